This is an optimization exercise on Yosys and OpenROAD, whose aim is small area, not a production implementation. RTL that was checked went through simulation tests only; none was proved equivalent to the original. Order is by start time. A run may have started before the one above it ended, and the first run may already hold edits. The series may have gaps, and a smaller design here may also do less where the tests do not look. The RTL of runs 8 and 10 was laid out without a check of its function. No activity file was given, so power comes from the tool's default toggle rates.

<file path="design/flow/design.v">
module register_file (sys_clk, sys_rst_n, addr, wdata, strb, wr_en, rd_en, rdata, div_val, div_en, timer_en, error_res, TDR, TCMP, int_en, int_st, int_clr, halt_req, halt_ack, cnt, load_back, cnt_clr, TDR_wr, tdr_wr_en);
	input wire sys_clk, sys_rst_n;
	input wire wr_en, rd_en;		 
	input wire [3:0] strb;
	input wire [11:0] addr;			
	input wire [31:0] wdata;
	output wire[31:0] rdata;		
	output wire error_res;			 
	input wire int_st;				 
	output wire int_en;				 
	output reg int_clr;				 
	output wire [63:0] TDR, TCMP;	 
	input wire [63:0] cnt;			 
	input wire load_back;
	output reg cnt_clr;				 
	output reg tdr_wr_en;			 
	output reg [63:0] TDR_wr;			
	output wire [3:0] div_val;
	output wire div_en, timer_en;
	output wire  halt_req;
	input wire halt_ack;			 
	parameter ADDR_TCR 		= 12'h00;	 
	parameter ADDR_TDR0 	= 12'h04;	 
	parameter ADDR_TDR1 	= 12'h08;
	parameter ADDR_TCMP0	= 12'h0C;	 
	parameter ADDR_TCMP1	= 12'h10;
	parameter ADDR_TIER		= 12'h14;	 
	parameter ADDR_TISR		= 12'h18;	 
	parameter ADDR_THCSR	= 12'h1C;	 
	reg [31:0] TCR, TDR0, TDR1, TCMP0, TCMP1, TIER, TISR, THCSR;
	wire [31:0] mask 	= { {8{strb[3]}}, {8{strb[2]}}, {8{strb[1]}}, {8{strb[0]}}};
	wire [31:0] TDR0_n 	= (TDR0 & ~mask) | (wdata & mask);
	wire [31:0] TDR1_n 	= (TDR1 & ~mask) | (wdata & mask);
	wire addr_is_TCR = (addr == ADDR_TCR);
	wire b0 = strb[0];
	wire b1 = strb[1];
	wire change_div_en 	= wr_en && addr_is_TCR && b0 && (wdata[1] != TCR[1]);
	wire change_div_val	= wr_en && addr_is_TCR && b1 && (wdata[11:8] != TCR[11:8]);
	wire err_illegal_div_val = wr_en && addr_is_TCR && b1 && (wdata[11:8] > 4'd8);
	wire err_change_when_run = TCR[0] && (change_div_en || change_div_val);
	always @(posedge sys_clk or negedge sys_rst_n) begin
		if (!sys_rst_n) begin	 
			TCR 	<= 32'h0000_0100;
			TCMP0 	<= 32'hFFFF_FFFF;
			TCMP1 	<= 32'hFFFF_FFFF;
			TIER 	<= 32'd0;
			TISR[31:1]	<= 31'd0;
			THCSR[31:2]	<= 30'd0;
			THCSR[0]	<= 1'b0;
			cnt_clr		<= 1'b0;
			int_clr		<= 1'b0;
		end else begin
			int_clr	<= 1'b0;
			cnt_clr	<= 1'b0;
			if (wr_en) begin	 
				case (addr)
					ADDR_TCR:
					begin
						TCR[31:12]	<= 20'd0;
						TCR[7:2]	<= 6'd0;
						if (!error_res) begin
							if (b0)	 
								TCR[0]		<= wdata[0];
							if (b0)	 
								TCR[1]		<= wdata[1];
							if (b1)	 
								TCR[11:8]	<= wdata[11:8];
						end
						if (b0 && (TCR[0] == 1'b1) && (wdata[0] == 1'b0)) begin
							cnt_clr	<= 1'b1;
						end
					end
					ADDR_TCMP0:
					begin
						if (strb[0] == 1'b1) begin
							TCMP0[7:0]		<= wdata[7:0];
						end
						if (strb[1] == 1'b1) begin
							TCMP0[15:8]		<= wdata[15:8];
						end
						if (strb[2] == 1'b1) begin
							TCMP0[23:16]	<= wdata[23:16];
						end
						if (strb[3] == 1'b1) begin
							TCMP0[31:24]	<= wdata[31:24];
						end
					end
					ADDR_TCMP1:	
					begin
						if (strb[0] == 1'b1) begin
							TCMP1[7:0]		<= wdata[7:0];
						end
						if (strb[1] == 1'b1) begin
							TCMP1[15:8]		<= wdata[15:8];
						end
						if (strb[2] == 1'b1) begin
							TCMP1[23:16]	<= wdata[23:16];
						end
						if (strb[3] == 1'b1) begin
							TCMP1[31:24]	<= wdata[31:24];
						end
					end
					ADDR_TIER:
					begin
						TIER[31:1]		<= 31'd0;
						if (strb[0] == 1'b1) begin
							TIER[0]			<= wdata[0];	 
						end
					end
					ADDR_TISR:
					begin
						TISR[31:1]		<= 31'd0;
						if (int_st == 1'b1) begin		
							if (wdata[0] == 1'b1 && strb[0] == 1'b1) begin	 
								int_clr	<= 1'b1;
							end 
						end
					end
					ADDR_THCSR:
					begin
						THCSR[31:2]		<= 30'd0;
						if (strb[0] == 1'b1) begin
							THCSR[0]	<= wdata[0];	 
						end
					end
					default: begin
					end 
				endcase
			end 
		end	
	end
	always @(posedge sys_clk or negedge sys_rst_n) begin
		if (!sys_rst_n) begin
			TDR0	<= 32'd0;
			TDR1	<= 32'd0;
			tdr_wr_en	<= 1'b0;
			TDR_wr		<= 64'd0;
		end else begin
			tdr_wr_en	<= 1'b0;	 
			if (wr_en == 1'b1 && addr == ADDR_TDR0) begin	 
				TDR0		<= TDR0_n;	
				tdr_wr_en	<= 1'b1;
				TDR_wr		<= {TDR1, TDR0_n};
			end else if (wr_en == 1'b1 && addr == ADDR_TDR1) begin	 
				TDR1		<= TDR1_n;
				tdr_wr_en	<= 1'b1;
				TDR_wr		<= {TDR1_n, TDR0};
			end else if (load_back == 1'b1) begin	 
				TDR0		<= cnt[31:0];
				TDR1		<= cnt[63:32];
			end
		end
	end
	always @(posedge sys_clk or negedge sys_rst_n) begin
		if (!sys_rst_n)
			TISR[0]		<= 1'b0;
		else
			TISR[0]		<= int_st;
	end	
	always @(posedge sys_clk or negedge sys_rst_n) begin
		if (!sys_rst_n) 
			THCSR[1]	<= 1'b0;
		else
			THCSR[1]	<= halt_ack;
	end
	assign rdata	= 	rd_en? 
						(addr == ADDR_TCR) 	? TCR 	:
						(addr == ADDR_TDR0)	? TDR0	:
						(addr == ADDR_TDR1)	? TDR1	:
						(addr == ADDR_TCMP0)? TCMP0 :
						(addr == ADDR_TCMP1)? TCMP1 :
						(addr == ADDR_TIER)	? TIER	:
						(addr == ADDR_TISR)	? TISR	:
						(addr == ADDR_THCSR)? THCSR	: 32'd0
						:32'd0;
	assign error_res=	err_illegal_div_val || err_change_when_run;
	assign timer_en = 	TCR[0];
	assign div_en 	= 	TCR[1];
	assign div_val	= 	TCR[11:8];
	assign TDR		= 	{TDR0, TDR1};
	assign TCMP		= 	{TCMP0, TCMP1};
	assign int_en 	= 	TIER[0];
	assign halt_req	= 	THCSR[0];
endmodule
module interrupt_control (sys_clk, sys_rst_n, TDR, TCMP, int_en, int_st, int_clr, timer_int);
	input wire sys_clk, sys_rst_n;
	input wire int_en, int_clr;
	input wire [63:0] TDR, TCMP;
	output reg int_st;
	output wire timer_int;
	wire cmp_hit = (TDR == TCMP);
	always @(posedge sys_clk or negedge sys_rst_n) begin
		if (!sys_rst_n) begin
			int_st <= 1'b0;
		end else if (int_clr) begin	 
			int_st <= 1'b0;
		end else if (cmp_hit) begin	 
			int_st <= 1'b1;
		end else 
			int_st <= int_st;
	end
	assign timer_int = int_en ? int_st : 1'b0;
endmodule
module counter_control (sys_clk, sys_rst_n, timer_en, halt_req, div_en, div_val, cnt_en);
	input wire sys_clk, sys_rst_n;
	input wire timer_en, halt_req, div_en;
	input wire [3:0] div_val;
	output reg cnt_en;
	reg [7:0] cnt_div;
	reg timer_en_q;		 
	reg warm_up;		 
	reg div_en_q;		 
	reg [3:0] div_val_q; 
	always @(posedge sys_clk or negedge sys_rst_n) begin
		if (!sys_rst_n) begin
			timer_en_q	<= 1'b0;
		end else begin
			timer_en_q	<= timer_en;
		end
	end
	wire en_rise = timer_en && ~timer_en_q;
	always @(posedge sys_clk or negedge sys_rst_n) begin
		if (!sys_rst_n) begin
			div_en_q 	<= 1'b0;
			div_val_q	<= 4'd0;
		end else begin
			div_en_q	<= div_en;
			div_val_q	<= div_val;
		end
	end	
	wire div_en_rise	= div_en && ~div_en_q;
	wire div_val_chg	= (div_val != div_val_q);
	always @(posedge sys_clk or negedge sys_rst_n) begin
		if (!sys_rst_n) begin
			warm_up	<= 1'b0;
		end	else begin
			warm_up	<= en_rise;
		end
	end
	always @(posedge sys_clk or negedge sys_rst_n) begin
		if (!sys_rst_n) begin
			cnt_en	<= 1'b0;
			cnt_div	<= 8'd0;
		end else if (!timer_en) begin
			cnt_en	<= 1'b0;
			cnt_div	<= 8'd0;
		end else if (halt_req) begin
			cnt_en	<= 1'b0;
			cnt_div	<= cnt_div;
		end else begin
			if (div_val == 4'd0) begin
				if (en_rise) begin
					cnt_en	<= 1'b0;
					cnt_div	<= 8'd0;
				end else begin 
					cnt_en	<= 1'b1;
					cnt_div	<= cnt_div;
				end
			end else begin
				if (!div_en) begin
					if (en_rise) begin
						cnt_en	<= 1'b0;
						cnt_div	<= 8'd0;
					end else begin
						cnt_en	<= 1'b1;
						cnt_div	<= cnt_div;
					end
				end else if (en_rise || div_en_rise || (div_val_chg && timer_en && div_en)) begin
					cnt_en	<= 1'b0;
					cnt_div	<= 8'd0;
				end else if (cnt_div == (8'd1 << div_val) - 1) begin
					if (warm_up) begin
						cnt_en	<= 1'b0;
					end else begin
						cnt_en	<= 1'b1;
					end
					cnt_div	<= 8'd0;
				end else begin
					cnt_div	<= cnt_div + 8'd1;
					cnt_en	<= 1'b0;
				end
			end
		end
	end
endmodule
module counter (sys_clk, sys_rst_n, cnt_en, cnt, load_back, cnt_clr, tdr_wr_en, TDR_wr);
	input wire sys_clk, sys_rst_n;
	input wire cnt_en;
	input wire cnt_clr;
	input wire tdr_wr_en;
	input wire [63:0] TDR_wr;
	output reg [63:0] cnt;
	output reg load_back;
	always @(posedge sys_clk or negedge sys_rst_n) begin
		if (!sys_rst_n) begin
			cnt 		<= 64'd0;
			load_back	<= 1'b0;
		end else if (cnt_clr == 1'b1 || cnt == 64'hFFFF_FFFF_FFFF_FFFF) begin
			cnt 		<= 64'd0;
			load_back	<= 1'b1;
		end else if (tdr_wr_en == 1'b1) begin	 
			cnt			<= TDR_wr;
			load_back	<= 1'b0;
		end else if (cnt_en == 1'b1) begin		 
			cnt 		<= cnt + 1;
			load_back	<= 1'b1;
		end else begin
			load_back	<= 1'b0;
		end
	end
endmodule
module halt_gen (sys_clk, sys_rst_n, dbg_en, halt_req, halt_ack);
	input wire sys_clk, sys_rst_n;
	input wire dbg_en, halt_req;
	output reg halt_ack;
	always @(posedge sys_clk or negedge sys_rst_n) begin
		if (!sys_rst_n) begin
			halt_ack 	<= 1'b0;
		end else
			halt_ack	<= dbg_en & halt_req;		
	end
endmodule
module apb_slave (sys_clk, sys_rst_n, dbg_mode, tim_psel, tim_pwrite, tim_penable, tim_paddr, tim_pwdata, tim_pstrb, strb, tim_pslverr, tim_prdata, tim_pready, error_res, addr, wdata, rdata, wr_en, rd_en);
	input wire sys_clk, sys_rst_n;
	input wire dbg_mode, tim_psel, tim_pwrite, tim_penable;
	input wire [11:0] tim_paddr;
	input wire [31:0] tim_pwdata;
	input wire [3:0] tim_pstrb;
	output reg tim_pready, tim_pslverr;
	output wire [31:0] tim_prdata;
	output wire [11:0] addr;
	output wire [31:0] wdata;
	output reg wr_en, rd_en;
	output wire [3:0] strb;
	input wire [31:0] rdata;
	input wire error_res;
	reg [1:0] present_state, next_state;
	parameter IDLE		= 2'b00;
	parameter SETUP		= 2'b01;
	parameter ACCESS	= 2'b10;
	reg [11:0] 	addr_t;
	reg [31:0] 	wdata_t;
	reg [3:0]	strb_t;
	reg			pwrite_t;
	always @(posedge sys_clk or negedge sys_rst_n) begin
		if (!sys_rst_n) begin
			addr_t		<= 12'd0;
			wdata_t		<= 32'd0;
			pwrite_t	<= 1'b0;
			strb_t		<= 4'hF;
		end else if (tim_psel && !tim_penable) begin	 
			addr_t		<= tim_paddr;
			wdata_t		<= tim_pwdata;
			pwrite_t	<= tim_pwrite;
			strb_t		<= tim_pstrb;
		end
	end
	always @(posedge sys_clk or negedge sys_rst_n) begin
		if (!sys_rst_n)
			present_state	<= IDLE;
		else
			present_state	<= next_state;
	end
	always @(*) begin
		tim_pslverr = 1'b0;
		tim_pready 	= 1'b0;
		wr_en		= 1'b0;
		rd_en		= 1'b0;
		next_state	= present_state;
		case (present_state)
			IDLE: begin
				if (tim_psel && !tim_penable) 
					next_state	= SETUP;
				else
					next_state	= IDLE;
			end
			SETUP: begin
				if (!tim_psel) 
					next_state 	= IDLE;
				else if (tim_penable)
					next_state	= ACCESS;
				else
					next_state	= SETUP;
			end
			ACCESS: begin	
				if (pwrite_t) 
					wr_en	= 1'b1;
				else
					rd_en	= 1'b1;
				tim_pready	= 1'b1;
				tim_pslverr = error_res;
				next_state	= IDLE;
			end
			default: tim_pslverr = 1'b1;
		endcase
	end
	assign tim_prdata 	= rd_en ? rdata : 32'd0;
	assign addr 		= addr_t;
	assign wdata		= wdata_t;
	assign strb			= pwrite_t ? strb_t : 4'b0000;
endmodule
module timer_top (sys_clk, sys_rst_n, tim_psel, tim_pwrite, tim_penable, tim_paddr, tim_pwdata, tim_prdata, tim_pstrb, tim_pready, tim_pslverr, tim_int, dbg_mode); 
	input wire sys_clk, sys_rst_n;
	input wire tim_psel, tim_pwrite, tim_penable, dbg_mode;
	input wire [11:0] tim_paddr;
	input wire [31:0] tim_pwdata;
	input wire [3:0] tim_pstrb;
	output wire [31:0] tim_prdata;
	output wire tim_pready, tim_pslverr, tim_int;
	wire error_res, wr_en, rd_en;
	wire [11:0] addr;
	wire [31:0] wdata, rdata;
	wire [3:0] strb;
	wire timer_en, div_en;
	wire [3:0] div_val;
	wire [63:0] cnt;
	wire cnt_clr, tdr_wr_en;
	wire [63:0] TDR_wr;
	wire load_back;
	wire cnt_en;
	wire [63:0] TDR, TCMP;
	wire int_en, int_st, int_clr;
	wire halt_req, halt_ack;
	apb_slave apb_1 (
		.sys_clk	(sys_clk),
		.sys_rst_n	(sys_rst_n),
		.dbg_mode	(dbg_mode),
		.tim_psel	(tim_psel),
		.tim_pwrite	(tim_pwrite),
		.tim_penable(tim_penable),
		.tim_paddr	(tim_paddr),
		.tim_pwdata	(tim_pwdata),
		.tim_pstrb	(tim_pstrb),
		.tim_pslverr(tim_pslverr),
		.tim_prdata	(tim_prdata),
		.tim_pready	(tim_pready),
		.error_res	(error_res),
		.addr		(addr),
		.wdata		(wdata),
		.rdata		(rdata),
		.wr_en		(wr_en),
		.rd_en		(rd_en),
		.strb		(strb)
	);
	register_file register_1 (
		.sys_clk	(sys_clk),
		.sys_rst_n	(sys_rst_n),
		.addr		(addr),
		.wdata		(wdata),
		.rdata		(rdata),
		.wr_en		(wr_en),
		.rd_en		(rd_en),
		.div_en		(div_en),
		.div_val	(div_val),
		.timer_en	(timer_en),
		.cnt		(cnt),
		.cnt_clr	(cnt_clr),
		.tdr_wr_en	(tdr_wr_en),
		.TDR_wr		(TDR_wr),
		.error_res	(error_res),
		.TDR		(TDR),
		.TCMP		(TCMP),
		.int_en		(int_en),
		.int_st		(int_st),
		.int_clr	(int_clr),
		.halt_req	(halt_req),
		.halt_ack	(halt_ack),
		.strb		(strb),
		.load_back	(load_back)
	);
	counter_control cnt_ctrl_1 (
		.sys_clk	(sys_clk),
		.sys_rst_n	(sys_rst_n),
		.timer_en	(timer_en),
		.halt_req	(halt_ack),
		.div_en		(div_en),
		.div_val	(div_val),
		.cnt_en		(cnt_en)
	);
	counter counter_1 (
		.sys_clk	(sys_clk),
		.sys_rst_n	(sys_rst_n),
		.cnt_en		(cnt_en),
		.cnt		(cnt),
		.cnt_clr	(cnt_clr),
		.tdr_wr_en	(tdr_wr_en),
		.TDR_wr		(TDR_wr),
		.load_back	(load_back)
	);
	interrupt_control int_ctrl_1 (
		.sys_clk	(sys_clk),
		.sys_rst_n	(sys_rst_n),
		.TDR		(TDR),
		.TCMP		(TCMP),
		.int_en		(int_en),
		.int_st		(int_st),
		.int_clr	(int_clr),
		.timer_int	(tim_int)
	);
	halt_gen halt_1 (
		.sys_clk	(sys_clk),
		.sys_rst_n	(sys_rst_n),
		.dbg_en		(dbg_mode),
		.halt_req	(halt_req),
		.halt_ack	(halt_ack)
	);
endmodule
</file>
<file path="design/flow/run.sh">
#!/bin/bash
# synth_recipe.tcl (not shown) runs the flow's synth.tcl, then flattens the netlist and writes it again
# the make line also repeats each setting of config.mk as NAME=value (left out here)
make -C /OpenROAD-flow-scripts/flow DESIGN_CONFIG=/design/flow/config.mk WORK_HOME=/design/flow/orfs CLKGATE_MAP_FILE= SYNTH_SCRIPT=/design/flow/synth_recipe.tcl finish
</file>
<file path="design/flow/config.mk">
export PLATFORM = sky130hd
export DESIGN_NAME = timer_top
export DESIGN_NICKNAME = timer_top
export VERILOG_FILES = /design/flow/design.v
export SDC_FILE = /design/flow/constraint.sdc
export NUM_CORES = 4
export LEC_CHECK = 0
export CAP_MARGIN = 20
export CORE_MARGIN = 2
export CORE_UTILIZATION = 40
export SLEW_MARGIN = 20
</file>
<file path="design/flow/constraint.sdc">
create_clock -name core_clock -period 7.0 [get_ports {sys_clk}]
set_input_delay 1.4000 -clock core_clock [delete_from_list [all_inputs] [get_ports {sys_clk}]]
set_output_delay 1.4000 -clock core_clock [all_outputs]
set_load 0.01 [all_outputs]
</file>
==> results_dict.tcl, run 1 <==
set metrics [dict create \
    reg2reg_to "register_1.TDR0[1]" \
    grt_pass1_wl_um 93800 \
    area_growth_pct 14.8 \
    max_stage_delay_ps 590 \
    crit_slowest_cell "clkdlybuf4s50_1" \
    yosys-top-cells-area "dfrtp_1 (37%), dfstp_2 (10%), mux2_2 (7.3%)" \
    min_period_ps 5170 \
    dp.final_hpwl_um 43700 \
    place.gp.congestion 0.936 \
    cts_hold_buf 0 \
    yosysSeqAreaShare 0.474 \
    cp.required_ps 5600 \
    wl_um 62000 \
    cts_buffers 39 \
    r2r_slack_ps 2710 \
    layout.nets 1911 \
    place_ws_ps 2480 \
    critical_path.cell_chain "nor4_2 > and2_1 > buf_4 > nand2_1 > nor2_2 > buf_4 > nand2_1 > o21ai_0 > clkdlybuf4s50_1" \
    io_buffers 88 \
    grt_setup_unrepaired "no" \
    status "finished clean" \
    worst_setup_path_end_kind "primary output" \
    irDropWorstVdd_mv 0.169 \
    async_reset_ff_frac 1.00 \
    worst_pin_slew_ps 1000 \
    setup-tns-final_ps 0 \
    diodes 0 \
    synthCells 1808 \
    min_from "register_1.int_clr" \
    via_per_inst 6.11 \
    slew-limit-headroom 0.331 \
    skew_ps 20.8 \
    rows 77 \
    r2r_start "apb_1.present_state[0]" \
    grt.total_usage 0.263 \
    fin_cells 2471 \
    setup_violations 0 \
    synthDominantCellAreaShare 0.374 \
    die_x_um 217 \
    cts_tree "yes" \
    fmax_mhz 193 \
    core-area_um2 44400 \
    grt_pass1_vias 14800 \
    layout_setup_ws_ps 1830 \
    postCtsResizedCells 0 \
    grt_max_degree 154 \
    die_y_um 217 \
    htreeDepth 2 \
    io_pins 89 \
    start_util 0.407 \
    synth_top_area_cell "dfrtp_1" \
    drtAntennaViolNets 0 \
    clockRootBuffer "clkbuf_16" \
    ys.warnings.count 6 \
    drt_iter0_markers 1490 \
    whs_path_depth 1 \
    worstPathArrival_ps 3770 \
    timing.final.crit_share 0.738 \
    drive_gt1_frac 0.179 \
    leakage_uw 0.00919 \
    synth_area_um2 18100 \
    synth_nets 1869 \
    die_area_um2 46900 \
    worstSetupStartpoint "apb_1.addr_t[4]" \
    gr-total-overflow 0 \
    clkTransAtPathRegs_ps 60 \
    synth_edf_count 0 \
    placedCellCount 2401 \
    path_class "reg -> out" \
    synth_cell_types 75 \
    cts_setup_buffers 0 \
    maxCapViolCount 0 \
    vias 15100 \
    critical_path.startpoint_type "register" \
    firstDrtPassIters 6 \
    whs_endpoint "int_ctrl_1.int_st" \
    cts_buffer_depth 3 \
    drc_errors 0 \
    hold_viol_final 0 \
    ff2ff_path_depth 11 \
    hold_path_class "reg -> reg" \
    insertion_delay_ps 560 \
    wire_per_inst_um 25.1 \
    cts_sinks 339 \
    cellPowerDensity_nw_per_um2 212 \
    critPathMaxFanout 25 \
    finalMaxSlewViolations 0 \
    ys_seq_elements 339 \
    ys_dominant_reg_cell "dfrtp_1" \
    grt_antenna_before_repair 0 \
    synth_area_per_cell_um2 10.0 \
]
[power by group]
| group | internal, uW | total, uW | switching, uW |
|---|---|---|---|
| combinational | 90.2 | 199 | 109 |
| clock | 1240 | 2090 | 849 |
| sequential | 2010 | 2120 | 114 |
| total | 3340 | 4410 | 1070 |
[cell usage after synthesis (24+ instances only)]
library cell	number
a2bb2oi_1	29
xor2_1	79
clkbuf_1	69
xnor2_1	42
nand3_1	63
nor2_1	154
o21ai_0	86
buf_2	28
dfstp_2	69
dfrtp_1	270
a21oi_1	130
mux2i_1	52
mux2_2	118
nand2_1	171
nand4_1	31
a211oi_1	36
o22ai_1	33
nor4_1	24
a22oi_1	44
nor3_1	25
[cells in the final DEF (no fill, tap or decap), drive strengths merged, types with 17 or more instances in the layout]
cell and n:
xor2 79, clkdlybuf4s50 87, a22o 17, nand4 35, and3 17, mux2i 52, mux2 118, buf 25
nand3 66, nand2 173, nor4 32, a211oi 38, nor3 34, and2 30, a2bb2oi 29, a21oi 130
inv 20, nor2 155, dfstp 69, clkbuf 54, a22oi 44, o22ai 33, dfrtp 270, o21ai 88
nor2b 19, xnor2 42
[metal layers]
metal | wire (um) | global-route usage | vias up
li1 | - | - | 6670
met4 | 2490 | 0.109 | 0
met2 | 27400 | 0.395 | 743
met3 | 5510 | 0.0515 | 131
met5 | 0 | 0 | -
met1 | 26600 | 0.371 | 7551
[worst max-delay path: cells and delay by family (launching register included)]
kind / cells / cell delay [ps]
and+or+nand+nor: 5 / 1380
buffers and inverters: 3 / 1280
AOI/OAI and AO/OA: 1 / 110
DFF: 1 / 420
[flip-flops by register name, indices dropped and copies added (netlist names), 2 cells and up]
signal	flops
cnt_ctrl_1.cnt_div	8
register_1.TCR	6
apb_1.wdata_t	32
apb_1.addr_t	12
register_1.THCSR	2
apb_1.present_state	2
cnt_ctrl_1.div_val_q	4
register_1.TDR_wr	64
register_1.TCMP0	32
register_1.TCMP1	32
register_1.TDR1	32
counter_1.cnt	64
apb_1.strb_t	4
register_1.TDR0	32
[worst max-delay path by stage]
stage	endpoint	depth (start not counted)
final	tim_prdata[17]	9
after global routing	tim_prdata[2]	7
after CTS	tim_prdata[29]	7
after detailed placement	tim_prdata[29]	7
after global placement	tim_prdata[2]	9
after floorplan	tim_prdata[14]	7
[per-stage QoR]
stage	hold WS [ps]	instance area (um^2)	total power, uW	util
floorplan	349	18100	2200	-
global placement	382	19500	2340	0.438
detailed placement	394	19500	2350	0.438
CTS	402	20800	4440	0.467
global route	421	20800	4550	0.467
finish	397	20800	4410	0.467
[cell families after synthesis]
kind of cell,after synthesis,share of synthesized area
buffers and inverters,130,0.0305
DFF,339,0.474
and+or+nand+nor,600,0.170
muxes,171,0.103
adders and majority gates,7,0.00484
xor gates and xnor gates,121,0.0586
AOI/OAI and AO/OA,440,0.159
[area by class of cell]
| class | instances | area (um^2) |
|---|---|---|
| inverters | 19 | 71.3 |
| clock inverters | 16 | 165 |
| fillers | 4142 | 23700 |
| flip-flops and latches | 339 | 8570 |
| repair buffers | 112 | 1080 |
| clock buffers | 54 | 1130 |
| multi-input cells | 1339 | 9000 |
| well taps | 592 | 741 |
==> run 2, diff against run 1 <==
==> design/flow/design.v (replaced) <==
module timer_top (sys_clk, sys_rst_n, tim_psel, tim_pwrite, tim_penable, tim_paddr, tim_pwdata, tim_prdata, tim_pstrb, tim_pready, tim_pslverr, tim_int, dbg_mode);
	input wire sys_clk, sys_rst_n;
	input wire tim_psel, tim_pwrite, tim_penable, dbg_mode;
	input wire [11:0] tim_paddr;
	input wire [31:0] tim_pwdata;
	input wire [3:0] tim_pstrb;
	output wire [31:0] tim_prdata;
	output wire tim_pready, tim_pslverr, tim_int;
	reg acc;
	always @(posedge sys_clk or negedge sys_rst_n)
		if (!sys_rst_n) acc <= 1'b0;
		else            acc <= tim_psel & tim_penable & ~acc;
	wire wr = acc &  tim_pwrite;
	wire rd = acc & ~tim_pwrite;
	wire [31:0] wdata = tim_pwdata;
	wire [3:0]  strb  = tim_pstrb;
	wire a_ok   = (tim_paddr[11:5] == 7'd0) && (tim_paddr[1:0] == 2'd0);
	wire [2:0] ai = tim_paddr[4:2];
	wire is_tcr   = a_ok && (ai == 3'd0);
	wire is_tdr0  = a_ok && (ai == 3'd1);
	wire is_tdr1  = a_ok && (ai == 3'd2);
	wire is_tcmp0 = a_ok && (ai == 3'd3);
	wire is_tcmp1 = a_ok && (ai == 3'd4);
	wire is_tier  = a_ok && (ai == 3'd5);
	wire is_tisr  = a_ok && (ai == 3'd6);
	wire is_thcsr = a_ok && (ai == 3'd7);
	reg timer_en, div_en;
	reg [3:0] div_val;
	reg int_en, halt_req, int_st;
	reg [31:0] tcmp0, tcmp1;
	reg [31:0] tdr0, tdr1;
	reg [63:0] cnt;
	reg load_back, tdr_wr_en, cnt_clr, int_clr;
	reg int_st_q, halt_ack, halt_ack_q, timer_en_q, cnt_en, rst_q;
	reg [7:0] cnt_div;
	wire tcr_wr = wr & is_tcr;
	wire err_div_val = strb[1] & (wdata[11:8] > 4'd8);
	wire err_run = timer_en & ((strb[0] & (wdata[1] != div_en)) | (strb[1] & (wdata[11:8] != div_val)));
	wire error_res = tcr_wr & (err_div_val | err_run);
	always @(posedge sys_clk or negedge sys_rst_n) begin
		if (!sys_rst_n) begin
			timer_en <= 1'b0;
			div_en   <= 1'b0;
			div_val  <= 4'd1;
			int_en   <= 1'b0;
			halt_req <= 1'b0;
		end else begin
			if (tcr_wr & ~error_res & strb[0]) begin
				timer_en <= wdata[0];
				div_en   <= wdata[1];
			end
			if (tcr_wr & ~error_res & strb[1])
				div_val <= wdata[11:8];
			if (wr & is_tier & strb[0])
				int_en <= wdata[0];
			if (wr & is_thcsr & strb[0])
				halt_req <= wdata[0];
		end
	end
	genvar b;
	generate for (b = 0; b < 4; b = b + 1) begin : g_cmp
		always @(posedge sys_clk) begin
			if (!sys_rst_n) begin
				tcmp0[8*b+7:8*b] <= 8'hFF;
				tcmp1[8*b+7:8*b] <= 8'hFF;
			end else begin
				if (wr & is_tcmp0 & strb[b]) tcmp0[8*b+7:8*b] <= wdata[8*b+7:8*b];
				if (wr & is_tcmp1 & strb[b]) tcmp1[8*b+7:8*b] <= wdata[8*b+7:8*b];
			end
		end
	end endgenerate
	wire tdr_wr = wr & (is_tdr0 | is_tdr1);
	wire tdr_lb = load_back & ~tdr_wr;
	generate for (b = 0; b < 4; b = b + 1) begin : g_tdr
		always @(posedge sys_clk) begin
			if (wr & is_tdr0 & strb[b])  tdr0[8*b+7:8*b] <= wdata[8*b+7:8*b];
			else if (tdr_lb)             tdr0[8*b+7:8*b] <= cnt[8*b+7:8*b];
			if (wr & is_tdr1 & strb[b])  tdr1[8*b+7:8*b] <= wdata[8*b+7:8*b];
			else if (tdr_lb)             tdr1[8*b+7:8*b] <= cnt[32+8*b+7:32+8*b];
		end
	end endgenerate
	always @(posedge sys_clk) begin
		tdr_wr_en  <= tdr_wr;
		cnt_clr    <= tcr_wr & strb[0] & timer_en & ~wdata[0];
		int_clr    <= wr & is_tisr & int_st & wdata[0] & strb[0];
		int_st_q   <= int_st;
		halt_ack   <= dbg_mode & halt_req;
		halt_ack_q <= halt_ack;
		timer_en_q <= timer_en;
		rst_q      <= ~sys_rst_n;
	end
	wire all_ones = &cnt;
	wire cnt_zero = cnt_clr | all_ones | ~sys_rst_n;
	always @(posedge sys_clk) begin
		if (cnt_zero) begin
			cnt       <= 64'd0;
			load_back <= 1'b1;
		end else if (tdr_wr_en) begin
			cnt       <= {tdr1, tdr0};
			load_back <= 1'b0;
		end else begin
			cnt       <= cnt + {63'd0, cnt_en};
			load_back <= cnt_en;
		end
	end
	wire en_rise = timer_en & ~timer_en_q;
	wire no_div  = ~div_en | (div_val == 4'd0);
	wire [7:0] div_mask = ~(8'hFF << div_val);
	wire div_term = ((cnt_div | ~div_mask) == 8'hFF);
	always @(posedge sys_clk) begin
		if (!timer_en) begin
			cnt_en  <= 1'b0;
			cnt_div <= 8'd0;
		end else if (halt_ack) begin
			cnt_en  <= 1'b0;
		end else if (no_div | en_rise | div_term) begin
			cnt_en  <= ~en_rise;
			cnt_div <= 8'd0;
		end else begin
			cnt_en  <= 1'b0;
			cnt_div <= cnt_div + 8'd1;
		end
	end
	wire cmp_hit = ({tdr1, tdr0} == {tcmp1, tcmp0}) & ~rst_q;
	always @(posedge sys_clk or negedge sys_rst_n)
		if (!sys_rst_n)   int_st <= 1'b0;
		else if (int_clr) int_st <= 1'b0;
		else if (cmp_hit) int_st <= 1'b1;
	assign tim_int = int_en & int_st;
	reg [31:0] rdata;
	always @(*) begin
		rdata = 32'd0;
		if (a_ok)
			case (ai)
				3'd0: rdata = {20'd0, div_val, 6'd0, div_en, timer_en};
				3'd1: rdata = tdr0;
				3'd2: rdata = tdr1;
				3'd3: rdata = tcmp0;
				3'd4: rdata = tcmp1;
				3'd5: rdata = {31'd0, int_en};
				3'd6: rdata = {31'd0, int_st_q};
				3'd7: rdata = {30'd0, halt_ack_q, halt_req};
			endcase
	end
	assign tim_prdata  = rd ? rdata : 32'd0;
	assign tim_pready  = acc;
	assign tim_pslverr = error_res;
endmodule
==> results_dict.tcl, run 2 <==
set metrics [dict create \
    status "finished clean" \
    ys.warnings.count 1 \
    io_buffers 88 \
    maxCapViolCount 0 \
    hold_viol_final 0 \
    cts_setup_buffers 0 \
    vias 9984 \
    start_util 0.406 \
    path_common_cell "clkdlybuf4s50_1" \
    yosysSeqAreaShare 0.439 \
    synth_area_per_cell_um2 9.15 \
    setup_violations 0 \
    synth_cell_types 67 \
    grt.total_usage 0.246 \
    skew_ps 15.3 \
    grt_pass1_wl_um 58100 \
    largest_reg_flops 64 \
    path_buf_inv 3 \
    min_period_ps 5610 \
    fmax_mhz 178 \
    cts_buffer_depth 3 \
    cts_hold_buf 0 \
    hold_path_class "reg -> reg" \
    grt_setup_unrepaired "no" \
    grt_max_degree 86 \
    area_growth_pct 17.3 \
    postCtsResizedCells 0 \
    min_from "acc" \
    async_reset_ff_frac 0.0455 \
    place.gp.congestion 0.889 \
    clockRootBuffer "clkbuf_16" \
    synthMostInstantiatedCell "nand3_1" \
    wl_um 37900 \
    timing.final.crit_share 0.802 \
    ys_dominant_reg_cell "dfxtp_1" \
    yosys.area_share.simple 0.232 \
    max_stage_delay_ps 740 \
    placedCellCount 1685 \
    io_pins 89 \
    worst_pin_slew_ps 1010 \
    htreeDepth 1 \
    yosys.area_share.xor_xnor 0.0913 \
    slew-limit-headroom 0.327 \
    drive_gt1_frac 0.120 \
    wire_per_inst_um 22.0 \
    met2_usage 0.386 \
    largest_register "cnt" \
    core-area_um2 28600 \
    layout.nets 1385 \
    dp.final_hpwl_um 26800 \
    muxShareOfSynthArea 0.0830 \
    final_core_util 0.476 \
    synth_area_um2 11600 \
    ys_seq_elements 220 \
    cts_buffers 25 \
    critical_path.cell_chain "clkdlybuf4s50_1 > nor2_1 > and2_1 > buf_12 > a22oi_1 > a21oi_1 > clkdlybuf4s50_1" \
    synth_compound_area_frac 0.116 \
    yosys-top-cells-area "dfxtp_1 (25%), edfxtp_1 (17%), xnor2_1 (7.2%)" \
    die_y_um 174 \
    synthDominantCellAreaShare 0.252 \
    grt_pass1_vias 9518 \
    final_cell_mix "nand3_1 (161), nand2_1 (146), dfxtp_1 (146), nor2_1 (105), xnor2_1 (96)" \
    grt_util_met1 0.336 \
    irDropWorstVdd_mv 0.159 \
    grt_antenna_before_repair 0 \
    drtAntennaViolNets 0 \
    top_usage_layer "met2" \
    clkTransAtPathRegs_ps 60 \
    path_class "in -> out" \
    final_common_cell "nand3_1" \
    critPathMaxFanout 18 \
    firstDrtPassIters 7 \
    worst_setup_path_end_kind "primary output" \
    leakage_uw 0.00505 \
    critical_path.startpoint_type "input port" \
    r2r_start "acc" \
    critPathTopFamily "buffers and inverters" \
    cellPowerDensity_nw_per_um2 201 \
    setup-tns-final_ps 0 \
    met3_usage 0.0429 \
    gr-total-overflow 0 \
    cp.required_ps 5600 \
    fin_cells 1727 \
    die_area_um2 30400 \
    synth_top_family_by_area "simple AND/OR/NAND/NOR gates" \
    worstPathArrival_ps 4210 \
    synth_edf_count 64 \
    drc_errors 0 \
    finalMaxSlewViolations 0 \
    insertion_delay_ps 520 \
    synth_top_area_cell "dfxtp_1" \
    synth_fa_ha_area_frac 0.00323 \
    synth_nets 1326 \
    diodes 0 \
    drt_iter0_markers 1037 \
    via_per_inst 5.78 \
    synth_commonest_cells "nand3_1 (161), dfxtp_1 (146), nand2_1 (146)" \
    cts_tree "yes" \
    die_x_um 174 \
    cts_sinks 220 \
    rows 62 \
    crit_slowest_cell "clkdlybuf4s50_1" \
    worstSetupStartpoint "tim_paddr[4]" \
    synthCells 1269 \
]
## run 2: logic make-up after synthesis
group	after synthesis
AND/OR/NAND/NOR	538
adder cells (fa/ha/maj)	3
buffers and inverters	106
multiplexers	87
XOR/XNOR	121
AO/OA/AOI/OAI	194
flip-flops	220
## run 2: layout make-up
cell class,count,area (um^2)
fillers,2686,15000
multi-input cells,943,6110
flip-flops and latches,220,5100
repair buffers,106,1050
clock buffers,31,688
well taps,384,480
inverters,32,120
clock inverters,11,80.1
## run 2: worst reg2reg max path: cells and delay by family (launching register included)
family        cells  cell delay (ps)
flops             1              360
simple gates      5             2470
buf+inv           1              340
## run 2: power breakdown
| group | switching, uW | internal (uW) | leakage [uW] | total [uW] |
|---|---|---|---|---|
| logic | 90.0 | 55.1 | 0.00270 | 145 |
| clock network | 530 | 726 | 0.000376 | 1260 |
| registers | 16.8 | 1320 | 0.00197 | 1340 |
| total | 637 | 2100 | 0.00505 | 2740 |
## run 2: layer usage
layer | vias up | share of wire | wire length, um
met5 | - | 0 | 0
li1 | 4705 | - | -
met4 | 0 | 0.042 | 1590
met2 | 403 | 0.45 | 17000
met1 | 4798 | 0.44 | 16600
met3 | 78 | 0.072 | 2730
## run 2: final timing paths
kind                                   to  slack [ps]  cells past startpoint
max                        tim_prdata[20]        1390                      7
max in group asynchronous      div_val[1]        5290                      2
min reg2reg                           acc         440                      1
min in group asynchronous        halt_req        1120                      2
max reg2reg                      tdr0[13]        3470                      6
min                                   acc         440                      1
## run 2: metrics by stage
step	area (um^2)	total power (uW)	hold slack [ps]	setup WS, ps
final	13600	2740	443	1390
after global routing	13600	2820	464	1170
after CTS	13600	2750	445	1430
after detailed placement	12900	1510	434	1440
after global placement	12900	1510	431	1440
after floorplan	11600	1430	345	2620
==> run 3, diff against run 2 <==
--- a/design/flow/config.mk
+++ b/design/flow/config.mk
@@ -5,6 +5,7 @@
 export SDC_FILE = /design/flow/constraint.sdc
 export NUM_CORES = 4
 export LEC_CHECK = 0
+export ABC_AREA = 1
 export CAP_MARGIN = 20
 export CORE_MARGIN = 2
 export CORE_UTILIZATION = 40
==> results_dict.tcl, run 3 <==
set metrics [dict create \
    insertion_delay_ps 530 \
    worstSetupStartpoint "tim_paddr[6]" \
    drive_gt1_frac 0.0388 \
    place.gp.congestion 1.01 \
    grt.total_usage 0.286 \
    dp.final_hpwl_um 36800 \
    wire_per_inst_um 19.8 \
    grt_pass1_vias 12000 \
    start_util 0.405 \
    timing.final.crit_share 0.818 \
    firstDrtPassIters 6 \
    irDropWorstVdd_mv 0.141 \
    placedInstanceArea_um2 14000 \
    ys.warnings.count 1 \
    io_buffers 88 \
    path_class "in -> out" \
    hold_path_class "reg -> reg" \
    r2r_start "acc" \
    area_growth_pct 16.8 \
    max_stage_delay_ps 590 \
    path_common_cell "clkdlybuf4s50_1" \
    cts_sinks 220 \
    critical_path.cell_chain "clkdlybuf4s50_1 > or2_1 > nor2_1 > nand2_1 > nor3b_2 > nand2_2 > a41oi_1 > clkdlybuf4s50_1" \
    grt_antenna_before_repair 0 \
    synth_cell_types 41 \
    grt_setup_unrepaired "no" \
    vias 13000 \
    r2r_slack_ps 3890 \
    fmax_mhz 175 \
    maxCapViolCount 0 \
    wl_um 47800 \
    largest_reg_flops 64 \
    gr-total-overflow 0 \
    final_common_cell "nand2_1" \
    skew_ps 10.6 \
    placedCellCount 2365 \
    yosysSeqAreaShare 0.401 \
    path_depth 8 \
    status "finished clean" \
    synthMostInstantiatedCell "nand2_1" \
    setup-tns-final_ps 0 \
    ys_seq_elements 220 \
    reg2reg_to "tdr1[14]" \
    synth_commonest_cells "nand2_1 (543), nor2_1 (274), inv_1 (263)" \
    ys_dominant_reg_cell "dfxtp_1" \
    crit_slowest_cell "clkdlybuf4s50_1" \
    fin_cells 2413 \
    layout.nets 2048 \
    grt_max_degree 85 \
    cts_tree "yes" \
    htreeDepth 1 \
    worst_pin_slew_ps 1090 \
    min_period_ps 5720 \
    synthCells 1918 \
    postCtsResizedCells 0 \
    slew-limit-headroom 0.268 \
    synth_area_per_cell_um2 6.63 \
    critPathMaxFanout 26 \
    core-area_um2 31400 \
    whs_ps 386 \
    rows 65 \
    async_reset_ff_frac 0.0455 \
    critical_path.startpoint_type "input port" \
    hold_viol_final 0 \
    finalMaxSlewViolations 0 \
    grt_pass1_wl_um 72400 \
    synth_area_um2 12700 \
    largest_register "cnt" \
    cts_setup_buffers 0 \
    final_cell_area_um2 14900 \
    yosys-top-cells-area "dfxtp_1 (23%), nand2_1 (16%), edfxtp_1 (15%)" \
    clkTransAtPathRegs_ps 60 \
    io_pins 89 \
    clockRootBuffer "clkbuf_16" \
    drc_errors 0 \
    drtAntennaViolNets 0 \
    worst_setup_path_end_kind "primary output" \
    synth_edf_count 64 \
    synth_nets 1975 \
    cellPowerDensity_nw_per_um2 197 \
    die_y_um 182 \
    ff2ff_path_depth 4 \
    final_cell_mix "nand2_1 (543), nor2_1 (273), inv_1 (262), o21ai_0 (148), dfxtp_1 (146)" \
    drt_iter0_markers 1461 \
    synthDominantCellAreaShare 0.230 \
    cts_buffer_depth 3 \
    diodes 0 \
    setup_violations 0 \
    cp.required_ps 5600 \
    synth_top_area_cell "dfxtp_1" \
    die_area_um2 33200 \
    via_per_inst 5.37 \
    endpoint "tim_prdata[3]" \
    die_x_um 182 \
    leakage_uw 0.00639 \
    critPathTopFamily "simple AND/OR/NAND/NOR gates" \
    cts_buffers 26 \
    path_buf_inv 2 \
    worstPathArrival_ps 4320 \
    cts_hold_buf 0 \
]
[run 3: cell types whose count changed after synthesis, moves of 79 or more]
| cell | delta |
|---|---|
| inv_1 | +232 |
| nand3_1 | -91 |
| nor2_1 | +169 |
| o21ai_0 | +135 |
| nand2_1 | +397 |
| xnor2_1 | -79 |
[run 3: layer usage]
metal	GRT usage	routed length [um]	vias to the layer above
li1	-	-	6359
met1	0.423	22400	6097
met2	0.439	20600	446
met3	0.0413	3650	48
met4	0.0703	1100	0
met5	0	0	-
[run 3: final cells by class]
type / instances / area (um^2)
clock buffer: 34 / 722
clock inverter: 14 / 171
fill: 3290 / 16500
inverter: 267 / 1000
multi-input combinational: 1377 / 6400
sequential: 220 / 5100
tap: 402 / 503
timing repair buffer: 99 / 958
[run 3: power by group]
part	internal, uW	switching [uW]	leakage (uW)	total [uW]
clock	871	555	0.000443	1430
sequential	1320	18.5	0.00197	1340
combinational	53.1	97.4	0.00398	151
[run 3: kinds of logic after synthesis]
logic type               after synthesis  share of synthesized area
AO/OA/AOI/OAI                        335                      0.148
XOR/XNOR                              49                     0.0338
adder cells (fa/ha/maj)                3                    0.00295
buffers and inverters                321                     0.0960
flip-flops                           220                      0.401
multiplexers                           2                    0.00157
AND/OR/NAND/NOR                      988                      0.317
[run 3: how the worst min path moves through the flow]
stage            start       end  slack, ps  depth (start not counted)
5_1_grt         int_st  int_st_q        400                          0
3_3_place_gp   int_clr    int_st        370                          1
6_report       int_clr    int_st        390                          1
2_1_floorplan  int_clr    int_st        360                          1
3_5_place_dp    int_st  int_st_q        380                          0
4_1_cts        int_clr    int_st        390                          1
[run 3: worst register-to-register path: cells and delay by family (launching register included)]
kind	cells	cell delay, ps
flip-flops	1	400
AND/OR/NAND/NOR	4	2350
[run 3: through the flow]
stage / setup WS [ps] / util / total power, uW
after detailed placement: 1290 / 0.445 / 1520
after global placement: 1380 / 0.445 / 1520
after global routing: 1070 / 0.473 / 3000
final: 1280 / 0.473 / 2920
after floorplan: 2820 / - / 1430
after CTS: 1280 / 0.473 / 2930
==> run 4, diff against run 3 <==
--- a/design/flow/config.mk
+++ b/design/flow/config.mk
@@ -5,8 +5,8 @@
 export SDC_FILE = /design/flow/constraint.sdc
 export NUM_CORES = 4
 export LEC_CHECK = 0
-export ABC_AREA = 1
 export CAP_MARGIN = 20
 export CORE_MARGIN = 2
 export CORE_UTILIZATION = 40
+export CTS_BUF_LIST = sky130_fd_sc_hd__clkbuf_4
 export SLEW_MARGIN = 20
==> results_dict.tcl, run 4 <==
set metrics [dict create \
    status "finished clean" \
    synth_area_um2 11600 \
    grt_pass1_vias 9891 \
    path_common_cell "clkdlybuf4s50_1" \
    reg2reg_to "tdr0[12]" \
    cts_tree "yes" \
    core-area_um2 28600 \
    firstDrtPassIters 5 \
    area_growth_pct 18.7 \
    die_area_um2 30400 \
    critical_path.startpoint_type "input port" \
    setup-tns-final_ps 0 \
    synthMostInstantiatedCell "nand3_1" \
    die_y_um 174 \
    whs_endpoint "acc" \
    final_common_cell "nand3_1" \
    timing.final.crit_share 0.800 \
    placedCellCount 1685 \
    min_period_ps 5600 \
    synth_top_area_cell "dfxtp_1" \
    layout.nets 1426 \
    yosys-top-cells-area "dfxtp_1 (25%), edfxtp_1 (17%), xnor2_1 (7.2%)" \
    comb_power_share 0.051 \
    cp.required_ps 5600 \
    clkTransAtPathRegs_ps 60 \
    setup_violations 0 \
    drive_gt1_frac 0.166 \
    grt.total_usage 0.252 \
    vias 10300 \
    cts_buffers 66 \
    synthCells 1269 \
    grt_setup_unrepaired "no" \
    p_int_uw 2170 \
    slew-limit-headroom 0.318 \
    io_pins 89 \
    synthDominantCellAreaShare 0.252 \
    postCtsResizedCells 0 \
    cellPowerDensity_nw_per_um2 208 \
    via_per_inst 5.69 \
    critPathMaxFanout 18 \
    skew_ps 32.6 \
    hold_viol_final 0 \
    async_reset_ff_frac 0.0455 \
    placedInstanceArea_um2 12900 \
    wl_um 38600 \
    ys.warnings.count 1 \
    hold_path_class "reg -> reg" \
    synth_cell_types 67 \
    max_stage_delay_ps 730 \
    irDropWorstVdd_mv 0.118 \
    multi_input_area_um2 6110 \
    synth_nets 1326 \
    pwr-share-clk 0.482 \
    crit_slowest_cell "clkdlybuf4s50_1" \
    fmax_mhz 179 \
    critical_path.cell_chain "clkdlybuf4s50_1 > nor2_1 > and2_1 > buf_12 > a22oi_1 > a21oi_1 > clkdlybuf4s50_1" \
    power_switching_share 0.242 \
    largest_reg_flops 64 \
    seqCellArea_um2 5100 \
    p_seq_frac 0.467 \
    fin_cells 1806 \
    die_x_um 174 \
    whs_path_depth 1 \
    maxCapViolCount 0 \
    grt_max_degree 86 \
    insertion_delay_ps 670 \
    htreeDepth 3 \
    cts_hold_buf 0 \
    final_cell_mix "nand3_1 (161), nand2_1 (146), dfxtp_1 (146), clkbuf_4 (106), nor2_1 (105)" \
    drtAntennaViolNets 0 \
    synth_commonest_cells "nand3_1 (161), dfxtp_1 (146), nand2_1 (146)" \
    place.gp.congestion 0.889 \
    synth_edf_count 64 \
    wire_per_inst_um 21.4 \
    min_from "acc" \
    r2r_start "acc" \
    ys_seq_elements 220 \
    yosysSeqAreaShare 0.439 \
    leakage_uw 0.00522 \
    drt_iter0_markers 1007 \
    worst_setup_path_end_kind "primary output" \
    fillers 2727 \
    clockRootBuffer "clkbuf_4" \
    start_util 0.406 \
    largest_register "cnt" \
    synth_area_per_cell_um2 9.15 \
    r2r_slack_ps 3490 \
    io_buffers 88 \
    ys_dominant_reg_cell "dfxtp_1" \
    finalMaxSlewViolations 0 \
    gr-total-overflow 0 \
    worst_pin_slew_ps 1020 \
    p_sw_uw 694 \
    grt_antenna_before_repair 1 \
    rows 62 \
    path_class "in -> out" \
    drc_errors 0 \
    final_cell_area_um2 13800 \
    grt_pass1_wl_um 59200 \
    worstPathArrival_ps 4200 \
    cts_setup_buffers 0 \
    ff2ff_path_depth 6 \
    cts_buffer_depth 3 \
    cts_sinks 220 \
    dp.final_hpwl_um 26800 \
]
==> run 4: cell count changes after synthesis, sizes merged, moves of 45 or more <==
cell,change
nand2,-400
inv,-235
nor2,-176
o21ai,-159
nand3,+95
xnor2,+79
mux2,+74
a22oi,+45
==> run 4: routing by layer <==
metal,vias up,wire [um],global-route usage
li1,4829,-,-
met1,4968,16900,0.336
met2,416,17800,0.396
met3,71,2500,0.0475
met4,0,1370,0.115
met5,-,0,0
==> run 4: cells by family after synthesis <==
logic type      count (synthesis)  synth area share
compound gates                194             0.116
xor+xnor                      121            0.0913
fa+ha+maj                       3           0.00323
buf+inv                       106            0.0359
flops                         220             0.439
mux                            87            0.0830
simple gates                  538             0.232
==> run 4: worst max-delay path: cells and delay by family <==
family / cells / cell delay (ps)
compound gates: 2 / 290
buf+inv: 3 / 1550
simple gates: 2 / 930
==> run 4: stage by stage <==
| stage | hold WS (ps) | utilization | total power [uW] | worst slack, ps |
|---|---|---|---|---|
| floorplan | 345 | - | 1430 | 2620 |
| global placement | 431 | 0.449 | 1510 | 1440 |
| detailed placement | 434 | 0.449 | 1510 | 1440 |
| CTS | 446 | 0.481 | 2890 | 1430 |
| global route | 464 | 0.481 | 2980 | 1170 |
| finish | 443 | 0.481 | 2870 | 1400 |
==> run 4: worst max path at each step <==
| stage | endpoint | from | cells after the start | slack (ps) |
|---|---|---|---|---|
| after floorplan | tim_prdata[21] | tim_paddr[4] | 8 | 2620 |
| after global placement | tim_prdata[14] | tim_paddr[4] | 7 | 1440 |
| after detailed placement | tim_prdata[7] | tim_paddr[4] | 7 | 1440 |
| final | tim_prdata[20] | tim_paddr[4] | 7 | 1400 |
| after global routing | tim_prdata[21] | tim_paddr[4] | 7 | 1170 |
| after CTS | tim_prdata[7] | tim_paddr[4] | 7 | 1430 |
==> run 4: area by class of cell <==
type / count / share of cell area
flip-flops and latches: 220 / 0.370
well taps: 384 / 0.0349
repair buffers: 106 / 0.0761
clock buffers: 106 / 0.0577
clock inverters: 13 / 0.00926
multi-input cells: 943 / 0.443
diodes: 2 / 0.000363
inverters: 32 / 0.00872
==> run 4: power groups by stage <==
stage | Sequential (uW) | Clock, uW | Combinational, uW
3_5_place_dp | 1370 | 0 | 143
4_1_cts | 1340 | 1400 | 144
3_3_place_gp | 1370 | 0 | 143
2_1_floorplan | 1360 | 0 | 66.1
5_1_grt | 1340 | 1480 | 155
6_report | 1340 | 1380 | 145
==> run 5, diff against run 4 <==
--- a/design/flow/config.mk
+++ b/design/flow/config.mk
@@ -8,5 +8,6 @@
 export CAP_MARGIN = 20
 export CORE_MARGIN = 2
 export CORE_UTILIZATION = 40
-export CTS_BUF_LIST = sky130_fd_sc_hd__clkbuf_4
+export CTS_BUF_LIST = sky130_fd_sc_hd__clkbuf_2
+export CTS_CLUSTER_SIZE = 20
 export SLEW_MARGIN = 20
==> results_dict.tcl, run 5 <==
set metrics [dict create \
    yosysSeqAreaShare 0.439 \
    path_common_cell "clkdlybuf4s50_1" \
    timing.final.crit_share 0.805 \
    grt_pass1_vias 9902 \
    drc_errors 0 \
    final_common_cell "nand3_1" \
    wl_um 38300 \
    synth_nets 1326 \
    synth_cell_types 67 \
    grt_pass1_wl_um 59000 \
    setup_violations 0 \
    ys.warnings.count 1 \
    max_stage_delay_ps 730 \
    cts_tree "yes" \
    io_buffers 88 \
    synth_edf_count 64 \
    start_util 0.406 \
    whs_path_depth 2 \
    vias 10200 \
    ff2ff_path_depth 6 \
    largest_reg_flops 64 \
    worstSetupStartpoint "tim_paddr[4]" \
    postCtsResizedCells 0 \
    synth_area_per_cell_um2 9.15 \
    synth_area_um2 11600 \
    cts_setup_buffers 0 \
    cts_buffer_depth 3 \
    crit_slowest_cell "clkdlybuf4s50_1" \
    clkTransAtPathRegs_ps 100 \
    skew_ps 34.5 \
    hold_viol_final 0 \
    gr-total-overflow 0 \
    cellPowerDensity_nw_per_um2 180 \
    r2r_slack_ps 3470 \
    grt_setup_unrepaired "no" \
    setup-tns-final_ps 0 \
    via_per_inst 5.69 \
    grt.total_usage 0.250 \
    synth_commonest_cells "nand3_1 (161), dfxtp_1 (146), nand2_1 (146)" \
    min_period_ps 5630 \
    slew-limit-headroom 0.346 \
    die_y_um 174 \
    critical_path.startpoint_type "input port" \
    grt_max_degree 86 \
    place.gp.congestion 0.889 \
    yosys-top-cells-area "dfxtp_1 (25%), edfxtp_1 (17%), xnor2_1 (7.2%)" \
    path_class "in -> out" \
    drive_gt1_frac 0.157 \
    async_reset_ff_frac 0.0455 \
    final_cell_mix "nand3_1 (161), nand2_1 (146), dfxtp_1 (146), nor2_1 (105), xnor2_1 (96)" \
    cp.required_ps 5600 \
    reg2reg_to "tdr0[11]" \
    placedCellCount 1685 \
    fin_cells 1797 \
    synthDominantCellAreaShare 0.252 \
    cts_hold_buf 0 \
    cts_sinks 220 \
    io_pins 89 \
    die_area_um2 30400 \
    critPathMaxFanout 18 \
    largest_register "cnt" \
    synth_top_area_cell "dfxtp_1" \
    irDropWorstVdd_mv 0.0712 \
    rows 62 \
    endpoint "tim_prdata[20]" \
    layout.nets 1419 \
    status "finished clean" \
    drtAntennaViolNets 0 \
    cts_buffers 59 \
    die_x_um 174 \
    worst_setup_path_end_kind "primary output" \
    ys_seq_elements 220 \
    fmax_mhz 177 \
    firstDrtPassIters 7 \
    finalMaxSlewViolations 0 \
    area_growth_pct 15.3 \
    clockRootBuffer "clkbuf_2" \
    htreeDepth 2 \
    synthMostInstantiatedCell "nand3_1" \
    leakage_uw 0.00509 \
    worstPathArrival_ps 4230 \
    core-area_um2 28600 \
    ys_dominant_reg_cell "dfxtp_1" \
    grt_antenna_before_repair 1 \
    wire_per_inst_um 21.3 \
    insertion_delay_ps 850 \
    drt_iter0_markers 975 \
    r2r_start "acc" \
    synthCells 1269 \
    worst_pin_slew_ps 982 \
    maxCapViolCount 0 \
    dp.final_hpwl_um 26800 \
    hold_path_class "reg -> reg" \
    critical_path.cell_chain "clkdlybuf4s50_1 > nor2_1 > and2_1 > buf_12 > a22oi_1 > a21oi_1 > clkdlybuf4s50_1" \
]
==> run 5: changes by cell type in the layout (fill, tap and decap cells not counted), sizes merged <==
cell    change
clkinv      +8
clkbuf     -11
bufinv      -3
inv         -2
diode       -1
==> run 5: cell families (layout without fill, tap and decap cells) <==
group | Yosys count | after routing | synth area share
AO/OA/AOI/OAI | 194 | 194 | 0.116
buffers and inverters | 106 | 249 | 0.0359
multiplexers | 87 | 87 | 0.0830
XOR/XNOR | 121 | 121 | 0.0913
adder cells (fa/ha/maj) | 3 | 3 | 0.00323
other | 0 | 1 | 0
flip-flops | 220 | 220 | 0.439
AND/OR/NAND/NOR | 538 | 538 | 0.232
==> run 5: worst max-delay path: cells and delay by family <==
kind	cells	cell delay (ps)
buffers and inverters	3	1560
and+or+nand+nor	2	960
AOI/OAI and AO/OA	2	290
==> run 5: how the worst min path moves through the flow <==
| stage | from | endpoint |
|---|---|---|
| 6_report | timer_en_q | cnt_en |
| 5_1_grt | acc | acc |
| 4_1_cts | acc | acc |
| 3_5_place_dp | acc | acc |
| 3_3_place_gp | acc | acc |
| 2_1_floorplan | timer_en | timer_en_q |
==> run 5: report_power, final <==
part / leakage, uW / switching (uW) / internal (uW) / total [uW]
clock: 0.000422 / 565 / 356 / 921
combinational: 0.00270 / 89.8 / 55.1 / 145
sequential: 0.00197 / 16.8 / 1320 / 1340
==> run 5: final cells by class <==
cell class              count  area [um^2]
fillers                  2757        15200
multi-input cells         943         6110
flip-flops and latches    220         5100
repair buffers            106         1050
well taps                 384          480
clock buffers              95          475
inverters                  32          120
clock inverters            16         61.3
diodes                      1         2.50
==> run 5: stage by stage <==
stage               setup slack (ps)  instance area (um^2)  total power [uW]  utilization  hold WS, ps
floorplan                       2620                 11600              1430            -          345
global placement                1440                 12900              1510        0.449          431
detailed placement              1440                 12900              1510        0.449          434
CTS                             1430                 13400              2430        0.468          452
global route                    1160                 13400              2510        0.468          470
finish                          1370                 13400              2400        0.468          448
==> run 5: per-layer routing <==
layer  GRT usage  vias to the layer above  part of all wire
met3      0.0553                       84             0.068
met2       0.388                      404              0.45
met1       0.331                     4925              0.44
li1            -                     4808                 -
met5           0                        -                 0
met4       0.122                        0             0.040
==> run 6, diff against run 5 <==
==> design/flow/flow/run.sh (new file) <==
#!/bin/bash
# Standard ORFS layout with two changes: ports get sky130_fd_sc_hd__buf_1
# buffers, and CTS uses small clock buffers without dummy loads.
set -euo pipefail
export BUFFER_PORTS_ARGS="-buffer_cell sky130_fd_sc_hd__buf_1"
export CTS_ARGS="-sink_clustering_enable -repair_clock_nets -dont_use_dummy_load -buf_list sky130_fd_sc_hd__clkbuf_2 -sink_clustering_size 20"
bash standard.sh > standard.log 2>&1
==> design/flow/standard.sh (new file) <==
#!/bin/bash
# synth_recipe.tcl (not shown) runs the flow's synth.tcl, then flattens the netlist and writes it again
# the make line also repeats each setting of config.mk as NAME=value (left out here)
make -C /OpenROAD-flow-scripts/flow DESIGN_CONFIG=/design/flow/config.mk WORK_HOME=/design/flow/orfs CLKGATE_MAP_FILE= SYNTH_SCRIPT=/design/flow/synth_recipe.tcl "${@:-finish}"
--- a/design/flow/config.mk
+++ b/design/flow/config.mk
@@ -8,6 +8,4 @@
 export CAP_MARGIN = 20
 export CORE_MARGIN = 2
 export CORE_UTILIZATION = 40
-export CTS_BUF_LIST = sky130_fd_sc_hd__clkbuf_2
-export CTS_CLUSTER_SIZE = 20
 export SLEW_MARGIN = 20
removed: design/flow/run.sh
==> results_dict.tcl, run 6 <==
set metrics [dict create \
    status "finished clean" \
    min_period_ps 5220 \
    clockRootBuffer "clkbuf_2" \
    final_cell_mix "nand3_1 (161), nand2_1 (146), dfxtp_1 (146), nor2_1 (105), xnor2_1 (96)" \
    yosysSeqAreaShare 0.439 \
    worstPathArrival_ps 3820 \
    grt_pass1_wl_um 57400 \
    grt_antenna_before_repair 1 \
    final_cell_area_um2 12600 \
    synth_cell_types 67 \
    grt.total_usage 0.244 \
    synth_area_um2 11600 \
    die_area_um2 30400 \
    cts_hold_buf 0 \
    async_reset_ff_frac 0.0455 \
    hold_viol_final 0 \
    vias 10200 \
    synth_edf_count 64 \
    via_per_inst 5.84 \
    drtAntennaViolNets 0 \
    largest_register "cnt" \
    synthCells 1269 \
    fmax_mhz 192 \
    synthDominantCellAreaShare 0.252 \
    cts_setup_buffers 0 \
    wl_um 37700 \
    skew_ps 140 \
    finalMaxSlewViolations 0 \
    path_class "in -> out" \
    yosys-top-cells-area "dfxtp_1 (25%), edfxtp_1 (17%), xnor2_1 (7.2%)" \
    muxShareOfSynthArea 0.0830 \
    p_int_uw 1580 \
    path_common_cell "buf_1" \
    io_pins 89 \
    synthMostInstantiatedCell "nand3_1" \
    core-area_um2 28600 \
    pwr-share-clk 0.330 \
    ys_seq_elements 220 \
    final_common_cell "nand3_1" \
    firstDrtPassIters 6 \
    start_util 0.406 \
    synth_top_family_by_area "simple AND/OR/NAND/NOR gates" \
    synth_commonest_cells "nand3_1 (161), dfxtp_1 (146), nand2_1 (146)" \
    max_stage_delay_ps 680 \
    ys.warnings.count 1 \
    p_seq_frac 0.614 \
    leakage_uw 0.00467 \
    gr-total-overflow 0 \
    die_x_um 174 \
    wire_per_inst_um 21.6 \
    grt_max_degree 86 \
    worst_pin_slew_ps 1020 \
    insertion_delay_ps 880 \
    hold_path_class "reg -> reg" \
    largest_reg_flops 64 \
    setup_violations 0 \
    postCtsResizedCells 0 \
    synth_nets 1326 \
    die_y_um 174 \
    grt_pass1_vias 9530 \
    synth_fa_ha_area_frac 0.00323 \
    drt_iter0_markers 970 \
    cts_tree "yes" \
    synth_area_per_cell_um2 9.15 \
    yosys.area_share.simple 0.232 \
    cp.required_ps 5600 \
    maxCapViolCount 0 \
    path_buf_inv 3 \
    io_buffers 88 \
    grt_setup_unrepaired "no" \
    htreeDepth 2 \
    critical_path.cell_chain "buf_1 > nor2b_1 > and2_2 > buf_12 > a22oi_1 > a21oi_1 > buf_1" \
    crit_slowest_cell "and2_2" \
    cellPowerDensity_nw_per_um2 174 \
    p_sw_uw 603 \
    synth_top_area_cell "dfxtp_1" \
    place.gp.congestion 0.872 \
    rows 62 \
    layout.nets 1415 \
    power_switching_share 0.276 \
    clkTransAtPathRegs_ps 90 \
    setup-tns-final_ps 0 \
    cts_buffer_depth 3 \
    yosys.area_share.xor_xnor 0.0913 \
    critical_path.startpoint_type "input port" \
    critPathMaxFanout 32 \
    area_growth_pct 8.08 \
    cts_buffers 60 \
    critPathTopFamily "buffers and inverters" \
    synth_compound_area_frac 0.116 \
    worst_setup_path_end_kind "primary output" \
    placedInstanceArea_um2 12200 \
    ys_dominant_reg_cell "dfxtp_1" \
    timing.final.crit_share 0.745 \
    irDropWorstVdd_mv 0.0849 \
    comb_power_share 0.056 \
    drc_errors 0 \
    cts_sinks 220 \
    dp.final_hpwl_um 26400 \
    drive_gt1_frac 0.133 \
    slew-limit-headroom 0.323 \
]
-- run 6: final timing paths --
path	from	to	slack [ps]	depth (start not counted)
min	acc	acc	450	1
max in group asynchronous	sys_rst_n	timer_en	5520	2
min reg2reg	acc	acc	450	1
max reg2reg	acc	tdr0[26]	3810	4
min in group asynchronous	sys_rst_n	div_val[2]	750	2
max	tim_paddr[2]	tim_prdata[30]	1780	7
-- run 6: through the flow --
step	setup slack [ps]	total power, uW	hold WS [ps]	instances	utilization
detailed placement	1830	1490	433	1680	0.428
CTS	1830	2200	444	1740	0.438
global placement	1890	1490	429	1680	0.428
global route	1550	2270	463	1741	0.438
finish	1780	2180	447	1741	0.438
floorplan	2620	1430	345	1269	-
-- run 6: cell families after synthesis --
family          Yosys count
mux                      87
xor+xnor                121
compound gates          194
flops                   220
fa+ha+maj                 3
buf+inv                 106
simple gates            538
-- run 6: area by class of cell --
class                   instances  area, um^2
fillers                      2888       16100
multi-input cells             943        6110
flip-flops and latches        220        5100
well taps                     384         480
repair buffers                101         442
clock buffers                  60         300
inverters                      32         120
diodes                          1        2.50
-- run 6: power by group through the flow --
stage	sequential [uW]	combinational (uW)	clock, uW
after floorplan	1360	66.1	0
after global placement	1370	119	0
after detailed placement	1370	120	0
after CTS	1340	121	738
after global routing	1340	132	798
final	1340	122	719
-- run 6: worst reg2reg max path, stage by stage, from the launching register on --
cell,delay (ps)
dfrtp_1,370
nor4b_1,330
nand4_1,610
o21ai_1,920
nand2_1,530
-- run 6: routing by layer --
metal | wire [um] | vias to the layer above | share of wire | global-route usage
li1 | - | 4755 | - | -
met3 | 2660 | 66 | 0.071 | 0.0446
met1 | 16700 | 4935 | 0.44 | 0.335
met5 | 0 | - | 0 | 0
met2 | 17200 | 417 | 0.46 | 0.384
met4 | 1120 | 0 | 0.030 | 0.0907
==> run 7, diff against run 6 <==
--- a/design/flow/design.v
+++ b/design/flow/design.v
@@ -89,6 +89,12 @@
 		timer_en_q <= timer_en;
 		rst_q      <= ~sys_rst_n;
 	end
+	wire [63:0] inc_c;
+	assign inc_c[0] = cnt_en;
+	genvar gi;
+	generate for (gi = 1; gi < 64; gi = gi + 1) begin : g_inc
+		assign inc_c[gi] = inc_c[gi-1] & cnt[gi-1];
+	end endgenerate
 	wire all_ones = &cnt;
 	wire cnt_zero = cnt_clr | all_ones | ~sys_rst_n;
 	always @(posedge sys_clk) begin
@@ -99,7 +105,7 @@
 			cnt       <= {tdr1, tdr0};
 			load_back <= 1'b0;
 		end else begin
-			cnt       <= cnt + {63'd0, cnt_en};
+			cnt <= cnt ^ inc_c;
 			load_back <= cnt_en;
 		end
 	end
@@ -121,7 +127,7 @@
 			cnt_div <= cnt_div + 8'd1;
 		end
 	end
-	wire cmp_hit = ({tdr1, tdr0} == {tcmp1, tcmp0}) & ~rst_q;
+	wire cmp_hit = ~(|({tdr1, tdr0} ^ {tcmp1, tcmp0})) & ~rst_q;
 	always @(posedge sys_clk or negedge sys_rst_n)
 		if (!sys_rst_n)   int_st <= 1'b0;
 		else if (int_clr) int_st <= 1'b0;
==> results_dict.tcl, run 7 <==
set metrics [dict create \
    core-area_um2 27700 \
    placedInstanceArea_um2 12800 \
    drive_gt1_frac 0.217 \
    synthMostInstantiatedCell "dfxtp_1" \
    largest_register "cnt" \
    irDropWorstVdd_mv 0.0916 \
    ff2ff_path_depth 67 \
    async_reset_ff_frac 0.0455 \
    gr-total-overflow 0 \
    hold_path_class "reg -> reg" \
    die_x_um 171 \
    layout_setup_ws_ps -3600 \
    cts_sinks 220 \
    wl_um 35900 \
    setup_violations 24 \
    largest_reg_flops 64 \
    path_common_cell "ha_4" \
    cts_buffer_depth 3 \
    final_cell_area_um2 13100 \
    hold_viol_final 0 \
    muxShareOfSynthArea 0.178 \
    via_per_inst 5.69 \
    synth_compound_area_frac 0.0872 \
    reg2reg_to "cnt[63]" \
    io_pins 89 \
    synth_commonest_cells "dfxtp_1 (146), mux2i_1 (115), nand2_1 (89)" \
    cts_tree "yes" \
    clockRootBuffer "clkbuf_2" \
    wire_per_inst_um 22.9 \
    critPathMaxFanout 2 \
    die_y_um 171 \
    synthDominantCellAreaShare 0.261 \
    worst_setup_path_end_kind "register" \
    worstPathArrival_ps 11310 \
    vias 8915 \
    synth_cell_types 62 \
    critical_path.startpoint_type "register" \
    clkTransAtPathRegs_ps 90 \
    seqCellArea_um2 5100 \
    fmax_mhz 94.3 \
    multi_input_area_um2 6540 \
    yosys.area_share.xor_xnor 0.0438 \
    htreeDepth 2 \
    min_from "halt_ack" \
    wl_met3_um 2060 \
    synth_edf_count 64 \
    cellPowerDensity_nw_per_um2 166 \
    max_stage_delay_ps 340 \
    cp.required_ps 7700 \
    insertion_delay_ps 920 \
    area_growth_pct 17.2 \
    violatedChecks "setup timing" \
    ys_dominant_reg_cell "dfxtp_1" \
    setup-tns-final_ps -43560 \
    synth_area_per_cell_um2 10.5 \
    min_period_ps 10600 \
    grt_antenna_before_repair 1 \
    whs_path_depth 0 \
    grt_setup_unrepaired "yes" \
    start_util 0.404 \
    layout.nets 1309 \
    final_common_cell "dfxtp_1" \
    cts_setup_buffers 0 \
    whs_endpoint "halt_ack_q" \
    ys_seq_elements 220 \
    worst_pin_slew_ps 1100 \
    die_area_um2 29400 \
    r2r_start "cnt[0]" \
    firstDrtPassIters 5 \
    path_class "reg -> reg" \
    p_total_uw 2180 \
    finalMaxSlewViolations 0 \
    top_layer "met4" \
    final_core_util 0.474 \
    dr_wl_met2_um 16400 \
    synth_fa_ha_area_frac 0.0715 \
    grt_pass1_vias 8898 \
    timing.final.crit_share 1.51 \
    synthCells 1062 \
    synth_nets 1180 \
    place.gp.congestion 0.876 \
    yosysSeqAreaShare 0.455 \
    grt.total_usage 0.248 \
    leakage_uw 0.00508 \
    io_buffers 88 \
    drc_errors 0 \
    final_cell_mix "dfxtp_1 (143), mux2i_1 (114), nand2_1 (89), buf_1 (87), nor2_1 (82)" \
    drt_iter0_markers 722 \
    slew-limit-headroom 0.268 \
    dp.final_hpwl_um 25000 \
    wl_met1_um 16800 \
    rows 61 \
    drtAntennaViolNets 0 \
    yosys.area_share.simple 0.131 \
    skew_ps 140 \
    synth_area_um2 11200 \
    maxCapViolCount 0 \
    status "failed layout checks" \
    grt_pass1_wl_um 54700 \
    cts_buffers 61 \
    grt_max_degree 77 \
    synth_top_family_by_area "multiplexers" \
    r2r_slack_ps -3600 \
    synth_top_area_cell "dfxtp_1" \
    ys.warnings.count 1 \
    yosys-top-cells-area "dfxtp_1 (26%), edfxtp_1 (17%), mux2i_1 (10%)" \
    cts_hold_buf 0 \
    crit_slowest_cell "dfxtp_2" \
    fillers 2608 \
]
==> run 7: cell count changes in the layout (fill, tap and decap cells not counted), moves of 33 or more <==
cell / delta
nand3_1: -119
mux2i_1: +101
ha_4: +63
nand2_1: -57
xnor2_1: -50
a211oi_1: -33
==> run 7: cell families after synthesis <==
| family | after synthesis |
|---|---|
| AO/OA/AOI/OAI | 143 |
| multiplexers | 190 |
| flip-flops | 220 |
| AND/OR/NAND/NOR | 301 |
| XOR/XNOR | 56 |
| buffers and inverters | 88 |
| adder cells (fa/ha/maj) | 64 |
==> run 7: metal layers <==
layer / vias to the layer above / track usage
met3: 60 / 0.0451
met1: 4442 / 0.351
met2: 296 / 0.389
met4: 0 / 0.0667
met5: - / 0
li1: 4117 / -
==> run 7: stage by stage <==
step / hold WS, ps / setup WS, ps / cells
global route: 430 / -3860 / 1568
CTS: 421 / -3590 / 1567
global placement: 419 / -3630 / 1506
floorplan: 345 / -3270 / 1062
detailed placement: 423 / -3660 / 1506
finish: 410 / -3600 / 1568
==> run 7: how the worst max path moves through the flow <==
stage                 from       to  slack (ps)  cells past startpoint
CTS                 cnt[0]  cnt[63]       -3590                     67
floorplan           cnt[0]  cnt[63]       -3270                     67
global placement    cnt_en  cnt[63]       -3630                     67
detailed placement  cnt_en  cnt[63]       -3660                     67
global route        cnt[0]  cnt[63]       -3860                     67
finish              cnt[0]  cnt[63]       -3600                     67
==> run 7: power by group <==
| group | switching, uW | internal, uW | total [uW] |
|---|---|---|---|
| clock | 499 | 226 | 725 |
| combinational | 87.9 | 33.4 | 121 |
| sequential | 16.8 | 1320 | 1340 |
==> run 7: area by class of cell <==
class / instances / share of cell area
Inverter: 31 / 0.00886
Timing Repair Buffer: 123 / 0.0455
Antenna cell: 1 / 0.000191
Tap cell: 378 / 0.0360
Clock buffer: 61 / 0.0232
Multi-Input combinational cell: 754 / 0.498
Sequential cell: 220 / 0.388
==> run 7: critical path, delay by kind of cell (launching register included) <==
family	cells	cell delay, ps
xor+xnor	1	110
flops	1	340
fa+ha+maj	63	9660
compound gates	1	150
simple gates	2	100
==> run 7: what timing repair did <==
action,4_1_cts,5_1_grt
endpoints found under the setup margin,24,25
pin swaps,12,12
gates resized for setup,1,1
==> run 8, diff against run 7 <==
--- a/design/flow/design.v
+++ b/design/flow/design.v
@@ -89,13 +89,21 @@
 		timer_en_q <= timer_en;
 		rst_q      <= ~sys_rst_n;
 	end
-	wire [63:0] inc_c;
-	assign inc_c[0] = cnt_en;
-	genvar gi;
-	generate for (gi = 1; gi < 64; gi = gi + 1) begin : g_inc
-		assign inc_c[gi] = inc_c[gi-1] & cnt[gi-1];
+	localparam NB = 64 / 8;
+	wire [NB-1:0] blk_ones;
+	wire [NB:0]   blk_c;
+	wire [63:0]   inc_c;
+	assign blk_c[0] = cnt_en;
+	genvar gi, gj;
+	generate for (gi = 0; gi < NB; gi = gi + 1) begin : g_blk
+		assign blk_ones[gi] = &cnt[8*gi +: 8];
+		assign blk_c[gi+1]  = blk_c[gi] & blk_ones[gi];
+		assign inc_c[8*gi] = blk_c[gi];
+		for (gj = 1; gj < 8; gj = gj + 1) begin : g_bit
+			assign inc_c[8*gi+gj] = inc_c[8*gi+gj-1] & cnt[8*gi+gj-1];
+		end
 	end endgenerate
-	wire all_ones = &cnt;
+	wire all_ones = &blk_ones;
 	wire cnt_zero = cnt_clr | all_ones | ~sys_rst_n;
 	always @(posedge sys_clk) begin
 		if (cnt_zero) begin
==> results_dict.tcl, run 8 <==
set metrics [dict create \
    synthMostInstantiatedCell "dfxtp_1" \
    synth_nets 1165 \
    wl_um 32100 \
    ys_dominant_reg_cell "dfxtp_1" \
    irDropWorstVdd_mv 0.0874 \
    vias 8590 \
    gr-total-overflow 0 \
    timing.final.crit_share 0.715 \
    die_y_um 172 \
    worst_setup_path_end_kind "primary output" \
    area_growth_pct 8.27 \
    core-area_um2 27700 \
    grt_setup_unrepaired "no" \
    largest_reg_flops 64 \
    ys.warnings.count 1 \
    slew-limit-headroom 0.348 \
    setup_violations 0 \
    p_sw_uw 578 \
    fin_cells 1537 \
    path_common_cell "buf_1" \
    cellPowerDensity_nw_per_um2 177 \
    grt_pass1_vias 8424 \
    final_core_util 0.440 \
    async_reset_ff_frac 0.0455 \
    power_switching_share 0.269 \
    whs_path_depth 1 \
    pwr-share-clk 0.324 \
    path_buf_inv 3 \
    whs_endpoint "acc" \
    synth_area_um2 11300 \
    synth_area_per_cell_um2 10.7 \
    cts_buffers 59 \
    cts_tree "yes" \
    skew_ps 176 \
    setup-tns-final_ps 0 \
    reg2reg_to "cnt[63]" \
    synth_top_area_cell "dfxtp_1" \
    drt_iter0_markers 628 \
    io_buffers 88 \
    p_int_uw 1570 \
    min_from "acc" \
    ys_seq_elements 220 \
    comb_power_share 0.054 \
    wire_per_inst_um 20.9 \
    grt_pass1_wl_um 49100 \
    final_cell_mix "dfxtp_1 (145), mux2i_1 (123), nor2_1 (92), nand2_1 (89), buf_1 (87)" \
    drive_gt1_frac 0.141 \
    grt.total_usage 0.220 \
    hold_viol_final 0 \
    synth_commonest_cells "dfxtp_1 (146), mux2i_1 (123), nor2_1 (92)" \
    synth_cell_types 65 \
    dp.final_hpwl_um 23000 \
    start_util 0.406 \
    worstPathArrival_ps 3600 \
    p_total_uw 2150 \
    path_class "in -> out" \
    maxCapViolCount 0 \
    place.gp.congestion 0.855 \
    insertion_delay_ps 910 \
    htreeDepth 2 \
    critical_path.startpoint_type "input port" \
    status "finished clean" \
    fillers 2709 \
    crit_slowest_cell "and2_1" \
    leakage_uw 0.00511 \
    grt_max_degree 75 \
    grt_antenna_before_repair 1 \
    cts_setup_buffers 0 \
    r2r_start "cnt[18]" \
    hold_path_class "reg -> reg" \
    firstDrtPassIters 7 \
    placedInstanceArea_um2 11900 \
    synthCells 1054 \
    min_period_ps 5000 \
    die_area_um2 29500 \
    rows 61 \
    fmax_mhz 200 \
    die_x_um 172 \
    r2r_slack_ps 3580 \
    cts_hold_buf 0 \
    synthDominantCellAreaShare 0.260 \
    final_cell_area_um2 12200 \
    finalMaxSlewViolations 0 \
    largest_register "cnt" \
    clockRootBuffer "clkbuf_2" \
    cts_sinks 220 \
    drc_errors 0 \
    critical_path.cell_chain "buf_1 > and2_1 > buf_4 > a22oi_1 > a21oi_1 > buf_1" \
    ff2ff_path_depth 15 \
    worst_pin_slew_ps 975 \
    placedCellCount 1477 \
    yosysSeqAreaShare 0.453 \
    critPathTopFamily "buffers and inverters" \
    critPathMaxFanout 19 \
    synth_edf_count 64 \
    layout.nets 1271 \
    p_seq_frac 0.622 \
    yosys-top-cells-area "dfxtp_1 (26%), edfxtp_1 (17%), mux2i_1 (11%)" \
    drtAntennaViolNets 0 \
    final_common_cell "dfxtp_1" \
    max_stage_delay_ps 690 \
    postCtsResizedCells 0 \
    via_per_inst 5.59 \
    clkTransAtPathRegs_ps 80 \
    io_pins 89 \
    cts_buffer_depth 3 \
    cp.required_ps 5600 \
]
-- run 8: cell count changes after synthesis, sizes merged, moves of 6 or more --
cell,previous run,this run
xor2,9,28
nand3,51,16
xnor2,47,37
nand2,91,97
nor2,82,92
mux2i,115,123
ha,64,57
-- run 8: per-layer routing --
layer / global-route usage / part of all wire
met4: 0.0741 / 0.021
met2: 0.349 / 0.47
met1: 0.301 / 0.46
met5: 0 / 0
met3: 0.0400 / 0.053
-- run 8: worst reg2reg max path, delay by kind of cell (launching register included) --
kind,cells,cell delay (ps)
simple gates,6,1520
xor+xnor,1,110
flops,1,380
fa+ha+maj,7,1090
compound gates,1,140
-- run 8: how the worst max path moves through the flow --
stage,start,to,slack [ps],cells after the start
5_1_grt,tim_paddr[3],tim_prdata[14],1850,7
6_report,tim_paddr[4],tim_prdata[17],2000,6
3_5_place_dp,tim_paddr[4],tim_prdata[15],1980,7
3_3_place_gp,tim_paddr[4],tim_prdata[15],2050,7
4_1_cts,tim_paddr[4],tim_prdata[15],1980,7
2_1_floorplan,tim_paddr[4],tim_prdata[20],2870,8
-- run 8: cells by family after synthesis --
group	after synthesis	synth area share
muxes	199	0.185
DFF	220	0.453
adders and majority gates	57	0.0634
buffers and inverters	80	0.0323
xor gates and xnor gates	65	0.0506
AOI/OAI and AO/OA	141	0.0872
and+or+nand+nor	292	0.128
-- run 8: final cells by class --
cell class	instances	area, um^2	share of cell area
Antenna cell	1	2.50	0.000205
Tap cell	378	473	0.0388
Multi-Input combinational cell	754	5800	0.476
Inverter	27	101	0.00832
Timing Repair Buffer	98	407	0.0334
Clock buffer	59	295	0.0242
Sequential cell	220	5100	0.419
-- run 8: power groups by stage --
stage	combinational (uW)	sequential (uW)	clock (uW)
after floorplan	66.1	1360	0
after global placement	117	1370	0
after detailed placement	118	1370	0
after CTS	118	1340	722
after global routing	127	1340	785
final	117	1340	696
-- run 8: through the flow --
step / setup slack [ps] / hold WS (ps)
floorplan: 2870 / 381
global placement: 2050 / 438
detailed placement: 1980 / 437
CTS: 1980 / 457
global route: 1850 / 477
finish: 2000 / 454
==> run 9, diff against run 8 <==
--- a/design/flow/design.v
+++ b/design/flow/design.v
@@ -89,18 +89,18 @@
 		timer_en_q <= timer_en;
 		rst_q      <= ~sys_rst_n;
 	end
-	localparam NB = 64 / 8;
+	localparam NB = 64 / 16;
 	wire [NB-1:0] blk_ones;
 	wire [NB:0]   blk_c;
 	wire [63:0]   inc_c;
 	assign blk_c[0] = cnt_en;
 	genvar gi, gj;
 	generate for (gi = 0; gi < NB; gi = gi + 1) begin : g_blk
-		assign blk_ones[gi] = &cnt[8*gi +: 8];
+		assign blk_ones[gi] = &cnt[16*gi +: 16];
 		assign blk_c[gi+1]  = blk_c[gi] & blk_ones[gi];
-		assign inc_c[8*gi] = blk_c[gi];
-		for (gj = 1; gj < 8; gj = gj + 1) begin : g_bit
-			assign inc_c[8*gi+gj] = inc_c[8*gi+gj-1] & cnt[8*gi+gj-1];
+		assign inc_c[16*gi] = blk_c[gi];
+		for (gj = 1; gj < 16; gj = gj + 1) begin : g_bit
+			assign inc_c[16*gi+gj] = inc_c[16*gi+gj-1] & cnt[16*gi+gj-1];
 		end
 	end endgenerate
 	wire all_ones = &blk_ones;
==> results_dict.tcl, run 9 <==
set metrics [dict create \
    synthMostInstantiatedCell "dfxtp_1" \
    path_class "in -> out" \
    met3_usage 0.0356 \
    final_cell_area_um2 12100 \
    wire_per_inst_um 21.3 \
    place.gp.congestion 0.852 \
    rows 61 \
    die_area_um2 29200 \
    slew-limit-headroom 0.368 \
    setup_violations 0 \
    core-area_um2 27600 \
    htreeDepth 2 \
    synth_cell_types 60 \
    skew_ps 109 \
    cp.required_ps 5600 \
    io_pins 89 \
    ys.warnings.count 1 \
    cts_buffers 57 \
    r2r_slack_ps 2650 \
    synthCells 1051 \
    dp.final_hpwl_um 23700 \
    p_total_uw 2140 \
    cts_sinks 220 \
    hold_viol_final 0 \
    largest_register "cnt" \
    status "finished clean" \
    grt_setup_unrepaired "no" \
    drt_iter0_markers 634 \
    synth_area_per_cell_um2 10.6 \
    cts_buffer_depth 3 \
    synthDominantCellAreaShare 0.262 \
    comb_power_share 0.055 \
    power_switching_share 0.268 \
    die_x_um 171 \
    wl_um 32700 \
    gr-total-overflow 0 \
    grt.total_usage 0.226 \
    final_common_cell "dfxtp_1" \
    synth_nets 1166 \
    p_int_uw 1570 \
    ys_seq_elements 220 \
    yosys-top-cells-area "dfxtp_1 (26%), edfxtp_1 (17%), mux2i_1 (10%)" \
    drtAntennaViolNets 0 \
    min_period_ps 5320 \
    area_growth_pct 8.52 \
    cellPowerDensity_nw_per_um2 177 \
    worst_setup_path_end_kind "primary output" \
    whs_ps 426 \
    postCtsResizedCells 0 \
    grt_pass1_vias 8419 \
    clkTransAtPathRegs_ps 100 \
    p_sw_uw 573 \
    irDropWorstVdd_mv 0.0829 \
    fin_cells 1533 \
    met2_usage 0.356 \
    hold_path_class "reg -> reg" \
    fillers 2757 \
    placedCellCount 1475 \
    cts_tree "yes" \
    async_reset_ff_frac 0.0455 \
    p_seq_frac 0.626 \
    synth_area_um2 11200 \
    clockRootBuffer "clkbuf_2" \
    timing.final.crit_share 0.759 \
    worstPathArrival_ps 3920 \
    grt_pass1_wl_um 50100 \
    setup-tns-final_ps 0 \
    ys_dominant_reg_cell "dfxtp_1" \
    worst_pin_slew_ps 948 \
    firstDrtPassIters 6 \
    fmax_mhz 188 \
    synth_commonest_cells "dfxtp_1 (146), mux2i_1 (113), nand2_1 (87)" \
    via_per_inst 5.61 \
    critical_path.startpoint_type "input port" \
    io_buffers 88 \
    placedInstanceArea_um2 11800 \
    cts_setup_buffers 0 \
    leakage_uw 0.00505 \
    pwr-share-clk 0.319 \
    grt_max_degree 50 \
    drc_errors 0 \
    synth_edf_count 64 \
    layout.nets 1271 \
    synth_top_area_cell "dfxtp_1" \
    grt_antenna_before_repair 1 \
    final_cell_mix "dfxtp_1 (145), mux2i_1 (113), nand2_1 (87), buf_1 (87), nor2_1 (80)" \
    yosysSeqAreaShare 0.457 \
    largest_reg_flops 64 \
    die_y_um 171 \
    maxCapViolCount 0 \
    start_util 0.404 \
    insertion_delay_ps 850 \
    finalMaxSlewViolations 0 \
    critPathMaxFanout 24 \
    grt_util_met1 0.314 \
    top_usage_layer "met2" \
    vias 8599 \
    cts_hold_buf 0 \
    drive_gt1_frac 0.136 \
]
-- run 9: changes by cell type in the layout (fill, tap and decap cells not counted), moves of 5 or more --
cell	change
nor2b_1	-7
mux2i_1	-10
nand3_1	+36
nand2_2	-5
and2_1	-6
mux2_1	-6
nor2_1	-12
xor2_1	-24
xnor2_1	+23
-- run 9: logic make-up after synthesis --
group                      synth area share
buffers and inverters                0.0291
xor gates and xnor gates             0.0503
muxes                                 0.178
adders and majority gates            0.0684
AOI/OAI and AO/OA                    0.0851
and+or+nand+nor                       0.132
DFF                                   0.457
-- run 9: final timing paths --
check	end	from	cells after the start
worst min register to register	int_st_q	int_st	0
max in group asynchronous	int_st	sys_rst_n	2
min in group asynchronous	div_val[1]	sys_rst_n	1
worst max register to register	cnt[63]	cnt[9]	23
worst max-delay path	tim_prdata[1]	tim_paddr[2]	7
worst min-delay path	int_st_q	int_st	0
-- run 9: area by class of cell --
cell class,count,area [um^2],share of cell area
antenna,1,2.50,0.000207
clock buffer,57,285,0.0236
sequential,220,5100,0.421
timing repair buffer,98,407,0.0336
inverter,25,93.8,0.00776
tap,378,473,0.0391
multi-input combinational,754,5740,0.474
-- run 9: metal layers --
metal	vias up	wire length [um]
li1	4063	-
met1	4160	15000
met2	311	15000
met3	65	1850
met4	0	852
met5	-	0
-- run 9: stage by stage --
stage               setup slack [ps]  utilization
floorplan                       2840            -
global placement                1690        0.428
detailed placement              1670        0.428
CTS                             1650        0.438
global route                    1390        0.438
finish                          1680        0.438
-- run 9: power groups by stage --
stage          logic, uW  clock network [uW]  registers (uW)
2_1_floorplan       64.9                   0            1360
3_5_place_dp         118                   0            1370
5_1_grt              129                 770            1340
6_report             118                 683            1340
4_1_cts              118                 707            1340
3_3_place_gp         117                   0            1370
-- run 9: worst max-delay path, cell delays in order --
cell and delay [ps]:
buf_1 570, nor2b_1 310, and2_1 670, buf_4 430, a22oi_1 120, a31oi_1 220, buf_1 180
==> run 10, diff against run 9 <==
--- a/design/flow/design.v
+++ b/design/flow/design.v
@@ -89,18 +89,18 @@
 		timer_en_q <= timer_en;
 		rst_q      <= ~sys_rst_n;
 	end
-	localparam NB = 64 / 16;
+	localparam NB = 64 / 32;
 	wire [NB-1:0] blk_ones;
 	wire [NB:0]   blk_c;
 	wire [63:0]   inc_c;
 	assign blk_c[0] = cnt_en;
 	genvar gi, gj;
 	generate for (gi = 0; gi < NB; gi = gi + 1) begin : g_blk
-		assign blk_ones[gi] = &cnt[16*gi +: 16];
+		assign blk_ones[gi] = &cnt[32*gi +: 32];
 		assign blk_c[gi+1]  = blk_c[gi] & blk_ones[gi];
-		assign inc_c[16*gi] = blk_c[gi];
-		for (gj = 1; gj < 16; gj = gj + 1) begin : g_bit
-			assign inc_c[16*gi+gj] = inc_c[16*gi+gj-1] & cnt[16*gi+gj-1];
+		assign inc_c[32*gi] = blk_c[gi];
+		for (gj = 1; gj < 32; gj = gj + 1) begin : g_bit
+			assign inc_c[32*gi+gj] = inc_c[32*gi+gj-1] & cnt[32*gi+gj-1];
 		end
 	end endgenerate
 	wire all_ones = &blk_ones;
==> results_dict.tcl, run 10 <==
set metrics [dict create \
    status "finished clean" \
    critPathMaxFanout 3 \
    synth_area_um2 11200 \
    final_cell_mix "dfxtp_1 (140), mux2i_1 (115), nand2_1 (89), buf_1 (87), nor2_1 (81)" \
    final_common_cell "dfxtp_1" \
    grt.total_usage 0.238 \
    irDropWorstVdd_mv 0.113 \
    largest_reg_flops 64 \
    path_class "reg -> reg" \
    ys_seq_elements 220 \
    ys.warnings.count 1 \
    cts_tree "yes" \
    clkTransAtPathRegs_ps 100 \
    worst_pin_slew_ps 1150 \
    comb_power_share 0.056 \
    pwr-share-clk 0.319 \
    synthCells 1057 \
    core-area_um2 27700 \
    vias 8817 \
    largest_register "cnt" \
    fmax_mhz 150 \
    max_stage_delay_ps 340 \
    cts_buffers 57 \
    firstDrtPassIters 5 \
    final_core_util 0.442 \
    synth_edf_count 64 \
    place_ws_ps 4.33 \
    leakage_uw 0.00510 \
    cellPowerDensity_nw_per_um2 175 \
    layout_setup_ws_ps 322 \
    fillers 2697 \
    via_per_inst 5.71 \
    area_growth_pct 9.33 \
    place.gp.congestion 0.915 \
    synth_commonest_cells "dfxtp_1 (146), mux2i_1 (115), nand2_1 (89)" \
    cts_buffer_depth 3 \
    synth_top_area_cell "dfxtp_1" \
    worst_setup_path_end_kind "register" \
    synthMostInstantiatedCell "dfxtp_1" \
    fin_cells 1544 \
    power_switching_share 0.269 \
    die_area_um2 29400 \
    rows 61 \
    cp.required_ps 7730 \
    path_common_cell "ha_1" \
    hold_viol_final 0 \
    synthDominantCellAreaShare 0.261 \
    grt_pass1_vias 8818 \
    die_y_um 171 \
    drive_gt1_frac 0.167 \
    min_period_ps 6680 \
    setup_violations 0 \
    gr-total-overflow 0 \
    start_util 0.405 \
    hold_path_class "reg -> reg" \
    maxCapViolCount 0 \
    p_seq_frac 0.625 \
    drc_errors 0 \
    async_reset_ff_frac 0.0455 \
    drtAntennaViolNets 0 \
    seqCellArea_um2 5110 \
    p_int_uw 1570 \
    multi_input_area_um2 5820 \
    synth_cell_types 60 \
    htreeDepth 2 \
    synth_area_per_cell_um2 10.6 \
    grt_antenna_before_repair 1 \
    io_buffers 88 \
    p_sw_uw 575 \
    slew-limit-headroom 0.236 \
    critical_path.startpoint_type "register" \
    dp.final_hpwl_um 24700 \
    timing.final.crit_share 0.954 \
    clockRootBuffer "clkbuf_2" \
    whs_ps 457 \
    wl_um 34300 \
    grt_max_degree 76 \
    crit_slowest_cell "dfxtp_1" \
    worstPathArrival_ps 7410 \
    cts_sinks 220 \
    placedCellCount 1482 \
    io_pins 89 \
    insertion_delay_ps 870 \
    wire_per_inst_um 22.2 \
    die_x_um 171 \
    finalMaxSlewViolations 0 \
    layout.nets 1281 \
    yosysSeqAreaShare 0.455 \
    ys_dominant_reg_cell "dfxtp_1" \
    drt_iter0_markers 740 \
    synth_nets 1174 \
    yosys-top-cells-area "dfxtp_1 (26%), edfxtp_1 (17%), mux2i_1 (10%)" \
    skew_ps 114 \
    grt_pass1_wl_um 52800 \
    cts_hold_buf 0 \
]
## run 10: cell count changes after synthesis, sizes merged, moves of 4 or more
cell	delta
nand4	-5
xnor2	-28
nor4	+4
clkbuf	-4
buf	+10
xor2	+21
## run 10: final cells by class
type                    instances  area share
flip-flops and latches        220       0.417
well taps                     378      0.0386
diodes                          4    0.000817
clock buffers                  57      0.0233
multi-input cells             754       0.475
inverters                      25     0.00766
repair buffers                106      0.0381
## run 10: critical path: cells and delay by family, from the launching register on
| family | cells | cell delay, ps |
|---|---|---|
| compound gates | 1 | 140 |
| simple gates | 5 | 500 |
| flops | 1 | 340 |
| xor+xnor | 1 | 140 |
| fa+ha+maj | 31 | 5430 |
## run 10: path summary, 6_finish.rpt
kind | from | end | slack, ps | depth (start not counted)
worst max-delay path | cnt[1] | cnt[63] | 320 | 38
worst min-delay path | halt_ack | halt_ack_q | 460 | 0
worst max register to register | cnt[1] | cnt[63] | 320 | 38
worst min register to register | halt_ack | halt_ack_q | 460 | 0
max in group asynchronous | sys_rst_n | div_val[2] | 5580 | 2
min in group asynchronous | sys_rst_n | halt_req | 760 | 2
## run 10: what timing repair did
| item | CTS | global route |
|---|---|---|
| setup buffers | 0 | 1 |
| pin swaps | 2 | 6 |
| resized for setup | 5 | 20 |
| setup endpoints to repair | 1 | 4 |
| endpoints found under the hold margin | 0 | 0 |
## run 10: power groups by stage
stage	Sequential, uW	Clock, uW	Combinational [uW]
2_1_floorplan	1360	0	64.3
3_3_place_gp	1370	0	120
3_5_place_dp	1370	0	121
4_1_cts	1340	706	121
5_1_grt	1340	766	131
6_report	1340	682	121
## run 10: metrics by stage
stage               TNS [ps]  power (uW)  instance area, um^2
floorplan                  0        1420                11200
global placement           0        1490                11900
detailed placement         0        1490                11900
CTS                        0        2160                12200
global route           -44.2        2240                12300
finish                     0        2140                12300
## run 10: cell families (layout without fill, tap and decap cells)
| logic type | after synthesis | after routing | share of synthesized area |
|---|---|---|---|
| compound gates | 144 | 144 | 0.0893 |
| xor+xnor | 57 | 57 | 0.0445 |
| buf+inv | 83 | 188 | 0.0317 |
| fa+ha+maj | 63 | 63 | 0.0703 |
| other cells | 0 | 4 | 0 |
| simple gates | 299 | 299 | 0.130 |
| flops | 220 | 220 | 0.455 |
| mux | 191 | 191 | 0.179 |
## run 10: layer usage
layer | global-route usage | vias up | share of wire
li1 | - | 4085 | -
met1 | 0.319 | 4331 | 0.44
met2 | 0.380 | 330 | 0.46
met3 | 0.0520 | 71 | 0.074
met4 | 0.0859 | 0 | 0.029
met5 | 0 | - | 0
==> run 11, diff against run 10 <==
--- a/design/flow/design.v
+++ b/design/flow/design.v
@@ -89,18 +89,18 @@
 		timer_en_q <= timer_en;
 		rst_q      <= ~sys_rst_n;
 	end
-	localparam NB = 64 / 32;
+	localparam NB = 64 / 16;
 	wire [NB-1:0] blk_ones;
 	wire [NB:0]   blk_c;
 	wire [63:0]   inc_c;
 	assign blk_c[0] = cnt_en;
 	genvar gi, gj;
 	generate for (gi = 0; gi < NB; gi = gi + 1) begin : g_blk
-		assign blk_ones[gi] = &cnt[32*gi +: 32];
+		assign blk_ones[gi] = &cnt[16*gi +: 16];
 		assign blk_c[gi+1]  = blk_c[gi] & blk_ones[gi];
-		assign inc_c[32*gi] = blk_c[gi];
-		for (gj = 1; gj < 32; gj = gj + 1) begin : g_bit
-			assign inc_c[32*gi+gj] = inc_c[32*gi+gj-1] & cnt[32*gi+gj-1];
+		assign inc_c[16*gi] = blk_c[gi];
+		for (gj = 1; gj < 16; gj = gj + 1) begin : g_bit
+			assign inc_c[16*gi+gj] = inc_c[16*gi+gj-1] & cnt[16*gi+gj-1];
 		end
 	end endgenerate
 	wire all_ones = &blk_ones;
==> design/flow/flow/run.sh (replaced) <==
#!/bin/bash
# Standard ORFS layout with two changes: ports get sky130_fd_sc_hd__buf_1
# buffers, and CTS uses small clock buffers without dummy loads.
set -euo pipefail
export BUFFER_PORTS_ARGS="-buffer_cell sky130_fd_sc_hd__buf_1"
export CTS_ARGS="-sink_clustering_enable -repair_clock_nets -dont_use_dummy_load -buf_list sky130_fd_sc_hd__clkbuf_4 -sink_clustering_size 40"
bash standard.sh > standard.log 2>&1
==> results_dict.tcl, run 11 <==
set metrics [dict create \
    synth_top_area_cell "dfxtp_1" \
    yosysSeqAreaShare 0.457 \
    grt_setup_unrepaired "no" \
    ys_seq_elements 220 \
    drc_errors 0 \
    rows 61 \
    skew_ps 102 \
    cp.required_ps 5600 \
    synth_area_per_cell_um2 10.6 \
    endpoint "tim_prdata[1]" \
    placedCellCount 1475 \
    dp.final_hpwl_um 23700 \
    fmax_mhz 187 \
    die_y_um 171 \
    final_core_util 0.444 \
    maxCapViolCount 0 \
    r2r_start "cnt[11]" \
    setup_violations 0 \
    drtAntennaViolNets 0 \
    via_per_inst 5.59 \
    cts_setup_buffers 0 \
    grt_pass1_vias 8449 \
    area_growth_pct 9.93 \
    die_x_um 171 \
    cts_buffer_depth 3 \
    path_class "in -> out" \
    start_util 0.404 \
    cts_hold_buf 0 \
    core-area_um2 27600 \
    r2r_slack_ps 2660 \
    synth_cell_types 60 \
    min_period_ps 5330 \
    ys_dominant_reg_cell "dfxtp_1" \
    postCtsResizedCells 0 \
    vias 8583 \
    cts_buffers 59 \
    htreeDepth 2 \
    io_buffers 88 \
    hold_viol_final 0 \
    synthDominantCellAreaShare 0.262 \
    finalMaxSlewViolations 0 \
    synthMostInstantiatedCell "dfxtp_1" \
    synthCells 1051 \
    hold_path_class "reg -> reg" \
    synth_area_um2 11200 \
    cellPowerDensity_nw_per_um2 188 \
    min_from "int_st" \
    critical_path.startpoint_type "input port" \
    slew-limit-headroom 0.357 \
    worstPathArrival_ps 3930 \
    wl_um 32600 \
    cts_sinks 220 \
    reg2reg_to "cnt[63]" \
    insertion_delay_ps 700 \
    largest_reg_flops 64 \
    worst_pin_slew_ps 964 \
    wire_per_inst_um 21.3 \
    synth_nets 1166 \
    grt.total_usage 0.225 \
    final_common_cell "dfxtp_1" \
    final_cell_mix "dfxtp_1 (145), mux2i_1 (113), nand2_1 (87), buf_1 (87), nor2_1 (80)" \
    ys.warnings.count 1 \
    gr-total-overflow 0 \
    status "finished clean" \
    setup-tns-final_ps 0 \
    grt_antenna_before_repair 1 \
    fin_cells 1535 \
    largest_register "cnt" \
    grt_max_degree 50 \
    synth_commonest_cells "dfxtp_1 (146), mux2i_1 (113), nand2_1 (87)" \
    layout.nets 1273 \
    ff2ff_path_depth 23 \
    drt_iter0_markers 704 \
    async_reset_ff_frac 0.0455 \
    worstSetupStartpoint "tim_paddr[2]" \
    grt_pass1_wl_um 50100 \
    io_pins 89 \
    worst_setup_path_end_kind "primary output" \
    timing.final.crit_share 0.762 \
    irDropWorstVdd_mv 0.0913 \
    clockRootBuffer "clkbuf_4" \
    die_area_um2 29200 \
    clkTransAtPathRegs_ps 70 \
    drive_gt1_frac 0.138 \
    synth_edf_count 64 \
    cts_tree "yes" \
    leakage_uw 0.00509 \
    critPathMaxFanout 24 \
    place.gp.congestion 0.852 \
    yosys-top-cells-area "dfxtp_1 (26%), edfxtp_1 (17%), mux2i_1 (10%)" \
    firstDrtPassIters 5 \
]
run 11: metrics by stage:
stage	total power, uW	hold WS [ps]	instance area (um^2)	setup slack [ps]
after detailed placement	1490	428	11800	1670
after global placement	1490	427	11800	1690
final	2310	411	12300	1670
after CTS	2340	386	12300	1650
after floorplan	1430	381	11200	2840
after global routing	2410	415	12300	1390
run 11: layout make-up:
| class | count | area, um^2 |
|---|---|---|
| diodes | 1 | 2.50 |
| inverters | 25 | 93.8 |
| repair buffers | 98 | 407 |
| multi-input cells | 754 | 5740 |
| flip-flops and latches | 220 | 5100 |
| fillers | 2750 | 15400 |
| clock buffers | 59 | 443 |
| well taps | 378 | 473 |
run 11: critical path, stage by stage:
cell and delay [ps]:
buf_1 580, nor2b_1 320, and2_1 670, buf_4 430, a22oi_1 120, a31oi_1 210
buf_1 180
run 11: where the power goes:
| part | internal [uW] | switching (uW) |
|---|---|---|
| combinational | 34.8 | 83.6 |
| sequential | 1320 | 17.6 |
| clock | 378 | 469 |
| total | 1740 | 570 |
run 11: per-layer routing:
metal  wire (um)  vias to the layer above  GRT usage
met2       14900                      300      0.355
met1       14900                     4161      0.313
li1            -                     4062          -
met3        1970                       60     0.0377
met4         852                        0     0.0718
met5           0                        -          0
run 11: kinds of logic (layout without fill, tap and decap cells):
family	Yosys count	in the layout	share of synthesized area
compound gates	140	140	0.0851
xor+xnor	64	64	0.0503
fa+ha+maj	61	61	0.0684
buf+inv	77	182	0.0291
flops	220	220	0.457
mux	188	188	0.178
other cells	0	1	0
simple gates	301	301	0.132
run 11: how the worst min path moves through the flow:
stage / to / cells past startpoint
final: int_st_q / 0
after global routing: int_st_q / 0
after CTS: int_st_q / 0
after detailed placement: int_st_q / 0
after global placement: int_st_q / 0
after floorplan: int_st_q / 0
==> run 12, diff against run 11 <==
==> design/flow/flow/run.sh (replaced) <==
#!/bin/bash
# Standard ORFS layout with two changes: ports get sky130_fd_sc_hd__buf_1
# buffers, and CTS uses small clock buffers without dummy loads.
set -euo pipefail
export BUFFER_PORTS_ARGS="-buffer_cell sky130_fd_sc_hd__buf_1"
export CTS_ARGS="-sink_clustering_enable -repair_clock_nets -dont_use_dummy_load -buf_list sky130_fd_sc_hd__clkbuf_8 -sink_clustering_size 16 -sink_clustering_max_diameter 100"
bash standard.sh > standard.log 2>&1
==> results_dict.tcl, run 12 <==
set metrics [dict create \
    area_growth_pct 8.03 \
    whs_path_depth 1 \
    gr-total-overflow 0 \
    grt_antenna_before_repair 0 \
    critPathMaxFanout 24 \
    path_common_cell "buf_1" \
    hold_path_class "reg -> reg" \
    hold_viol_final 0 \
    critical_path.cell_chain "buf_1 > nor2b_1 > and2_1 > buf_4 > a22oi_1 > a31oi_1 > buf_1" \
    yosys-top-cells-area "dfxtp_1 (26%), edfxtp_1 (17%), mux2i_1 (10%)" \
    path_buf_inv 3 \
    synthDominantCellAreaShare 0.262 \
    wire_per_inst_um 21.7 \
    synth_top_family_by_area "multiplexers" \
    place.gp.congestion 0.852 \
    drtAntennaViolNets 0 \
    die_area_um2 29200 \
    slew-limit-headroom 0.371 \
    whs_endpoint "acc" \
    r2r_start "cnt[3]" \
    wl_um 32400 \
    setup_violations 0 \
    skew_ps 36.8 \
    synth_area_per_cell_um2 10.6 \
    yosys.area_share.simple 0.132 \
    grt_pass1_wl_um 49400 \
    cts_hold_buf 0 \
    clockRootBuffer "clkbuf_8" \
    max_stage_delay_ps 680 \
    leakage_uw 0.00494 \
    ys_dominant_reg_cell "dfxtp_1" \
    io_pins 89 \
    worst_setup_path_end_kind "primary output" \
    start_util 0.404 \
    via_per_inst 5.64 \
    cts_buffer_depth 3 \
    final_core_util 0.436 \
    synth_nets 1166 \
    synth_top_area_cell "dfxtp_1" \
    worstPathArrival_ps 3930 \
    drt_iter0_markers 721 \
    htreeDepth 1 \
    cp.required_ps 5600 \
    ys.warnings.count 1 \
    ys_seq_elements 220 \
    diodes 0 \
    synth_fa_ha_area_frac 0.0684 \
    cts_setup_buffers 0 \
    status "finished clean" \
    layout.nets 1231 \
    cts_buffers 17 \
    grt_setup_unrepaired "no" \
    die_x_um 171 \
    final_common_cell "dfxtp_1" \
    drc_errors 0 \
    yosysSeqAreaShare 0.457 \
    worst_pin_slew_ps 944 \
    async_reset_ff_frac 0.0455 \
    setup-tns-final_ps 0 \
    fmax_mhz 188 \
    min_period_ps 5330 \
    synth_cell_types 60 \
    ff2ff_path_depth 23 \
    largest_reg_flops 64 \
    crit_slowest_cell "and2_1" \
    final_cell_mix "dfxtp_1 (145), mux2i_1 (113), nand2_1 (87), buf_1 (87), nor2_1 (80)" \
    synth_edf_count 64 \
    critical_path.startpoint_type "input port" \
    postCtsResizedCells 0 \
    reg2reg_to "cnt[63]" \
    synthCells 1051 \
    firstDrtPassIters 5 \
    vias 8412 \
    path_class "in -> out" \
    synth_area_um2 11200 \
    grt_pass1_vias 8092 \
    rows 61 \
    synthMostInstantiatedCell "dfxtp_1" \
    grt_max_degree 50 \
    cts_sinks 220 \
    io_buffers 88 \
    insertion_delay_ps 540 \
    cellPowerDensity_nw_per_um2 174 \
    min_from "acc" \
    drive_gt1_frac 0.105 \
    irDropWorstVdd_mv 0.0807 \
    maxCapViolCount 0 \
    dp.final_hpwl_um 23700 \
    muxShareOfSynthArea 0.178 \
    timing.final.crit_share 0.762 \
    synth_compound_area_frac 0.0851 \
    whs_ps 447 \
    cts_tree "yes" \
    r2r_slack_ps 2690 \
    synth_commonest_cells "dfxtp_1 (146), mux2i_1 (113), nand2_1 (87)" \
    yosys.area_share.xor_xnor 0.0503 \
    finalMaxSlewViolations 0 \
    critPathTopFamily "buffers and inverters" \
    die_y_um 171 \
    core-area_um2 27600 \
    largest_register "cnt" \
    grt.total_usage 0.222 \
    clkTransAtPathRegs_ps 100 \
]
run 12: cell families (layout without fill, tap and decap cells):
group | Yosys count | count (layout)
simple gates | 301 | 301
flops | 220 | 220
mux | 188 | 188
compound gates | 140 | 140
buf+inv | 77 | 140
xor+xnor | 64 | 64
fa+ha+maj | 61 | 61
run 12: worst max path at each step:
stage | startpoint | end | depth (start not counted)
final | tim_paddr[2] | tim_prdata[1] | 7
after global routing | tim_paddr[2] | tim_prdata[1] | 7
after CTS | tim_paddr[2] | tim_prdata[1] | 7
after detailed placement | tim_paddr[2] | tim_prdata[1] | 7
after global placement | tim_paddr[2] | tim_prdata[1] | 7
after floorplan | tim_paddr[6] | tim_prdata[12] | 6
run 12: layer usage:
metal | share of wire | vias up | track usage
met5 | 0 | - | 0
met4 | 0.019 | 0 | 0.0538
met3 | 0.058 | 37 | 0.0241
met2 | 0.46 | 263 | 0.359
met1 | 0.46 | 4144 | 0.317
li1 | - | 3968 | -
run 12: layout make-up:
class | instances | area (um^2)
flip-flops and latches | 220 | 5100
repair buffers | 98 | 407
multi-input cells | 754 | 5740
well taps | 378 | 473
inverters | 25 | 93.8
fillers | 2746 | 15600
clock buffers | 17 | 234
run 12: where the power goes:
group	switching [uW]	total [uW]	internal [uW]	leakage, uW
logic	83.7	119	34.8	0.00284
clock network	418	639	220	0.000122
registers	17.6	1340	1320	0.00198
total	520	2100	1580	0.00494
run 12: metrics by stage:
step                setup slack (ps)  cells  power, uW  cell area, um^2
floorplan                       2840   1051       1430            11200
global placement                1690   1475       1490            11800
detailed placement              1670   1475       1490            11800
CTS                             1650   1492       2110            12000
global route                    1390   1492       2170            12000
finish                          1670   1492       2100            12000
==> run 13, diff against run 12 <==
==> design/flow/flow/run.sh (replaced) <==
#!/bin/bash
# Standard ORFS layout with two changes: ports get sky130_fd_sc_hd__buf_1
# buffers, and CTS uses small clock buffers without dummy loads.
set -euo pipefail
export BUFFER_PORTS_ARGS="-buffer_cell sky130_fd_sc_hd__buf_1"
export CTS_ARGS="-sink_clustering_enable -repair_clock_nets -dont_use_dummy_load -buf_list sky130_fd_sc_hd__clkbuf_4 -sink_clustering_size 8 -sink_clustering_max_diameter 60"
bash standard.sh > standard.log 2>&1
==> results_dict.tcl, run 13 <==
set metrics [dict create \
    comb_power_share 0.056 \
    muxShareOfSynthArea 0.178 \
    area_growth_pct 8.25 \
    power_switching_share 0.253 \
    cts_hold_buf 0 \
    synth_commonest_cells "dfxtp_1 (146), mux2i_1 (113), nand2_1 (87)" \
    grt_max_degree 50 \
    final_core_util 0.437 \
    slew-limit-headroom 0.364 \
    largest_register "cnt" \
    skew_ps 94.8 \
    final_cell_mix "dfxtp_1 (145), mux2i_1 (113), nand2_1 (87), buf_1 (87), nor2_1 (80)" \
    worst_pin_slew_ps 953 \
    vias 8473 \
    min_period_ps 5330 \
    dp.final_hpwl_um 23700 \
    start_util 0.404 \
    ys_dominant_reg_cell "dfxtp_1" \
    whs_ps 446 \
    wire_per_inst_um 21.6 \
    cp.required_ps 5600 \
    whs_path_depth 1 \
    ys.warnings.count 1 \
    synthDominantCellAreaShare 0.262 \
    insertion_delay_ps 630 \
    via_per_inst 5.61 \
    ys_seq_elements 220 \
    io_pins 89 \
    timing.final.crit_share 0.761 \
    r2r_slack_ps 2670 \
    pwr-share-clk 0.311 \
    p_int_uw 1580 \
    yosys.area_share.xor_xnor 0.0503 \
    final_common_cell "dfxtp_1" \
    whs_endpoint "acc" \
    synth_area_um2 11200 \
    p_seq_frac 0.633 \
    r2r_start "cnt[0]" \
    core-area_um2 27600 \
    synthMostInstantiatedCell "dfxtp_1" \
    worstPathArrival_ps 3930 \
    synth_top_area_cell "dfxtp_1" \
    drive_gt1_frac 0.118 \
    status "finished clean" \
    wl_um 32600 \
    ff2ff_path_depth 23 \
    hold_path_class "reg -> reg" \
    yosys.area_share.simple 0.132 \
    cts_setup_buffers 0 \
    largest_reg_flops 64 \
    critPathMaxFanout 24 \
    layout.nets 1248 \
    critical_path.startpoint_type "input port" \
    drtAntennaViolNets 0 \
    irDropWorstVdd_mv 0.102 \
    synth_top_family_by_area "multiplexers" \
    cts_sinks 220 \
    p_total_uw 2120 \
    cts_buffers 34 \
    met3_usage 0.0285 \
    io_buffers 88 \
    maxCapViolCount 0 \
    synth_compound_area_frac 0.0851 \
    gr-total-overflow 0 \
    synthCells 1051 \
    met2_usage 0.357 \
    grt_pass1_vias 8242 \
    grt_pass1_wl_um 49700 \
    htreeDepth 2 \
    grt_util_met1 0.316 \
    max_stage_delay_ps 670 \
    synth_edf_count 64 \
    yosysSeqAreaShare 0.457 \
    leakage_uw 0.00497 \
    synth_fa_ha_area_frac 0.0684 \
    grt_antenna_before_repair 1 \
    grt.total_usage 0.224 \
    top_usage_layer "met2" \
    p_sw_uw 535 \
    rows 61 \
    yosys-top-cells-area "dfxtp_1 (26%), edfxtp_1 (17%), mux2i_1 (10%)" \
    drc_errors 0 \
    setup_violations 0 \
    postCtsResizedCells 0 \
    path_common_cell "buf_1" \
    reg2reg_to "cnt[63]" \
    cts_tree "yes" \
    finalMaxSlewViolations 0 \
    die_y_um 171 \
    cts_buffer_depth 3 \
    crit_slowest_cell "and2_1" \
    clkTransAtPathRegs_ps 100 \
    worst_setup_path_end_kind "primary output" \
    die_area_um2 29200 \
    path_class "in -> out" \
    critical_path.cell_chain "buf_1 > nor2b_1 > and2_1 > buf_4 > a22oi_1 > a31oi_1 > buf_1" \
    grt_setup_unrepaired "no" \
    fillers 2751 \
    setup-tns-final_ps 0 \
    clockRootBuffer "clkbuf_4" \
    fmax_mhz 188 \
    place.gp.congestion 0.852 \
    min_from "acc" \
    firstDrtPassIters 5 \
    synth_cell_types 60 \
    die_x_um 171 \
    async_reset_ff_frac 0.0455 \
    hold_viol_final 0 \
    drt_iter0_markers 674 \
    cellPowerDensity_nw_per_um2 175 \
    synth_nets 1166 \
    synth_area_per_cell_um2 10.6 \
]
==> run 13: cell count changes in the layout (fill, tap and decap cells not counted), sizes merged <==
cell / change
clkbuf: +17
diode: +1
==> run 13: worst max-delay path by stage <==
stage,startpoint,end,cells after the start
detailed placement,tim_paddr[2],tim_prdata[1],7
global placement,tim_paddr[2],tim_prdata[1],7
floorplan,tim_paddr[6],tim_prdata[12],6
CTS,tim_paddr[2],tim_prdata[1],7
finish,tim_paddr[2],tim_prdata[1],7
global route,tim_paddr[2],tim_prdata[1],7
==> run 13: critical path: cells and delay by family <==
family / cells / cell delay, ps
AND/OR/NAND/NOR: 2 / 980
AO/OA/AOI/OAI: 2 / 330
buffers and inverters: 3 / 1210
==> run 13: power by group through the flow <==
| stage | combinational, uW | sequential, uW | clock (uW) |
|---|---|---|---|
| CTS | 118 | 1340 | 679 |
| detailed placement | 118 | 1370 | 0 |
| global placement | 117 | 1370 | 0 |
| floorplan | 64.9 | 1360 | 0 |
| finish | 118 | 1340 | 659 |
| global route | 129 | 1340 | 725 |
==> run 13: logic make-up after synthesis <==
kind of cell / count (synthesis)
mux: 188
flops: 220
xor+xnor: 64
fa+ha+maj: 61
simple gates: 301
compound gates: 140
buf+inv: 77
==> run 13: layer usage <==
layer  share of wire  routed length, um  vias to the layer above
met2            0.46              14800                      296
li1                -                  -                     4020
met1            0.46              14900                     4107
met4           0.028                926                        0
met3           0.057               1850                       50
met5               0                  0                        -
==> run 13: cell type report <==
cell class / count / area [um^2] / area share
Clock buffer: 34 / 255 / 0.0211
Multi-Input combinational cell: 754 / 5740 / 0.475
Timing Repair Buffer: 98 / 407 / 0.0337
Inverter: 25 / 93.8 / 0.00777
Sequential cell: 220 / 5100 / 0.423
Tap cell: 378 / 473 / 0.0392
Antenna cell: 1 / 2.50 / 0.000207
==> run 13: through the flow <==
stage	worst slack [ps]	instance area (um^2)	instances
global route	1400	12100	1510
finish	1670	12100	1510
floorplan	2840	11200	1051
CTS	1660	12100	1509
detailed placement	1670	11800	1475
global placement	1690	11800	1475
==> run 14, diff against run 13 <==
--- a/design/flow/design.v
+++ b/design/flow/design.v
@@ -72,11 +72,13 @@
 	wire tdr_wr = wr & (is_tdr0 | is_tdr1);
 	wire tdr_lb = load_back & ~tdr_wr;
 	generate for (b = 0; b < 4; b = b + 1) begin : g_tdr
+		wire w0 = wr & is_tdr0 & strb[b];
+		wire w1 = wr & is_tdr1 & strb[b];
+		wire h0 = ~w0 & ~tdr_lb;
+		wire h1 = ~w1 & ~tdr_lb;
 		always @(posedge sys_clk) begin
-			if (wr & is_tdr0 & strb[b])  tdr0[8*b+7:8*b] <= wdata[8*b+7:8*b];
-			else if (tdr_lb)             tdr0[8*b+7:8*b] <= cnt[8*b+7:8*b];
-			if (wr & is_tdr1 & strb[b])  tdr1[8*b+7:8*b] <= wdata[8*b+7:8*b];
-			else if (tdr_lb)             tdr1[8*b+7:8*b] <= cnt[32+8*b+7:32+8*b];
+			tdr0[8*b+7:8*b] <= ({8{w0}} & wdata[8*b+7:8*b]) | ({8{tdr_lb}} & cnt[8*b+7:8*b])       | ({8{h0}} & tdr0[8*b+7:8*b]);
+			tdr1[8*b+7:8*b] <= ({8{w1}} & wdata[8*b+7:8*b]) | ({8{tdr_lb}} & cnt[32+8*b+7:32+8*b]) | ({8{h1}} & tdr1[8*b+7:8*b]);
 		end
 	end endgenerate
 	always @(posedge sys_clk) begin
@@ -105,17 +107,11 @@
 	end endgenerate
 	wire all_ones = &blk_ones;
 	wire cnt_zero = cnt_clr | all_ones | ~sys_rst_n;
+	wire cnt_ld  = ~cnt_zero &  tdr_wr_en;
+	wire cnt_inc = ~cnt_zero & ~tdr_wr_en;
 	always @(posedge sys_clk) begin
-		if (cnt_zero) begin
-			cnt       <= 64'd0;
-			load_back <= 1'b1;
-		end else if (tdr_wr_en) begin
-			cnt       <= {tdr1, tdr0};
-			load_back <= 1'b0;
-		end else begin
-			cnt <= cnt ^ inc_c;
-			load_back <= cnt_en;
-		end
+		cnt       <= ({64{cnt_ld}} & {tdr1, tdr0}) | ({64{cnt_inc}} & (cnt ^ inc_c));
+		load_back <= cnt_zero | (cnt_inc & cnt_en);
 	end
 	wire en_rise = timer_en & ~timer_en_q;
 	wire no_div  = ~div_en | (div_val == 4'd0);
==> design/flow/flow/run.sh (replaced) <==
#!/bin/bash
# Standard ORFS layout with two changes: ports get sky130_fd_sc_hd__buf_1
# buffers, and CTS uses small clock buffers without dummy loads.
set -euo pipefail
export BUFFER_PORTS_ARGS="-buffer_cell sky130_fd_sc_hd__buf_1"
export CTS_ARGS="-sink_clustering_enable -repair_clock_nets -dont_use_dummy_load -buf_list sky130_fd_sc_hd__clkbuf_8 -sink_clustering_size 16 -sink_clustering_max_diameter 100"
bash standard.sh > standard.log 2>&1
==> results_dict.tcl, run 14 <==
set metrics [dict create \
    status "finished clean" \
    largest_register "cnt" \
    grt_antenna_before_repair 0 \
    cts_buffers 17 \
    grt.total_usage 0.226 \
    worstPathArrival_ps 3620 \
    cts_hold_buf 0 \
    grt_pass1_wl_um 51200 \
    final_cell_area_um2 11900 \
    clkTransAtPathRegs_ps 100 \
    setup_violations 0 \
    rows 61 \
    critical_path.cell_chain "buf_1 > nor2b_1 > and2_1 > buf_4 > a22oi_1 > a21oi_1 > buf_1" \
    placedInstanceArea_um2 11600 \
    critPathMaxFanout 30 \
    p_total_uw 2000 \
    synthMostInstantiatedCell "dfxtp_1" \
    async_reset_ff_frac 0.0455 \
    diodes 0 \
    io_pins 89 \
    wire_per_inst_um 22.6 \
    core-area_um2 27800 \
    synth_area_um2 11300 \
    fmax_mhz 199 \
    yosysSeqAreaShare 0.395 \
    critical_path.startpoint_type "input port" \
    largest_reg_flops 64 \
    vias 8936 \
    wl_um 33800 \
    leakage_uw 0.00491 \
    place.gp.congestion 0.850 \
    drt_iter0_markers 755 \
    die_x_um 172 \
    synth_edf_count 0 \
    final_common_cell "dfxtp_1" \
    cts_tree "yes" \
    cts_setup_buffers 0 \
    ys_seq_elements 220 \
    die_y_um 172 \
    timing.final.crit_share 0.716 \
    gr-total-overflow 0 \
    via_per_inst 5.97 \
    irDropWorstVdd_mv 0.103 \
    area_growth_pct 5.27 \
    maxCapViolCount 0 \
    cp.required_ps 5600 \
    die_area_um2 29600 \
    insertion_delay_ps 540 \
    final_cell_mix "dfxtp_1 (210), buf_1 (87), nand2_1 (84), mux2i_1 (68), a221o_1 (64)" \
    drc_errors 0 \
    min_period_ps 5020 \
    grt_setup_unrepaired "no" \
    firstDrtPassIters 7 \
    synth_nets 1199 \
    drive_gt1_frac 0.0930 \
    start_util 0.406 \
    clockRootBuffer "clkbuf_8" \
    cts_sinks 220 \
    io_buffers 88 \
    synth_commonest_cells "dfxtp_1 (210), nand2_1 (84), mux2i_1 (68)" \
    skew_ps 55.8 \
    cellPowerDensity_nw_per_um2 168 \
    hold_viol_final 0 \
    worst_setup_path_end_kind "primary output" \
    synth_area_per_cell_um2 10.4 \
    dp.final_hpwl_um 24200 \
    synth_top_area_cell "dfxtp_1" \
    ys_dominant_reg_cell "dfxtp_1" \
    worst_pin_slew_ps 1040 \
    grt_max_degree 76 \
    cts_buffer_depth 3 \
    postCtsResizedCells 0 \
    ys.warnings.count 1 \
    setup-tns-final_ps 0 \
    hold_path_class "reg -> reg" \
    synthCells 1084 \
    finalMaxSlewViolations 0 \
    grt_pass1_vias 8448 \
    layout.nets 1235 \
    max_stage_delay_ps 610 \
    path_class "in -> out" \
    crit_slowest_cell "buf_1" \
    htreeDepth 1 \
    synthDominantCellAreaShare 0.373 \
    slew-limit-headroom 0.307 \
    drtAntennaViolNets 0 \
    path_common_cell "buf_1" \
    yosys-top-cells-area "dfxtp_1 (37%), ha_1 (6.8%), mux2i_1 (6.0%)" \
    synth_cell_types 62 \
]
-- run 14: cell count changes in the layout (fill, tap and decap cells not counted), moves of 45 or more --
| cell | before | now |
|---|---|---|
| edfxtp_1 | 64 | 0 |
| nor2_1 | 80 | 15 |
| a221o_1 | 0 | 64 |
| dfxtp_1 | 145 | 210 |
| mux2i_1 | 113 | 68 |
| a22o_1 | 5 | 62 |
| nor3b_2 | 0 | 48 |
| mux2_2 | 72 | 7 |
-- run 14: metrics by stage --
stage | hold slack (ps) | setup WS, ps | std cells | util
finish | 443 | 1980 | 1496 | 0.427
global route | 485 | 1850 | 1496 | 0.427
CTS | 449 | 2020 | 1496 | 0.427
detailed placement | 435 | 2030 | 1479 | 0.419
global placement | 431 | 2050 | 1479 | 0.419
floorplan | 345 | 2870 | 1084 | -
-- run 14: power breakdown --
group / switching (uW) / internal (uW) / leakage, uW / total, uW
logic: 77.5 / 24.9 / 0.00295 / 102
registers: 0.443 / 1250 / 0.00183 / 1250
clock network: 423 / 220 / 0.000122 / 643
total: 501 / 1500 / 0.00491 / 2000
-- run 14: final cells by class --
cell class | count | area (um^2)
fillers | 2780 | 15900
flip-flops and latches | 220 | 4460
inverters | 25 | 93.8
multi-input cells | 757 | 6200
well taps | 378 | 473
repair buffers | 99 | 414
clock buffers | 17 | 234
-- run 14: kinds of logic after synthesis --
| group | after synthesis | synth area share |
|---|---|---|
| AND/OR/NAND/NOR | 294 | 0.173 |
| XOR/XNOR | 49 | 0.0381 |
| multiplexers | 79 | 0.0713 |
| adder cells (fa/ha/maj) | 61 | 0.0677 |
| buffers and inverters | 107 | 0.0576 |
| flip-flops | 220 | 0.395 |
| AO/OA/AOI/OAI | 274 | 0.197 |
-- run 14: per-layer routing --
metal / up-vias / GRT usage / part of all wire
met3: 54 / 0.0304 / 0.053
met5: - / 0 / 0
met2: 279 / 0.361 / 0.45
met1: 4438 / 0.320 / 0.46
met4: 0 / 0.0650 / 0.029
li1: 4165 / - / -
-- run 14: critical path: cells and delay by family --
kind	cells	cell delay, ps
AO/OA/AOI/OAI	2	460
AND/OR/NAND/NOR	2	530
buffers and inverters	3	1220
-- run 14: path summary, 6_finish.rpt --
check | from | endpoint | slack, ps | cells past startpoint
max in group asynchronous | sys_rst_n | int_en | 5280 | 2
worst min-delay path | acc | acc | 440 | 1
worst max register to register | cnt[15] | cnt[63] | 2640 | 23
worst min register to register | acc | acc | 440 | 1
min in group asynchronous | sys_rst_n | acc | 1120 | 2
worst max-delay path | tim_paddr[3] | tim_prdata[3] | 1980 | 7
==> run 15, diff against run 14 <==
--- a/design/flow/design.v
+++ b/design/flow/design.v
@@ -72,13 +72,11 @@
 	wire tdr_wr = wr & (is_tdr0 | is_tdr1);
 	wire tdr_lb = load_back & ~tdr_wr;
 	generate for (b = 0; b < 4; b = b + 1) begin : g_tdr
-		wire w0 = wr & is_tdr0 & strb[b];
-		wire w1 = wr & is_tdr1 & strb[b];
-		wire h0 = ~w0 & ~tdr_lb;
-		wire h1 = ~w1 & ~tdr_lb;
 		always @(posedge sys_clk) begin
-			tdr0[8*b+7:8*b] <= ({8{w0}} & wdata[8*b+7:8*b]) | ({8{tdr_lb}} & cnt[8*b+7:8*b])       | ({8{h0}} & tdr0[8*b+7:8*b]);
-			tdr1[8*b+7:8*b] <= ({8{w1}} & wdata[8*b+7:8*b]) | ({8{tdr_lb}} & cnt[32+8*b+7:32+8*b]) | ({8{h1}} & tdr1[8*b+7:8*b]);
+			if (wr & is_tdr0 & strb[b])  tdr0[8*b+7:8*b] <= wdata[8*b+7:8*b];
+			else if (tdr_lb)             tdr0[8*b+7:8*b] <= cnt[8*b+7:8*b];
+			if (wr & is_tdr1 & strb[b])  tdr1[8*b+7:8*b] <= wdata[8*b+7:8*b];
+			else if (tdr_lb)             tdr1[8*b+7:8*b] <= cnt[32+8*b+7:32+8*b];
 		end
 	end endgenerate
 	always @(posedge sys_clk) begin
==> results_dict.tcl, run 15 <==
set metrics [dict create \
    path_class "in -> out" \
    leakage_uw 0.00494 \
    yosys.area_share.simple 0.114 \
    fin_cells 1389 \
    synth_nets 1100 \
    cts_hold_buf 0 \
    grt_max_degree 61 \
    maxCapViolCount 0 \
    worst_setup_path_end_kind "primary output" \
    slew-limit-headroom 0.253 \
    cellPowerDensity_nw_per_um2 178 \
    final_cell_mix "dfxtp_1 (146), buf_1 (87), nand2_1 (85), mux2_2 (73), edfxtp_1 (64)" \
    synthDominantCellAreaShare 0.266 \
    critPathMaxFanout 21 \
    timing.final.crit_share 0.802 \
    ys_seq_elements 220 \
    met3_usage 0.0208 \
    ys_dominant_reg_cell "dfxtp_1" \
    synth_edf_count 64 \
    rows 60 \
    start_util 0.408 \
    dp.final_hpwl_um 23100 \
    core-area_um2 27000 \
    clockRootBuffer "clkbuf_8" \
    io_pins 89 \
    max_stage_delay_ps 950 \
    drive_gt1_frac 0.121 \
    worst_pin_slew_ps 1120 \
    irDropWorstVdd_mv 0.114 \
    drt_iter0_markers 641 \
    final_common_cell "dfxtp_1" \
    setup_violations 0 \
    diodes 0 \
    synth_cell_types 59 \
    crit_slowest_cell "nor2b_2" \
    yosys-top-cells-area "dfxtp_1 (27%), edfxtp_1 (17%), mux2_2 (7.5%)" \
    cts_sinks 220 \
    insertion_delay_ps 530 \
    synth_commonest_cells "dfxtp_1 (146), nand2_1 (85), mux2_2 (73)" \
    grt_pass1_wl_um 48900 \
    status "finished clean" \
    placedInstanceArea_um2 11500 \
    finalMaxSlewViolations 0 \
    final_core_util 0.436 \
    synth_fa_ha_area_frac 0.0694 \
    cts_buffers 17 \
    cp.required_ps 5600 \
    grt_util_met1 0.298 \
    setup-tns-final_ps 0 \
    wl_um 31800 \
    hold_path_class "reg -> reg" \
    fmax_mhz 178 \
    path_common_cell "buf_1" \
    synth_area_um2 11000 \
    die_y_um 170 \
    yosys.area_share.xor_xnor 0.0606 \
    synth_area_per_cell_um2 11.2 \
    top_usage_layer "met2" \
    worstPathArrival_ps 4210 \
    die_x_um 170 \
    skew_ps 54.8 \
    area_growth_pct 6.99 \
    postCtsResizedCells 0 \
    critical_path.startpoint_type "input port" \
    gr-total-overflow 0 \
    synth_compound_area_frac 0.129 \
    cts_tree "yes" \
    synth_top_area_cell "dfxtp_1" \
    p_total_uw 2100 \
    via_per_inst 5.82 \
    vias 8089 \
    htreeDepth 1 \
    min_period_ps 5610 \
    layout.nets 1165 \
    cts_buffer_depth 3 \
    largest_reg_flops 64 \
    final_cell_area_um2 11800 \
    synthCells 985 \
    hold_viol_final 0 \
    grt_setup_unrepaired "no" \
    grt_antenna_before_repair 0 \
    muxShareOfSynthArea 0.127 \
    clkTransAtPathRegs_ps 90 \
    cts_setup_buffers 0 \
    wire_per_inst_um 22.9 \
    drc_errors 0 \
    placedCellCount 1372 \
    met2_usage 0.385 \
    yosysSeqAreaShare 0.464 \
    io_buffers 88 \
    synthMostInstantiatedCell "dfxtp_1" \
    synth_top_family_by_area "compound AO/OA/AOI/OAI gates" \
    place.gp.congestion 0.862 \
    ys.warnings.count 1 \
    firstDrtPassIters 5 \
    largest_register "cnt" \
    grt.total_usage 0.221 \
    die_area_um2 28800 \
    grt_pass1_vias 8036 \
    drtAntennaViolNets 0 \
    async_reset_ff_frac 0.0455 \
    critical_path.cell_chain "buf_1 > nor2b_1 > nor2b_2 > buf_4 > a22oi_1 > a21oi_1 > buf_1" \
]
==> run 15: cell count changes after synthesis, moves of 13 or more <==
| cell | change |
|---|---|
| a221o_1 | -64 |
| buf_4 | -19 |
| dfxtp_1 | -64 |
| edfxtp_1 | +64 |
| mux2_2 | +66 |
| mux2i_1 | -13 |
| nand3_1 | +34 |
| nor2b_1 | -17 |
| nor3b_2 | -50 |
| xnor2_1 | +28 |
==> run 15: cell families (layout without fill, tap and decap cells) <==
family | after synthesis | after routing
flip-flops | 220 | 220
AO/OA/AOI/OAI | 190 | 190
buffers and inverters | 71 | 134
adder cells (fa/ha/maj) | 61 | 61
XOR/XNOR | 76 | 76
multiplexers | 130 | 130
AND/OR/NAND/NOR | 237 | 237
==> run 15: worst paths after layout <==
check | from | end | slack [ps] | cells after the start
setup / recovery | tim_paddr[2] | tim_prdata[4] | 1390 | 7
hold / removal | acc | acc | 460 | 1
setup reg to reg | cnt[14] | cnt[63] | 2780 | 23
hold reg to reg | acc | acc | 460 | 1
max in group asynchronous | sys_rst_n | int_en | 5180 | 3
min in group asynchronous | sys_rst_n | div_en | 920 | 2
==> run 15: layout make-up <==
cell class                      instances  area (um^2)
Timing Repair Buffer                  102          437
Fill cell                            2587        15200
Tap cell                              341          427
Clock buffer                           17          234
Sequential cell                       220         5100
Inverter                               15         56.3
Multi-Input combinational cell        694         5510
==> run 15: power breakdown <==
group	switching (uW)	internal, uW
clock	415	221
combinational	87.0	36.1
sequential	17.8	1320
total	520	1580
==> run 15: routing by layer <==
metal	vias to the layer above	share of wire
li1	3808	-
met1	3998	0.44
met2	251	0.49
met3	32	0.049
met4	0	0.021
met5	-	0
==> run 15: critical path: cells and delay by family <==
family | cells | cell delay [ps]
and+or+nand+nor | 2 | 1340
buffers and inverters | 3 | 1190
AOI/OAI and AO/OA | 2 | 260
==> run 15: stage by stage <==
step                hold slack, ps  setup WS [ps]
floorplan                      381           2870
global placement               442           1470
detailed placement             452           1410
CTS                            457           1400
global route                   472           1190
finish                         456           1390
==> run 16, diff against run 15 <==
--- a/design/flow/config.mk
+++ b/design/flow/config.mk
@@ -7,5 +7,5 @@
 export LEC_CHECK = 0
 export CAP_MARGIN = 20
 export CORE_MARGIN = 2
-export CORE_UTILIZATION = 40
+export CORE_UTILIZATION = 55
 export SLEW_MARGIN = 20
==> results_dict.tcl, run 16 <==
set metrics [dict create \
    whs_ps 464 \
    top_usage_layer "met2" \
    crit_slowest_cell "buf_1" \
    cts_tree "yes" \
    yosys-top-cells-area "dfxtp_1 (27%), edfxtp_1 (17%), mux2_2 (7.5%)" \
    synth_top_area_cell "dfxtp_1" \
    grt_util_met1 0.400 \
    critPathMaxFanout 28 \
    gr-total-overflow 0 \
    status "finished clean" \
    place.gp.congestion 0.871 \
    ys.warnings.count 1 \
    slew-limit-headroom 0.264 \
    start_util 0.563 \
    worst_setup_path_end_kind "primary output" \
    drive_gt1_frac 0.118 \
    leakage_uw 0.00492 \
    synth_nets 1100 \
    ff2ff_path_depth 21 \
    cellPowerDensity_nw_per_um2 179 \
    reg2reg_to "cnt[47]" \
    io_buffers 88 \
    grt_max_degree 61 \
    path_class "in -> out" \
    final_common_cell "dfxtp_1" \
    core-area_um2 19500 \
    grt_pass1_wl_um 48500 \
    drtAntennaViolNets 0 \
    cts_setup_buffers 0 \
    largest_register "cnt" \
    final_cell_mix "dfxtp_1 (146), buf_1 (87), nand2_1 (85), mux2_2 (73), edfxtp_1 (64)" \
    grt_antenna_before_repair 0 \
    critical_path.cell_chain "buf_1 > nor2b_1 > and2_1 > buf_4 > a22oi_1 > a21oi_1 > buf_1" \
    placedInstanceArea_um2 11400 \
    clockRootBuffer "clkbuf_8" \
    finalMaxSlewViolations 0 \
    clkTransAtPathRegs_ps 110 \
    cp.required_ps 5600 \
    grt_pass1_vias 8150 \
    postCtsResizedCells 0 \
    path_common_cell "buf_1" \
    yosysSeqAreaShare 0.464 \
    die_x_um 145 \
    dp.final_hpwl_um 22400 \
    maxCapViolCount 0 \
    synth_cell_types 59 \
    synth_edf_count 64 \
    timing.final.crit_share 0.768 \
    cts_sinks 220 \
    endpoint "tim_prdata[25]" \
    htreeDepth 1 \
    critical_path.startpoint_type "input port" \
    met3_usage 0.0433 \
    die_area_um2 21100 \
    fillers 1751 \
    multi_input_area_um2 5510 \
    min_period_ps 5370 \
    hold_viol_final 0 \
    synth_commonest_cells "dfxtp_1 (146), nand2_1 (85), mux2_2 (73)" \
    synthMostInstantiatedCell "dfxtp_1" \
    die_y_um 145 \
    r2r_start "cnt[31]" \
    placedCellCount 1293 \
    final_cell_area_um2 11600 \
    synth_area_per_cell_um2 11.2 \
    synthDominantCellAreaShare 0.266 \
    layout.nets 1162 \
    fin_cells 1310 \
    worstPathArrival_ps 3970 \
    r2r_slack_ps 2560 \
    irDropWorstVdd_mv 0.133 \
    skew_ps 25.0 \
    fmax_mhz 186 \
    worstSetupStartpoint "tim_paddr[2]" \
    via_per_inst 6.23 \
    vias 8157 \
    setup_violations 0 \
    firstDrtPassIters 5 \
    wl_um 31000 \
    seqCellArea_um2 5100 \
    area_growth_pct 5.91 \
    hold_path_class "reg -> reg" \
    wire_per_inst_um 23.7 \
    grt.total_usage 0.292 \
    drc_errors 0 \
    setup-tns-final_ps 0 \
    cts_buffers 17 \
    worst_pin_slew_ps 1100 \
    insertion_delay_ps 510 \
    cts_hold_buf 0 \
    async_reset_ff_frac 0.0455 \
    drt_iter0_markers 617 \
    max_stage_delay_ps 650 \
    rows 51 \
    synth_area_um2 11000 \
    cts_buffer_depth 3 \
    synthCells 985 \
    met2_usage 0.489 \
    grt_setup_unrepaired "no" \
    largest_reg_flops 64 \
    diodes 0 \
    ys_dominant_reg_cell "dfxtp_1" \
    ys_seq_elements 220 \
    io_pins 89 \
]
run 16: cell counts after synthesis:
Identical to the previous run, type by type.
run 16: through the flow:
stage	util	total power [uW]	setup WS, ps
after floorplan	-	1430	2870
after global placement	0.584	1490	1750
after detailed placement	0.584	1490	1710
after CTS	0.596	2100	1700
after global routing	0.596	2150	1410
final	0.596	2080	1630
run 16: where the power goes:
part           leakage [uW]  total, uW  internal, uW  switching (uW)
clock              0.000122        619           220             399
sequential          0.00197       1340          1320            17.2
combinational       0.00283        121          35.0            85.5
total               0.00492       2080          1580             502
run 16: logic make-up (layout without fill, tap and decap cells):
logic type	after synthesis	in the layout	share of synthesized area
AOI/OAI and AO/OA	190	190	0.129
xor gates and xnor gates	76	76	0.0606
and+or+nand+nor	237	237	0.114
DFF	220	220	0.464
adders and majority gates	61	61	0.0694
buffers and inverters	71	131	0.0362
muxes	130	130	0.127
run 16: how the worst min path moves through the flow:
| stage | start | end | slack (ps) | depth (start not counted) |
|---|---|---|---|---|
| 3_3_place_gp | acc | acc | 440 | 1 |
| 5_1_grt | acc | acc | 500 | 1 |
| 4_1_cts | acc | acc | 470 | 1 |
| 2_1_floorplan | int_st | int_st_q | 380 | 0 |
| 6_report | acc | acc | 460 | 1 |
| 3_5_place_dp | acc | acc | 450 | 1 |
run 16: final cells by class:
class | instances | area share
clock buffer | 17 | 0.0201
inverter | 15 | 0.00484
multi-input combinational | 694 | 0.473
sequential | 220 | 0.438
tap | 265 | 0.0285
timing repair buffer | 99 | 0.0356
run 16: worst max-delay path: cells and delay by family:
kind            cells  cell delay (ps)
simple gates        2              910
buf+inv             3             1300
compound gates      2              360
run 16: routing by layer:
metal / vias to the layer above / part of all wire
met1: 4055 / 0.44
met3: 40 / 0.055
met2: 265 / 0.48
met5: - / 0
li1: 3797 / -
met4: 0 / 0.021
==> run 17, diff against run 16 <==
--- a/design/flow/config.mk
+++ b/design/flow/config.mk
@@ -7,5 +7,5 @@
 export LEC_CHECK = 0
 export CAP_MARGIN = 20
 export CORE_MARGIN = 2
-export CORE_UTILIZATION = 55
+export CORE_UTILIZATION = 80
 export SLEW_MARGIN = 20
==> results_dict.tcl, run 17 <==
set metrics [dict create \
    die_y_um 121 \
    path_class "in -> out" \
    rows 42 \
    cellPowerDensity_nw_per_um2 180 \
    io_pins 89 \
    drive_gt1_frac 0.117 \
    gr-total-overflow 0 \
    whs_ps 469 \
    synth_area_per_cell_um2 11.2 \
    final_cell_mix "dfxtp_1 (146), buf_1 (87), nand2_1 (85), mux2_2 (73), edfxtp_1 (64)" \
    grt_max_degree 77 \
    cp.required_ps 5600 \
    largest_register "cnt" \
    cts_buffers 17 \
    yosys-top-cells-area "dfxtp_1 (27%), edfxtp_1 (17%), mux2_2 (7.5%)" \
    min_period_ps 4950 \
    start_util 0.823 \
    diodes 0 \
    worst_setup_path_end_kind "primary output" \
    postCtsResizedCells 0 \
    p_seq_frac 0.646 \
    async_reset_ff_frac 0.0455 \
    final_common_cell "dfxtp_1" \
    ys_dominant_reg_cell "dfxtp_1" \
    critPathMaxFanout 31 \
    core-area_um2 13300 \
    grt.total_usage 0.409 \
    clkTransAtPathRegs_ps 100 \
    cts_sinks 220 \
    grt_pass1_vias 8369 \
    firstDrtPassIters 6 \
    hold_viol_final 0 \
    place.gp.congestion 0.931 \
    r2r_slack_ps 2630 \
    grt_antenna_before_repair 0 \
    finalMaxSlewViolations 0 \
    via_per_inst 7.11 \
    synthMostInstantiatedCell "dfxtp_1" \
    synth_edf_count 64 \
    worst_pin_slew_ps 981 \
    area_growth_pct 4.83 \
    wl_um 30000 \
    synth_nets 1100 \
    largest_reg_flops 64 \
    critical_path.startpoint_type "input port" \
    clockRootBuffer "clkbuf_8" \
    die_area_um2 14700 \
    irDropWorstVdd_mv 0.174 \
    cts_setup_buffers 0 \
    timing.final.crit_share 0.707 \
    wire_per_inst_um 24.6 \
    hold_path_class "reg -> reg" \
    vias 8677 \
    p_int_uw 1580 \
    pwr-share-clk 0.296 \
    setup-tns-final_ps 0 \
    status "finished clean" \
    fmax_mhz 202 \
    io_buffers 88 \
    skew_ps 33.3 \
    cts_buffer_depth 3 \
    yosysSeqAreaShare 0.464 \
    htreeDepth 1 \
    layout.nets 1161 \
    drc_errors 0 \
    synth_area_um2 11000 \
    ys_seq_elements 220 \
    leakage_uw 0.00492 \
    dp.final_hpwl_um 21000 \
    worstPathArrival_ps 3550 \
    power_switching_share 0.239 \
    drtAntennaViolNets 0 \
    cts_tree "yes" \
    grt_pass1_wl_um 46000 \
    synth_cell_types 59 \
    setup_violations 0 \
    slew-limit-headroom 0.346 \
    maxCapViolCount 0 \
    synthDominantCellAreaShare 0.266 \
    drt_iter0_markers 1062 \
    comb_power_share 0.058 \
    die_x_um 121 \
    p_sw_uw 496 \
    grt_setup_unrepaired "no" \
    synthCells 985 \
    insertion_delay_ps 520 \
    synth_top_area_cell "dfxtp_1" \
    synth_commonest_cells "dfxtp_1 (146), nand2_1 (85), mux2_2 (73)" \
    ys.warnings.count 1 \
    cts_hold_buf 0 \
]
run 17: cell counts after synthesis:
No cell type changed its count.
run 17: stage by stage:
stage	area (um^2)	worst slack [ps]	instances	util	total power, uW
after floorplan	11000	2870	985	-	1430
after global placement	11300	2280	1203	0.846	1480
after detailed placement	11300	2170	1203	0.846	1480
after CTS	11500	2110	1220	0.863	2060
after global routing	11500	1930	1220	0.863	2110
final	11500	2050	1220	0.863	2070
run 17: routing by layer:
| metal | global-route usage | routed length (um) | up-vias |
|---|---|---|---|
| li1 | - | - | 3805 |
| met1 | 0.528 | 11500 | 4163 |
| met2 | 0.660 | 13800 | 579 |
| met3 | 0.0672 | 2860 | 130 |
| met4 | 0.220 | 1860 | 0 |
| met5 | 0.0147 | 0 | - |
run 17: cells by family (layout without fill, tap and decap cells):
logic type | after synthesis | after routing | synth area share
multiplexers | 130 | 130 | 0.127
adder cells (fa/ha/maj) | 61 | 61 | 0.0694
XOR/XNOR | 76 | 76 | 0.0606
AO/OA/AOI/OAI | 190 | 190 | 0.129
flip-flops | 220 | 220 | 0.464
buffers and inverters | 71 | 130 | 0.0362
AND/OR/NAND/NOR | 237 | 237 | 0.114
run 17: worst max-delay path, cell delays in order:
cell and delay (ps):
buf_1 630, nor2b_1 360, nor2b_2 200, buf_4 410
a22oi_1 200, a21oi_1 180, buf_1 160
run 17: area by class of cell:
class | count | area (um^2)
clock buffers | 17 | 234
multi-input cells | 694 | 5510
flip-flops and latches | 220 | 5100
repair buffers | 98 | 407
well taps | 176 | 220
inverters | 15 | 56.3
fillers | 726 | 1830
run 17: worst paths after layout:
check,startpoint,to,cells past startpoint
worst max-delay path,tim_paddr[2],tim_prdata[21],7
worst min-delay path,acc,acc,1
worst max register to register,cnt[1],cnt[63],23
worst min register to register,acc,acc,1
max in group asynchronous,sys_rst_n,div_val[3],2
min in group asynchronous,sys_rst_n,int_en,2
run 17: power groups by stage:
stage          Combinational [uW]  Clock (uW)  Sequential (uW)
2_1_floorplan                69.2           0             1360
3_3_place_gp                  112           0             1370
3_5_place_dp                  115           0             1370
4_1_cts                       116         608             1340
5_1_grt                       126         647             1340
6_report                      120         614             1340
==> run 18, diff against run 17 <==
--- a/design/flow/config.mk
+++ b/design/flow/config.mk
@@ -7,5 +7,7 @@
 export LEC_CHECK = 0
 export CAP_MARGIN = 20
 export CORE_MARGIN = 2
-export CORE_UTILIZATION = 80
+export CORE_UTILIZATION = 70
+export GPL_ROUTABILITY_DRIVEN = 0
+export GPL_TIMING_DRIVEN = 0
 export SLEW_MARGIN = 20
==> results_dict.tcl, run 18 <==
set metrics [dict create \
    status "finished clean" \
    ff2ff_path_depth 23 \
    cts_buffers 17 \
    wl_um 31500 \
    ys_seq_elements 220 \
    htreeDepth 1 \
    critical_path.startpoint_type "input port" \
    path_depth 8 \
    largest_reg_flops 64 \
    comb_power_share 0.063 \
    core-area_um2 15300 \
    rows 45 \
    insertion_delay_ps 530 \
    irDropWorstVdd_mv 0.202 \
    p_seq_frac 0.639 \
    firstDrtPassIters 6 \
    largest_register "cnt" \
    grt_max_degree 17 \
    critPathTopFamily "buffers and inverters" \
    hold_viol_final 0 \
    via_per_inst 6.74 \
    yosys-top-cells-area "dfxtp_1 (27%), edfxtp_1 (17%), mux2_2 (7.5%)" \
    io_buffers 86 \
    leakage_uw 0.00505 \
    min_period_ps 5300 \
    cp.required_ps 5600 \
    cts_buffer_depth 3 \
    synth_nets 1100 \
    area_growth_pct 7.47 \
    synth_cell_types 59 \
    worst_setup_path_end_kind "primary output" \
    synthDominantCellAreaShare 0.266 \
    met2_usage 0.606 \
    cts_setup_buffers 0 \
    grt.total_usage 0.375 \
    synth_area_um2 11000 \
    drive_gt1_frac 0.126 \
    power_switching_share 0.245 \
    synth_top_area_cell "dfxtp_1" \
    whs_path_depth 1 \
    cts_sinks 220 \
    max_stage_delay_ps 580 \
    synth_edf_count 64 \
    grt_pass1_wl_um 47100 \
    fmax_mhz 189 \
    io_pins 89 \
    grt_util_met1 0.495 \
    vias 8760 \
    synthCells 985 \
    synthMostInstantiatedCell "dfxtp_1" \
    die_area_um2 16700 \
    wire_per_inst_um 24.3 \
    finalMaxSlewViolations 0 \
    final_common_cell "dfxtp_1" \
    top_usage_layer "met2" \
    path_class "in -> out" \
    synth_commonest_cells "dfxtp_1 (146), nand2_1 (85), mux2_2 (73)" \
    async_reset_ff_frac 0.0455 \
    grt_pass1_vias 8296 \
    die_y_um 129 \
    met3_usage 0.0673 \
    slew-limit-headroom 0.447 \
    drt_iter0_markers 1015 \
    crit_slowest_cell "clkbuf_1" \
    dp.final_hpwl_um 23100 \
    setup-tns-final_ps 0 \
    ys_dominant_reg_cell "dfxtp_1" \
    drtAntennaViolNets 0 \
    final_core_util 0.774 \
    cts_tree "yes" \
    drc_errors 0 \
    skew_ps 21.2 \
    fillers 1072 \
    p_sw_uw 514 \
    setup_violations 0 \
    grt_antenna_before_repair 1 \
    critPathMaxFanout 10 \
    synth_area_per_cell_um2 11.2 \
    cellPowerDensity_nw_per_um2 177 \
    pwr-share-clk 0.298 \
    worst_pin_slew_ps 829 \
    die_x_um 129 \
    final_cell_mix "dfxtp_1 (146), buf_1 (87), nand2_1 (85), mux2_2 (73), edfxtp_1 (64)" \
    p_int_uw 1580 \
    maxCapViolCount 0 \
    grt_setup_unrepaired "no" \
    path_buf_inv 4 \
    postCtsResizedCells 0 \
    layout.nets 1205 \
    ys.warnings.count 1 \
    start_util 0.720 \
    hold_path_class "reg -> reg" \
    critical_path.cell_chain "buf_1 > nor2b_1 > nor2b_1 > buf_2 > clkbuf_1 > a22oi_1 > a21oi_1 > buf_1" \
    clockRootBuffer "clkbuf_8" \
    timing.final.crit_share 0.758 \
    gr-total-overflow 0 \
    worstPathArrival_ps 3900 \
    yosysSeqAreaShare 0.464 \
    cts_hold_buf 0 \
    clkTransAtPathRegs_ps 80 \
    diodes 0 \
]
run 18: cell counts after synthesis:
No cell type changed its count.
run 18: per-layer routing:
layer	vias to the layer above	share of wire
li1	3889	-
met1	4215	0.39
met4	0	0.049
met3	109	0.098
met2	547	0.46
met5	-	0
run 18: power by group through the flow:
stage	logic, uW	clock network, uW	registers [uW]
5_1_grt	139	665	1340
6_report	132	624	1340
4_1_cts	128	620	1340
3_5_place_dp	127	0	1370
2_1_floorplan	69.2	0	1360
3_3_place_gp	126	0	1370
run 18: area by class of cell:
| type | count | area (um^2) | share of cell area |
|---|---|---|---|
| Timing Repair Buffer | 86 | 323 | 0.0273 |
| Multi-Input combinational cell | 694 | 5500 | 0.465 |
| Sequential cell | 220 | 5100 | 0.431 |
| Clock buffer | 17 | 234 | 0.0198 |
| Buffer | 56 | 342 | 0.0289 |
| Tap cell | 211 | 264 | 0.0223 |
| Inverter | 15 | 56.3 | 0.00477 |
run 18: worst paths after layout:
kind	end	slack, ps	from
setup / recovery	tim_prdata[25]	1700	tim_paddr[4]
hold / removal	acc	470	acc
setup reg to reg	cnt[63]	2600	cnt[15]
hold reg to reg	acc	470	acc
max in group asynchronous	div_val[1]	5550	sys_rst_n
min in group asynchronous	int_st	930	sys_rst_n
run 18: cells by family (layout without fill, tap and decap cells):
group | after synthesis | after routing | synth area share
fa+ha+maj | 61 | 61 | 0.0694
buf+inv | 71 | 174 | 0.0362
compound gates | 190 | 190 | 0.129
simple gates | 237 | 237 | 0.114
mux | 130 | 130 | 0.127
xor+xnor | 76 | 76 | 0.0606
flops | 220 | 220 | 0.464
run 18: through the flow:
step / cells / worst slack (ps) / total power [uW] / area [um^2] / hold WS [ps]
2_1_floorplan: 985 / 2870 / 1430 / 11000 / 381
3_3_place_gp: 1282 / 1770 / 1490 / 11600 / 433
3_5_place_dp: 1282 / 1830 / 1490 / 11600 / 429
4_1_cts: 1299 / 1820 / 2090 / 11800 / 456
5_1_grt: 1299 / 1640 / 2140 / 11800 / 470
6_report: 1299 / 1700 / 2100 / 11800 / 470
==> run 19, diff against run 18 <==
--- a/design/flow/config.mk
+++ b/design/flow/config.mk
@@ -8,6 +8,4 @@
 export CAP_MARGIN = 20
 export CORE_MARGIN = 2
 export CORE_UTILIZATION = 70
-export GPL_ROUTABILITY_DRIVEN = 0
-export GPL_TIMING_DRIVEN = 0
 export SLEW_MARGIN = 20
==> results_dict.tcl, run 19 <==
set metrics [dict create \
    status "finished clean" \
    grt.total_usage 0.353 \
    clkTransAtPathRegs_ps 100 \
    cts_buffers 17 \
    synth_cell_types 59 \
    synth_area_per_cell_um2 11.2 \
    skew_ps 31.0 \
    p_total_uw 2070 \
    final_core_util 0.758 \
    synth_edf_count 64 \
    setup_violations 0 \
    top_usage_layer "met2" \
    met3_usage 0.0491 \
    min_period_ps 5270 \
    grt_max_degree 76 \
    rows 45 \
    worst_setup_path_end_kind "primary output" \
    yosys.area_share.xor_xnor 0.0606 \
    synth_commonest_cells "dfxtp_1 (146), nand2_1 (85), mux2_2 (73)" \
    synth_area_um2 11000 \
    met2_usage 0.568 \
    die_x_um 129 \
    irDropWorstVdd_mv 0.166 \
    cts_tree "yes" \
    finalMaxSlewViolations 0 \
    final_cell_mix "dfxtp_1 (146), buf_1 (87), nand2_1 (85), mux2_2 (73), edfxtp_1 (64)" \
    final_common_cell "dfxtp_1" \
    via_per_inst 6.67 \
    setup-tns-final_ps 0 \
    ys_dominant_reg_cell "dfxtp_1" \
    hold_viol_final 0 \
    whs_ps 474 \
    die_y_um 129 \
    insertion_delay_ps 520 \
    drt_iter0_markers 779 \
    grt_pass1_wl_um 44900 \
    ys.warnings.count 1 \
    htreeDepth 1 \
    wire_per_inst_um 23.4 \
    fin_cells 1254 \
    cts_setup_buffers 0 \
    grt_pass1_vias 7911 \
    cts_hold_buf 0 \
    io_pins 89 \
    synth_fa_ha_area_frac 0.0694 \
    synth_top_family_by_area "compound AO/OA/AOI/OAI gates" \
    largest_register "cnt" \
    synth_top_area_cell "dfxtp_1" \
    synthMostInstantiatedCell "dfxtp_1" \
    dp.final_hpwl_um 20700 \
    placedCellCount 1237 \
    critical_path.startpoint_type "input port" \
    slew-limit-headroom 0.358 \
    hold_path_class "reg -> reg" \
    yosys.area_share.simple 0.114 \
    muxShareOfSynthArea 0.127 \
    critPathMaxFanout 27 \
    grt_antenna_before_repair 1 \
    start_util 0.720 \
    largest_reg_flops 64 \
    maxCapViolCount 0 \
    cp.required_ps 5600 \
    path_class "in -> out" \
    clockRootBuffer "clkbuf_8" \
    fillers 1110 \
    cts_buffer_depth 3 \
    async_reset_ff_frac 0.0455 \
    area_growth_pct 5.16 \
    synth_nets 1100 \
    drtAntennaViolNets 0 \
    synthCells 985 \
    firstDrtPassIters 5 \
    drc_errors 0 \
    postCtsResizedCells 0 \
    core-area_um2 15300 \
    cts_sinks 220 \
    vias 8365 \
    layout.nets 1160 \
    grt_util_met1 0.483 \
    yosysSeqAreaShare 0.464 \
    die_area_um2 16700 \
    diodes 0 \
    cellPowerDensity_nw_per_um2 179 \
    grt_setup_unrepaired "no" \
    place.gp.congestion 0.879 \
    ys_seq_elements 220 \
    gr-total-overflow 0 \
    worstPathArrival_ps 3870 \
    fmax_mhz 190 \
    worst_pin_slew_ps 963 \
    drive_gt1_frac 0.116 \
    leakage_uw 0.00491 \
    io_buffers 88 \
    yosys-top-cells-area "dfxtp_1 (27%), edfxtp_1 (17%), mux2_2 (7.5%)" \
    wl_um 29300 \
    timing.final.crit_share 0.753 \
    synthDominantCellAreaShare 0.266 \
    synth_compound_area_frac 0.129 \
]
-- run 19: cell counts after synthesis --
No cell type changed its count.
-- run 19: worst max-delay path: stages --
cell and delay (ps):
buf_1 610, nor2b_1 370, and2_1 550, buf_4 420, a22oi_1 120, a21oi_1 190
buf_1 170
-- run 19: kinds of logic after synthesis --
kind of cell	count (synthesis)
compound gates	190
xor+xnor	76
fa+ha+maj	61
buf+inv	71
flops	220
mux	130
simple gates	237
-- run 19: where the power goes --
part / total (uW) / switching, uW / internal, uW / leakage (uW)
registers: 1340 / 17.2 / 1320 / 0.00197
clock network: 612 / 392 / 220 / 0.000122
logic: 118 / 83.3 / 34.4 / 0.00282
total: 2070 / 492 / 1580 / 0.00491
-- run 19: worst paths after layout --
path                         startpoint             to  slack [ps]  depth (start not counted)
setup reg to reg                cnt[15]        cnt[47]        2680                         21
min in group asynchronous     sys_rst_n       halt_req        1180                          2
hold / removal                      acc            acc         470                          1
max in group asynchronous     sys_rst_n     div_val[1]        5220                          2
setup / recovery           tim_paddr[2]  tim_prdata[6]        1730                          7
hold reg to reg                     acc            acc         470                          1
-- run 19: final cells by class --
| cell class | instances | area [um^2] | area share |
|---|---|---|---|
| clock buffers | 17 | 234 | 0.0202 |
| inverters | 15 | 56.3 | 0.00487 |
| multi-input cells | 694 | 5510 | 0.477 |
| flip-flops and latches | 220 | 5100 | 0.441 |
| well taps | 211 | 264 | 0.0228 |
| repair buffers | 97 | 399 | 0.0345 |
-- run 19: per-layer routing --
layer	share of wire	up-vias
met5	0	-
met1	0.42	4072
li1	-	3798
met2	0.46	428
met4	0.041	0
met3	0.077	67
-- run 19: stage by stage --
stage	cell area, um^2	worst slack, ps
5_1_grt	11600	1550
3_5_place_dp	11300	1810
4_1_cts	11600	1810
6_report	11600	1730
3_3_place_gp	11300	1900
2_1_floorplan	11000	2870
==> run 20, diff against run 19 <==
==> design/flow/flow/run.sh (replaced) <==
#!/bin/bash
# Standard ORFS layout with three changes:
#  - Yosys maps the logic with an area-oriented ABC script (flow/abc_speed.script,
#    used in place of ORFS's own); registers are left as the standard synthesis makes them.
#  - ports get sky130_fd_sc_hd__buf_1 buffers;
#  - CTS uses clkbuf_8 leaf buffers without dummy loads.
set -euo pipefail
here=$(pwd)
rm -rf "$here/scripts"
cp -r "$FLOW_HOME/scripts" "$here/scripts"
cp "$here/flow/abc_speed.script" "$here/scripts/abc_speed.script"
export BUFFER_PORTS_ARGS="-buffer_cell sky130_fd_sc_hd__buf_1"
export CTS_ARGS="-sink_clustering_enable -repair_clock_nets -dont_use_dummy_load -buf_list sky130_fd_sc_hd__clkbuf_8 -sink_clustering_size 16 -sink_clustering_max_diameter 100"
bash standard.sh SCRIPTS_DIR="$here/scripts" finish > standard.log 2>&1
==> design/flow/flow/abc_speed.script (new file) <==
&get -n
&st
&dch
&nf -R 1000 -p -a
&put
topo
==> results_dict.tcl, run 20 <==
set metrics [dict create \
    synth_cell_types 36 \
    drc_errors 0 \
    path_class "in -> out" \
    drive_gt1_frac 0.0315 \
    hold_path_class "reg -> reg" \
    drt_iter0_markers 948 \
    irDropWorstVdd_mv 0.138 \
    firstDrtPassIters 7 \
    die_area_um2 15700 \
    setup_violations 0 \
    area_growth_pct 8.59 \
    cellPowerDensity_nw_per_um2 183 \
    ys_dominant_reg_cell "dfxtp_1" \
    critical_path.startpoint_type "input port" \
    cts_buffer_depth 3 \
    wl_um 25300 \
    final_core_util 0.774 \
    synth_nets 1082 \
    skew_ps 22.5 \
    p_int_uw 1570 \
    async_reset_ff_frac 0.0455 \
    timing.final.crit_share 0.723 \
    p_sw_uw 480 \
    dp.final_hpwl_um 18500 \
    die_x_um 125 \
    clkTransAtPathRegs_ps 100 \
    cts_hold_buf 0 \
    start_util 0.712 \
    hold_viol_final 0 \
    vias 8146 \
    layout.nets 1198 \
    wl_met3_um 1670 \
    gr-total-overflow 0 \
    place.gp.congestion 0.924 \
    worstSetupStartpoint "tim_paddr[8]" \
    worst_setup_path_end_kind "primary output" \
    layout_setup_ws_ps 1940 \
    ys_seq_elements 220 \
    maxCapViolCount 0 \
    comb_power_share 0.050 \
    synthCells 967 \
    diodes 0 \
    synth_top_area_cell "dfxtp_1" \
    min_from "int_clr" \
    cts_sinks 220 \
    clockRootBuffer "clkbuf_8" \
    r2r_start "cnt[27]" \
    synth_area_um2 10300 \
    io_buffers 88 \
    largest_register "cnt" \
    grt_max_degree 75 \
    synthDominantCellAreaShare 0.283 \
    drtAntennaViolNets 0 \
    synth_area_per_cell_um2 10.7 \
    leakage_uw 0.00476 \
    synthMostInstantiatedCell "nand2_1" \
    critPathMaxFanout 26 \
    finalMaxSlewViolations 0 \
    grt_antenna_before_repair 0 \
    cts_buffers 17 \
    synth_edf_count 64 \
    fillers 1038 \
    yosysSeqAreaShare 0.494 \
    cts_tree "yes" \
    io_pins 89 \
    synth_commonest_cells "nand2_1 (196), dfxtp_1 (146), nand3_1 (76)" \
    r2r_slack_ps 2730 \
    dr_wl_met2_um 12200 \
    via_per_inst 6.44 \
    final_cell_mix "nand2_1 (195), dfxtp_1 (146), buf_1 (87), nand3_1 (76), mux2_1 (72)" \
    worst_pin_slew_ps 1130 \
    insertion_delay_ps 510 \
    largest_reg_flops 64 \
    worstPathArrival_ps 3660 \
    setup-tns-final_ps 0 \
    grt.total_usage 0.322 \
    p_seq_frac 0.651 \
    p_total_uw 2050 \
    cts_setup_buffers 0 \
    die_y_um 125 \
    slew-limit-headroom 0.239 \
    grt_pass1_wl_um 40600 \
    wl_met1_um 10800 \
    power_switching_share 0.234 \
    status "finished clean" \
    postCtsResizedCells 0 \
    grt_pass1_vias 7835 \
    ys.warnings.count 1 \
    whs_ps 382 \
    pwr-share-clk 0.299 \
    fmax_mhz 198 \
    rows 44 \
    place_ws_ps 1650 \
    top_layer "met4" \
    wire_per_inst_um 20.0 \
    yosys-top-cells-area "dfxtp_1 (28%), edfxtp_1 (19%), mux2_1 (7.9%)" \
    grt_setup_unrepaired "no" \
    core-area_um2 14500 \
    htreeDepth 1 \
    final_common_cell "nand2_1" \
    cp.required_ps 5600 \
    min_period_ps 5060 \
]
## run 20: changes by cell type in the layout (fill, tap and decap cells not counted), sizes merged, moves of 14 or more
| cell | delta |
|---|---|
| a222oi | +30 |
| a22oi | -55 |
| inv | -14 |
| mux2i | -55 |
| nand2 | +109 |
| nand3 | +26 |
## run 20: power by group through the flow
stage | registers, uW | clock network [uW] | logic, uW
floorplan | 1360 | 0 | 46.9
finish | 1340 | 614 | 102
global route | 1340 | 660 | 110
CTS | 1340 | 619 | 101
global placement | 1370 | 0 | 100
detailed placement | 1370 | 0 | 100
## run 20: area by class of cell
class	count	area [um^2]	area share
sequential	220	5100	0.455
clock buffer	17	234	0.0209
multi-input combinational	741	5220	0.466
tap	184	230	0.0206
timing repair buffer	97	399	0.0356
inverter	6	22.5	0.00201
## run 20: per-layer routing
layer  vias to the layer above  track usage
li1                       3882            -
met1                      3897        0.440
met2                       321        0.551
met3                        46       0.0372
met4                         0       0.0856
met5                         -            0
## run 20: through the flow
stage	cell area (um^2)	instances
floorplan	10300	967
CTS	11200	1265
global placement	11000	1248
finish	11200	1265
global route	11200	1265
detailed placement	11000	1248
## run 20: path summary, 6_finish.rpt
path | depth (start not counted) | endpoint
max | 7 | tim_prdata[26]
min | 1 | int_st
max reg2reg | 21 | cnt[63]
min reg2reg | 1 | int_st
max in group asynchronous | 2 | acc
min in group asynchronous | 2 | div_val[2]
## run 20: cell families (layout without fill, tap and decap cells)
kind of cell	count (synthesis)	after routing	share of synthesized area
AOI/OAI and AO/OA	151	151	0.115
xor gates and xnor gates	78	78	0.0662
adders and majority gates	61	61	0.0740
buffers and inverters	6	120	0.00218
DFF	220	220	0.494
muxes	72	72	0.0786
and+or+nand+nor	379	379	0.170
## run 20: worst max-delay path, stage by stage
cell and delay (ps):
buf_1 70, nor4_1 260, nand3_1 280, nor3b_1 590, nand2_2 540, a21oi_1 330, buf_1 180
==> run 21, diff against run 20 <==
--- a/design/flow/design.v
+++ b/design/flow/design.v
@@ -72,11 +72,13 @@
 	wire tdr_wr = wr & (is_tdr0 | is_tdr1);
 	wire tdr_lb = load_back & ~tdr_wr;
 	generate for (b = 0; b < 4; b = b + 1) begin : g_tdr
+		wire w0 = wr & is_tdr0 & strb[b];
+		wire w1 = wr & is_tdr1 & strb[b];
+		wire h0 = ~w0 & ~tdr_lb;
+		wire h1 = ~w1 & ~tdr_lb;
 		always @(posedge sys_clk) begin
-			if (wr & is_tdr0 & strb[b])  tdr0[8*b+7:8*b] <= wdata[8*b+7:8*b];
-			else if (tdr_lb)             tdr0[8*b+7:8*b] <= cnt[8*b+7:8*b];
-			if (wr & is_tdr1 & strb[b])  tdr1[8*b+7:8*b] <= wdata[8*b+7:8*b];
-			else if (tdr_lb)             tdr1[8*b+7:8*b] <= cnt[32+8*b+7:32+8*b];
+			tdr0[8*b+7:8*b] <= ({8{w0}} & wdata[8*b+7:8*b]) | ({8{tdr_lb}} & cnt[8*b+7:8*b])       | ({8{h0}} & tdr0[8*b+7:8*b]);
+			tdr1[8*b+7:8*b] <= ({8{w1}} & wdata[8*b+7:8*b]) | ({8{tdr_lb}} & cnt[32+8*b+7:32+8*b]) | ({8{h1}} & tdr1[8*b+7:8*b]);
 		end
 	end endgenerate
 	always @(posedge sys_clk) begin
==> results_dict.tcl, run 21 <==
set metrics [dict create \
    hold_path_class "reg -> reg" \
    synth_edf_count 0 \
    final_cell_mix "nand2_1 (313), dfxtp_1 (210), buf_1 (87), xnor2_1 (70), nand3_1 (67)" \
    async_reset_ff_frac 0.0455 \
    ys.warnings.count 1 \
    critical_path.cell_chain "buf_1 > nor4_1 > nand3_1 > nor3b_1 > nand2_1 > buf_4 > a21oi_1 > buf_1" \
    io_buffers 88 \
    io_pins 89 \
    diodes 0 \
    yosys-top-cells-area "dfxtp_1 (42%), nand2_1 (12%), ha_1 (7.7%)" \
    cellPowerDensity_nw_per_um2 181 \
    grt_pass1_wl_um 42900 \
    crit_slowest_cell "nor3b_1" \
    cts_tree "yes" \
    yosys.area_share.xor_xnor 0.0690 \
    die_x_um 123 \
    drt_iter0_markers 1271 \
    drtAntennaViolNets 0 \
    skew_ps 14.6 \
    cts_hold_buf 0 \
    grt_pass1_vias 8395 \
    leakage_uw 0.00475 \
    timing.final.crit_share 0.736 \
    synthDominantCellAreaShare 0.425 \
    final_common_cell "nand2_1" \
    slew-limit-headroom 0.267 \
    placedInstanceArea_um2 10600 \
    setup_violations 0 \
    synth_area_um2 9900 \
    fmax_mhz 194 \
    synth_top_family_by_area "simple AND/OR/NAND/NOR gates" \
    start_util 0.716 \
    wire_per_inst_um 19.4 \
    rows 43 \
    core-area_um2 13800 \
    largest_register "cnt" \
    clkTransAtPathRegs_ps 100 \
    path_common_cell "buf_1" \
    grt_antenna_before_repair 0 \
    finalMaxSlewViolations 0 \
    synthMostInstantiatedCell "nand2_1" \
    max_stage_delay_ps 620 \
    layout.nets 1326 \
    muxShareOfSynthArea 0.00683 \
    vias 9110 \
    firstDrtPassIters 7 \
    grt.total_usage 0.358 \
    maxCapViolCount 0 \
    status "finished clean" \
    largest_reg_flops 64 \
    htreeDepth 1 \
    setup-tns-final_ps 0 \
    synth_top_area_cell "dfxtp_1" \
    grt_setup_unrepaired "no" \
    yosysSeqAreaShare 0.450 \
    min_period_ps 5150 \
    postCtsResizedCells 0 \
    worstPathArrival_ps 3750 \
    synthCells 1092 \
    drc_errors 0 \
    die_y_um 123 \
    path_class "in -> out" \
    synth_commonest_cells "nand2_1 (313), dfxtp_1 (210), xnor2_1 (70)" \
    critical_path.startpoint_type "input port" \
    cts_sinks 220 \
    yosys.area_share.simple 0.224 \
    synth_area_per_cell_um2 9.07 \
    dp.final_hpwl_um 18900 \
    wl_um 27000 \
    whs_ps 395 \
    r2r_slack_ps 2790 \
    place.gp.congestion 0.844 \
    cts_buffer_depth 3 \
    final_cell_area_um2 10800 \
    synth_fa_ha_area_frac 0.0771 \
    hold_viol_final 0 \
    via_per_inst 6.56 \
    grt_max_degree 76 \
    ys_seq_elements 220 \
    cts_setup_buffers 0 \
    gr-total-overflow 0 \
    synth_compound_area_frac 0.170 \
    cts_buffers 17 \
    synth_nets 1207 \
    critPathMaxFanout 17 \
    worst_pin_slew_ps 1100 \
    clockRootBuffer "clkbuf_8" \
    cp.required_ps 5600 \
    ys_dominant_reg_cell "dfxtp_1" \
    irDropWorstVdd_mv 0.172 \
    worst_setup_path_end_kind "primary output" \
    synth_cell_types 34 \
    area_growth_pct 9.24 \
    drive_gt1_frac 0.0314 \
    die_area_um2 15100 \
    insertion_delay_ps 510 \
]
[run 21: cell count changes in the layout (fill, tap and decap cells not counted), sizes merged, moves of 10 or more]
cell    delta
a22oi     +64
and3      +16
dfxtp     +64
edfxtp    -64
mux2      -66
nand2    +117
nor2      +10
[run 21: report_power, final]
| group | total [uW] | switching [uW] | internal [uW] | leakage, uW |
|---|---|---|---|---|
| clock | 604 | 384 | 220 | 0.000122 |
| sequential | 1260 | 4.35 | 1260 | 0.00183 |
| combinational | 98.8 | 73.7 | 25.1 | 0.00280 |
[run 21: kinds of logic (layout without fill, tap and decap cells)]
family	Yosys count	in the layout
muxes	6	6
and+or+nand+nor	503	503
adders and majority gates	61	61
DFF	220	220
xor gates and xnor gates	78	78
buffers and inverters	6	123
AOI/OAI and AO/OA	218	218
[run 21: path summary, 6_finish.rpt]
path / from / endpoint / depth (start not counted)
max: tim_paddr[8] / tim_prdata[13] / 8
min reg2reg: int_clr / int_st / 1
min: int_clr / int_st / 1
max reg2reg: cnt[28] / cnt[63] / 21
min in group asynchronous: sys_rst_n / div_en / 2
max in group asynchronous: sys_rst_n / div_val[3] / 2
[run 21: layer usage]
layer | wire length, um | up-vias | track usage
met4 | 855 | 0 | 0.122
met1 | 10900 | 4281 | 0.485
li1 | - | 4266 | -
met2 | 12600 | 497 | 0.587
met3 | 2580 | 66 | 0.0507
met5 | 0 | - | 0
[run 21: final cells by class]
| cell class | instances | area (um^2) |
|---|---|---|
| Timing Repair Buffer | 100 | 422 |
| Clock buffer | 17 | 234 |
| Sequential cell | 220 | 4460 |
| Inverter | 6 | 22.5 |
| Fill cell | 1009 | 3010 |
| Tap cell | 180 | 225 |
| Multi-Input combinational cell | 866 | 5460 |
[run 21: stage by stage]
stage | worst slack, ps | cells | total power, uW | utilization
floorplan | 1520 | 1092 | 1330 | -
global placement | 2020 | 1372 | 1380 | 0.765
detailed placement | 1930 | 1372 | 1380 | 0.765
CTS | 1910 | 1389 | 1960 | 0.782
global route | 1520 | 1389 | 2020 | 0.782
finish | 1850 | 1389 | 1960 | 0.782
[run 21: worst max-delay path, delay by kind of cell]
| kind | cells | cell delay, ps |
|---|---|---|
| AO/OA/AOI/OAI | 1 | 150 |
| buffers and inverters | 3 | 600 |
| AND/OR/NAND/NOR | 4 | 1580 |
==> run 22, diff against run 21 <==
--- a/design/flow/flow/run.sh
+++ b/design/flow/flow/run.sh
@@ -10,5 +10,5 @@
 cp -r "$FLOW_HOME/scripts" "$here/scripts"
 cp "$here/flow/abc_speed.script" "$here/scripts/abc_speed.script"
 export BUFFER_PORTS_ARGS="-buffer_cell sky130_fd_sc_hd__buf_1"
-export CTS_ARGS="-sink_clustering_enable -repair_clock_nets -dont_use_dummy_load -buf_list sky130_fd_sc_hd__clkbuf_8 -sink_clustering_size 16 -sink_clustering_max_diameter 100"
+export CTS_ARGS="-sink_clustering_enable -repair_clock_nets -dont_use_dummy_load -buf_list sky130_fd_sc_hd__clkbuf_4 -sink_clustering_size 10 -sink_clustering_max_diameter 60"
 bash standard.sh SCRIPTS_DIR="$here/scripts" finish > standard.log 2>&1
==> results_dict.tcl, run 22 <==
set metrics [dict create \
    grt_antenna_before_repair 0 \
    ff2ff_path_depth 21 \
    wl_um 26900 \
    p_sw_uw 473 \
    postCtsResizedCells 0 \
    whs_endpoint "int_st" \
    whs_ps 396 \
    htreeDepth 1 \
    pwr-share-clk 0.292 \
    layout.nets 1334 \
    die_area_um2 15100 \
    synth_edf_count 0 \
    critPathMaxFanout 17 \
    status "finished clean" \
    via_per_inst 6.57 \
    cp.required_ps 5600 \
    grt_max_degree 76 \
    io_buffers 88 \
    largest_reg_flops 64 \
    worstPathArrival_ps 3760 \
    vias 9184 \
    timing.final.crit_share 0.737 \
    cts_hold_buf 0 \
    final_cell_mix "nand2_1 (313), dfxtp_1 (210), buf_1 (87), xnor2_1 (70), nand3_1 (67)" \
    wire_per_inst_um 19.3 \
    io_pins 89 \
    final_common_cell "nand2_1" \
    area_growth_pct 8.77 \
    yosysSeqAreaShare 0.450 \
    power_switching_share 0.247 \
    comb_power_share 0.051 \
    cts_setup_buffers 0 \
    firstDrtPassIters 7 \
    diodes 0 \
    drtAntennaViolNets 0 \
    min_period_ps 5160 \
    cellPowerDensity_nw_per_um2 178 \
    min_from "int_clr" \
    setup_violations 0 \
    clkTransAtPathRegs_ps 120 \
    ys_dominant_reg_cell "dfxtp_1" \
    hold_path_class "reg -> reg" \
    reg2reg_to "cnt[63]" \
    placedInstanceArea_um2 10600 \
    critical_path.startpoint_type "input port" \
    async_reset_ff_frac 0.0455 \
    skew_ps 19.5 \
    synth_top_area_cell "dfxtp_1" \
    yosys-top-cells-area "dfxtp_1 (42%), nand2_1 (12%), ha_1 (7.7%)" \
    ys.warnings.count 1 \
    hold_viol_final 0 \
    slew-limit-headroom 0.295 \
    synth_area_per_cell_um2 9.07 \
    synth_commonest_cells "nand2_1 (313), dfxtp_1 (210), xnor2_1 (70)" \
    synth_nets 1207 \
    cts_buffers 25 \
    cts_tree "yes" \
    drc_errors 0 \
    core-area_um2 13800 \
    path_class "in -> out" \
    worst_setup_path_end_kind "primary output" \
    drive_gt1_frac 0.0378 \
    clockRootBuffer "clkbuf_4" \
    setup-tns-final_ps 0 \
    grt_setup_unrepaired "no" \
    irDropWorstVdd_mv 0.125 \
    whs_path_depth 1 \
    maxCapViolCount 0 \
    p_total_uw 1920 \
    r2r_start "cnt[28]" \
    dp.final_hpwl_um 18900 \
    ys_seq_elements 220 \
    insertion_delay_ps 670 \
    synthCells 1092 \
    synthMostInstantiatedCell "nand2_1" \
    finalMaxSlewViolations 0 \
    fmax_mhz 194 \
    synth_area_um2 9900 \
    final_cell_area_um2 10800 \
    p_int_uw 1450 \
    worst_pin_slew_ps 1050 \
    r2r_slack_ps 2800 \
    drt_iter0_markers 1177 \
    grt_pass1_wl_um 43000 \
    largest_register "cnt" \
    start_util 0.716 \
    cts_sinks 220 \
    die_x_um 123 \
    fillers 1008 \
    cts_buffer_depth 3 \
    grt.total_usage 0.358 \
    gr-total-overflow 0 \
    p_seq_frac 0.657 \
    grt_pass1_vias 8497 \
    synthDominantCellAreaShare 0.425 \
    place.gp.congestion 0.844 \
    synth_cell_types 34 \
    leakage_uw 0.00474 \
    rows 43 \
    die_y_um 123 \
]
-- run 22: per-layer routing --
metal | share of wire | GRT usage | vias up
met5 | 0 | 0 | -
met1 | 0.40 | 0.483 | 4260
met2 | 0.46 | 0.588 | 556
met3 | 0.10 | 0.0507 | 78
li1 | - | - | 4290
met4 | 0.035 | 0.131 | 0
-- run 22: cell families (layout without fill, tap and decap cells) --
logic type | count (synthesis) | count (layout) | share of synthesized area
simple gates | 503 | 503 | 0.224
flops | 220 | 220 | 0.450
compound gates | 218 | 218 | 0.170
xor+xnor | 78 | 78 | 0.0690
fa+ha+maj | 61 | 61 | 0.0771
mux | 6 | 6 | 0.00682
buf+inv | 6 | 131 | 0.00227
-- run 22: worst max-delay path by stage --
stage	start	endpoint	slack, ps	cells after the start
after floorplan	tim_paddr[2]	tim_prdata[1]	1520	4
after detailed placement	tim_paddr[8]	tim_prdata[13]	1930	8
after global routing	tim_paddr[8]	tim_prdata[22]	1520	8
after CTS	tim_paddr[8]	tim_prdata[13]	1910	8
final	tim_paddr[8]	tim_prdata[13]	1840	8
after global placement	tim_paddr[8]	tim_prdata[13]	2020	8
-- run 22: area by class of cell --
type	count	area, um^2	share of cell area
sequential	220	4460	0.414
clock buffer	25	188	0.0174
inverter	6	22.5	0.00209
timing repair buffer	100	422	0.0392
tap	180	225	0.0209
multi-input combinational	866	5460	0.507
-- run 22: critical path, cell delays in order --
cell	delay (ps)
buf_1	70
nor4_1	280
nand3_1	210
nor3b_1	620
nand2_1	470
buf_4	360
a21oi_1	160
buf_1	170
-- run 22: power by group through the flow --
| stage | clock (uW) | sequential [uW] | combinational (uW) |
|---|---|---|---|
| CTS | 565 | 1260 | 95.3 |
| floorplan | 0 | 1290 | 39.9 |
| finish | 560 | 1260 | 98.5 |
| global placement | 0 | 1290 | 93.2 |
| detailed placement | 0 | 1290 | 95.1 |
| global route | 609 | 1260 | 105 |
-- run 22: through the flow --
step	setup WS [ps]	cells	util
2_1_floorplan	1520	1092	-
3_3_place_gp	2020	1372	0.765
3_5_place_dp	1930	1372	0.765
4_1_cts	1910	1397	0.779
5_1_grt	1520	1397	0.779
6_report	1840	1397	0.779

==> what the ideal ports hide <==
The flow's constraints put no driver on any port. The routed layouts listed below were extracted and timed again, unchanged, in two steps. Step 1 assumes that a clkbuf_16 drives the clock port and a buf_2 every other input. Step 2 moves the port delays by t, midway between the first and last clock arrival at a register: inputs arrive t later, outputs are due t later. That takes back most of the time a late clock gives input paths. Slacks: no drivers / after step 1 / after step 2; pairs: no drivers / after step 1.
run	shift t [ns]	setup slack, ns	worst slew at a driven data input, ns
run 1	0.607	1.832 / 1.778 / 2.386	0.05
run 2	0.562	1.385 / 1.343 / 1.343	0.05
run 3	0.581	1.275 / 1.252 / 1.252	0.04
run 4	0.706	1.400 / 1.363 / 1.363	0.05
run 5	0.879	1.366 / 1.329 / 1.329	0.05
run 6	0.861	1.784 / 1.747 / 1.747	0.05
run 7	0.889	-3.602 / -3.602 / -3.602	0.04
run 8	0.863	1.996 / 1.961 / 1.961	0.04
run 9	0.838	1.685 / 1.635 / 1.635	0.05
run 10	0.863	0.322 / 0.322 / 0.322	0.04
run 11	0.695	1.666 / 1.616 / 1.616	0.05
run 12	0.568	1.668 / 1.611 / 1.611	0.05
run 13	0.635	1.673 / 1.619 / 1.619	0.05
run 14	0.558	1.985 / 1.944 / 1.944	0.07
run 15	0.551	1.386 / 1.340 / 1.340	0.04
run 16	0.542	1.627 / 1.599 / 1.599	0.04
run 17	0.543	2.053 / 2.022 / 2.022	0.04
run 18	0.561	1.697 / 1.671 / 1.671	0.04
run 19	0.540	1.731 / 1.705 / 1.705	0.04
run 20	0.542	1.941 / 1.920 / 1.920	0.04
run 21	0.543	1.847 / 1.828 / 1.828	0.04
run 22	0.694	1.839 / 1.819 / 1.819	0.04
The setup slack of run 12, which loses most, moves by -0.057 ns with the drivers and by -0.057 ns with both steps.
